Background: an optimization exercise with open tools, aiming at a short achievable clock period and few clock cycles. Do not read the settings as production practice. At most, simulation tests tie the RTL to the original design; equivalence was not proved. Order is by start time. A run may have started before the one above it ended, and the first run may already hold edits. The series may have gaps, and a smaller design here may also do less where the tests do not look. Function not checked in run 1: the RTL went through the layout flow alone.

### design/flow/config.mk
export PLATFORM = sky130hd
export DESIGN_NAME = mips_core
export DESIGN_NICKNAME = mips_core
export VERILOG_FILES = /design/flow/design.v
export SDC_FILE = /design/flow/constraint.sdc
export NUM_CORES = 4
export LEC_CHECK = 0
export CAP_MARGIN = 20
export CORE_MARGIN = 2
export CORE_UTILIZATION = 40
export PLACE_DENSITY = 0.6
export SLEW_MARGIN = 20
### design/flow/run.sh
#!/bin/bash
# synth_recipe.tcl (not shown) runs the flow's synth.tcl, then flattens the netlist and writes it again
# the make line also repeats each setting of config.mk as NAME=value (left out here)
make -C /OpenROAD-flow-scripts/flow DESIGN_CONFIG=/design/flow/config.mk WORK_HOME=/design/flow/orfs CLKGATE_MAP_FILE= SYNTH_SCRIPT=/design/flow/synth_recipe.tcl finish
### design/flow/design.v
`timescale 1ns / 1ps
module mips_core
(
	input clk,
	input rst,
	output [11:0] imem_addr,
	input [31:0] imem_rdata,
	output [5:0] dmem_addr,
	output [31:0] dmem_wdata,
	output dmem_we,
	input [31:0] dmem_rdata,
	output halted
);
	wire [31:0] PCBranch_DE;	
	wire [31:0] PCJump_DE;
	wire [25:0] PCImmediate_DE;
	wire [31:0] Instr_IF;
	wire [31:0] PCPlus4_IF;
	wire [31:0] PC_IF;
	wire [4:0] RegToWrite_WB;
	wire [31:0] Result_WB;
	wire [31:0] AOperand_DE;
	wire [31:0] BOperand_DE;
	wire [31:0] ExtendedImmediate_DE;
	wire [4:0] DestRegAlu_DE;
	wire [4:0] DestRegLoad_DE;
	wire [31:0] PCPlus4_DE;
	wire [4:0] RegS_DE;
	wire [31:0] ALUOut_EX;
	wire [31:0] DataToWrite_EX;
	wire [4:0] RegToWrite_EX;
	wire [31:0] PCPlus4_EX;
	wire [31:0] ALUOut_ME;
	wire [31:0] ReadData_ME;
	wire [4:0] RegToWrite_ME;
	wire [31:0] PCPlus4_ME;
	wire [31:0] ALUOut_W_ME;
	wire C_PCSrc_DE;	
	wire [1:0] C_Jump_W_DE;
	wire C_RegWrite_WB;
	wire C_RegWrite_DE;
	wire C_DataSource_DE;
	wire C_MemWrite_DE;
	wire C_RegDest_DE;
	wire [1:0] C_Jump_DE;
	wire C_AluSource_DE;
	wire [3:0] C_ALUSel_DE;
	wire C_StoreLoad_DE;
	wire [1:0] C_Extend_DE;
	wire C_RegWrite_EX;
	wire C_DataSource_EX;
	wire C_MemWrite_EX;
	wire [1:0] C_Jump_EX;
	wire C_StoreLoad_EX;
	wire [1:0] C_Extend_EX;
	wire C_RegWrite_ME;
	wire C_DataSource_ME;
	wire [1:0] C_Jump_ME;
	wire C_StoreLoad_ME;
	wire [1:0] C_Extend_ME;
	wire C_Halt_DE_W;
	wire C_Halt_DE;
	wire C_Halt_EX;
	wire C_Halt_ME;
	wire C_Halt_WB;
	wire [4:0] HZ_Rs_DE;
	wire [4:0] HZ_Rt_DE;
	wire [4:0] HZ_Rs_EX;
	wire [4:0] HZ_Rt_EX;
	wire [4:0] HZ_RDest_EX;
	wire [4:0] HZ_RDest_ME;
	wire HZ_C_Branch_DE;
	wire HZ_C_Load_EX;
	wire HZ_C_WriteReg_EX;
	wire HZ_C_Load_ME;
	wire HZ_C_WriteReg_ME;
	wire HZ_C_StallPC_IF;
	wire HZ_C_StallOutput_IF;
	wire [1:0] HZ_C_ForwardA_DE;
	wire [1:0] HZ_C_ForwardB_DE;
	wire HZ_C_FlushOutput_DE;
	wire [1:0] HZ_C_ForwardA_EX;
	wire [1:0] HZ_C_ForwardB_EX;
	IF instruction_fetch
	(
		.clk(clk),
		.rst(rst),
		.IF_PCBranch(PCBranch_DE),
		.IF_PCJump(PCJump_DE), 
		.IF_PCImmediate(PCImmediate_DE),
		.IF_C_PCSrc(C_PCSrc_DE),
		.IF_C_Jump(C_Jump_W_DE),
		.IF_C_Halt(C_Halt_DE_W),
		.IF_C_StallPC_HZ(HZ_C_StallPC_IF),
		.IF_C_StallOutput_HZ(HZ_C_StallOutput_IF),
		.IF_ImemData(imem_rdata),
		.IF_ImemAddr(imem_addr),
		.IF_Instr(Instr_IF),
		.IF_PCPlus4(PCPlus4_IF),
		.IF_PC(PC_IF)
	);
	DE decoder
	(
		.clk(clk),
		.rst(rst),
		.DE_Instr(Instr_IF),
		.DE_PCPlus4(PCPlus4_IF),
		.DE_RegToWrite(RegToWrite_WB),
		.DE_Result(Result_WB),
		.DE_ALUOut(ALUOut_W_ME),
		.DE_C_RegWrite(C_RegWrite_WB),
		.DE_C_ForwardA_HZ(HZ_C_ForwardA_DE),
		.DE_C_ForwardB_HZ(HZ_C_ForwardB_DE),
		.DE_C_FlushOutput_HZ(HZ_C_FlushOutput_DE),
		.DE_AOperand(AOperand_DE),
		.DE_BOperand(BOperand_DE),
		.DE_ExtendedImmediate(ExtendedImmediate_DE),
		.DE_DestRegAlu(DestRegAlu_DE),
		.DE_DestRegLoad(DestRegLoad_DE),
		.DE_PCPlus4_O(PCPlus4_DE),
		.DE_PCImmediate(PCImmediate_DE),
		.DE_PCBranch(PCBranch_DE),
		.DE_PCJump(PCJump_DE),
		.DE_RegS_W(HZ_Rs_DE),
		.DE_RegS(RegS_DE),
		.DE_RegT(HZ_Rt_DE),
		.DE_C_RegWrite_O(C_RegWrite_DE),
		.DE_C_DataSource(C_DataSource_DE),
		.DE_C_MemWrite(C_MemWrite_DE),
		.DE_C_PCSrc(C_PCSrc_DE),
		.DE_C_Jump_W(C_Jump_W_DE),
		.DE_C_Jump(C_Jump_DE),
		.DE_C_RegDest(C_RegDest_DE),
		.DE_C_AluSource(C_AluSource_DE),
		.DE_C_ALUSel(C_ALUSel_DE),
		.DE_C_StoreLoad(C_StoreLoad_DE),
		.DE_C_Extend(C_Extend_DE),
		.DE_C_Halt(C_Halt_DE),
		.DE_C_Halt_W(C_Halt_DE_W),
		.DE_C_Branch_HZ(HZ_C_Branch_DE)
	);
	EX execution
	(
		.clk(clk),
		.rst(rst),
		.EX_AOperand(AOperand_DE),
		.EX_BOperand(BOperand_DE),
		.EX_DestRegAlu(DestRegAlu_DE),
		.EX_DestRegLoad(DestRegLoad_DE),
		.EX_ExtendedImmediate(ExtendedImmediate_DE),
		.EX_PCPlus4(PCPlus4_DE),
		.EX_ALUOut_I(ALUOut_W_ME),
		.EX_Result(Result_WB),
		.EX_RegS(RegS_DE),
		.EX_C_RegWrite(C_RegWrite_DE),
		.EX_C_DataSource(C_DataSource_DE),
		.EX_C_MemWrite(C_MemWrite_DE),
		.EX_C_Jump(C_Jump_DE),
		.EX_C_RegDest(C_RegDest_DE),
		.EX_C_AluSource(C_AluSource_DE),
		.EX_C_ALUSel(C_ALUSel_DE),
		.EX_C_StoreLoad(C_StoreLoad_DE),
		.EX_C_Extend(C_Extend_DE),
		.EX_C_Halt(C_Halt_DE),
		.EX_C_ForwardA_HZ(HZ_C_ForwardA_EX),
		.EX_C_ForwardB_HZ(HZ_C_ForwardB_EX),
		.EX_ALUOut(ALUOut_EX),
		.EX_DataToWrite(DataToWrite_EX),
		.EX_RegToWrite(RegToWrite_EX),
		.EX_PCPlus4_O(PCPlus4_EX),
		.EX_RegS_O(HZ_Rs_EX),
		.EX_RegT(HZ_Rt_EX),
		.EX_RegDest(HZ_RDest_EX),
		.EX_C_RegWrite_O(C_RegWrite_EX),
		.EX_C_DataSource_O(C_DataSource_EX),
		.EX_C_MemWrite_O(C_MemWrite_EX),
		.EX_C_Jump_O(C_Jump_EX),
		.EX_C_StoreLoad_O(C_StoreLoad_EX),
		.EX_C_Extend_O(C_Extend_EX),
		.EX_C_Halt_O(C_Halt_EX),
		.EX_C_Load_HZ(HZ_C_Load_EX),
		.EX_C_WriteReg_HZ(HZ_C_WriteReg_EX)
	);
	ME memory
	(
		.clk(clk),
		.rst(rst),
		.ME_ALUOut(ALUOut_EX),
		.ME_DataToWrite(DataToWrite_EX),
		.ME_RegToWrite(RegToWrite_EX),
		.ME_PCPlus4(PCPlus4_EX),
		.ME_DmemRData(dmem_rdata),
		.ME_C_RegWrite(C_RegWrite_EX),
		.ME_C_DataSource(C_DataSource_EX),
		.ME_C_MemWrite(C_MemWrite_EX),
		.ME_C_Jump(C_Jump_EX),
		.ME_C_StoreLoad(C_StoreLoad_EX),
		.ME_C_Extend(C_Extend_EX),
		.ME_C_Halt(C_Halt_EX),
		.ME_ALUOut_O(ALUOut_ME),
		.ME_ReadData(ReadData_ME),
		.ME_RegToWrite_O(RegToWrite_ME),
		.ME_PCPlus4_O(PCPlus4_ME),
		.ME_ALUOut_O_W(ALUOut_W_ME),
		.ME_RegDest(HZ_RDest_ME),
		.ME_DmemAddr(dmem_addr),
		.ME_DmemWData(dmem_wdata),
		.ME_DmemWe(dmem_we),
		.ME_C_RegWrite_O(C_RegWrite_ME),
		.ME_C_DataSource_O(C_DataSource_ME),
		.ME_C_Jump_O(C_Jump_ME),
		.ME_C_StoreLoad_O(C_StoreLoad_ME),
		.ME_C_Extend_O(C_Extend_ME),
		.ME_C_Halt_O(C_Halt_ME),
		.ME_C_Load_HZ(HZ_C_Load_ME),
		.ME_C_WriteReg_HZ(HZ_C_WriteReg_ME)
	);
	WB write_back
	(
		.WB_ALUOut(ALUOut_ME),
		.WB_ReadData(ReadData_ME),
		.WB_RegToWrite(RegToWrite_ME),
		.WB_PCPlus4(PCPlus4_ME),
		.WB_C_RegWrite(C_RegWrite_ME),
		.WB_C_DataSource(C_DataSource_ME),
		.WB_C_Jump(C_Jump_ME),
		.WB_C_StoreLoad(C_StoreLoad_ME),
		.WB_C_Extend(C_Extend_ME),
		.WB_C_Halt(C_Halt_ME),
		.WB_Result(Result_WB),
		.WB_RegToWrite_O(RegToWrite_WB),
		.WB_C_RegWrite_O(C_RegWrite_WB),
		.WB_C_Halt_O(C_Halt_WB)
	);
	HazardUnit hazard
	(
		.DE_Rs(HZ_Rs_DE),
		.DE_Rt(HZ_Rt_DE),
		.EX_Rs(HZ_Rs_EX),
		.EX_Rt(HZ_Rt_EX),
		.EX_RDest(HZ_RDest_EX),
		.ME_RDest(HZ_RDest_ME),
		.WB_RDest(RegToWrite_WB),
		.DE_C_Branch(HZ_C_Branch_DE),
		.EX_C_Load(HZ_C_Load_EX),
		.EX_C_WriteReg(HZ_C_WriteReg_EX),
		.ME_C_Load(HZ_C_Load_ME),
		.ME_C_WriteReg(HZ_C_WriteReg_ME),
		.WB_C_WriteReg(C_RegWrite_WB),
		.IF_C_StallPC(HZ_C_StallPC_IF),
		.IF_C_StallOutput(HZ_C_StallOutput_IF),
		.DE_C_ForwardA(HZ_C_ForwardA_DE),
		.DE_C_ForwardB(HZ_C_ForwardB_DE),
		.DE_C_FlushOutput(HZ_C_FlushOutput_DE),
		.EX_C_ForwardA(HZ_C_ForwardA_EX),
		.EX_C_ForwardB(HZ_C_ForwardB_EX)
	);
	assign halted = C_Halt_WB;
endmodule
`timescale 1ns / 1ps
module IF
(
	input clk,
	input rst,
	input [31:0] IF_PCBranch,		 
	input [31:0] IF_PCJump,			 
	input [25:0] IF_PCImmediate,	 
	input IF_C_PCSrc,		 
	input [1:0] IF_C_Jump,		 
	input IF_C_Halt,
	input IF_C_StallPC_HZ,
	input IF_C_StallOutput_HZ,
	input [31:0] IF_ImemData,
	output [11:0] IF_ImemAddr,
	output reg [31:0] IF_Instr, 
	output reg [31:0] IF_PCPlus4,
	output wire [31:0] IF_PC
);
	reg [31:0] PC;	 
	reg [31:0] PCPlus4;	 
	wire [31:0] PCFromImmediate;	 
	wire [31:0] PCAfterMux1;	 
	wire [31:0] PCAfterMux2;	 
	assign PCFromImmediate = {6'b000000, IF_PCImmediate};
	assign PCAfterMux1 = (IF_C_PCSrc) ? IF_PCBranch : PCPlus4;
	assign PCAfterMux2 = (IF_C_Jump == 2'b00) ? PCAfterMux1 : ((IF_C_Jump == 2'b01) ? PCFromImmediate : IF_PCJump);
	always @*
	begin
		PCPlus4 = PC + 1'b1;
	end
	always @(posedge clk)
	begin
		if(rst)
		begin
			PC <= 32'b0;
		end
		else if(IF_C_StallPC_HZ == 1'b0 && IF_C_Halt == 1'b0)
		begin
			PC <= PCAfterMux2;
		end
	end
	assign IF_PC = PC;
	assign IF_ImemAddr = PC[11:0];
	always @(posedge clk)
	begin
		if(rst)
		begin
			IF_Instr <= 32'b0;
			IF_PCPlus4 <= 32'b0;
		end
		else if(IF_C_StallOutput_HZ == 1'b0)
		begin
			if(IF_C_PCSrc | (IF_C_Jump[1] | IF_C_Jump[0]))
			begin
				IF_Instr <= 32'b00000000000000000000000000000000;
			end
			else if(IF_C_Halt)
			begin
				IF_Instr <= 32'b11111100000000000000000000000000;
			end
			else
			begin
				IF_Instr <= IF_ImemData;
			end
			IF_PCPlus4 <= PCPlus4;
		end
	end
endmodule
`timescale 1ns / 1ps
module DE
(
	input clk,
	input rst,
	input [31:0] DE_Instr, 
	input [31:0] DE_PCPlus4,
	input [4:0] DE_RegToWrite,
	input [31:0] DE_Result,
	input [31:0] DE_ALUOut,
	input DE_C_RegWrite,
	input [1:0] DE_C_ForwardA_HZ,
	input [1:0] DE_C_ForwardB_HZ,
	input DE_C_FlushOutput_HZ,
	output reg [31:0] DE_AOperand,
	output reg [31:0] DE_BOperand,
	output reg [31:0] DE_ExtendedImmediate,
	output reg [4:0] DE_DestRegAlu,
	output reg [4:0] DE_DestRegLoad,
	output reg [31:0] DE_PCPlus4_O,
	output wire [25:0] DE_PCImmediate,  
	output wire [31:0] DE_PCBranch,  
	output wire [31:0] DE_PCJump, 
	output wire [4:0] DE_RegS_W,
	output reg [4:0] DE_RegS,
	output wire [4:0] DE_RegT,
	output reg DE_C_RegWrite_O,
	output reg DE_C_DataSource,
	output reg DE_C_MemWrite,
	output wire DE_C_PCSrc,	 
	output wire [1:0] DE_C_Jump_W,
	output reg [1:0] DE_C_Jump,
	output reg DE_C_RegDest,
	output reg DE_C_AluSource,
	output reg [3:0] DE_C_ALUSel,
	output reg DE_C_StoreLoad,
	output reg [1:0] DE_C_Extend,
	output reg DE_C_Halt,
	output wire DE_C_Halt_W,
	output wire DE_C_Branch_HZ
);
	reg [31:0] REGISTERS [0:31];
	wire [4:0] REG_A;
	wire [4:0] REG_B;
	wire [31:0] AOperand;
	wire [31:0] BOperand;
	reg [31:0] RD1;
	reg [31:0] RD2;
	wire [4:0] DestRegAlu;
	wire [4:0] DestRegLoad;
	wire [4:0] RegisterS;
	wire [15:0] Immediate;
	wire [31:0] ExtendedImmediate;
	wire write;
	assign REG_A = {DE_Instr[25:21]};
	assign REG_B = {DE_Instr[20:16]};
	assign RegisterS = {DE_Instr[25:21]};
	assign DestRegLoad = {DE_Instr[20:16]};
	assign DestRegAlu = {DE_Instr[15:11]};
	assign Immediate = {DE_Instr[15:0]};
	assign write = DE_C_RegWrite;
	assign ExtendedImmediate = {((Immediate[15] == 1'b1) ? 16'b1111111111111111 : 16'b0000000000000000), Immediate};
	reg [31:0] VALID;
	always @(posedge clk)
	begin
		if (write)
		begin
			REGISTERS[DE_RegToWrite] <= DE_Result;
		end
	end
	always @(posedge clk)
	begin
		if (rst)
		begin
			VALID <= 32'b0;
		end
		else if (write)
		begin
			VALID[DE_RegToWrite] <= 1'b1;
		end
	end
	always @(negedge clk)
	begin
		RD1 <= VALID[REG_A] ? REGISTERS[REG_A] : 32'b0;
		RD2 <= VALID[REG_B] ? REGISTERS[REG_B] : 32'b0;
	end
	assign AOperand = RD1;
	assign BOperand = RD2;
	wire [31:0] OpA;
	wire [31:0] OpB;
	assign OpA = (DE_C_ForwardA_HZ == 2'b00) ? AOperand : ((DE_C_ForwardA_HZ == 2'b01) ? DE_Result : DE_ALUOut);
	assign OpB = (DE_C_ForwardB_HZ == 2'b00) ? BOperand : ((DE_C_ForwardB_HZ == 2'b01) ? DE_Result : DE_ALUOut);
	reg [31:0] CalculatedBranch;
	reg Z;
	wire Zero;
	wire BNE;
	wire BEQ;
	always @*
	begin
		CalculatedBranch = DE_PCPlus4 + ExtendedImmediate;  
		Z = (OpA == OpB);
	end
	assign DE_PCBranch = CalculatedBranch;	
	assign DE_PCJump = OpA;
	assign DE_PCImmediate = {DE_Instr[25:0]}; 
	assign DE_RegS_W = RegisterS;
	assign DE_RegT = DestRegLoad;
	always @(posedge clk)
	begin
		if(rst)
		begin
			DE_AOperand <= 32'b0;
			DE_BOperand <= 32'b0;
			DE_ExtendedImmediate <= 32'b0;
			DE_DestRegAlu <= 5'b0;
			DE_DestRegLoad <= 5'b0;
			DE_PCPlus4_O <= 32'b0;
			DE_RegS <= 5'b0;
		end
		else
		begin
			DE_AOperand <= OpA;
			DE_BOperand <= OpB;
			DE_ExtendedImmediate <= ExtendedImmediate;
			DE_DestRegAlu <= DestRegAlu;
			DE_DestRegLoad <= DestRegLoad;
			DE_PCPlus4_O <= DE_PCPlus4;
			DE_RegS <= RegisterS;
		end
	end
	wire [5:0] Op;
	wire [5:0] Funct;
	assign Op = {DE_Instr[31:26]};
	assign Funct =  {DE_Instr[5:0]};
	reg RegWrite;
	reg DataSource;
	reg MemWrite;
	reg BranchEq;
	reg BranchNe;
	reg [1:0] Jump;
	reg RegDest;
	reg AluSource;
	reg [3:0] ALUSel;
	reg StoreLoad;
	reg [1:0] Extend;
	reg Halt;
	wire C_RegWrite_O;
	wire C_DataSource;
	wire C_MemWrite;
	wire C_BranchEq;
	wire C_BranchNe;
	wire [1:0] C_Jump;
	wire C_RegDest;
	wire C_AluSource;
	wire [3:0] C_ALUSel;
	wire C_StoreLoad;
	wire [1:0] C_Extend;
	wire C_Halt;
	assign C_RegWrite_O = RegWrite;
	assign C_DataSource = DataSource;
	assign C_MemWrite = MemWrite;
	assign C_BranchEq = BranchEq;
	assign C_BranchNe = BranchNe;
	assign C_Jump = Jump;
	assign C_RegDest = RegDest;
	assign C_AluSource = AluSource;
	assign C_ALUSel =  ALUSel;
	assign C_StoreLoad = StoreLoad;
	assign C_Extend = Extend;
	assign C_Halt = Halt;
	always @*
	begin
		case (Op)
			6'b000000:	 
			begin
				RegDest = 1'b1;
				AluSource = 1'b0;
				MemWrite = 1'b0;
				BranchEq = 1'b0;
				BranchNe = 1'b0;
				DataSource = 1'b0;
				StoreLoad = 1'b0;
				Extend = 2'b00;
				Halt = 1'b0;
				case (Funct)
					6'b000000:	 
					begin
						ALUSel = 4'b0000;	 
						Jump = 2'b00;
						RegWrite = 1'b1;
					end
					6'b000010:	 
					begin
						ALUSel = 4'b0001;	 
						Jump = 2'b00;
						RegWrite = 1'b1;
					end
					6'b000011:	 
					begin
						ALUSel = 4'b0010;	 
						Jump = 2'b00;
						RegWrite = 1'b1;
					end
					6'b000100:	 
					begin
						ALUSel = 4'b0011;	 
						Jump = 2'b00;
						RegWrite = 1'b1;
					end
					6'b000110:	 
					begin
						ALUSel = 4'b0100;	 
						Jump = 2'b00;
						RegWrite = 1'b1;
					end
					6'b000111:	 
					begin
						ALUSel = 4'b0101;	 
						Jump = 2'b00;
						RegWrite = 1'b1;
					end
					6'b100001:	 
					begin
						ALUSel = 4'b0110;	 
						Jump = 2'b00;
						RegWrite = 1'b1;
					end
					6'b100011:	 
					begin
						ALUSel = 4'b0111;	 
						Jump = 2'b00;
						RegWrite = 1'b1;
					end
					6'b100100:	 
					begin
						ALUSel = 4'b1000;	 
						Jump = 2'b00;
						RegWrite = 1'b1;
					end
					6'b100101:	 
					begin
						ALUSel = 4'b1001;	 
						Jump = 2'b00;
						RegWrite = 1'b1;
					end
					6'b100110:	 
					begin
						ALUSel = 4'b1010;	 
						Jump = 2'b00;
						RegWrite = 1'b1;
					end
					6'b100111:	 
					begin
						ALUSel = 4'b1011;	 
						Jump = 2'b00;
						RegWrite = 1'b1;
					end
					6'b101010:	 
					begin
						ALUSel = 4'b1100;	 
						Jump = 2'b00;
						RegWrite = 1'b1;
					end
					6'b001000:	 
					begin
						ALUSel = 4'b1111;	 
						Jump = 2'b10;
						RegWrite = 1'b0;
					end
					6'b001001:	 
					begin
						ALUSel = 4'b1110;
						Jump = 2'b10;
						RegWrite = 1'b1;
					end
					default:
					begin
						ALUSel = 4'b1111;	 
						Jump = 2'b00;      
						RegWrite = 1'b0;   
					end
				endcase
			end
			6'b100000:	 
			begin
				ALUSel = 4'b0110;	 
				RegDest = 1'b0;
				AluSource = 1'b1;
				MemWrite = 1'b0;
				BranchEq = 1'b0;
				BranchNe = 1'b0;
				Jump = 2'b00;
				RegWrite = 1'b1;
				DataSource = 1'b1;
				StoreLoad = 1'b1;
				Extend = 2'b10;
				Halt = 1'b0;
			end
			6'b100001:	 
			begin
				ALUSel = 4'b0110;	 
				RegDest = 1'b0;
				AluSource = 1'b1;
				MemWrite = 1'b0;
				BranchEq = 1'b0;
				BranchNe = 1'b0;
				Jump = 2'b00;
				RegWrite = 1'b1;
				DataSource = 1'b1;
				StoreLoad = 1'b1;
				Extend = 2'b11;
				Halt = 1'b0;
			end
			6'b100011:	 
			begin
				ALUSel = 4'b0110;	 
				RegDest = 1'b0;
				AluSource = 1'b1;
				MemWrite = 1'b0;
				BranchEq = 1'b0;
				BranchNe = 1'b0;
				Jump = 2'b00;
				RegWrite = 1'b1;
				DataSource = 1'b1;
				StoreLoad = 1'b0;
				Extend = 2'b00;
				Halt = 1'b0;
			end
			6'b100100:	 
			begin
				ALUSel = 4'b0110;	 
				RegDest = 1'b0;
				AluSource = 1'b1;
				MemWrite = 1'b0;
				BranchEq = 1'b0;
				BranchNe = 1'b0;
				Jump = 2'b00;
				RegWrite = 1'b1;
				DataSource = 1'b1;
				StoreLoad = 1'b1;
				Extend = 2'b00;
				Halt = 1'b0;
			end
			6'b100101:	 
			begin
				ALUSel = 4'b0110;	 
				RegDest = 1'b0;
				AluSource = 1'b1;
				MemWrite = 1'b0;
				BranchEq = 1'b0;
				BranchNe = 1'b0;
				Jump = 2'b00;
				RegWrite = 1'b1;
				DataSource = 1'b1;
				StoreLoad = 1'b1;
				Extend = 2'b01;
				Halt = 1'b0;
			end
			6'b100111:	 
			begin
				ALUSel = 4'b0110;	 
				RegDest = 1'b0;
				AluSource = 1'b1;
				MemWrite = 1'b0;
				BranchEq = 1'b0;
				BranchNe = 1'b0;
				Jump = 2'b00;
				RegWrite = 1'b1;
				DataSource = 1'b1;
				StoreLoad = 1'b0;
				Extend = 2'b00;
				Halt = 1'b0;
			end
			6'b101000:	 
			begin
				ALUSel = 4'b0110;	 
				RegDest = 1'b0;	 
				AluSource = 1'b1;
				MemWrite = 1'b1;
				BranchEq = 1'b0;
				BranchNe = 1'b0;
				Jump = 2'b00;
				RegWrite = 1'b0;
				DataSource = 1'b0;  
				StoreLoad = 1'b1;
				Extend = 2'b10;
				Halt = 1'b0;
			end
			6'b101001:	 
			begin
				ALUSel = 4'b0110;	 
				RegDest = 1'b0;	 
				AluSource = 1'b1;
				MemWrite = 1'b1;
				BranchEq = 1'b0;
				BranchNe = 1'b0;
				Jump = 2'b00;
				RegWrite = 1'b0;
				DataSource = 1'b0;  
				StoreLoad = 1'b1;
				Extend = 2'b11;
				Halt = 1'b0;
			end
			6'b101011:	 
			begin
				ALUSel = 4'b0110;	 
				RegDest = 1'b0;	 
				AluSource = 1'b1;
				MemWrite = 1'b1;
				BranchEq = 1'b0;
				BranchNe = 1'b0;
				Jump = 2'b00;
				RegWrite = 1'b0;
				DataSource = 1'b0;  
				StoreLoad = 1'b0;
				Extend = 2'b00;
				Halt = 1'b0;
			end
			6'b001000:	 
			begin
				ALUSel = 4'b0110;	 
				RegDest = 1'b0;
				AluSource = 1'b1;
				MemWrite = 1'b0;
				BranchEq = 1'b0;
				BranchNe = 1'b0;
				Jump = 2'b00;
				RegWrite = 1'b1;
				DataSource = 1'b0;
				StoreLoad = 1'b0;
				Extend = 2'b00;
				Halt = 1'b0;
			end
			6'b001100:	 
			begin
				ALUSel = 4'b1000;	 
				RegDest = 1'b0;
				AluSource = 1'b1;
				MemWrite = 1'b0;
				BranchEq = 1'b0;
				BranchNe = 1'b0;
				Jump = 2'b00;
				RegWrite = 1'b1;
				DataSource = 1'b0;
				StoreLoad = 1'b0;
				Extend = 2'b00;
				Halt = 1'b0;
			end
			6'b001101:	 
			begin
				ALUSel = 4'b1001;	 
				RegDest = 1'b0;
				AluSource = 1'b1;
				MemWrite = 1'b0;
				BranchEq = 1'b0;
				BranchNe = 1'b0;
				Jump = 2'b00;
				RegWrite = 1'b1;
				DataSource = 1'b0;
				StoreLoad = 1'b0;
				Extend = 2'b00;
				Halt = 1'b0;
			end
			6'b001110:	 
			begin
				ALUSel = 4'b1010;	 
				RegDest = 1'b0;
				AluSource = 1'b1;
				MemWrite = 1'b0;
				BranchEq = 1'b0;
				BranchNe = 1'b0;
				Jump = 2'b00;
				RegWrite = 1'b1;
				DataSource = 1'b0;
				StoreLoad = 1'b0;
				Extend = 2'b00;
				Halt = 1'b0;
			end
			6'b001111:	 
			begin
				ALUSel = 4'b1101;	 
				RegDest = 1'b0;
				AluSource = 1'b1;
				MemWrite = 1'b0;
				BranchEq = 1'b0;
				BranchNe = 1'b0;
				Jump = 2'b00;
				RegWrite = 1'b1;
				DataSource = 1'b0;
				StoreLoad = 1'b0;
				Extend = 2'b00;
				Halt = 1'b0;
			end
			6'b001010:	 
			begin
				ALUSel = 4'b1100;	 
				RegDest = 1'b0;
				AluSource = 1'b1;
				MemWrite = 1'b0;
				BranchEq = 1'b0;
				BranchNe = 1'b0;
				Jump = 2'b00;
				RegWrite = 1'b1;
				DataSource = 1'b0;
				StoreLoad = 1'b0;
				Extend = 2'b00;
				Halt = 1'b0;
			end
			6'b000100:	 
			begin
				ALUSel = 4'b1111;	 
				RegDest = 1'b0;	 
				AluSource = 1'b0;	 
				MemWrite = 1'b0;	
				BranchEq = 1'b1;
				BranchNe = 1'b0;
				Jump = 2'b00;
				RegWrite = 1'b0;
				DataSource = 1'b0; 
				StoreLoad = 1'b0;
				Extend = 2'b00;
				Halt = 1'b0;
			end
			6'b000101:	 
			begin
				ALUSel = 4'b1111;	 
				RegDest = 1'b0;	 
				AluSource = 1'b0;	 
				MemWrite = 1'b0;
				BranchEq = 1'b0;
				BranchNe = 1'b1;
				Jump = 2'b00;
				RegWrite = 1'b0;
				DataSource = 1'b0; 
				StoreLoad = 1'b0;
				Extend = 2'b00;
				Halt = 1'b0;
			end
			6'b000010:	 
			begin
				ALUSel = 4'b1111;	 
				RegDest = 1'b0;	 
				AluSource = 1'b0;	 
				MemWrite = 1'b0;
				BranchEq = 1'b0;
				BranchNe = 1'b0;
				Jump = 2'b01;
				RegWrite = 1'b0;
				DataSource = 1'b0; 
				StoreLoad = 1'b0;
				Extend = 2'b00;
				Halt = 1'b0;
			end
			6'b000011:	 
			begin
				ALUSel = 4'b1110;	
				RegDest = 1'b0;	 
				AluSource = 1'b0;	 
				MemWrite = 1'b0;
				BranchEq = 1'b0;
				BranchNe = 1'b0;
				Jump = 2'b01;
				RegWrite = 1'b1;
				DataSource = 1'b0; 
				StoreLoad = 1'b0;
				Extend = 2'b00;
				Halt = 1'b0;
			end
			6'b111111:	 
			begin
				ALUSel = 4'b1111;	
				RegDest = 1'b0;	 
				AluSource = 1'b0;	 
				MemWrite = 1'b0;
				BranchEq = 1'b0;
				BranchNe = 1'b0;
				Jump = 2'b00;
				RegWrite = 1'b0;
				DataSource = 1'b0; 
				StoreLoad = 1'b0;
				Extend = 2'b00;
				Halt = 1'b1;
			end
			default:
			begin
				ALUSel = 4'b1111;	 
				RegDest = 1'b0;	 
				AluSource = 1'b0;	 
				MemWrite = 1'b0;   
				BranchEq = 1'b0;   
				BranchNe = 1'b0;   
				Jump = 2'b00;      
				RegWrite = 1'b0;   
				DataSource = 1'b0; 
				StoreLoad = 1'b0;  
				Extend = 2'b00;    
				Halt = 1'b1;       
			end
		endcase
	end
	assign Zero = Z;
	assign BEQ = C_BranchEq & Zero;
	assign BNE = C_BranchNe & ~Zero;
	assign DE_C_PCSrc = BEQ | BNE;	 
	assign DE_C_Jump_W = C_Jump;  
	assign DE_C_Branch_HZ = ((C_BranchEq == 1'b1) | (C_BranchNe == 1'b1) | (C_Jump == 2'b10)) ? 1'b1 : 1'b0;  
	assign DE_C_Halt_W = C_Halt;
	always @(posedge clk)
	begin
		begin
			if(rst | DE_C_FlushOutput_HZ)
			begin
				DE_C_RegWrite_O <= 1'b0;
				DE_C_DataSource <= 1'b0;
				DE_C_MemWrite <= 1'b0;
				DE_C_Jump <= 2'b00;
				DE_C_RegDest <= 1'b0;
				DE_C_AluSource <= 1'b0;
				DE_C_ALUSel <= 4'b0000;
				DE_C_StoreLoad <= 1'b0;
				DE_C_Extend <= 2'b00;
				DE_C_Halt <= 1'b0;
			end
			else
			begin
				DE_C_RegWrite_O <= C_RegWrite_O;
				DE_C_DataSource <= C_DataSource;
				DE_C_MemWrite <= C_MemWrite;
				DE_C_Jump <= C_Jump;
				DE_C_RegDest <= C_RegDest;
				DE_C_AluSource <= C_AluSource;
				DE_C_ALUSel <= C_ALUSel;
				DE_C_StoreLoad <= C_StoreLoad;
				DE_C_Extend <= C_Extend;
				DE_C_Halt <= C_Halt;
			end
		end
	end
endmodule
`timescale 1ns / 1ps
module EX
(
	input clk,
	input rst,
	input [31:0] EX_AOperand,
	input [31:0] EX_BOperand,
	input [4:0] EX_DestRegAlu,
	input [4:0] EX_DestRegLoad,
	input [31:0] EX_ExtendedImmediate,
	input [31:0] EX_PCPlus4,
	input [31:0] EX_ALUOut_I,
	input [31:0] EX_Result,
	input [4:0] EX_RegS,
	input EX_C_RegWrite,
	input EX_C_DataSource,
	input EX_C_MemWrite,
	input [1:0] EX_C_Jump,
	input EX_C_RegDest,
	input EX_C_AluSource,
	input [3:0] EX_C_ALUSel,
	input EX_C_StoreLoad,
	input [1:0] EX_C_Extend,
	input EX_C_Halt,
	input [1:0] EX_C_ForwardA_HZ,
	input [1:0] EX_C_ForwardB_HZ,
	output reg [31:0] EX_ALUOut,
	output reg [31:0] EX_DataToWrite,
	output reg [4:0] EX_RegToWrite,
	output reg [31:0] EX_PCPlus4_O,
	output wire [4:0] EX_RegS_O,
	output wire [4:0] EX_RegT,
	output wire [4:0] EX_RegDest,
	output reg EX_C_RegWrite_O,
	output reg EX_C_DataSource_O,
	output reg EX_C_MemWrite_O,
	output reg [1:0] EX_C_Jump_O,
	output reg EX_C_StoreLoad_O,
	output reg [1:0] EX_C_Extend_O,
	output reg EX_C_Halt_O,
	output wire EX_C_Load_HZ,
	output wire EX_C_WriteReg_HZ
 );
   wire [31:0] BOperand;
	wire [4:0] RegToWrite;
	reg [31:0] ALURes;
	wire [31:0] ALUOut;
	wire [31:0] SrcA;
	wire [31:0] SrcB;
	assign SrcA = (EX_C_ForwardA_HZ == 2'b00) ? EX_AOperand : ((EX_C_ForwardA_HZ == 2'b01) ? EX_Result : EX_ALUOut_I);
	assign SrcB = (EX_C_ForwardB_HZ == 2'b00) ? EX_BOperand : ((EX_C_ForwardB_HZ == 2'b01) ? EX_Result : EX_ALUOut_I);
	wire [4:0] Shamt;
	assign ALUOut = ALURes;
	assign BOperand = (EX_C_AluSource) ? EX_ExtendedImmediate : SrcB;
	assign RegToWrite = (EX_C_ALUSel == 4'b1110) ? 5'b11111 : ((EX_C_RegDest)  ? EX_DestRegAlu :  EX_DestRegLoad);
	assign Shamt = {EX_ExtendedImmediate[10:6]};
	always @*
	begin
		case(EX_C_ALUSel)
			4'b0000: ALURes = BOperand <<  Shamt;							 
			4'b0001: ALURes = BOperand >>  Shamt;							 
			4'b0010: ALURes = BOperand >>>  Shamt;							 
			4'b0011: ALURes = BOperand <<  SrcA;							 
			4'b0100: ALURes = BOperand >>  SrcA;							 
			4'b0101: ALURes = BOperand >>>  SrcA;							 
			4'b0110: ALURes = SrcA + BOperand;								 
			4'b0111: ALURes = SrcA - BOperand;								 
			4'b1000: ALURes = SrcA & BOperand;								 
			4'b1001: ALURes = SrcA | BOperand;								 
			4'b1010: ALURes = SrcA ^ BOperand;								 
			4'b1011: ALURes = ~(SrcA | BOperand);							 
			4'b1100: ALURes = SrcA < BOperand;	  							 
			4'b1101: ALURes = BOperand << 16;								 
			4'b1110: ALURes = EX_PCPlus4;									 
			default: ALURes = 32'b00000000000000000000000000000000;	 
		endcase	
	end
	assign EX_RegS_O = EX_RegS;
	assign EX_RegT = EX_DestRegLoad;
	assign EX_RegDest = RegToWrite;
	always @(posedge clk)
	begin
		if(rst)
		begin
			EX_ALUOut <= 32'b0;
			EX_DataToWrite <= 32'b0;
			EX_RegToWrite <= 5'b0;
			EX_PCPlus4_O <= 32'b0;
		end
		else
		begin
			EX_ALUOut <= ALUOut;
			EX_DataToWrite <= SrcB;
			EX_RegToWrite <= RegToWrite;
			EX_PCPlus4_O <= EX_PCPlus4;
		end
	end
	assign EX_C_Load_HZ = EX_C_DataSource;
	assign EX_C_WriteReg_HZ = EX_C_RegWrite;
	always @(posedge clk)
	begin
		if(rst)
		begin
			EX_C_RegWrite_O <= 1'b0;
			EX_C_DataSource_O <= 1'b0;
			EX_C_MemWrite_O <= 1'b0;
			EX_C_Jump_O <= 2'b00;
			EX_C_StoreLoad_O <= 1'b0;
			EX_C_Extend_O <= 2'b00;
			EX_C_Halt_O <= 1'b0;
		end
		else
		begin
			EX_C_RegWrite_O <= EX_C_RegWrite;
			EX_C_DataSource_O <= EX_C_DataSource;
			EX_C_MemWrite_O <= EX_C_MemWrite;
			EX_C_Jump_O <= EX_C_Jump;
			EX_C_StoreLoad_O <= EX_C_StoreLoad;
			EX_C_Extend_O <= EX_C_Extend;
			EX_C_Halt_O <= EX_C_Halt;
		end
	end
endmodule
`timescale 1ns / 1ps
module ME
(
	input clk,
	input rst,
	input [31:0] ME_ALUOut,
	input [31:0] ME_DataToWrite,
	input [4:0] ME_RegToWrite,
	input [31:0] ME_PCPlus4,
	input [31:0] ME_DmemRData,
	input ME_C_RegWrite,
	input ME_C_DataSource,
	input ME_C_MemWrite,
	input [1:0] ME_C_Jump,
	input ME_C_StoreLoad,
	input [1:0] ME_C_Extend,
	input ME_C_Halt,
	output reg [31:0] ME_ALUOut_O,
	output reg [31:0] ME_ReadData,
	output reg [4:0] ME_RegToWrite_O,
	output reg [31:0] ME_PCPlus4_O,
	output wire [31:0] ME_ALUOut_O_W,
	output wire [4:0] ME_RegDest,
	output wire [5:0] ME_DmemAddr,
	output wire [31:0] ME_DmemWData,
	output wire ME_DmemWe,
	output reg ME_C_RegWrite_O,
	output reg ME_C_DataSource_O,
	output reg [1:0] ME_C_Jump_O,
	output reg ME_C_StoreLoad_O,
	output reg [1:0] ME_C_Extend_O,
	output reg ME_C_Halt_O,
	output wire ME_C_Load_HZ,
	output wire ME_C_WriteReg_HZ
);
	wire [31:0] ReadData;
	wire [31:0] TrimData;
	wire [31:0] WriteData;
	assign ReadData = ME_DmemRData;
	assign TrimData = (ME_C_Extend == 2'b00) ? 
															{24'b000000000000000000000000, {ME_DataToWrite[7:0]}} : 
						  ((ME_C_Extend == 2'b01) ? 
															{16'b0000000000000000, {ME_DataToWrite[15:0]}} : 
						  ((ME_C_Extend == 2'b10) ? 
															{((ME_DataToWrite[7] == 1'b1) ? 24'b111111111111111111111111 : 24'b000000000000000000000000), {ME_DataToWrite[7:0]}} : 
															{((ME_DataToWrite[15] == 1'b1) ? 16'b1111111111111111 : 16'b0000000000000000), {ME_DataToWrite[15:0]}}));
	assign WriteData = (ME_C_StoreLoad == 1'b0) ? ME_DataToWrite : TrimData;
	assign ME_DmemAddr = ME_ALUOut[5:0];
	assign ME_DmemWData = WriteData;
	assign ME_DmemWe = ME_C_MemWrite;
	assign ME_ALUOut_O_W = ME_ALUOut;
	assign ME_RegDest = ME_RegToWrite;
	always @(posedge clk)
	begin
		if(rst)
		begin
			ME_ALUOut_O <= 32'b0;
			ME_ReadData <= 32'b0;
			ME_RegToWrite_O <= 5'b0;
			ME_PCPlus4_O <= 32'b0;
		end
		else
		begin
			ME_ALUOut_O <= ME_ALUOut;
			ME_ReadData <= ReadData;
			ME_RegToWrite_O <= ME_RegToWrite;
			ME_PCPlus4_O <= ME_PCPlus4;
		end
	end
	assign ME_C_Load_HZ = ME_C_DataSource;
	assign ME_C_WriteReg_HZ = ME_C_RegWrite;
	always @(posedge clk)
	begin
		if(rst)
		begin
			ME_C_RegWrite_O <= 1'b0;
			ME_C_DataSource_O <= 1'b0;
			ME_C_Jump_O <= 2'b00;
			ME_C_StoreLoad_O <= 1'b0;
			ME_C_Extend_O <= 2'b00;
			ME_C_Halt_O <= 1'b0;
		end
		else
		begin
			ME_C_RegWrite_O <= ME_C_RegWrite;
			ME_C_DataSource_O <= ME_C_DataSource;
			ME_C_Jump_O <= ME_C_Jump;
			ME_C_StoreLoad_O <= ME_C_StoreLoad;
			ME_C_Extend_O <= ME_C_Extend;
			ME_C_Halt_O <= ME_C_Halt;
		end
	end
endmodule
`timescale 1ns / 1ps
module WB
(
	input [31:0] WB_ALUOut,
	input [31:0] WB_ReadData,
	input [4:0] WB_RegToWrite,
	input [31:0] WB_PCPlus4,
	input WB_C_RegWrite,
	input WB_C_DataSource,
	input [1:0] WB_C_Jump,
	input WB_C_StoreLoad,
	input [1:0] WB_C_Extend,
	input WB_C_Halt,
	output wire [31:0] WB_Result,
	output wire [4:0] WB_RegToWrite_O,
	output wire WB_C_RegWrite_O,
	output wire WB_C_Halt_O
);
	wire [31:0] Result;
	wire Jump_A;
	wire Jump_B;
	wire [31:0] TrimData;
	wire [31:0] ReadData;
	assign TrimData = (WB_C_Extend == 2'b00) ? 
															{24'b000000000000000000000000, {WB_ReadData[7:0]}} : 
						  ((WB_C_Extend == 2'b01) ? 
															{16'b0000000000000000, {WB_ReadData[15:0]}} : 
						  ((WB_C_Extend == 2'b10) ? 
															{((WB_ReadData[7] == 1'b1) ? 24'b111111111111111111111111 : 24'b000000000000000000000000), {WB_ReadData[7:0]}} : 
															{((WB_ReadData[15] == 1'b1) ? 16'b1111111111111111 : 16'b0000000000000000), {WB_ReadData[15:0]}}));
	assign ReadData = (WB_C_StoreLoad == 1'b0) ? WB_ReadData : TrimData;
	assign Result = (WB_C_DataSource) ? ReadData : WB_ALUOut;
	assign Jump_A = {WB_C_Jump[1]};
	assign Jump_B = {WB_C_Jump[0]};
	assign WB_Result = (Jump_A | Jump_B) ? WB_PCPlus4 : Result;
	assign WB_RegToWrite_O = WB_RegToWrite;
	assign WB_C_RegWrite_O = WB_C_RegWrite;
	assign WB_C_Halt_O = WB_C_Halt;
endmodule
`timescale 1ns / 1ps
module HazardUnit
(
    input [4:0] DE_Rs,
	 input [4:0] DE_Rt,
	 input [4:0] EX_Rs,
	 input [4:0] EX_Rt,
	 input [4:0] EX_RDest,
	 input [4:0] ME_RDest,
	 input [4:0] WB_RDest,
	 input DE_C_Branch,
	 input EX_C_Load,
	 input EX_C_WriteReg,
	 input ME_C_Load,
	 input ME_C_WriteReg,
	 input WB_C_WriteReg,
	 output wire IF_C_StallPC,
	 output wire IF_C_StallOutput,
	 output wire [1:0] DE_C_ForwardA,
	 output wire [1:0] DE_C_ForwardB,
	 output wire DE_C_FlushOutput,
	 output wire [1:0] EX_C_ForwardA,
	 output wire [1:0] EX_C_ForwardB
);
	wire LWStall;
	wire BranchStall;
	assign LWStall = ((EX_C_Load == 1'b1) & ((DE_Rs == EX_RDest) | (DE_Rt == EX_RDest))) ? 1'b1 : 1'b0;
	assign BranchStall = (((DE_C_Branch == 1'b1) & (EX_C_WriteReg == 1'b1) & ((DE_Rs == EX_RDest) | (DE_Rt == EX_RDest))) | 
								 ((DE_C_Branch == 1'b1) & (ME_C_Load == 1'b1) & ((DE_Rs == ME_RDest) | (DE_Rt == ME_RDest)))) ? 1'b1 : 1'b0;
	assign IF_C_StallPC = (LWStall | BranchStall) ? 1'b1 : 1'b0;
	assign IF_C_StallOutput = (LWStall | BranchStall) ? 1'b1 : 1'b0;
	assign DE_C_ForwardA = ((ME_C_WriteReg == 1'b1) & (DE_Rs == ME_RDest)) ? 2'b10 : 
								  (((WB_C_WriteReg == 1'b1) & (DE_Rs == WB_RDest)) ? 2'b01 : 2'b00);
	assign DE_C_ForwardB = ((ME_C_WriteReg == 1'b1) & (DE_Rt == ME_RDest)) ? 2'b10 : 
								  (((WB_C_WriteReg == 1'b1) & (DE_Rt == WB_RDest)) ? 2'b01 : 2'b00);
	assign DE_C_FlushOutput = (LWStall | BranchStall) ? 1'b1 : 1'b0;
	assign EX_C_ForwardA = ((ME_C_WriteReg == 1'b1) & (EX_Rs == ME_RDest)) ? 2'b10 : 
								  (((WB_C_WriteReg == 1'b1) & (EX_Rs == WB_RDest)) ? 2'b01 : 2'b00);
	assign EX_C_ForwardB = ((ME_C_WriteReg == 1'b1) & (EX_Rt == ME_RDest)) ? 2'b10 : 
								  (((WB_C_WriteReg == 1'b1) & (EX_Rt == WB_RDest)) ? 2'b01 : 2'b00);
endmodule
### design/flow/constraint.sdc
create_clock -name core_clock -period 10.0 [get_ports {clk}]
set_input_delay 2.0000 -clock core_clock [delete_from_list [all_inputs] [get_ports {clk}]]
set_output_delay 2.0000 -clock core_clock [all_outputs]
set_load 0.01 [all_outputs]
==> results of run 1 <==
state kept, by name, indices dropped and copies added (netlist names), 12 cells and up, named ones only:
name                          flops
memory.ME_ReadData               32
memory.ME_PCPlus4_O              32
decoder.REGISTERS              1024
decoder.DE_ExtendedImmediate     12
execution.EX_ALUOut              32
execution.EX_PCPlus4_O           32
decoder.VALID                    32
decoder.DE_BOperand              32
memory.ME_ALUOut_O               32
instruction_fetch.IF_Instr       32
execution.EX_DataToWrite         32
decoder.DE_AOperand              32
decoder.RD1                      32
instruction_fetch.IF_PCPlus4     32
decoder.RD2                      32
instruction_fetch.PC             32
decoder.DE_PCPlus4_O             32
Yosys cell counts, drive strengths merged, types with 29 or more instances:
cell,instances,area share [%]
a211oi,134,1.2
a21o,37,0.34
a21oi,337,2.1
a221oi,53,0.58
a222oi,34,0.42
a22o,36,0.39
a22oi,44,0.41
a31oi,50,0.38
and2,58,0.44
buf,159,1.0
clkbuf,342,1.6
dfxtp,554,14
edfxtp,1024,38
ha,143,2.2
inv,189,0.87
mux2,32,0.44
mux2i,208,2.5
mux4,662,18
nand2,391,1.8
nand2b,38,0.29
nand3,71,0.43
nor2,617,2.8
nor2b,249,1.9
nor3,50,0.31
nor4,29,0.28
o211ai,52,0.48
o21a,29,0.27
o21ai,284,1.7
o221ai,31,0.33
o22ai,34,0.26
o31ai,31,0.29
xnor2,86,0.92
xor2,63,0.68
layout make-up:
type | instances | area share [%]
Antenna cell | 2 | 0.005421
Clock buffer | 216 | 4.895
Clock inverter | 159 | 1.281
Inverter | 189 | 0.7684
Multi-Input combinational cell | 4156 | 40.77
Sequential cell | 1578 | 45.35
Tap cell | 2672 | 3.621
Timing Repair Buffer | 321 | 3.307
metal layers:
metal	routed length, um	global-route usage [%]	vias up	share of wire (%)
met5	54	0	-	0.018
met3	24570	4.839	662	8.3
met1	115900	36.48	29610	39
li1	-	-	24920	-
met4	17110	14.24	8	5.8
met2	138800	44.82	2907	47
worst max-delay path: cells and delay by family, from the launching register on:
family	cells	cell delay, ps
AND/OR/NAND/NOR	2	1100
AO/OA/AOI/OAI	8	2210
buffers and inverters	1	130
adder cells (fa/ha/maj)	1	290
XOR/XNOR	1	150
flip-flops	1	290
how the worst max path moves through the flow:
stage / from / to / slack, ps / depth (start not counted)
detailed placement: decoder.RD1[24]$_SDFF_NN0_ / register / 820 / 13
global placement: decoder.RD1[24]$_SDFF_NN0_ / register / 830 / 13
global route: decoder.RD1[22]$_SDFF_NN0_ / register / 560 / 14
finish: decoder.RD1[31]$_SDFF_NN0_ / register / 730 / 13
floorplan: decoder.RD1[10]$_SDFF_NN0_ / register / 1600 / 16
CTS: decoder.RD1[24]$_SDFF_NN0_ / register / 880 / 13
through the flow:
step                      util (%)  cells  hold slack [ps]  instance area (um2)
final                        45.54   9293            435.8                92320
after global routing         45.54   9291            455.6                92320
after CTS                    45.43   9282            441.3                92100
after detailed placement     42.62   8908            421.2                86400
after global placement       42.61   8908            418.7                86390
after floorplan                  -   6425            413.8                81730
logic make-up (layout without fill, tap and decap cells):
logic type               Yosys count  in the layout  synth area share, %
AO/OA/AOI/OAI                   1371           1371                11.19
adder cells (fa/ha/maj)          146            146                2.263
XOR/XNOR                         149            149                1.606
other                              0              2                    0
flip-flops                      1578           1578                51.19
buffers and inverters            691            885                3.460
AND/OR/NAND/NOR                 1588           1588                9.055
multiplexers                     902            902                21.23
==> run_results.csv, run 1 <==
group,metric,value,unit
routing,ant_nets,0,
place,dp_worst_setup_slack,820.8,ps
floorplan,core,202700,um2
synth,synth-warning-count,4,
timing,rsz_0062_raised_after_global_routing,"false",
synth,synth_edf_count,1024,
finish,area_growth,12.96,%
timing,report.final.hold_viol_count,0,
timing,timing_max_transition_violations_final,0,
critical_path,reg2reg_depth,13,
global_routing,grt_first_pass_wirelength,421.7,mm
synth,postSynthRegisterBits,1578,
finish,layout-drive-gt1-share,19.53,%
routing,routed_wirelength,296.4,mm
timing,setup_ws,733.0,ps
worst_hold_path,worstHoldStart,"execution.EX_PCPlus4_O[5]$_SDFF_PP0_",
synth,seq_area_frac_synth,51.19,%
cts,postCtsHoldBufs,0,
critical_path,worst-endpoint-arrival,9940,ps
routing,drt_drc_violations_left,0,
cts,cts_sinks,1578,
cts,cts.path.max_buffers,3,
global_routing,globalRouteTotalUtil,27.93,%
routing,drt_pre_antenna_iters,8,
finish,number_of_nets_in_the_layout,6691,
cts,htree_num_levels,4,
synth,synthesis.instances,6425,
routing,vias_per_cell,6.252,
timing,final-setup-viol-count,0,
critical_path,regToRegStartpoint,"decoder.RD1[31]$_SDFF_NN0_",
floorplan,initial_core_util,40.31,%
finish,filler_cell_count,18140,
floorplan,die_height,456.0,um
finish,multi_input_area,37640,um2
cts,clock_latency_on_the_worst_skew_pair,830,ps
synth,avgSynthCellArea,12.72,um2
timing,tightest_slew,1248,ps
finish,final_cell_mix,"edfxtp_1 (1024), mux4_2 (662), nor2_1 (574)",
global_routing,overflow,0,
cts,clock-root-buffer,"clkbuf_16",
global_routing,antenna_found_initial,11,
synth,post_synth_num_cell_types,94,
routing,detail_route.wl_per_cell,31.89,um
synth,synth_async_sr_flop_share,0,%
place,port_buffers,117,
critical_path,worstSetupStartpointType,"register",
floorplan,total_die_area,208000,um2
global_routing,grt_start_max_net_pins,99,
floorplan,die_width,456.0,um
cts,tritoncts,"yes",
critical_path,worstPathRequired,10670,ps
routing,detail_route.iter0.violations,7809,
worst_hold_path,hold_end,"memory.ME_PCPlus4_O[5]$_SDFF_PP0_",
synth,synth_ff_type,"edfxtp_1",
critical_path,worst_path_largest_cell_delay,570,ps
critical_path,critical_path.slowest_cell,"or4_1",
global_routing,grt_pass1_vias,57070,
timing,headroom_to_the_max_slew_limit,15.92,%
floorplan,pin_count,118,
critical_path,regToRegSetupSlack,730,ps
routing,routed-via-count,58100,
finish,layout.cells.most_common,"edfxtp_1",
cts,cts_resized,0,
cts,cts.clk_slew.worst_paths,60,ps
cts,numCtsBuffers,169,
critical_path,cells_along_the_critical_path,"a222oi_1 > xor2_1 > nor4_1 > o2111ai_1 > or4_1 > a21oi_4 > o31a_1 > inv_1 > ha_1 > o21ai_0 > a211o_1 > o211ai_1 > o22ai_1",
timing,fin_worst_skew,98.45,ps
floorplan,core.rowCount,165,
synth,synth.cell_area,81730,um2
place,gpl.final_weighted_congestion,1.013,
timing,tns,0,ps
finish,seqCellArea,41870,um2
critical_path,critPathCaptureType,"register",
run_status,status,"finished clean",
critical_path,timing.critical_path.fanout_max,7,
worst_hold_path,min_path_cells,1,
critical_path,timing.setup.critical_path_class,"register to register",
worst_hold_path,min_path_type,"register to register",
place,place_hpwl,198.7,mm
flow_run,cap_violations,0,
cts,post-cts-setup-buffer-count,0,
Power of run 1 is not shown: the default activity estimate is doubtful for this run.
==> run 2, diff against run 1 <==
==> design/flow/design.v (replaced) <==
`timescale 1ns / 1ps
module mips_core
(
	input clk,
	input rst,
	output [11:0] imem_addr,
	input [31:0] imem_rdata,
	output [5:0] dmem_addr,
	output [31:0] dmem_wdata,
	output dmem_we,
	input [31:0] dmem_rdata,
	output halted
);
	reg [31:0] pc;
	reg        d_valid_r;
	reg        e_redir_q;		 
	wire       d_valid = d_valid_r & ~e_redir_q;
	reg [31:0] d_ir;
	reg [31:0] d_pc1;		 
	reg [31:0] d_rs_oh, d_rt_oh;	 
	reg        d_pred;		 
	reg [31:0] d_ptgt;		 
	reg [31:0] link;		 
	reg [31:0] d_pc;		 
	localparam BTB_N = 4;
	reg [BTB_N-1:0] btb_v;
	reg [31:0] btb_pc [0:BTB_N-1];
	reg [31:0] btb_tg [0:BTB_N-1];
	reg [1:0]  btb_ptr;
	reg        e_valid_r;
	wire       e_valid = e_valid_r & ~e_redir_q;
	reg [31:0] e_a;			 
	reg [31:0] e_b;			 
	reg [31:0] e_s;			 
	reg [4:0]  e_sh;		 
	reg        e_fa_n, e_fa_ad, e_fa_sb, e_fa_lg, e_fa_sh, e_fa_st;
	reg        e_fb_n, e_fb_ad, e_fb_sb, e_fb_lg, e_fb_sh, e_fb_st;
	reg        e_fs_n, e_fs_ad, e_fs_sb, e_fs_lg, e_fs_sh, e_fs_st;
	reg        e_add, e_sub, e_and, e_or, e_xor, e_nor, e_slt, e_shl, e_shr, e_passb;
	reg        e_shvar;
	reg        e_we;
	reg [4:0]  e_rd;
	reg        e_load;
	reg        e_store;
	reg [1:0]  e_sext;		 
	reg [2:0]  e_lty;		 
	reg        e_br, e_bne, e_pred;
	reg [31:0] e_alt;		 
	reg        e_jr;
	reg        e_mis1, e_mis0;	 
	reg        e_jrv;		 
	reg        e_jpred;		 
	wire       e_lgu = e_and | e_or | e_xor | e_nor | e_passb;	 
	wire       e_shu = e_shl | e_shr;
	reg        e_halt;
	reg        m_we;
	reg [4:0]  m_rd;
	reg [31:0] m_add, m_sub, m_lg, m_sh;
	reg        m_slt;		 
	reg        m_u_ad, m_u_sb, m_u_lg, m_u_sh, m_u_st;
	reg [5:0]  m_addr;
	reg [31:0] m_sdata;
	reg        m_store;
	reg        m_load;
	reg [2:0]  m_lty;
	reg        w_we;
	reg [4:0]  w_rd;
	reg [31:0] w_res;
	reg        stall_r;		 
	reg        halted_r;
	reg [31:0] rf [0:31];
	wire [5:0]  op = d_ir[31:26];
	wire [5:0]  fn = d_ir[5:0];
	wire [4:0]  rs = d_ir[25:21];
	wire [4:0]  rt = d_ir[20:16];
	wire [4:0]  rd = d_ir[15:11];
	wire [31:0] simm = {{16{d_ir[15]}}, d_ir[15:0]};
	wire is_r    = (op == 6'h00);
	wire f_sll   = is_r & (fn == 6'h00);
	wire f_srl   = is_r & (fn == 6'h02);
	wire f_sra   = is_r & (fn == 6'h03);
	wire f_sllv  = is_r & (fn == 6'h04);
	wire f_srlv  = is_r & (fn == 6'h06);
	wire f_srav  = is_r & (fn == 6'h07);
	wire f_jr    = is_r & (fn == 6'h08);
	wire f_jalr  = is_r & (fn == 6'h09);
	wire f_addu  = is_r & (fn == 6'h21);
	wire f_subu  = is_r & (fn == 6'h23);
	wire f_and   = is_r & (fn == 6'h24);
	wire f_or    = is_r & (fn == 6'h25);
	wire f_xor   = is_r & (fn == 6'h26);
	wire f_nor   = is_r & (fn == 6'h27);
	wire f_slt   = is_r & (fn == 6'h2a);
	wire o_addi  = (op == 6'h08);
	wire o_slti  = (op == 6'h0a);
	wire o_andi  = (op == 6'h0c);
	wire o_ori   = (op == 6'h0d);
	wire o_xori  = (op == 6'h0e);
	wire o_lui   = (op == 6'h0f);
	wire o_lb    = (op == 6'h20);
	wire o_lh    = (op == 6'h21);
	wire o_lw    = (op == 6'h23);
	wire o_lbu   = (op == 6'h24);
	wire o_lhu   = (op == 6'h25);
	wire o_lwu   = (op == 6'h27);
	wire o_sb    = (op == 6'h28);
	wire o_sh    = (op == 6'h29);
	wire o_sw    = (op == 6'h2b);
	wire o_beq   = (op == 6'h04);
	wire o_bne   = (op == 6'h05);
	wire o_j     = (op == 6'h02);
	wire o_jal   = (op == 6'h03);
	wire is_load  = o_lb | o_lh | o_lw | o_lbu | o_lhu | o_lwu;
	wire is_store = o_sb | o_sh | o_sw;
	wire is_br    = o_beq | o_bne;
	wire is_ialu  = o_addi | o_slti | o_andi | o_ori | o_xori | o_lui;
	wire is_halt  = ~(is_r | is_ialu | is_load | is_store | is_br | o_j | o_jal);
	wire r_shc   = f_sll | f_srl | f_sra;
	wire r_shv   = f_sllv | f_srlv | f_srav;
	wire r_alu   = r_shc | r_shv | f_addu | f_subu | f_and | f_or | f_xor | f_nor | f_slt;
	wire use_rs  = (r_alu & ~r_shc) | f_jr | f_jalr | (is_ialu & ~o_lui) | is_load | is_store | is_br;
	wire use_rtb = r_alu | is_br;
	wire use_rts = is_store;
	wire d_wr    = r_alu | f_jalr | (is_ialu) | is_load | o_jal;
	wire [4:0] d_dst = (f_jalr | o_jal) ? 5'd31 : (is_r ? rd : rt);
	wire stall = d_valid & stall_r;
	reg [31:0] rf_s, rf_t;
	integer rk;
	always @*
	begin
		rf_s = 32'b0;
		rf_t = 32'b0;
		for (rk = 0; rk < 32; rk = rk + 1)
		begin
			rf_s = rf_s | ({32{d_rs_oh[rk]}} & rf[rk]);
			rf_t = rf_t | ({32{d_rt_oh[rk]}} & rf[rk]);
		end
	end
	wire w_s = w_we & (w_rd == rs);
	wire w_t = w_we & (w_rd == rt);
	wire [31:0] rd_s = w_s ? w_res : rf_s;
	wire [31:0] rd_t = w_t ? w_res : rf_t;
	wire fm_s = e_valid & e_we & (e_rd == rs);
	wire fm_t = e_valid & e_we & (e_rd == rt);
	wire fw_s = m_we & (m_rd == rs);
	wire fw_t = m_we & (m_rd == rt);
	wire [31:0] br_tgt = d_pc1 + simm;
	wire        d_same = (rs == rt);
	wire        d_bt   = is_br & ~d_pred & (d_same ? o_beq : (o_bne | (o_beq & d_ir[15])));
	wire        d_predx = d_pred | d_bt;	 
	wire [31:0] A = e_a | ({32{e_fa_ad}} & m_add) | ({32{e_fa_sb}} & m_sub) |
	                ({32{e_fa_lg}} & m_lg) | ({32{e_fa_sh}} & m_sh) | {31'b0, e_fa_st & m_slt};
	wire [31:0] B = e_b | ({32{e_fb_ad}} & m_add) | ({32{e_fb_sb}} & m_sub) |
	                ({32{e_fb_lg}} & m_lg) | ({32{e_fb_sh}} & m_sh) | {31'b0, e_fb_st & m_slt};
	wire [31:0] S = e_s | ({32{e_fs_ad}} & m_add) | ({32{e_fs_sb}} & m_sub) |
	                ({32{e_fs_lg}} & m_lg) | ({32{e_fs_sh}} & m_sh) | {31'b0, e_fs_st & m_slt};
	wire [31:0] sum  = A + B;
	wire [32:0] diff = {1'b0, A} - {1'b0, B};
	wire        ltu  = diff[32];
	wire [4:0]  shamt = e_shvar ? A[4:0] : e_sh;
	wire        shbig = e_shvar & (|A[31:5]);
	wire [31:0] shl  = B << shamt;
	wire [31:0] shr  = B >> shamt;
	wire [31:0] lgres =
		({32{e_and}}   & (A & B)) |
		({32{e_or}}    & (A | B)) |
		({32{e_xor}}   & (A ^ B)) |
		({32{e_nor}}   & ~(A | B)) |
		({32{e_passb}} & B);
	wire [31:0] shres = shbig ? 32'b0 : (e_shl ? shl : shr);
	wire eq_aa = (e_a == e_b);
	wire [31:0] m_stw = {31'b0, m_slt};
	wire eq_ab = (m_add == e_b), eq_sb = (m_sub == e_b), eq_lb = (m_lg == e_b), eq_hb = (m_sh == e_b);
	wire eq_tb = (m_stw == e_b);
	wire eq_aA = (e_a == m_add), eq_aS = (e_a == m_sub), eq_aL = (e_a == m_lg), eq_aH = (e_a == m_sh);
	wire eq_aT = (e_a == m_stw);
	wire eq = (e_fa_n & e_fb_n & eq_aa) | (~e_fa_n & ~e_fb_n) |
	          (e_fb_n & ((e_fa_ad & eq_ab) | (e_fa_sb & eq_sb) | (e_fa_lg & eq_lb) | (e_fa_sh & eq_hb) | (e_fa_st & eq_tb))) |
	          (e_fa_n & ((e_fb_ad & eq_aA) | (e_fb_sb & eq_aS) | (e_fb_lg & eq_aL) | (e_fb_sh & eq_aH) | (e_fb_st & eq_aT)));
	wire jeq = (e_fa_n & (e_a == e_alt)) | (e_fa_ad & (m_add == e_alt)) | (e_fa_sb & (m_sub == e_alt)) |
	           (e_fa_lg & (m_lg == e_alt)) | (e_fa_sh & (m_sh == e_alt)) | (e_fa_st & (m_stw == e_alt));
	wire [31:0] fast_res =
		({32{e_and}}   & (A & B)) |
		({32{e_or}}    & (A | B)) |
		({32{e_xor}}   & (A ^ B)) |
		({32{e_nor}}   & ~(A | B)) |
		({32{e_passb}} & B);
	wire e_redir = ((eq ? e_mis1 : e_mis0) | (e_jrv & ~(e_jpred & jeq))) & ~e_redir_q;
	wire [31:0] e_tgt = e_jr ? A : e_alt;
	wire [31:0] pc1 = pc + 32'd1;
	wire [5:0]  p_op = imem_rdata[31:26];
	wire [5:0]  p_fn = imem_rdata[5:0];
	wire        p_j   = (p_op == 6'h02) | (p_op == 6'h03);
	wire        p_beq = (p_op == 6'h04);
	wire        p_bne = (p_op == 6'h05);
	wire        p_jr  = (p_op == 6'h00) & (p_fn == 6'h08);
	wire        p_link = (p_op == 6'h03) | ((p_op == 6'h00) & (p_fn == 6'h09));
	wire [BTB_N-1:0] btb_hit;
	wire [31:0] btb_tgt;
	genvar bk;
	generate
		for (bk = 0; bk < BTB_N; bk = bk + 1)
		begin : g_btb
			assign btb_hit[bk] = btb_v[bk] & (btb_pc[bk] == pc);
		end
	endgenerate
	integer bj;
	reg [31:0] btb_sel;
	always @*
	begin
		btb_sel = 32'b0;
		for (bj = 0; bj < BTB_N; bj = bj + 1)
			btb_sel = btb_sel | ({32{btb_hit[bj]}} & btb_tg[bj]);
	end
	assign btb_tgt = btb_sel;
	wire        p_bt  = (|btb_hit) & (p_beq | p_bne);
	wire        p_take = p_j | p_bt | p_jr;
	wire        p_use_s = ((p_op == 6'h00) & ~((p_fn == 6'h00) | (p_fn == 6'h02) | (p_fn == 6'h03))) |
	                      (p_op == 6'h08) | (p_op == 6'h0a) | (p_op == 6'h0c) | (p_op == 6'h0d) | (p_op == 6'h0e) |
	                      (p_op[5] & ~p_op[4]) | p_beq | p_bne;
	wire        p_use_t = ((p_op == 6'h00) & ~((p_fn == 6'h08) | (p_fn == 6'h09))) | p_beq | p_bne |
	                      (p_op[5] & ~p_op[4] & p_op[3]);
	wire        p_stall = d_valid & is_load & ~stall &
	                      (((imem_rdata[25:21] == rt) & p_use_s) | ((imem_rdata[20:16] == rt) & p_use_t));
	wire [31:0] p_tgt = p_j ? {6'b0, imem_rdata[25:0]} : (p_jr ? link : btb_tgt);
	wire [31:0] sdata = (e_sext == 2'd2) ? {{24{S[7]}}, S[7:0]} :
	                    (e_sext == 2'd3) ? {{16{S[15]}}, S[15:0]} : S;
	assign dmem_addr  = m_addr;
	assign dmem_wdata = m_sdata;
	assign dmem_we    = m_store;
	reg [31:0] ldata;
	wire [31:0] w_next;
	always @*
	begin
		case (m_lty)
			3'd1: ldata = {{24{dmem_rdata[7]}}, dmem_rdata[7:0]};	 
			3'd2: ldata = {24'b0, dmem_rdata[7:0]};			 
			3'd3: ldata = {{16{dmem_rdata[15]}}, dmem_rdata[15:0]};	 
			3'd4: ldata = {16'b0, dmem_rdata[15:0]};		 
			default: ldata = dmem_rdata;				 
		endcase
	end
	wire [31:0] m_res = ({32{m_u_ad}} & m_add) | ({32{m_u_sb}} & m_sub) | ({32{m_u_lg}} & m_lg) |
	                    ({32{m_u_sh}} & m_sh) | {31'b0, m_u_st & m_slt};
	assign w_next = m_load ? ldata : m_res;
	wire d_go = d_valid & ~stall;		 
	wire        d_jx    = (f_jr & ~d_pred) | f_jalr;
	wire        d_redir = d_go & d_jx & (fm_s ? e_lgu : ~(fw_s & m_load));
	wire [31:0] d_jtgt  = fm_s ? fast_res : (fw_s ? m_res : rd_s);
	wire        d_bredir = d_go & d_bt;
	assign imem_addr = pc[11:0];
	assign halted = halted_r;
	always @(posedge clk)
	begin
		if (rst)
			pc <= 32'b0;
		else if (e_redir)
			pc <= e_tgt;
		else if (stall)
			pc <= pc;
		else if (d_bredir)
			pc <= br_tgt;
		else if (d_redir)
			pc <= d_jtgt;
		else if (p_take)
			pc <= p_tgt;
		else
			pc <= pc1;
	end
	always @(posedge clk)
	begin
		if (rst)
			d_valid_r <= 1'b0;
		else if (stall)
			d_valid_r <= 1'b1;
		else if (halted_r | (e_valid & e_halt) | (d_valid & is_halt) | d_redir | d_bredir)
			d_valid_r <= 1'b0;
		else
			d_valid_r <= 1'b1;
	end
	always @(posedge clk)
	begin
		if (rst)
			e_redir_q <= 1'b0;
		else
			e_redir_q <= e_redir;
	end
	always @(posedge clk)
	begin
		if (~stall)
		begin
			d_ir   <= imem_rdata;
			d_rs_oh <= 32'b1 << imem_rdata[25:21];
			d_rt_oh <= 32'b1 << imem_rdata[20:16];
			d_pc1  <= pc1;
			d_pc   <= pc;
			d_pred <= p_take;
			d_ptgt <= link;
		end
	end
	always @(posedge clk)
	begin
		if (rst)
			link <= 32'b0;
		else if (d_valid & (o_jal | f_jalr))
			link <= d_pc1;
	end
	integer bw;
	always @(posedge clk)
	begin
		if (rst)
		begin
			btb_v   <= {BTB_N{1'b0}};
			btb_ptr <= 2'd0;
		end
		else if (d_bredir & d_ir[15])
		begin
			btb_v[btb_ptr] <= 1'b1;
			btb_ptr <= btb_ptr + 2'd1;
		end
	end
	always @(posedge clk)
	begin
		for (bw = 0; bw < BTB_N; bw = bw + 1)
			if (d_bredir & d_ir[15] & (btb_ptr == bw))
			begin
				btb_pc[bw] <= d_pc;
				btb_tg[bw] <= br_tgt;
			end
	end
	always @(posedge clk)
	begin
		if (rst)
			stall_r <= 1'b0;
		else
			stall_r <= p_stall;
	end
	wire d_issue = ~rst & d_go;
	always @(posedge clk)
	begin
		e_valid_r <= d_issue;
		e_mis1  <= d_issue & is_br & (o_beq ? ~d_predx : d_predx);
		e_mis0  <= d_issue & is_br & (o_beq ? d_predx : ~d_predx);
		e_jrv   <= d_issue & (f_jr | f_jalr) & ~d_redir;
	end
	always @(posedge clk)
	begin
		e_a    <= fm_s ? 32'b0 : (fw_s ? w_next : rd_s);
		e_b    <= use_rtb ? ((fm_t ? 32'b0 : (fw_t ? w_next : rd_t))) :
		          (o_lui ? {d_ir[15:0], 16'b0} : ((f_jalr | o_jal) ? d_pc1 : simm));
		e_s    <= fm_t ? 32'b0 : (fw_t ? w_next : rd_t);
		e_sh   <= d_ir[10:6];
		e_fa_n  <= ~fm_s;
		e_fa_ad <= fm_s & e_add;
		e_fa_sb <= fm_s & e_sub;
		e_fa_lg <= fm_s & e_lgu;
		e_fa_sh <= fm_s & e_shu;
		e_fa_st <= fm_s & e_slt;
		e_fb_n  <= ~(fm_t & use_rtb);
		e_fb_ad <= fm_t & use_rtb & e_add;
		e_fb_sb <= fm_t & use_rtb & e_sub;
		e_fb_lg <= fm_t & use_rtb & e_lgu;
		e_fb_sh <= fm_t & use_rtb & e_shu;
		e_fb_st <= fm_t & use_rtb & e_slt;
		e_fs_n  <= ~fm_t;
		e_fs_ad <= fm_t & e_add;
		e_fs_sb <= fm_t & e_sub;
		e_fs_lg <= fm_t & e_lgu;
		e_fs_sh <= fm_t & e_shu;
		e_fs_st <= fm_t & e_slt;
		e_add  <= f_addu | o_addi | is_load | is_store;
		e_sub  <= f_subu;
		e_and  <= f_and | o_andi;
		e_or   <= f_or | o_ori;
		e_xor  <= f_xor | o_xori;
		e_nor  <= f_nor;
		e_slt  <= f_slt | o_slti;
		e_shl  <= f_sll | f_sllv;
		e_shr  <= f_srl | f_sra | f_srlv | f_srav;
		e_passb <= o_lui | f_jalr | o_jal;
		e_shvar <= r_shv;
		e_we   <= d_wr;
		e_rd   <= d_dst;
		e_load <= is_load;
		e_store <= is_store;
		e_sext <= o_sb ? 2'd2 : (o_sh ? 2'd3 : 2'd0);
		e_lty  <= o_lb ? 3'd1 : o_lbu ? 3'd2 : o_lh ? 3'd3 : o_lhu ? 3'd4 : 3'd0;
		e_br   <= is_br;
		e_bne  <= o_bne;
		e_pred <= d_predx;
		e_alt  <= (f_jr | f_jalr) ? d_ptgt : (d_predx ? d_pc1 : br_tgt);
		e_jr   <= f_jr | f_jalr;
		e_jpred <= d_pred & f_jr;
		e_halt <= is_halt;
	end
	always @(posedge clk)
	begin
		if (rst)
		begin
			m_we <= 1'b0;
			m_store <= 1'b0;
			m_load <= 1'b0;
		end
		else
		begin
			m_we <= e_valid & e_we;
			m_store <= e_valid & e_store;
			m_load <= e_valid & e_load;
		end
		m_rd    <= e_rd;
		m_add   <= sum;
		m_sub   <= diff[31:0];
		m_lg    <= lgres;
		m_sh    <= shres;
		m_u_ad  <= e_add;
		m_u_sb  <= e_sub;
		m_u_lg  <= e_lgu;
		m_u_sh  <= e_shu;
		m_u_st  <= e_slt;
		m_slt   <= ltu;
		if (e_load | e_store)
			m_addr <= sum[5:0];
		m_sdata <= sdata;
		m_lty   <= e_lty;
	end
	always @(posedge clk)
	begin
		if (rst)
			w_we <= 1'b0;
		else
			w_we <= m_we;
		w_rd  <= m_rd;
		w_res <= w_next;
	end
	integer k;
	always @(posedge clk)
	begin
		for (k = 0; k < 32; k = k + 1)
		begin
			if (rst)
				rf[k] <= 32'b0;
			else if (w_we && w_rd == k)
				rf[k] <= w_res;
		end
	end
	always @(posedge clk)
	begin
		if (rst)
			halted_r <= 1'b0;
		else if (e_valid & e_halt)
			halted_r <= 1'b1;
	end
endmodule
==> design/flow/flow/run.sh (new file) <==
#!/bin/bash
set -euo pipefail
bash standard.sh SETUP_SLACK_MARGIN=7 finish > standard_flow.log 2>&1
==> design/flow/standard.sh (new file) <==
#!/bin/bash
# synth_recipe.tcl (not shown) runs the flow's synth.tcl, then flattens the netlist and writes it again
# the make line also repeats each setting of config.mk as NAME=value (left out here)
make -C /OpenROAD-flow-scripts/flow DESIGN_CONFIG=/design/flow/config.mk WORK_HOME=/design/flow/orfs CLKGATE_MAP_FILE= SYNTH_SCRIPT=/design/flow/synth_recipe.tcl "${@:-finish}"
==> design/flow/config.mk (replaced) <==
export PLATFORM = sky130hd
export DESIGN_NAME = mips_core
export DESIGN_NICKNAME = mips_core
export VERILOG_FILES = /design/flow/design.v
export SDC_FILE = /design/flow/constraint.sdc
export NUM_CORES = 4
export LEC_CHECK = 0
export ABC_CLOCK_PERIOD_IN_PS = 2500
export CAP_MARGIN = 20
export CORE_MARGIN = 2
export CORE_UTILIZATION = 35
export PLACE_DENSITY = 0.5
export SETUP_SLACK_MARGIN = 5
export SLEW_MARGIN = 20
removed: design/flow/run.sh
==> run 2 against run 1 <==
Sequential cell count rose by 370. Final cell count increased by 72%. Via count is 88% higher. Final area is 35% higher. Die area rose by 38%. Global-route usage rose by 17 points. Critical path depth rose by 7.
==> run_results.csv, run 2 <==
group,metric,value,unit
run_status,status,"finished clean",
synth,synth_edf_count,455,
finish,layout.cells.most_common,"nand2_1",
critical_path,path_delay_family,"compound AO/OA/AOI/OAI gates",
cts,numCtsBuffers,226,
finish,largest_reg_flops,1024,
timing,tns,0,ps
critical_path,cells_along_the_critical_path,"a22oi_2 > and3_4 > buf_6 > buf_8 > ha_4 > fa_2 > o21bai_4 > a21oi_4 > o21ai_2 > o21ai_2 > o211ai_1 > buf_4 > a2111oi_4 > buf_6 > buf_4 > o31ai_4 > a21oi_2 > o21bai_1 > a21oi_2 > xnor2_2",
synth,cell_types_with_the_highest_counts_after_synthesis,"nand2_1 (2683), dfxtp_1 (1493), a21oi_1 (1469)",
timing,report.final.hold_viol_count,0,
critical_path,worst_path_largest_cell_delay,580,ps
synth,post-synth-top-area-cell,"dfxtp_1",
floorplan,core,281600,um2
synth,synth_largest_type_area_fraction,30.27,%
synth,seq_area_frac_synth,44.11,%
critical_path,worst-endpoint-arrival,4770,ps
global_routing,globalRouteTotalUtil,45.07,%
timing,final-setup-viol-count,0,
routing,routed_wirelength,687.5,mm
routing,ant_nets,0,
synth,synth_async_sr_flop_share,0,%
finish,max_flop_register,"rf",
timing,setup_ws,6051,ps
timing,tightest_slew,1160,ps
flow_run,cap_violations,0,
floorplan,pin_count,118,
floorplan,die_height,535.2,um
global_routing,grt_start_max_net_pins,131,
synth,yosys.cell_count.top_type,"nand2_1",
critical_path,worstSetupStartpointType,"register",
cts,tritoncts,"yes",
cts,cts.path.max_buffers,4,
critical_path,critPathCaptureType,"register",
worst_hold_path,min_path_type,"register to register",
critical_path,worstPathRequired,10820,ps
synth,synth.area.top_cells,"dfxtp_1 (30%), edfxtp_1 (14%), nand2_1 (10%)",
synth,synth-warning-count,4,
timing,timing_max_transition_violations_final,0,
routing,drt_drc_violations_left,0,
timing,finalCritPeriodShare,39.49,%
finish,final_cell_mix,"nand2_1 (2597), a21oi_1 (1348), dfxtp_1 (1270)",
critical_path,crit_buf_inv,5,
routing,routed-via-count,109300,
critical_path,regToRegSetupSlack,6050,ps
finish,number_of_nets_in_the_layout,12200,
floorplan,core.rowCount,195,
routing,detail_route.wl_per_cell,43.04,um
global_routing,grt_pass1_vias,97900,
routing,drt_pre_antenna_iters,14,
global_routing,overflow,0,
cts,htree_num_levels,4,
synth,avgSynthCellArea,8.315,um2
floorplan,total_die_area,286400,um2
finish,layout-drive-gt1-share,20.84,%
place,place_hpwl,410.8,mm
synth,post_synth_num_cell_types,88,
critical_path,timing.setup.critical_path_class,"register to register",
cts,clock-root-buffer,"clkbuf_16",
timing,rsz_0062_raised_after_global_routing,"true",
floorplan,initial_core_util,35.07,%
finish,filler_cell_count,27370,
timing,headroom_to_the_max_slew_limit,22.65,%
synth,synth_ff_type,"dfxtp_1",
timing,fin_worst_skew,136.0,ps
global_routing,grt_first_pass_wirelength,887.0,mm
place,gpl.final_weighted_congestion,1.040,
finish,fin_util,44.25,%
finish,area_growth,26.16,%
critical_path,critical_path.slowest_cell,"dfxtp_1",
timing,timing_limited_maximum_frequency,253.2,MHz
cts,cts_sinks,1948,
critical_path,timing.critical_path.fanout_max,3,
synth,postSynthRegisterBits,1948,
routing,detail_route.iter0.violations,21100,
place,port_buffers,117,
timing,finalWorstPathRequiredPeriod,3949,ps
cts,clock_latency_on_the_worst_skew_pair,1040,ps
finish,largestRegisters,"rf: 1024 flops, btb_pc: 128 flops, btb_tg: 128 flops",
routing,vias_per_cell,6.845,
cts,postCtsHoldBufs,0,
place,dp_worst_setup_slack,4168,ps
floorplan,die_width,535.2,um
synth,synthesis.instances,11880,
global_routing,antenna_found_initial,64,
synth,synth.cell_area,98740,um2
cts,cts.clk_slew.worst_paths,60,ps
[run 2: layout make-up]
| class | instances | area (um2) | area share (%) |
|---|---|---|---|
| Sequential cell | 1948 | 43960 | 35.28 |
| Clock inverter | 105 | 1529 | 1.227 |
| Tap cell | 3743 | 4683 | 3.759 |
| Antenna cell | 49 | 122.6 | 0.09843 |
| Multi-Input combinational cell | 8570 | 55670 | 44.69 |
| Timing Repair Buffer | 1108 | 11660 | 9.357 |
| Clock buffer | 310 | 6395 | 5.133 |
| Inverter | 139 | 563.0 | 0.4520 |
[run 2: logic make-up after synthesis]
logic type	after synthesis	share of synthesized area, %
muxes	128	1.313
adders and majority gates	137	1.759
AOI/OAI and AO/OA	3442	22.93
xor gates and xnor gates	738	6.554
and+or+nand+nor	4113	17.78
DFF	1948	44.11
buffers and inverters	1370	5.565
[run 2: per-stage QoR]
step / instance area (um2) / cells / hold WS (ps)
6_report: 124600 / 15970 / 325.9
5_1_grt: 124500 / 15930 / 330.4
4_1_cts: 118700 / 15670 / 327.7
3_5_place_dp: 103900 / 14920 / 315.0
3_3_place_gp: 103900 / 14910 / 314.0
2_1_floorplan: 99650 / 11880 / 309.6
[run 2: path summary, 6_finish.rpt]
path,from,end,depth (start not counted)
min,e_lty[1]$_SDFF_PP0_,m_lty[1]$_DFF_P_,0
max,e_fa_st$_DFF_P_,m_sub[24]$_DFF_P_,20
max reg2reg,e_fa_st$_DFF_P_,m_sub[24]$_DFF_P_,20
min reg2reg,e_lty[1]$_SDFF_PP0_,m_lty[1]$_DFF_P_,0
[run 2: per-layer routing]
metal / GRT usage (%) / vias to the layer above / part of all wire (%)
met5: 0 / - / 0.14
met4: 37.70 / 48 / 11
met3: 16.66 / 3498 / 14
met2: 64.07 / 10340 / 40
met1: 53.83 / 52780 / 35
li1: - / 42660 / -
[run 2: what timing repair did]
action | CTS | global route
gates resized for setup | 1234 | 787
endpoints found under the hold margin | 0 | 0
gates cloned | 34 | 31
buffers inserted | 305 | 222
pin swaps | 247 | 303
setup endpoints to repair | 1483 | 801
Testbench counts for the RTL of run 2, summed over its fixed seeds: cycles 438,104.
Power of run 2 is not shown: the default activity estimate is doubtful for this run.
==> run 3, diff against run 2 <==
--- a/design/flow/design.v
+++ b/design/flow/design.v
@@ -22,20 +22,20 @@
 	reg [31:0] d_ptgt;		 
 	reg [31:0] link;		 
 	reg [31:0] d_pc;		 
-	localparam BTB_N = 4;
-	reg [BTB_N-1:0] btb_v;
-	reg [31:0] btb_pc [0:BTB_N-1];
-	reg [31:0] btb_tg [0:BTB_N-1];
-	reg [1:0]  btb_ptr;
+	reg        d_cross;		 
 	reg        e_valid_r;
 	wire       e_valid = e_valid_r & ~e_redir_q;
 	reg [31:0] e_a;			 
 	reg [31:0] e_b;			 
 	reg [31:0] e_s;			 
 	reg [4:0]  e_sh;		 
-	reg        e_fa_n, e_fa_ad, e_fa_sb, e_fa_lg, e_fa_sh, e_fa_st;
-	reg        e_fb_n, e_fb_ad, e_fb_sb, e_fb_lg, e_fb_sh, e_fb_st;
-	reg        e_fs_n, e_fs_ad, e_fs_sb, e_fs_lg, e_fs_sh, e_fs_st;
+	reg        e_fa_ad, e_fa_sb, e_fa_ls, e_fa_st;
+	reg        e_fa_ad_h, e_fa_sb_h, e_fa_ls_h;
+	reg        e_fa_n, e_fc_ad, e_fc_sb, e_fc_ls, e_fc_st;
+	reg        e_fb_ad, e_fb_sb, e_fb_ls, e_fb_st;
+	reg        e_fb_ad_h, e_fb_sb_h, e_fb_ls_h;
+	reg        e_fb_n, e_fd_ad, e_fd_sb, e_fd_ls, e_fd_st;
+	reg        e_fs_ad, e_fs_sb, e_fs_ls, e_fs_st;
 	reg        e_add, e_sub, e_and, e_or, e_xor, e_nor, e_slt, e_shl, e_shr, e_passb;
 	reg        e_shvar;
 	reg        e_we;
@@ -55,9 +55,9 @@
 	reg        e_halt;
 	reg        m_we;
 	reg [4:0]  m_rd;
-	reg [31:0] m_add, m_sub, m_lg, m_sh;
+	reg [31:0] m_add, m_sub, m_ls;	 
 	reg        m_slt;		 
-	reg        m_u_ad, m_u_sb, m_u_lg, m_u_sh, m_u_st;
+	reg        m_u_ad, m_u_sb, m_u_ls, m_u_st;
 	reg [5:0]  m_addr;
 	reg [31:0] m_sdata;
 	reg        m_store;
@@ -69,6 +69,7 @@
 	reg        stall_r;		 
 	reg        halted_r;
 	reg [31:0] rf [0:31];
+	reg [31:0] rf_v;
 	wire [5:0]  op = d_ir[31:26];
 	wire [5:0]  fn = d_ir[5:0];
 	wire [4:0]  rs = d_ir[25:21];
@@ -132,8 +133,8 @@
 		rf_t = 32'b0;
 		for (rk = 0; rk < 32; rk = rk + 1)
 		begin
-			rf_s = rf_s | ({32{d_rs_oh[rk]}} & rf[rk]);
-			rf_t = rf_t | ({32{d_rt_oh[rk]}} & rf[rk]);
+			rf_s = rf_s | ({32{d_rs_oh[rk] & rf_v[rk]}} & rf[rk]);
+			rf_t = rf_t | ({32{d_rt_oh[rk] & rf_v[rk]}} & rf[rk]);
 		end
 	end
 	wire w_s = w_we & (w_rd == rs);
@@ -144,18 +145,24 @@
 	wire fm_t = e_valid & e_we & (e_rd == rt);
 	wire fw_s = m_we & (m_rd == rs);
 	wire fw_t = m_we & (m_rd == rt);
-	wire [31:0] br_tgt = d_pc1 + simm;
-	wire        d_same = (rs == rt);
-	wire        d_bt   = is_br & ~d_pred & (d_same ? o_beq : (o_bne | (o_beq & d_ir[15])));
-	wire        d_predx = d_pred | d_bt;	 
-	wire [31:0] A = e_a | ({32{e_fa_ad}} & m_add) | ({32{e_fa_sb}} & m_sub) |
-	                ({32{e_fa_lg}} & m_lg) | ({32{e_fa_sh}} & m_sh) | {31'b0, e_fa_st & m_slt};
-	wire [31:0] B = e_b | ({32{e_fb_ad}} & m_add) | ({32{e_fb_sb}} & m_sub) |
-	                ({32{e_fb_lg}} & m_lg) | ({32{e_fb_sh}} & m_sh) | {31'b0, e_fb_st & m_slt};
+	wire [31:0] br_tgt;
+	wire        br_co;
+	ks_add32 u_btgt (.a(d_pc1), .b(simm), .cin(1'b0), .s(br_tgt), .cout(br_co));
+	wire        d_predx = d_pred;	 
+	wire [31:0] A = e_a | {31'b0, e_fa_st & m_slt} |
+		{({16{e_fa_ad_h}} & m_add[31:16]) | ({16{e_fa_sb_h}} & m_sub[31:16]) | ({16{e_fa_ls_h}} & m_ls[31:16]),
+		 ({16{e_fa_ad}}   & m_add[15:0])  | ({16{e_fa_sb}}   & m_sub[15:0])  | ({16{e_fa_ls}}   & m_ls[15:0])};
+	wire [31:0] B = e_b | {31'b0, e_fb_st & m_slt} |
+		{({16{e_fb_ad_h}} & m_add[31:16]) | ({16{e_fb_sb_h}} & m_sub[31:16]) | ({16{e_fb_ls_h}} & m_ls[31:16]),
+		 ({16{e_fb_ad}}   & m_add[15:0])  | ({16{e_fb_sb}}   & m_sub[15:0])  | ({16{e_fb_ls}}   & m_ls[15:0])};
 	wire [31:0] S = e_s | ({32{e_fs_ad}} & m_add) | ({32{e_fs_sb}} & m_sub) |
-	                ({32{e_fs_lg}} & m_lg) | ({32{e_fs_sh}} & m_sh) | {31'b0, e_fs_st & m_slt};
-	wire [31:0] sum  = A + B;
-	wire [32:0] diff = {1'b0, A} - {1'b0, B};
+	                ({32{e_fs_ls}} & m_ls) | {31'b0, e_fs_st & m_slt};
+	wire [31:0] sum;
+	wire [32:0] diff;
+	wire        add_co, sub_co;
+	ks_add32 u_add (.a(A), .b(B),  .cin(1'b0), .s(sum),        .cout(add_co));
+	ks_add32 u_sub (.a(A), .b(~B), .cin(1'b1), .s(diff[31:0]), .cout(sub_co));
+	assign diff[32] = ~sub_co;		 
 	wire        ltu  = diff[32];
 	wire [4:0]  shamt = e_shvar ? A[4:0] : e_sh;
 	wire        shbig = e_shvar & (|A[31:5]);
@@ -170,15 +177,15 @@
 	wire [31:0] shres = shbig ? 32'b0 : (e_shl ? shl : shr);
 	wire eq_aa = (e_a == e_b);
 	wire [31:0] m_stw = {31'b0, m_slt};
-	wire eq_ab = (m_add == e_b), eq_sb = (m_sub == e_b), eq_lb = (m_lg == e_b), eq_hb = (m_sh == e_b);
+	wire eq_ab = (m_add == e_b), eq_sb = (m_sub == e_b), eq_lb = (m_ls == e_b);
 	wire eq_tb = (m_stw == e_b);
-	wire eq_aA = (e_a == m_add), eq_aS = (e_a == m_sub), eq_aL = (e_a == m_lg), eq_aH = (e_a == m_sh);
+	wire eq_aA = (e_a == m_add), eq_aS = (e_a == m_sub), eq_aL = (e_a == m_ls);
 	wire eq_aT = (e_a == m_stw);
 	wire eq = (e_fa_n & e_fb_n & eq_aa) | (~e_fa_n & ~e_fb_n) |
-	          (e_fb_n & ((e_fa_ad & eq_ab) | (e_fa_sb & eq_sb) | (e_fa_lg & eq_lb) | (e_fa_sh & eq_hb) | (e_fa_st & eq_tb))) |
-	          (e_fa_n & ((e_fb_ad & eq_aA) | (e_fb_sb & eq_aS) | (e_fb_lg & eq_aL) | (e_fb_sh & eq_aH) | (e_fb_st & eq_aT)));
-	wire jeq = (e_fa_n & (e_a == e_alt)) | (e_fa_ad & (m_add == e_alt)) | (e_fa_sb & (m_sub == e_alt)) |
-	           (e_fa_lg & (m_lg == e_alt)) | (e_fa_sh & (m_sh == e_alt)) | (e_fa_st & (m_stw == e_alt));
+	          (e_fb_n & ((e_fc_ad & eq_ab) | (e_fc_sb & eq_sb) | (e_fc_ls & eq_lb) | (e_fc_st & eq_tb))) |
+	          (e_fa_n & ((e_fd_ad & eq_aA) | (e_fd_sb & eq_aS) | (e_fd_ls & eq_aL) | (e_fd_st & eq_aT)));
+	wire jeq = (e_fa_n & (e_a == e_alt)) | (e_fc_ad & (m_add == e_alt)) | (e_fc_sb & (m_sub == e_alt)) |
+	           (e_fc_ls & (m_ls == e_alt)) | (e_fc_st & (m_stw == e_alt));
 	wire [31:0] fast_res =
 		({32{e_and}}   & (A & B)) |
 		({32{e_or}}    & (A | B)) |
@@ -190,31 +197,17 @@
 	wire [31:0] pc1 = pc + 32'd1;
 	wire [5:0]  p_op = imem_rdata[31:26];
 	wire [5:0]  p_fn = imem_rdata[5:0];
-	wire        p_j   = (p_op == 6'h02) | (p_op == 6'h03);
+	wire        f_ok;		 
+	wire        p_j, p_jr, p_bt, p_take, s_pj, s_pjr, s_pbt, s_pseq;
+	fdec u_fdec (.w(imem_rdata), .ok(f_ok), .j(p_j), .jr(p_jr), .bt(p_bt), .take(p_take),
+	             .s_j(s_pj), .s_jr(s_pjr), .s_bt(s_pbt), .s_seq(s_pseq));
 	wire        p_beq = (p_op == 6'h04);
 	wire        p_bne = (p_op == 6'h05);
-	wire        p_jr  = (p_op == 6'h00) & (p_fn == 6'h08);
 	wire        p_link = (p_op == 6'h03) | ((p_op == 6'h00) & (p_fn == 6'h09));
-	wire [BTB_N-1:0] btb_hit;
-	wire [31:0] btb_tgt;
-	genvar bk;
-	generate
-		for (bk = 0; bk < BTB_N; bk = bk + 1)
-		begin : g_btb
-			assign btb_hit[bk] = btb_v[bk] & (btb_pc[bk] == pc);
-		end
-	endgenerate
-	integer bj;
-	reg [31:0] btb_sel;
-	always @*
-	begin
-		btb_sel = 32'b0;
-		for (bj = 0; bj < BTB_N; bj = bj + 1)
-			btb_sel = btb_sel | ({32{btb_hit[bj]}} & btb_tg[bj]);
-	end
-	assign btb_tgt = btb_sel;
-	wire        p_bt  = (|btb_hit) & (p_beq | p_bne);
-	wire        p_take = p_j | p_bt | p_jr;
+	wire [11:0] p_s12;
+	wire        p_c12;
+	ks_add12 u_badd (.a(pc[11:0]), .b(imem_rdata[11:0]), .cin(1'b1), .s(p_s12), .cout(p_c12));
+	wire        p_cross = ~(((imem_rdata[15:12] == 4'h0) & ~p_c12) | ((imem_rdata[15:12] == 4'hf) & p_c12));
 	wire        p_use_s = ((p_op == 6'h00) & ~((p_fn == 6'h00) | (p_fn == 6'h02) | (p_fn == 6'h03))) |
 	                      (p_op == 6'h08) | (p_op == 6'h0a) | (p_op == 6'h0c) | (p_op == 6'h0d) | (p_op == 6'h0e) |
 	                      (p_op[5] & ~p_op[4]) | p_beq | p_bne;
@@ -222,7 +215,6 @@
 	                      (p_op[5] & ~p_op[4] & p_op[3]);
 	wire        p_stall = d_valid & is_load & ~stall &
 	                      (((imem_rdata[25:21] == rt) & p_use_s) | ((imem_rdata[20:16] == rt) & p_use_t));
-	wire [31:0] p_tgt = p_j ? {6'b0, imem_rdata[25:0]} : (p_jr ? link : btb_tgt);
 	wire [31:0] sdata = (e_sext == 2'd2) ? {{24{S[7]}}, S[7:0]} :
 	                    (e_sext == 2'd3) ? {{16{S[15]}}, S[15:0]} : S;
 	assign dmem_addr  = m_addr;
@@ -240,32 +232,54 @@
 			default: ldata = dmem_rdata;				 
 		endcase
 	end
-	wire [31:0] m_res = ({32{m_u_ad}} & m_add) | ({32{m_u_sb}} & m_sub) | ({32{m_u_lg}} & m_lg) |
-	                    ({32{m_u_sh}} & m_sh) | {31'b0, m_u_st & m_slt};
+	wire [31:0] m_res = ({32{m_u_ad}} & m_add) | ({32{m_u_sb}} & m_sub) | ({32{m_u_ls}} & m_ls) |
+	                    {31'b0, m_u_st & m_slt};
 	assign w_next = m_load ? ldata : m_res;
+	wire [31:0] e_a_nx, e_b_nx, e_s_nx;
+	wire        m_ld = m_load;
+	sel4 u_cap_a (
+		.s0(~fm_s & fw_s & m_ld),  .v0(ldata),
+		.s1(~fm_s & fw_s & ~m_ld), .v1(m_res),
+		.s2(~fm_s & ~fw_s),        .v2(rd_s),
+		.s3(1'b0),                 .v3(32'b0),
+		.y(e_a_nx));
+	sel4 u_cap_b (
+		.s0(use_rtb & ~fm_t & fw_t & m_ld),  .v0(ldata),
+		.s1(use_rtb & ~fm_t & fw_t & ~m_ld), .v1(m_res),
+		.s2(use_rtb & ~fm_t & ~fw_t),        .v2(rd_t),
+		.s3(~use_rtb),                       .v3(o_lui ? {d_ir[15:0], 16'b0} : ((f_jalr | o_jal) ? d_pc1 : simm)),
+		.y(e_b_nx));
+	sel4 u_cap_s (
+		.s0(~fm_t & fw_t & m_ld),  .v0(ldata),
+		.s1(~fm_t & fw_t & ~m_ld), .v1(m_res),
+		.s2(~fm_t & ~fw_t),        .v2(rd_t),
+		.s3(1'b0),                 .v3(32'b0),
+		.y(e_s_nx));
 	wire d_go = d_valid & ~stall;		 
 	wire        d_jx    = (f_jr & ~d_pred) | f_jalr;
 	wire        d_redir = d_go & d_jx & (fm_s ? e_lgu : ~(fw_s & m_load));
 	wire [31:0] d_jtgt  = fm_s ? fast_res : (fw_s ? m_res : rd_s);
-	wire        d_bredir = d_go & d_bt;
+	wire        d_bredir = d_go & is_br & d_pred & d_cross;
+	wire        s_db  = ~stall & d_bredir;
+	wire        s_dj  = ~stall & ~d_bredir & d_redir;
+	assign      f_ok  = ~stall & ~d_bredir & ~d_redir;
+	wire [31:0] pc_rest, pc_next;
+	pc_sel8 u_psel (
+		.s0(stall), .v0(pc),
+		.s1(s_db),  .v1(br_tgt),
+		.s2(s_dj),  .v2(d_jtgt),
+		.s3(s_pj),  .v3({6'b0, imem_rdata[25:0]}),
+		.s4(s_pjr), .v4(link),
+		.s5(s_pbt), .v5({pc[31:12], 12'b0}),
+		.s6(s_pseq), .v6(pc1),
+		.s7(1'b0), .v7(32'b0),
+		.y(pc_rest));
+	pc_fin u_pfin (.s(rst | e_redir), .a({32{~rst}} & e_tgt), .sb(s_pbt), .s12(p_s12), .b(pc_rest), .y(pc_next));
 	assign imem_addr = pc[11:0];
 	assign halted = halted_r;
 	always @(posedge clk)
 	begin
-		if (rst)
-			pc <= 32'b0;
-		else if (e_redir)
-			pc <= e_tgt;
-		else if (stall)
-			pc <= pc;
-		else if (d_bredir)
-			pc <= br_tgt;
-		else if (d_redir)
-			pc <= d_jtgt;
-		else if (p_take)
-			pc <= p_tgt;
-		else
-			pc <= pc1;
+		pc <= pc_next;
 	end
 	always @(posedge clk)
 	begin
@@ -295,6 +309,7 @@
 			d_pc1  <= pc1;
 			d_pc   <= pc;
 			d_pred <= p_take;
+			d_cross <= p_cross;
 			d_ptgt <= link;
 		end
 	end
@@ -305,37 +320,51 @@
 		else if (d_valid & (o_jal | f_jalr))
 			link <= d_pc1;
 	end
-	integer bw;
+	always @(posedge clk)
+	begin
+		if (rst)
+			stall_r <= 1'b0;
+		else
+			stall_r <= p_stall;
+	end
+	wire d_issue = ~rst & d_go;
 	always @(posedge clk)
 	begin
 		if (rst)
 		begin
-			btb_v   <= {BTB_N{1'b0}};
-			btb_ptr <= 2'd0;
+			e_fa_ad_h <= 1'b0;
+			e_fa_sb_h <= 1'b0;
+			e_fa_ls_h <= 1'b0;
+			e_fb_ad_h <= 1'b0;
+			e_fb_sb_h <= 1'b0;
+			e_fb_ls_h <= 1'b0;
 		end
-		else if (d_bredir & d_ir[15])
+		else
 		begin
-			btb_v[btb_ptr] <= 1'b1;
-			btb_ptr <= btb_ptr + 2'd1;
+			e_fa_ad_h <= fm_s & e_add;
+			e_fa_sb_h <= fm_s & e_sub;
+			e_fa_ls_h <= fm_s & (e_lgu | e_shu);
+			e_fb_ad_h <= fm_t & use_rtb & e_add;
+			e_fb_sb_h <= fm_t & use_rtb & e_sub;
+			e_fb_ls_h <= fm_t & use_rtb & (e_lgu | e_shu);
 		end
 	end
 	always @(posedge clk)
 	begin
-		for (bw = 0; bw < BTB_N; bw = bw + 1)
-			if (d_bredir & d_ir[15] & (btb_ptr == bw))
-			begin
-				btb_pc[bw] <= d_pc;
-				btb_tg[bw] <= br_tgt;
-			end
-	end
-	always @(posedge clk)
-	begin
-		if (rst)
-			stall_r <= 1'b0;
-		else
-			stall_r <= p_stall;
+		if (d_go)
+		begin
+			e_fa_n  <= ~fm_s;
+			e_fc_ad <= fm_s & e_add;
+			e_fc_sb <= fm_s & e_sub;
+			e_fc_ls <= fm_s & (e_lgu | e_shu);
+			e_fc_st <= fm_s & e_slt;
+			e_fb_n  <= ~(fm_t & use_rtb);
+			e_fd_ad <= fm_t & use_rtb & e_add;
+			e_fd_sb <= fm_t & use_rtb & e_sub;
+			e_fd_ls <= fm_t & use_rtb & (e_lgu | e_shu);
+			e_fd_st <= fm_t & use_rtb & e_slt;
+		end
 	end
-	wire d_issue = ~rst & d_go;
 	always @(posedge clk)
 	begin
 		e_valid_r <= d_issue;
@@ -345,28 +374,21 @@
 	end
 	always @(posedge clk)
 	begin
-		e_a    <= fm_s ? 32'b0 : (fw_s ? w_next : rd_s);
-		e_b    <= use_rtb ? ((fm_t ? 32'b0 : (fw_t ? w_next : rd_t))) :
-		          (o_lui ? {d_ir[15:0], 16'b0} : ((f_jalr | o_jal) ? d_pc1 : simm));
-		e_s    <= fm_t ? 32'b0 : (fw_t ? w_next : rd_t);
+		e_a    <= e_a_nx;
+		e_b    <= e_b_nx;
+		e_s    <= e_s_nx;
 		e_sh   <= d_ir[10:6];
-		e_fa_n  <= ~fm_s;
 		e_fa_ad <= fm_s & e_add;
 		e_fa_sb <= fm_s & e_sub;
-		e_fa_lg <= fm_s & e_lgu;
-		e_fa_sh <= fm_s & e_shu;
+		e_fa_ls <= fm_s & (e_lgu | e_shu);
 		e_fa_st <= fm_s & e_slt;
-		e_fb_n  <= ~(fm_t & use_rtb);
 		e_fb_ad <= fm_t & use_rtb & e_add;
 		e_fb_sb <= fm_t & use_rtb & e_sub;
-		e_fb_lg <= fm_t & use_rtb & e_lgu;
-		e_fb_sh <= fm_t & use_rtb & e_shu;
+		e_fb_ls <= fm_t & use_rtb & (e_lgu | e_shu);
 		e_fb_st <= fm_t & use_rtb & e_slt;
-		e_fs_n  <= ~fm_t;
 		e_fs_ad <= fm_t & e_add;
 		e_fs_sb <= fm_t & e_sub;
-		e_fs_lg <= fm_t & e_lgu;
-		e_fs_sh <= fm_t & e_shu;
+		e_fs_ls <= fm_t & (e_lgu | e_shu);
 		e_fs_st <= fm_t & e_slt;
 		e_add  <= f_addu | o_addi | is_load | is_store;
 		e_sub  <= f_subu;
@@ -410,12 +432,10 @@
 		m_rd    <= e_rd;
 		m_add   <= sum;
 		m_sub   <= diff[31:0];
-		m_lg    <= lgres;
-		m_sh    <= shres;
+		m_ls    <= lgres | ({32{e_shu}} & shres);
 		m_u_ad  <= e_add;
 		m_u_sb  <= e_sub;
-		m_u_lg  <= e_lgu;
-		m_u_sh  <= e_shu;
+		m_u_ls  <= e_lgu | e_shu;
 		m_u_st  <= e_slt;
 		m_slt   <= ltu;
 		if (e_load | e_store)
@@ -436,12 +456,15 @@
 	always @(posedge clk)
 	begin
 		for (k = 0; k < 32; k = k + 1)
-		begin
-			if (rst)
-				rf[k] <= 32'b0;
-			else if (w_we && w_rd == k)
+			if (w_we && w_rd == k)
 				rf[k] <= w_res;
-		end
+	end
+	always @(posedge clk)
+	begin
+		if (rst)
+			rf_v <= 32'b0;
+		else if (w_we)
+			rf_v <= rf_v | (32'b1 << w_rd);
 	end
 	always @(posedge clk)
 	begin
@@ -451,3 +474,152 @@
 			halted_r <= 1'b1;
 	end
 endmodule
+`timescale 1ns / 1ps
+module pc_sel8
+(
+	input s0, input [31:0] v0,
+	input s1, input [31:0] v1,
+	input s2, input [31:0] v2,
+	input s3, input [31:0] v3,
+	input s4, input [31:0] v4,
+	input s5, input [31:0] v5,
+	input s6, input [31:0] v6,
+	input s7, input [31:0] v7,
+	output [31:0] y
+);
+	assign y = ({32{s0}} & v0) | ({32{s1}} & v1) | ({32{s2}} & v2) | ({32{s3}} & v3) |
+	           ({32{s4}} & v4) | ({32{s5}} & v5) | ({32{s6}} & v6) | ({32{s7}} & v7);
+endmodule
+module pc_fin
+(
+	input s,
+	input [31:0] a,
+	input sb,
+	input [11:0] s12,
+	input [31:0] b,
+	output [31:0] y
+);
+	assign y = s ? a : (b | {20'b0, {12{sb}} & s12});
+endmodule
+module sel4
+(
+	input s0, input [31:0] v0,
+	input s1, input [31:0] v1,
+	input s2, input [31:0] v2,
+	input s3, input [31:0] v3,
+	output [31:0] y
+);
+	assign y = ({32{s0}} & v0) | ({32{s1}} & v1) | ({32{s2}} & v2) | ({32{s3}} & v3);
+endmodule
+module fdec
+(
+	input [31:0] w,
+	input ok,
+	output j,
+	output jr,
+	output bt,
+	output take,
+	output s_j,
+	output s_jr,
+	output s_bt,
+	output s_seq
+);
+	wire beq = (w[31:26] == 6'h04);
+	wire bne = (w[31:26] == 6'h05);
+	wire same = (w[25:21] == w[20:16]);
+	assign j  = (w[31:27] == 5'b00001);
+	assign jr = (w[31:26] == 6'h00) & (w[5:0] == 6'h08);
+	assign bt = same ? beq : (bne | (beq & w[15]));
+	assign take = j | jr | bt;
+	assign s_j = ok & j;
+	assign s_jr = ok & jr;
+	assign s_bt = ok & bt;
+	assign s_seq = ok & ~take;
+endmodule
+`timescale 1ns / 1ps
+module ks_node
+(
+	input gh,
+	input ph,
+	input gl,
+	input pl,
+	output g,
+	output p
+);
+	assign g = gh | (ph & gl);
+	assign p = ph & pl;
+endmodule
+module ks_add32
+(
+	input [31:0] a,
+	input [31:0] b,
+	input cin,
+	output [31:0] s,
+	output cout
+);
+	wire [31:0] x = a ^ b;
+	wire [31:0] g0 = {a[31:1] & b[31:1], (a[0] & b[0]) | (x[0] & cin)};
+	wire [31:0] p0 = {x[31:1], 1'b0};
+	wire [31:0] g [0:5];
+	wire [31:0] p [0:5];
+	assign g[0] = g0;
+	assign p[0] = p0;
+	genvar l, i;
+	generate
+		for (l = 0; l < 5; l = l + 1)
+		begin : lv
+			for (i = 0; i < 32; i = i + 1)
+			begin : bt
+				if (i >= (1 << l))
+				begin : nd
+					ks_node u (.gh(g[l][i]), .ph(p[l][i]), .gl(g[l][i - (1 << l)]), .pl(p[l][i - (1 << l)]),
+					           .g(g[l + 1][i]), .p(p[l + 1][i]));
+				end
+				else
+				begin : pass
+					assign g[l + 1][i] = g[l][i];
+					assign p[l + 1][i] = p[l][i];
+				end
+			end
+		end
+	endgenerate
+	assign s = x ^ {g[5][30:0], cin};
+	assign cout = g[5][31];
+endmodule
+module ks_add12
+(
+	input [11:0] a,
+	input [11:0] b,
+	input cin,
+	output [11:0] s,
+	output cout
+);
+	wire [11:0] x = a ^ b;
+	wire [11:0] g0 = {a[11:1] & b[11:1], (a[0] & b[0]) | (x[0] & cin)};
+	wire [11:0] p0 = {x[11:1], 1'b0};
+	wire [11:0] g [0:4];
+	wire [11:0] p [0:4];
+	assign g[0] = g0;
+	assign p[0] = p0;
+	genvar l, i;
+	generate
+		for (l = 0; l < 4; l = l + 1)
+		begin : lv
+			for (i = 0; i < 12; i = i + 1)
+			begin : bt
+				if (i >= (1 << l))
+				begin : nd
+					ks_node u (.gh(g[l][i]), .ph(p[l][i]), .gl(g[l][i - (1 << l)]), .pl(p[l][i - (1 << l)]),
+					           .g(g[l + 1][i]), .p(p[l + 1][i]));
+				end
+				else
+				begin : pass
+					assign g[l + 1][i] = g[l][i];
+					assign p[l + 1][i] = p[l][i];
+				end
+			end
+		end
+	endgenerate
+	assign s = x ^ {g[4][10:0], cin};
+	assign cout = g[4][11];
+endmodule
==> design/flow/flow/run.sh (replaced) <==
#!/bin/bash
set -euo pipefail
bash standard.sh SETUP_SLACK_MARGIN=7 MATCH_CELL_FOOTPRINT=0 \
  "BUFFER_PORTS_ARGS=-buffer_cell sky130_fd_sc_hd__buf_4" finish > standard_flow.log 2>&1
--- a/design/flow/config.mk
+++ b/design/flow/config.mk
@@ -8,7 +8,9 @@
 export ABC_CLOCK_PERIOD_IN_PS = 2500
 export CAP_MARGIN = 20
 export CORE_MARGIN = 2
-export CORE_UTILIZATION = 35
-export PLACE_DENSITY = 0.5
+export CORE_UTILIZATION = 30
+export PLACE_DENSITY = 0.45
 export SETUP_SLACK_MARGIN = 5
 export SLEW_MARGIN = 20
+export SYNTH_HIERARCHICAL = 1
+export SYNTH_MINIMUM_KEEP_SIZE = 0
==> run 3 against run 2 <==
Still clean on timing, DRC and antenna. Highest routed layer unchanged. Global-route usage is 9.8 points lower. Non-clock buffer count down 435. First-iteration DRC count fell by 28%. Fmax up 12%. Area after synthesis shrank 11%.
==> run_results.csv, run 3 <==
group,metric,value,unit
cts,cts.clk_slew.worst_paths,60,ps
floorplan,core,291100,um2
timing,tightest_slew,1276,ps
routing,vias_per_cell,6.601,
timing,final-setup-viol-count,0,
cts,tritoncts,"yes",
cts,postCtsHoldBufs,0,
routing,drt_drc_violations_left,0,
routing,routed_wirelength,547.6,mm
finish,final_cell_mix,"edfxtp_1 (1202), a22oi_1 (975), nand2_1 (511)",
place,gpl.final_weighted_congestion,1.058,
flow_run,cap_violations,0,
timing,setup_ws,6479,ps
worst_hold_path,min_path_type,"register to register",
synth,synthesis.instances,8058,
floorplan,die_height,545.0,um
run_status,status,"finished clean",
critical_path,worstPathRequired,10740,ps
finish,number_of_nets_in_the_layout,8547,
critical_path,worst_path_largest_cell_delay,410,ps
finish,fin_util,37.41,%
timing,fin_worst_skew,94.35,ps
critical_path,timing.critical_path.mode_cell,"buf_12",
finish,max_flop_register,"rf",
critical_path,timing.critical_path.fanout_max,14,
critical_path,worst-endpoint-arrival,4260,ps
floorplan,die_width,545.0,um
timing,rsz_0062_raised_after_global_routing,"true",
floorplan,pin_count,118,
routing,detail_route.iter0.violations,15210,
critical_path,critPathCaptureType,"register",
global_routing,grt_start_max_net_pins,98,
finish,area_growth,24.02,%
place,place_hpwl,343.5,mm
finish,layout-drive-gt1-share,23.63,%
critical_path,path_delay_family,"compound AO/OA/AOI/OAI gates",
routing,detail_route.wl_per_cell,44.22,um
floorplan,core.rowCount,198,
synth,avgSynthCellArea,10.90,um2
global_routing,globalRouteTotalUtil,35.28,%
cts,cts.path.max_buffers,4,
finish,largest_reg_flops,1024,
cts,cts_sinks,1666,
timing,tns,0,ps
cts,htree_num_levels,4,
synth,synth.cell_area,87810,um2
global_routing,overflow,0,
timing,report.final.hold_viol_count,0,
critical_path,cells_along_the_critical_path,"and2_2 > buf_12 > buf_16 > buf_12 > a22o_1 > a221oi_1 > a31oi_4 > mux2i_4 > mux2i_1 > a22oi_1 > nand4_1 > mux2_4",
place,port_buffers,117,
global_routing,antenna_found_initial,38,
cts,numCtsBuffers,196,
critical_path,timing.setup.critical_path_class,"register to register",
timing,timing_max_transition_violations_final,0,
global_routing,grt_pass1_vias,76230,
global_routing,grt_first_pass_wirelength,710.1,mm
place,dp_worst_setup_slack,5047,ps
timing,finalCritPeriodShare,35.21,%
timing,finalWorstPathRequiredPeriod,3521,ps
critical_path,critical_path.slowest_cell,"a221oi_1",
floorplan,total_die_area,297000,um2
cts,clock-root-buffer,"clkbuf_16",
synth,synth-warning-count,10,
timing,headroom_to_the_max_slew_limit,14.91,%
timing,timing_limited_maximum_frequency,284.0,MHz
routing,drt_pre_antenna_iters,10,
finish,layout.cells.most_common,"edfxtp_1",
critical_path,crit_buf_inv,3,
routing,ant_nets,0,
routing,routed-via-count,81750,
floorplan,initial_core_util,30.16,%
critical_path,worstSetupStartpointType,"register",
cts,clock_latency_on_the_worst_skew_pair,920,ps
-- run 3: cell types whose count changed in the layout (fill, tap and decap cells not counted), sizes merged, moves of 180 or more --
cell    previous run  this run
buf             1007       640
edfxtp           455      1202
a22oi            804      1048
xor2             482       302
nand2           2683       540
dfxtp           1493       464
and2              40       381
a21oi           1471       227
a21o              63       439
-- run 3: timing repair --
action                                  in CTS  in global routing
pin swaps                                   74                145
gates cloned                                29                 17
gates resized for setup                   1049                420
buffers inserted                           138                120
endpoints found under the setup margin     502                238
-- run 3: metrics by stage --
step / hold WS [ps] / instance area [um2] / std cells
after global placement: 315.7 / 93400 / 11700
after detailed placement: 313.2 / 93440 / 11710
after CTS: 326.8 / 105500 / 12230
after global routing: 338.7 / 108900 / 12370
final: 325.2 / 108900 / 12380
after floorplan: 309.6 / 88650 / 8189
-- run 3: routing by layer --
layer / global-route usage (%) / share of wire (%)
met4: 26.40 / 9.5
met2: 52.93 / 42
met3: 11.45 / 12
met1: 42.01 / 36
met5: 0.1623 / 0.052
-- run 3: cell type report --
type / count / area, um2
Inverter: 95 / 417.9
Antenna cell: 21 / 52.55
Tap cell: 3900 / 4880
Multi-Input combinational cell: 5676 / 43940
Clock inverter: 92 / 959.7
Timing Repair Buffer: 673 / 7325
Clock buffer: 261 / 5391
Sequential cell: 1666 / 45940
Fill cell: 28400 / 182200
-- run 3: worst paths after layout --
| path | startpoint | endpoint | slack [ps] | cells past startpoint |
|---|---|---|---|---|
| setup / recovery | d_rs_oh[16]$_SDFFCE_PN0N_ | pc[13]$_DFF_P_ | 6480 | 12 |
| hold / removal | e_lty[1]$_SDFF_PP0_ | m_lty[1]$_DFF_P_ | 330 | 0 |
| setup reg to reg | d_rs_oh[16]$_SDFFCE_PN0N_ | pc[13]$_DFF_P_ | 6480 | 12 |
| hold reg to reg | e_lty[1]$_SDFF_PP0_ | m_lty[1]$_DFF_P_ | 330 | 0 |
Testbench counts for the RTL of run 3, summed over its fixed seeds: cycles 424,173.
Power of run 3 is not shown: the default activity estimate is doubtful for this run.
==> run 4, diff against run 3 <==
--- a/design/flow/design.v
+++ b/design/flow/design.v
@@ -274,7 +274,7 @@
 		.s6(s_pseq), .v6(pc1),
 		.s7(1'b0), .v7(32'b0),
 		.y(pc_rest));
-	pc_fin u_pfin (.s(rst | e_redir), .a({32{~rst}} & e_tgt), .sb(s_pbt), .s12(p_s12), .b(pc_rest), .y(pc_next));
+	pc_fin u_pfin (.r(rst), .s(e_redir), .a(e_tgt), .sb(s_pbt), .s12(p_s12), .b(pc_rest), .y(pc_next));
 	assign imem_addr = pc[11:0];
 	assign halted = halted_r;
 	always @(posedge clk)
@@ -330,16 +330,7 @@
 	wire d_issue = ~rst & d_go;
 	always @(posedge clk)
 	begin
-		if (rst)
-		begin
-			e_fa_ad_h <= 1'b0;
-			e_fa_sb_h <= 1'b0;
-			e_fa_ls_h <= 1'b0;
-			e_fb_ad_h <= 1'b0;
-			e_fb_sb_h <= 1'b0;
-			e_fb_ls_h <= 1'b0;
-		end
-		else
+		if (~stall_r)
 		begin
 			e_fa_ad_h <= fm_s & e_add;
 			e_fa_sb_h <= fm_s & e_sub;
@@ -492,6 +483,7 @@
 endmodule
 module pc_fin
 (
+	input r,
 	input s,
 	input [31:0] a,
 	input sb,
@@ -499,7 +491,7 @@
 	input [31:0] b,
 	output [31:0] y
 );
-	assign y = s ? a : (b | {20'b0, {12{sb}} & s12});
+	assign y = {32{~r}} & (s ? a : (b | {20'b0, {12{sb}} & s12}));
 endmodule
 module sel4
 (
==> run 4 against run 3 <==
Still clean on timing, DRC and antenna. Sequential cell count unchanged. First-iteration DRC count is 3.1% higher. Final cell count rose by 1.6%. Critical path type unchanged. Critical endpoint is now pc[16]$_DFF_P_.
==> run_results.csv, run 4 <==
group,metric,value,unit
cts,tritoncts,"yes",
floorplan,total_die_area,297800,um2
global_routing,overflow,0,
timing,rsz_0062_raised_after_global_routing,"true",
timing,tns,0,ps
finish,max_flop_register,"rf",
timing,report.final.hold_viol_count,0,
critical_path,regToRegStartpoint,"m_ls[16]$_DFF_P_",
synth,synth-warning-count,10,
global_routing,globalRouteTotalUtil,35.69,%
critical_path,regToRegSetupSlack,6560,ps
flow_run,cap_violations,0,
cts,clock-root-buffer,"clkbuf_16",
cts,numCtsBuffers,194,
timing,tightest_slew,1207,ps
cts,cts_sinks,1666,
global_routing,grt_start_max_net_pins,73,
floorplan,core,291600,um2
timing,final-setup-viol-count,0,
finish,seqCellArea,45940,um2
synth,synthesis.instances,8153,
cts,clock_latency_on_the_worst_skew_pair,940,ps
floorplan,die_height,545.7,um
critical_path,worstSetupStartpointType,"register",
routing,routed_wirelength,556.7,mm
synth,synth.cell_area,88040,um2
worst_hold_path,min_path_cells,0,
finish,layout-drive-gt1-share,24.35,%
synth,avgSynthCellArea,10.80,um2
timing,fin_worst_skew,96.43,ps
cts,htree_num_levels,4,
floorplan,initial_core_util,30.19,%
cts,cts.clk_slew.worst_paths,60,ps
routing,vias_per_cell,6.596,
cts,cts.path.max_buffers,4,
routing,drt_pre_antenna_iters,10,
routing,ant_nets,0,
timing,finalCritPeriodShare,34.41,%
floorplan,die_width,545.7,um
finish,filler_cell_count,28380,
timing,timing_limited_maximum_frequency,290.6,MHz
global_routing,globalRouteMet1Util,42.48,%
routing,detail_route.iter0.violations,15680,
floorplan,core.rowCount,198,
global_routing,grt_pass1_vias,77400,
global_routing,grt-busiest-layer,"met2",
timing,finalWorstPathRequiredPeriod,3441,ps
timing,timing_max_transition_violations_final,0,
place,place_hpwl,343.1,mm
worst_hold_path,worstHoldStart,"m_rd[1]$_DFF_P_",
place,gpl.final_weighted_congestion,1.042,
worst_hold_path,min_path_type,"register to register",
place,port_buffers,117,
finish,largest_reg_flops,1024,
run_status,status,"finished clean",
cts,postCtsHoldBufs,0,
routing,detail_route.wl_per_cell,44.26,um
finish,final_cell_mix,"edfxtp_1 (1208), a22oi_1 (1080), nand2_1 (607)",
critical_path,timing.setup.critical_path_class,"register to register",
worst_hold_path,hold_end,"w_rd[1]$_DFF_P_",
global_routing,antenna_found_initial,45,
finish,layout.cells.most_common,"edfxtp_1",
timing,headroom_to_the_max_slew_limit,19.54,%
routing,routed-via-count,82960,
routing,drt_drc_violations_left,0,
finish,multi_input_area,44030,um2
critical_path,r2r_end,"pc[16]$_DFF_P_",
global_routing,grt_first_pass_wirelength,725.8,mm
global_routing,routing_usage_on_met2,53.17,%
floorplan,pin_count,118,
critical_path,worstPathRequired,10770,ps
finish,area_growth,25.37,%
finish,number_of_nets_in_the_layout,8718,
critical_path,worst-endpoint-arrival,4210,ps
critical_path,critPathCaptureType,"register",
critical_path,timing.critical_path.fanout_max,8,
global_routing,met3_resource_use_gr,10.88,%
critical_path,reg2reg_depth,12,
run 4: area by class of cell:
class / count / share of cell area [%]
tap: 3900 / 4.421
antenna: 35 / 0.07935
multi-input combinational: 5786 / 39.89
sequential: 1666 / 41.62
clock inverter: 112 / 1.246
timing repair buffer: 750 / 7.493
timing repair inverter: 1 / 0.004534
clock buffer: 248 / 4.890
inverter: 80 / 0.3548
run 4: layer usage:
metal / wire (um) / vias up
met5: 303 / -
met3: 68750 / 2414
met1: 196200 / 41060
met4: 57390 / 28
li1: - / 31690
met2: 234100 / 7764
run 4: critical path: stages, from the launching register on:
cell and delay [ps]:
dfxtp_2 660, a22oi_1 150, nand2_2 330, inv_1 190, ha_1 310, a22oi_1 180
nand2_1 130, a21oi_2 480, o21ai_2 280, a22oi_1 250, nand4_1 120, mux2i_1 150
nor2_1 70
run 4: how the worst max path moves through the flow:
stage	from	endpoint	slack, ps
3_5_place_dp	imem_rdata[1]	pc[1]$_DFF_P_	5440
4_1_cts	pc[7]$_DFF_P_	imem_addr[7]	6570
2_1_floorplan	imem_rdata[27]	pc[1]$_DFF_P_	6450
5_1_grt	d_ir[25]$_DFFE_PN_	pc[31]$_DFF_P_	6530
6_report	m_ls[16]$_DFF_P_	pc[16]$_DFF_P_	6560
3_3_place_gp	imem_rdata[1]	pc[12]$_DFF_P_	5330
run 4: metrics by stage:
step / std cells / worst slack [ps] / utilization [%] / hold WS (ps) / instance area [um2]
after floorplan: 8284 / 6455 / - / 309.6 / 88760
after global placement: 11790 / 5333 / 32.09 / 381.0 / 93560
after detailed placement: 11790 / 5435 / 32.10 / 381.4 / 93590
after CTS: 12450 / 6570 / 37.04 / 386.5 / 108000
after global routing: 12550 / 6528 / 37.83 / 398.1 / 110300
final: 12580 / 6559 / 37.85 / 388.4 / 110400
run 4: repair_timing:
item | CTS | global route
endpoints found under the setup margin | 424 | 520
hold endpoints to repair | 0 | 0
setup buffers | 251 | 92
cloned | 44 | 4
pin swaps | 144 | 145
resized for setup | 1227 | 278
Testbench counts for the RTL of run 4, summed over its fixed seeds: cycles 424,173.
Power of run 4 is not shown: the default activity estimate is doubtful for this run.
==> run 5, diff against run 4 <==
--- a/design/flow/design.v
+++ b/design/flow/design.v
@@ -257,8 +257,8 @@
 		.y(e_s_nx));
 	wire d_go = d_valid & ~stall;		 
 	wire        d_jx    = (f_jr & ~d_pred) | f_jalr;
-	wire        d_redir = d_go & d_jx & (fm_s ? e_lgu : ~(fw_s & m_load));
-	wire [31:0] d_jtgt  = fm_s ? fast_res : (fw_s ? m_res : rd_s);
+	wire        d_redir = d_go & d_jx & (fm_s ? e_lgu : (fw_s & ~m_load));
+	wire [31:0] d_jtgt  = fm_s ? fast_res : m_res;
 	wire        d_bredir = d_go & is_br & d_pred & d_cross;
 	wire        s_db  = ~stall & d_bredir;
 	wire        s_dj  = ~stall & ~d_bredir & d_redir;
==> run 5 against run 4 <==
Still clean on timing, DRC and antenna. Critical path depth down 11. Global-route usage grew 0.62 points. Sequential cell count stayed put. Clock skew is 19 ps lower. Fmax rose by 1.4%. Final area decreased by 2.7%. Via count shrank 2.8%. Critical path type is now register to output pin.
==> run_results.csv, run 5 <==
group,metric,value,unit
routing,detail_route.iter0.violations,14160,
floorplan,core.rowCount,198,
floorplan,initial_core_util,30.12,%
finish,number_of_nets_in_the_layout,8522,
finish,max_flop_register,"rf",
critical_path,crit_buf_inv,1,
synth,avgSynthCellArea,10.93,um2
timing,rsz_0062_raised_after_global_routing,"true",
floorplan,pin_count,118,
flow_run,cap_violations,0,
critical_path,critPathCaptureType,"output pin",
floorplan,die_width,544.4,um
timing,timing_limited_maximum_frequency,294.7,MHz
timing,hold_slack,327.4,ps
cts,cts.path.max_buffers,4,
synth,synth-warning-count,10,
global_routing,antenna_found_initial,33,
cts,htree_num_levels,4,
routing,drt_drc_violations_left,0,
timing,tns,0,ps
timing,report.final.hold_viol_count,0,
critical_path,critical_path.slowest_cell,"dfxtp_4",
timing,finalCritPeriodShare,33.94,%
synth,synth.cell_area,87610,um2
finish,layout-drive-gt1-share,22.86,%
critical_path,timing.critical_path.fanout_max,3,
critical_path,worstSetupStartpointType,"register",
global_routing,grt_first_pass_wirelength,726.1,mm
critical_path,path_delay_family,"flip-flops",
timing,fin_worst_skew,77.20,ps
critical_path,cells_along_the_critical_path,"buf_6",
global_routing,grt_pass1_vias,76610,
timing,timing_max_transition_violations_final,0,
timing,final-setup-viol-count,0,
cts,tritoncts,"yes",
routing,ant_nets,0,
place,port_buffers,117,
global_routing,globalRouteTotalUtil,36.31,%
global_routing,grt_start_max_net_pins,71,
cts,cts.clk_slew.worst_paths,60,ps
routing,highest-signal-layer,"met5",
timing,headroom_to_the_max_slew_limit,17.22,%
routing,met3_length,60.40,mm
finish,final_cell_mix,"edfxtp_1 (1208), a22oi_1 (1061), nand2_1 (456)",
run_status,status,"finished clean",
cts,clock-root-buffer,"clkbuf_16",
cts,cts_sinks,1666,
floorplan,die_height,544.4,um
global_routing,overflow,0,
place,place_hpwl,357.4,mm
floorplan,total_die_area,296400,um2
worst_hold_path,min_path_type,"register to register",
critical_path,timing.setup.critical_path_class,"register to output pin",
routing,wl_met1,203.8,mm
cts,clock_latency_on_the_worst_skew_pair,920,ps
finish,area_growth,22.65,%
critical_path,worstPathRequired,8000,ps
place,gpl.final_weighted_congestion,1.028,
finish,fin_util,36.94,%
finish,filler_cell_count,28690,
critical_path,worst_path_largest_cell_delay,400,ps
routing,drt_pre_antenna_iters,7,
routing,routed-via-count,80660,
critical_path,worst-endpoint-arrival,1390,ps
finish,largest_reg_flops,1024,
routing,detail_route.wl_per_cell,45.08,um
routing,vias_per_cell,6.525,
routing,dr_wl_met2,238.6,mm
floorplan,core,290800,um2
cts,numCtsBuffers,200,
routing,routed_wirelength,557.2,mm
finish,layout.cells.most_common,"edfxtp_1",
timing,finalWorstPathRequiredPeriod,3394,ps
synth,synthesis.instances,8012,
timing,tightest_slew,1242,ps
==> run 5: area by class of cell <==
cell class / instances / area [um2] / area share [%]
Antenna cell: 18 / 45.04 / 0.04192
Clock buffer: 268 / 5584 / 5.197
Clock inverter: 94 / 908.4 / 0.8454
Inverter: 80 / 351.6 / 0.3272
Multi-Input combinational cell: 5652 / 42970 / 39.99
Sequential cell: 1666 / 45860 / 42.68
Tap cell: 3900 / 4880 / 4.541
Timing Repair Buffer: 683 / 6845 / 6.371
==> run 5: what timing repair did <==
item / in CTS / in global routing
resized for setup: 855 / 331
gates cloned: 27 / 4
pin swaps: 148 / 108
setup buffers: 179 / 72
endpoints found under the setup margin: 676 / 278
hold buffers: 0 / 0
==> run 5: per-stage QoR <==
step / instances / setup WS, ps / cell area, um2
floorplan: 8143 / 6455 / 88330
global placement: 11690 / 4663 / 93400
detailed placement: 11700 / 5508 / 93480
CTS: 12270 / 6592 / 105300
global route: 12350 / 6598 / 107400
finish: 12360 / 6606 / 107400
==> run 5: layer usage <==
metal | GRT usage [%] | up-vias
met5 | 0.1948 | -
met4 | 28.62 | 24
met3 | 9.225 | 2050
met2 | 54.63 | 6885
met1 | 44.20 | 40480
li1 | - | 31220
==> run 5: final timing paths <==
path / from / endpoint / slack [ps] / cells after the start
setup / recovery: pc[9]$_DFF_P_ / imem_addr[9] / 6610 / 1
hold / removal: e_lty[2]$_SDFF_PP0_ / m_lty[2]$_DFF_P_ / 330 / 0
setup reg to reg: e_fb_sb_h$_DFFE_PN_ / pc[25]$_DFF_P_ / 6630 / 14
hold reg to reg: e_lty[2]$_SDFF_PP0_ / m_lty[2]$_DFF_P_ / 330 / 0
Testbench counts for the RTL of run 5, summed over its fixed seeds: cycles 424,173.
Power of run 5 is not shown: the default activity estimate is doubtful for this run.
==> run 6, diff against run 5 <==
--- a/design/flow/design.v
+++ b/design/flow/design.v
@@ -187,11 +187,11 @@
 	wire jeq = (e_fa_n & (e_a == e_alt)) | (e_fc_ad & (m_add == e_alt)) | (e_fc_sb & (m_sub == e_alt)) |
 	           (e_fc_ls & (m_ls == e_alt)) | (e_fc_st & (m_stw == e_alt));
 	wire [31:0] fast_res =
-		({32{e_and}}   & (A & B)) |
-		({32{e_or}}    & (A | B)) |
-		({32{e_xor}}   & (A ^ B)) |
-		({32{e_nor}}   & ~(A | B)) |
-		({32{e_passb}} & B);
+		({32{e_and}}   & (e_a & e_b)) |
+		({32{e_or}}    & (e_a | e_b)) |
+		({32{e_xor}}   & (e_a ^ e_b)) |
+		({32{e_nor}}   & ~(e_a | e_b)) |
+		({32{e_passb}} & e_b);
 	wire e_redir = ((eq ? e_mis1 : e_mis0) | (e_jrv & ~(e_jpred & jeq))) & ~e_redir_q;
 	wire [31:0] e_tgt = e_jr ? A : e_alt;
 	wire [31:0] pc1 = pc + 32'd1;
@@ -257,7 +257,7 @@
 		.y(e_s_nx));
 	wire d_go = d_valid & ~stall;		 
 	wire        d_jx    = (f_jr & ~d_pred) | f_jalr;
-	wire        d_redir = d_go & d_jx & (fm_s ? e_lgu : (fw_s & ~m_load));
+	wire        d_redir = d_go & d_jx & (fm_s ? (e_lgu & e_fa_n & e_fb_n) : (fw_s & ~m_load));
 	wire [31:0] d_jtgt  = fm_s ? fast_res : m_res;
 	wire        d_bredir = d_go & is_br & d_pred & d_cross;
 	wire        s_db  = ~stall & d_bredir;
==> run 6 against run 5 <==
Final cell count is 2.5% higher. Global-route usage is 0.79 points lower. Register-to-register slack worse by 120 ps. Critical path depth is 13 higher. Setup slack worse by 95 ps. Routed wire length is 0.36% higher. Non-clock buffer count is 49 higher. Area after synthesis is 1.9% higher. Sequential cell count stayed put. First-iteration DRC count is 4.4% higher. Utilization is 0.10 points higher.
==> run_results.csv, run 6 <==
group,metric,value,unit
run_status,status,"finished clean",
timing,rsz_0062_raised_after_global_routing,"true",
global_routing,overflow,0,
routing,highest-signal-layer,"met5",
cts,cts.path.max_buffers,4,
cts,clock_latency_on_the_worst_skew_pair,910,ps
finish,layout.cells.most_common,"edfxtp_1",
floorplan,initial_core_util,30.11,%
timing,final-setup-viol-count,0,
routing,met3_length,66.25,mm
timing,report.final.hold_viol_count,0,
critical_path,worst-endpoint-arrival,4210,ps
cts,numCtsBuffers,199,
global_routing,globalRouteTotalUtil,35.52,%
floorplan,die_height,549.6,um
critical_path,reg2reg_depth,14,
cts,cts_sinks,1666,
critical_path,regToRegSetupSlack,6510,ps
timing,tightest_slew,1234,ps
place,gpl.final_weighted_congestion,1.026,
routing,detail_route.iter0.violations,14770,
floorplan,total_die_area,302000,um2
synth,synth-warning-count,10,
routing,routed_wirelength,559.2,mm
synth,avgSynthCellArea,10.82,um2
critical_path,critPathCaptureType,"register",
finish,max_flop_register,"rf",
routing,drt_drc_violations_left,0,
finish,layout.cells.non_filler,12670,
timing,setup_ws,6511,ps
global_routing,antenna_found_initial,33,
worst_hold_path,hold_end,"m_lty[1]$_DFF_P_",
timing,headroom_to_the_max_slew_limit,16.88,%
routing,drt_pre_antenna_iters,8,
timing,timing_limited_maximum_frequency,286.7,MHz
critical_path,timing.setup.critical_path_class,"register to register",
floorplan,core,296500,um2
cts,cts.clk_slew.worst_paths,60,ps
global_routing,grt_pass1_vias,78100,
critical_path,r2r_end,"pc[15]$_DFF_P_",
finish,final_cell_mix,"edfxtp_1 (1208), a22oi_1 (1001), nand2_1 (534)",
routing,ant_nets,0,
cts,clock-root-buffer,"clkbuf_16",
global_routing,grt_start_max_net_pins,67,
floorplan,core.rowCount,200,
routing,routed-via-count,83280,
synth,synthesis.instances,8252,
finish,filler_cell_count,29040,
place,port_buffers,117,
timing,timing_max_transition_violations_final,0,
cts,tritoncts,"yes",
floorplan,pin_count,118,
timing,hold_slack,326.5,ps
finish,layout-drive-gt1-share,22.79,%
worst_hold_path,min_path_type,"register to register",
synth,synth.cell_area,89300,um2
place,place_hpwl,350.3,mm
cts,postCtsHoldBufs,0,
critical_path,timing.critical_path.fanout_max,11,
flow_run,cap_violations,0,
worst_hold_path,worstHoldStart,"e_lty[1]$_SDFF_PP0_",
global_routing,grt_first_pass_wirelength,729.3,mm
routing,dr_wl_met2,237.3,mm
cts,htree_num_levels,4,
finish,number_of_nets_in_the_layout,8862,
critical_path,regToRegStartpoint,"e_a[26]$_DFF_P_",
timing,finalWorstPathRequiredPeriod,3489,ps
timing,fin_worst_skew,101.9,ps
timing,tns,0,ps
finish,area_growth,23.03,%
routing,wl_met1,206.9,mm
routing,vias_per_cell,6.573,
critical_path,worstPathRequired,10720,ps
timing,finalCritPeriodShare,34.89,%
floorplan,die_width,549.6,um
routing,detail_route.wl_per_cell,44.14,um
worst_hold_path,min_path_cells,0,
critical_path,worstSetupStartpointType,"register",
place,dp_worst_setup_slack,5019,ps
finish,largest_reg_flops,1024,
place,placed_cells_incl_taps,11950,
[run 6: critical path, cell delays in order, from the launching register on]
cell and delay [ps]:
dfxtp_1 350, buf_6 240, inv_1 70, ha_1 340
nor4_2 330, nand4_1 240, o311a_1 400, and2_1 200
a21oi_2 210, a211oi_4 70, a21oi_4 190, buf_12 160
clkbuf_16 220, mux2i_1 220, nor2_1 80
[run 6: what timing repair did]
action	CTS	global route
gates cloned	30	4
gates resized for setup	952	244
endpoints found under the setup margin	378	514
setup buffers	236	74
pin swaps	164	114
[run 6: worst max-delay path by stage]
stage	start	to	slack (ps)	depth (start not counted)
final	e_a[26]$_DFF_P_	pc[15]$_DFF_P_	6510	14
after global routing	d_ir[24]$_DFFE_PN_	pc[17]$_DFF_P_	6420	17
after CTS	m_addr[0]$_DFFE_PP_	dmem_addr[0]	6520	1
after detailed placement	e_redir_q$_SDFF_PP0_	pc[20]$_DFF_P_	5020	15
after global placement	e_redir_q$_SDFF_PP0_	pc[15]$_DFF_P_	5060	15
after floorplan	imem_rdata[27]	pc[1]$_DFF_P_	6450	9
[run 6: stage by stage]
step	instance area (um2)	util, %
floorplan	90020	-
global placement	95070	32.06
detailed placement	95120	32.08
CTS	108100	36.46
global route	109800	37.04
finish	109900	37.05
[run 6: routing by layer]
metal	track usage, %	vias up
met5	0.1108	-
met4	24.38	26
met3	10.12	2003
met2	53.56	7184
met1	43.84	41870
li1	-	32200
[run 6: area by class of cell]
class / instances / area [um2] / area share [%]
Timing Repair inverter: 1 / 5.005 / 0.004556
Clock inverter: 116 / 1326 / 1.207
Antenna cell: 9 / 22.52 / 0.02050
Tap cell: 3939 / 4928 / 4.486
Multi-Input combinational cell: 5814 / 44390 / 40.41
Timing Repair Buffer: 732 / 7234 / 6.585
Sequential cell: 1666 / 45840 / 41.72
Clock buffer: 248 / 5425 / 4.938
Inverter: 145 / 688.2 / 0.6264
Testbench counts for the RTL of run 6, summed over its fixed seeds: cycles 424,173.
Power of run 6 is not shown: the default activity estimate is doubtful for this run.
==> run 7, diff against run 6 <==
--- a/design/flow/design.v
+++ b/design/flow/design.v
@@ -181,9 +181,6 @@
 	wire eq_tb = (m_stw == e_b);
 	wire eq_aA = (e_a == m_add), eq_aS = (e_a == m_sub), eq_aL = (e_a == m_ls);
 	wire eq_aT = (e_a == m_stw);
-	wire eq = (e_fa_n & e_fb_n & eq_aa) | (~e_fa_n & ~e_fb_n) |
-	          (e_fb_n & ((e_fc_ad & eq_ab) | (e_fc_sb & eq_sb) | (e_fc_ls & eq_lb) | (e_fc_st & eq_tb))) |
-	          (e_fa_n & ((e_fd_ad & eq_aA) | (e_fd_sb & eq_aS) | (e_fd_ls & eq_aL) | (e_fd_st & eq_aT)));
 	wire jeq = (e_fa_n & (e_a == e_alt)) | (e_fc_ad & (m_add == e_alt)) | (e_fc_sb & (m_sub == e_alt)) |
 	           (e_fc_ls & (m_ls == e_alt)) | (e_fc_st & (m_stw == e_alt));
 	wire [31:0] fast_res =
@@ -192,7 +189,12 @@
 		({32{e_xor}}   & (e_a ^ e_b)) |
 		({32{e_nor}}   & ~(e_a | e_b)) |
 		({32{e_passb}} & e_b);
-	wire e_redir = ((eq ? e_mis1 : e_mis0) | (e_jrv & ~(e_jpred & jeq))) & ~e_redir_q;
+	wire [9:0]  eqv = {eq_aa, eq_ab, eq_sb, eq_lb, eq_tb, eq_aA, eq_aS, eq_aL, eq_aT, jeq};
+	wire [9:0]  fwv = {e_fa_n, e_fb_n, e_fc_ad, e_fc_sb, e_fc_ls, e_fc_st, e_fd_ad, e_fd_sb, e_fd_ls, e_fd_st};
+	wire [4:0]  ctv = {e_mis1, e_mis0, e_jrv, e_jpred, e_redir_q};
+	wire e_redir, e_redir_h;
+	redir_sel u_redir   (.eqv(eqv), .fwv(fwv), .ctv(ctv), .r(e_redir));
+	redir_sel u_redir_h (.eqv(eqv), .fwv(fwv), .ctv(ctv), .r(e_redir_h));
 	wire [31:0] e_tgt = e_jr ? A : e_alt;
 	wire [31:0] pc1 = pc + 32'd1;
 	wire [5:0]  p_op = imem_rdata[31:26];
@@ -274,7 +276,7 @@
 		.s6(s_pseq), .v6(pc1),
 		.s7(1'b0), .v7(32'b0),
 		.y(pc_rest));
-	pc_fin u_pfin (.r(rst), .s(e_redir), .a(e_tgt), .sb(s_pbt), .s12(p_s12), .b(pc_rest), .y(pc_next));
+	pc_fin u_pfin (.r(rst), .s(e_redir), .sh(e_redir_h), .a(e_tgt), .sb(s_pbt), .s12(p_s12), .b(pc_rest), .y(pc_next));
 	assign imem_addr = pc[11:0];
 	assign halted = halted_r;
 	always @(posedge clk)
@@ -485,13 +487,15 @@
 (
 	input r,
 	input s,
+	input sh,		 
 	input [31:0] a,
 	input sb,
 	input [11:0] s12,
 	input [31:0] b,
 	output [31:0] y
 );
-	assign y = {32{~r}} & (s ? a : (b | {20'b0, {12{sb}} & s12}));
+	wire [31:0] nr = b | {20'b0, {12{sb}} & s12};
+	assign y = {32{~r}} & {sh ? a[31:16] : nr[31:16], s ? a[15:0] : nr[15:0]};
 endmodule
 module sel4
 (
@@ -615,3 +619,16 @@
 	assign s = x ^ {g[4][10:0], cin};
 	assign cout = g[4][11];
 endmodule
+module redir_sel
+(
+	input [9:0] eqv,	 
+	input [9:0] fwv,	 
+	input [4:0] ctv,	 
+	output r
+);
+	wire fa_n = fwv[9], fb_n = fwv[8];
+	wire eq = (fa_n & fb_n & eqv[9]) | (~fa_n & ~fb_n) |
+	          (fb_n & ((fwv[7] & eqv[8]) | (fwv[6] & eqv[7]) | (fwv[5] & eqv[6]) | (fwv[4] & eqv[5]))) |
+	          (fa_n & ((fwv[3] & eqv[4]) | (fwv[2] & eqv[3]) | (fwv[1] & eqv[2]) | (fwv[0] & eqv[1])));
+	assign r = ((eq ? ctv[4] : ctv[3]) | (ctv[2] & ~(ctv[1] & eqv[0]))) & ~ctv[0];
+endmodule
==> run 7 against run 6 <==
Still clean. Die area decreased by 0.33%. Final cell count down 0.29%. Global-route usage down 0.16 points. Fmax up 2.7%. Setup slack better by 93 ps. Routed wire length down 0.78%. Clock skew shrank 3.6 ps. Via count shrank 0.17%. Sequential share of layout area about the same. Critical path depth fell by 13. First-iteration DRC count rose by 1.2%. Area after synthesis decreased by 0.34%. Critical path type is now register to output pin.
==> run_results.csv, run 7 <==
group,metric,value,unit
timing,timing_limited_maximum_frequency,294.5,MHz
routing,detail_route.wl_per_cell,43.92,um
routing,vias_per_cell,6.581,
floorplan,pin_count,118,
timing,tns,0,ps
cts,cts_sinks,1666,
cts,tritoncts,"yes",
flow_run,cap_violations,0,
critical_path,worstSetupStartpointType,"register",
routing,routed_wirelength,554.8,mm
timing,final-setup-viol-count,0,
finish,fin_area,110100,um2
cts,cts.path.max_buffers,4,
routing,drt_pre_antenna_iters,8,
critical_path,cells_along_the_critical_path,"buf_6",
finish,max_flop_register,"rf",
timing,fin_worst_skew,98.35,ps
critical_path,crit_buf_inv,1,
floorplan,core.rowCount,199,
timing,headroom_to_the_max_slew_limit,19.94,%
synth,synth.cell_area,89000,um2
global_routing,globalRouteTotalUtil,35.36,%
critical_path,critPathCaptureType,"output pin",
critical_path,worst_path_largest_cell_delay,410,ps
timing,rsz_0062_raised_after_global_routing,"true",
routing,detail_route.iter0.violations,14950,
global_routing,grt_start_max_net_pins,66,
cts,cts.clk_slew.worst_paths,70,ps
routing,wl_met1,204.9,mm
critical_path,path_delay_family,"flip-flops",
global_routing,antenna_found_initial,39,
run_status,status,"finished clean",
critical_path,timing.setup.critical_path_class,"register to output pin",
floorplan,die_height,548.7,um
place,gpl.final_weighted_congestion,0.9951,
floorplan,core,294600,um2
cts,htree_num_levels,4,
finish,final_cell_mix,"edfxtp_1 (1208), a22oi_1 (1021), nand2_1 (495)",
critical_path,worstPathRequired,8000,ps
cts,clock_latency_on_the_worst_skew_pair,930,ps
routing,dr_wl_met2,234.4,mm
finish,number_of_nets_in_the_layout,8831,
finish,fin_util,37.37,%
finish,layout.cells.most_common,"edfxtp_1",
cts,postCtsHoldBufs,0,
synth,synth-warning-count,10,
critical_path,timing.critical_path.fanout_max,1,
finish,area_growth,23.68,%
cts,numCtsBuffers,193,
routing,routed-via-count,83140,
timing,finalWorstPathRequiredPeriod,3395,ps
timing,timing_max_transition_violations_final,0,
floorplan,initial_core_util,30.21,%
routing,drt_drc_violations_left,0,
timing,finalCritPeriodShare,33.95,%
place,dpl-instance-area,94250,um2
place,place_hpwl,349.3,mm
floorplan,total_die_area,301000,um2
routing,ant_nets,0,
routing,met3_length,65.93,mm
global_routing,grt_first_pass_wirelength,724.5,mm
timing,hold_slack,288.3,ps
routing,highest-signal-layer,"met5",
synth,synthesis.instances,8238,
synth,avgSynthCellArea,10.80,um2
critical_path,worst-endpoint-arrival,1400,ps
floorplan,die_width,548.7,um
finish,layout-drive-gt1-share,23.59,%
global_routing,overflow,0,
worst_hold_path,min_path_type,"register to register",
timing,tightest_slew,1199,ps
critical_path,critical_path.slowest_cell,"edfxtp_1",
global_routing,grt_pass1_vias,77600,
finish,largest_reg_flops,1024,
timing,report.final.hold_viol_count,0,
cts,clock-root-buffer,"clkbuf_16",
place,port_buffers,117,
==> run 7: stage by stage <==
step,setup slack (ps),std cells
floorplan,6461,8369
global placement,4960,11860
detailed placement,4942,11860
CTS,6566,12460
global route,6549,12620
finish,6605,12630
==> run 7: cell type report <==
cell class	instances	area [um2]
diodes	21	52.55
clock buffers	263	5409
clock inverters	97	1020
fillers	28640	184500
inverters	147	669.4
multi-input cells	5799	44880
flip-flops and latches	1666	45960
well taps	3919	4903
repair buffers	721	7178
==> run 7: path summary, 6_finish.rpt <==
path	start	to	slack, ps	depth (start not counted)
setup reg to reg	e_and$_DFF_P_	pc[20]$_DFF_P_	6660	14
hold reg to reg	e_lty[1]$_SDFF_PP0_	m_lty[1]$_DFF_P_	290	0
hold / removal	e_lty[1]$_SDFF_PP0_	m_lty[1]$_DFF_P_	290	0
setup / recovery	m_addr[3]$_DFFE_PP_	dmem_addr[3]	6600	1
==> run 7: routing by layer <==
metal | global-route usage [%] | vias to the layer above
met4 | 24.50 | 24
met3 | 10.28 | 2075
li1 | - | 32190
met2 | 52.85 | 7232
met5 | 0.07914 | -
met1 | 43.85 | 41620
==> run 7: repair_timing <==
action | in CTS | in global routing
cloned | 23 | 7
pin swaps | 104 | 220
buffers inserted | 222 | 143
endpoints found under the setup margin | 419 | 582
resized for setup | 923 | 475
Testbench counts for the RTL of run 7, summed over its fixed seeds: cycles 424,173.
Power of run 7 is not shown: the default activity estimate is doubtful for this run.

==> separate check: timing with driven ports <==
The results above use ideal ports. As a check the final layouts listed here were re-extracted and re-timed, cells and wires unchanged. Step 1, drivers: a clkbuf_16 drives clk and a buf_2 each remaining input, both assumed. Step 2 times the ports against the registers' clock, not the clock port: input delays grow and output delays shrink by t, the midpoint of the rising clock arrivals with the driver on. Slacks: no drivers / after step 1 / after step 2; pairs: no drivers / after step 1.
run	t (ns)	setup slack, ns	clock arrival spread, ns	worst register clock-pin slew, ns
run 2	1.064	6.051 / 6.051 / 5.482	0.137 / 0.136	0.07 / 0.07
run 3	0.965	6.479 / 6.479 / 5.750	0.103 / 0.104	0.07 / 0.07
run 4	1.000	6.559 / 6.494 / 5.837	0.102 / 0.101	0.07 / 0.07
run 5	0.984	6.606 / 6.504 / 5.814	0.084 / 0.085	0.07 / 0.07
run 6	0.968	6.511 / 6.463 / 5.652	0.118 / 0.118	0.07 / 0.07
run 7	0.987	6.605 / 6.503 / 5.768	0.099 / 0.099	0.08 / 0.08
After both steps every run listed still meets setup and hold. For run 6, which loses most, drivers alone change the setup slack by -0.048 ns; drivers and shift together by -0.859 ns.
